This is an optimization exercise on Yosys and OpenROAD, whose aim is small area, a short achievable clock period and few clock cycles, not a production implementation. At most, simulation tests tie the RTL to the original design; equivalence was not proved. Runs are listed by start time; runs that overlapped did not see each other's results, and the first one shown may already differ from the original design. The series may have gaps, and a smaller design here may also do less where the tests do not look. The RTL of runs 4 and 5 was laid out without a check of its function. Power figures rest on the tool's default switching activity, not on a simulated workload.

--- design.v ---
module HAMMING_IP #(parameter IP_BIT = 8) (
    IN_code,
    OUT_code
);
input [IP_BIT+4-1:0]  IN_code;
output reg [IP_BIT-1:0] OUT_code;
parameter EC_BIT = IP_BIT+4;         
wire [3:0] pos[EC_BIT-1:0];          
wire [3:0] tmp[EC_BIT-2:0];          
reg  [EC_BIT-1:0] decode_data;       
wire [3:0] err_idx, real_idx;        
genvar i;
generate
    for(i=0;i<EC_BIT;i=i+1) begin: position
        assign pos[i] = (IN_code[EC_BIT-1-i]) ? i+1 : 0;
    end
endgenerate
genvar j;
generate
    for(j=0;j<EC_BIT-1;j=j+1) begin: operate
        if(j==0)
            assign tmp[j] = pos[0] ^ pos[1];
        else
            assign tmp[j] = pos[j+1] ^ tmp[j-1];
    end
endgenerate
assign err_idx  = tmp[EC_BIT-2];
assign real_idx = EC_BIT - err_idx;
genvar k;
generate
    for(k=0;k<EC_BIT;k=k+1) begin: error_bit
        always @(*) begin
            if(k == real_idx)
                decode_data[k] = ~IN_code[k];
            else
                decode_data[k] = IN_code[k];
        end
    end
endgenerate
always @(*) begin
    OUT_code = {decode_data[EC_BIT-3], decode_data[EC_BIT-5], decode_data[EC_BIT-6], decode_data[EC_BIT-7],
                decode_data[EC_BIT-9 : 0]};
end
endmodule  
module MDC(
    clk,
	rst_n,
	in_valid,
    in_data, 
	in_mode,
    out_valid, 
	out_data
);
input clk, rst_n, in_valid;
input [8:0] in_mode;
input [14:0] in_data;
output reg out_valid;
output reg [206:0] out_data;
parameter s_IDLE          = 3'd0; 
parameter s_START         = 3'd1; 
parameter s_OUT           = 3'd2; 
parameter s_FOUR_STEP1    = 3'd3; 
parameter s_FOUR_STEP2    = 3'd4; 
parameter s_FOUR_STEP3    = 3'd5; 
parameter s_FOUR_STEP4    = 3'd6; 
reg  [2:0] c_s,n_s;
wire signed[10:0]data_decode;
reg  signed[10:0]data_reg;
wire [4:0] mode_decode;
reg  [4:0] mode;
reg  [4:0] in_cnt;                               
reg  [4:0] in_cnt_delay;                         
reg  [3:0] cnt_2_2;                              
reg  [1:0] cnt_3_3;                              
reg  [1:0] spec_cnt;                             
reg  signed [10:0] in_map      [15:0];           
reg  signed [22:0] result2_2   [8:0];            
reg  signed [22:0] special     [3:0];            
reg  signed [34:0] result3_3   [3:0];            
wire signed [47:0] result_4_4_reg;               
reg  signed [47:0] result_4_4;                   
wire signed [10:0] in_1, in_2, in_3, in_4;
wire signed [22:0] det1, det2;
reg  signed [10:0] mult1_1, mult2_1, mult3_1;
reg  signed [22:0] mult1_2, mult2_2, mult3_2;
wire signed [33:0] mult1, mult2, mult3;          
wire signed [34:0] subt;                         
wire signed [34:0] add_result;                   
wire signed [45:0] mult_4_4;                     
reg [1:0] idx_4_1, idx_4_2; 
wire result2_2_valid;
wire result3_3_valid;
wire special_valid;
reg [3:0] idx_2_2;
reg [1:0] idx_spec;
wire mode_2_2, mode_3_3, mode_4_4;
HAMMING_IP #(11) decode1 (.IN_code(in_data), .OUT_code(data_decode));
HAMMING_IP #(5)  decode2 (.IN_code(in_mode), .OUT_code(mode_decode));
always @(*)
begin
    case(c_s)
        s_IDLE:                                                       
            n_s = in_valid ? s_START : s_IDLE;
        s_START:                                                      
            n_s = (in_cnt_delay[4]) ? (mode_4_4 ? s_FOUR_STEP1 : s_OUT) : s_START; 
        s_OUT:                                                        
            n_s = s_IDLE;
        s_FOUR_STEP1:                                                 
            n_s = s_FOUR_STEP2;
        s_FOUR_STEP2:
            n_s = s_FOUR_STEP3;
        s_FOUR_STEP3:
            n_s = s_FOUR_STEP4;
        s_FOUR_STEP4:
            n_s = s_OUT;
        default:
            n_s = s_IDLE;
    endcase
end
always @(posedge clk or negedge rst_n)
begin
    if(!rst_n)
        c_s <= s_IDLE;
    else
        c_s <= n_s;
end
always @(posedge clk or negedge rst_n) begin
    if(!rst_n)
        in_cnt <= 0;
    else if(in_valid)
        in_cnt <= in_cnt + 1;
    else 
        in_cnt <= 0;
end
always @(posedge clk or negedge rst_n) begin
    if(!rst_n)
        in_cnt_delay <= 0; 
    else
        in_cnt_delay <= in_cnt; 
end
assign result2_2_valid = (in_cnt_delay == 5 || in_cnt_delay == 6 || in_cnt_delay == 7 || in_cnt_delay == 9 || in_cnt_delay == 10 || in_cnt_delay == 11 ||
                          in_cnt_delay == 13 || in_cnt_delay == 14 || in_cnt_delay == 15) ? 1 : 0;
always @(posedge clk or negedge rst_n) begin
    if(!rst_n)
        cnt_2_2 <= 0;
    else if(result2_2_valid)
        cnt_2_2 <= cnt_2_2 + 1;
    else if(n_s == s_IDLE)
        cnt_2_2 <= 0;
end
assign special_valid   = (in_cnt_delay == 10 || in_cnt_delay == 11 || in_cnt_delay == 14 || in_cnt_delay == 15) ? 1 : 0;
always @(posedge clk or negedge rst_n) begin
    if(!rst_n)  
        spec_cnt <= 0;
    else if(special_valid)
        spec_cnt <= spec_cnt + 1;
end
assign result3_3_valid = (in_cnt_delay == 11 || in_cnt_delay == 12 || in_cnt_delay == 15 || in_cnt_delay == 16) ? 1 : 0;  
always @(posedge clk or negedge rst_n) begin
    if(!rst_n)
        cnt_3_3 <= 0;
    else if(result3_3_valid)
        cnt_3_3 <= cnt_3_3 + 1;
end
always @(posedge clk) begin
    data_reg <= data_decode; 
end
always @(posedge clk) begin
    if(in_valid && in_cnt == 0)
        mode <= mode_decode;
end
always @(posedge clk) begin
    if(n_s == s_START) 
        in_map[in_cnt_delay] <= data_reg;
end
always @(posedge clk) begin 
    result2_2[cnt_2_2] <= det1;
end
always @(posedge clk) begin
    if(n_s == s_START || n_s == s_FOUR_STEP1)
        special[spec_cnt] <= det2; 
end
always @(posedge clk) begin
    if(result3_3_valid)
        result3_3[cnt_3_3] <= add_result;
    else if(n_s == s_FOUR_STEP2)
        result3_3[0] <= add_result;
    else if(n_s == s_FOUR_STEP3)
        result3_3[1] <= add_result;
end
always @(posedge clk or negedge rst_n) begin
    if(!rst_n)
        result_4_4 <= 0;
    else if(idx_4_2 == 3 || idx_4_2 == 2 || idx_4_1 == 1) 
        result_4_4 <= result_4_4_reg;
    else if(n_s == s_IDLE)
        result_4_4 <= 0;
end
assign mode_2_2 = (mode == 5'b00100) ? 1 : 0;
assign mode_3_3 = (mode == 5'b00110) ? 1 : 0;
assign mode_4_4 = (mode == 5'b10110) ? 1 : 0;
assign in_1 = (n_s == s_FOUR_STEP1) ? in_map[8]  : data_reg;
assign in_2 = (n_s == s_FOUR_STEP1) ? in_map[15] : in_map[in_cnt_delay-6];
assign in_3 = (n_s == s_FOUR_STEP1) ? in_map[11] : in_map[in_cnt_delay-4];
assign in_4 = (n_s == s_FOUR_STEP1) ? in_map[12] : in_map[in_cnt_delay-2];
DET deter1 (.in1(data_reg), .in2(in_map[in_cnt_delay-5]), .in3(in_map[in_cnt_delay-4]), .in4(in_map[in_cnt_delay-1]), 
            .out(det1));
DET deter2 (.in1(in_1), .in2(in_2), .in3(in_3), .in4(in_4), 
            .out(det2));
always @(*) begin
    case(in_cnt_delay)
    11: idx_2_2 = 4;
    12: idx_2_2 = 5;
    15: idx_2_2 = 7;
    16: idx_2_2 = 8;
    default: idx_2_2 = 0;
    endcase
end
always @(*) begin
    case(in_cnt_delay)
    11: idx_spec = 0;
    12: idx_spec = 1;
    15: idx_spec = 2;
    16: idx_spec = 3;
    default: idx_spec = 0;
    endcase
end
always @(*) begin
    if(n_s == s_FOUR_STEP2 || n_s == s_FOUR_STEP3) 
        mult1_1 = in_map[4];
    else
        mult1_1 = in_map[in_cnt_delay-11];
end
always @(*) begin
    if(n_s == s_FOUR_STEP2)
        mult3_1 = in_map[6];
    else if(n_s == s_FOUR_STEP3)
        mult3_1 = in_map[5];
    else
        mult3_1 = in_map[in_cnt_delay-10];
end
always @(*) begin
    if(n_s == s_FOUR_STEP2 || n_s == s_FOUR_STEP3)
        mult2_1 = in_map[7];
    else
        mult2_1 = in_map[in_cnt_delay-9];
end
always @(*) begin
    if(n_s == s_FOUR_STEP2)
        mult1_2 = result2_2[8];
    else if(n_s == s_FOUR_STEP3)
        mult1_2 = special[3];
    else
        mult1_2 = result2_2[idx_2_2];
end
always @(*) begin
    if(n_s == s_FOUR_STEP2 || n_s == s_FOUR_STEP3)
        mult3_2 = special[0];
    else
        mult3_2 = special[idx_spec];
end
always @(*) begin
    if(n_s == s_FOUR_STEP2)
        mult2_2 = special[2];
    else if(n_s == s_FOUR_STEP3)
        mult2_2 = result2_2[6];
    else
        mult2_2 = result2_2[idx_2_2-1];
end
assign mult1 = mult1_1 * mult1_2;            
assign mult2 = mult2_1 * mult2_2;            
assign mult3 = mult3_1 * mult3_2;            
assign subt  = mult1 - mult3;
assign add_result = subt + mult2;
always @(*) begin
    if(n_s == s_FOUR_STEP2)
        idx_4_1 = 0;
    else if(n_s == s_FOUR_STEP3)
        idx_4_1 = 3;
    else if(c_s == s_FOUR_STEP4)
        idx_4_1 = 2;
    else if(n_s == s_FOUR_STEP4)
        idx_4_1 = 1;
    else
        idx_4_1 = 0;
end
always @(*) begin
    if(n_s == s_FOUR_STEP2)
        idx_4_2 = 3;
    else if(n_s == s_FOUR_STEP3)
        idx_4_2 = 2;
    else if(c_s == s_FOUR_STEP4)
        idx_4_2 = 1;
    else if(n_s == s_FOUR_STEP4)
        idx_4_2 = 0;
    else
        idx_4_2 = 0;
end 
assign mult_4_4 = in_map[idx_4_1] * result3_3[idx_4_2];
assign result_4_4_reg = (idx_4_1 == 0 || idx_4_1 == 2) ? result_4_4 + mult_4_4 : result_4_4 - mult_4_4; 
always @(posedge clk or negedge rst_n) begin
    if(!rst_n)
        out_valid <= 0;
    else if(n_s == s_OUT && mode_2_2)
        out_valid <= 1;
    else if(c_s == s_OUT && mode_3_3)
        out_valid <= 1;
    else if(n_s == s_OUT && mode_4_4) 
        out_valid <= 1;
    else    
        out_valid <= 0;
end
always @(posedge clk or negedge rst_n) begin
    if(!rst_n)
        out_data <= 0;
    else if(n_s == s_OUT && mode_2_2)
        out_data <= {result2_2[0], result2_2[1], result2_2[2], result2_2[3], result2_2[4], result2_2[5], result2_2[6], result2_2[7], result2_2[8]};
    else if(c_s == s_OUT && mode_3_3)
        out_data <= {3'b0, {{16{result3_3[0][34]}},result3_3[0]},  {{16{result3_3[1][34]}},result3_3[1]}, {{16{result3_3[2][34]}},result3_3[2]}, {{16{result3_3[3][34]}},result3_3[3]}};
    else if(n_s == s_OUT && mode_4_4)
        out_data <= {{159{result_4_4_reg[47]}},result_4_4_reg};
    else
        out_data <= 0;
end
endmodule
module DET (in1, in2, in3, in4, out);
input  signed   [10:0] in1, in2, in3, in4;
output signed   [22:0] out;
wire signed     [21:0] mul1, mul2;
assign mul1 = in1 * in2;
assign mul2 = in3 * in4; 
assign out  = mul1 - mul2;
endmodule 
--- run.sh ---
#!/bin/bash
# synth_recipe.tcl (not shown) runs the flow's synth.tcl, then flattens the netlist and writes it again
# the make line also repeats each setting of config.mk as NAME=value (left out here)
make -C /OpenROAD-flow-scripts/flow DESIGN_CONFIG=/design/flow/config.mk WORK_HOME=/design/flow/orfs CLKGATE_MAP_FILE= SYNTH_SCRIPT=/design/flow/synth_recipe.tcl finish
--- config.mk ---
export PLATFORM = sky130hd
export DESIGN_NAME = MDC
export DESIGN_NICKNAME = MDC
export VERILOG_FILES = /design/flow/design.v
export SDC_FILE = /design/flow/constraint.sdc
export NUM_CORES = 4
export LEC_CHECK = 0
export CAP_MARGIN = 20
export CORE_MARGIN = 2
export CORE_UTILIZATION = 40
export SLEW_MARGIN = 20
--- constraint.sdc ---
create_clock -name core_clock -period 13.5 [get_ports {clk}]
set_input_delay 2.7000 -clock core_clock [delete_from_list [all_inputs] [get_ports {clk}]]
set_output_delay 2.7000 -clock core_clock [all_outputs]
set_load 0.01 [all_outputs]
==> out/results.ini, run 1 <==
[grt]
grt_pass1_vias = 82800
grt_max_degree = 141
antenna_found_initial = 24
grt_first_pass_wirelength_mm = 571
grt_usage = 0.290
grt_overflow = 0

[cells_and_area]
nNetsFinal = 12800
largest-register = result2_2
syn2layout_area_growth_pct = 11.8
fin_cells = 14200
largestRegisters = result2_2 x241, out_data x207, in_map x176
drive_gt1_frac = 0.104
fill_cells = 24700
largest_register_ffs = 241

[run]
max_cap_violations = 0

[floorplanning]
std_cell_rows = 188
core_area_sq_um = 263000
pin_count = 235
dieArea_sq_um = 268000
die_w_um = 518
start_util = 0.402
die_h_um = 518

[critical_path]
crit_arrival_ps = 13790
cp_slowest_stage_delay_ps = 750
cp_slowest_cell = nor4bb_1
start_kind = flip-flop
rr_worst_depth = 44
worstSetupPathType = flip-flop to flip-flop
critPathRequiredTime_ps = 14170
endpoint_kind = flip-flop
cpMostUsedCell = buf_4
critical_path.max_fanout = 26

[hold_path]
worstHoldPathCells = 0
min_path_type = flip-flop to flip-flop

[sta]
fin_crit_ps = 13120
setup_viol = 0
hold_viol_final = 0
worst_pin_slew_ps = 1190
slew_headroom = 0.209
rsz0062_at_grt = false
fin_skew_ps = 88.8
tns_ps = 0
fin_crit_sh = 0.972
slew_viol_final = 0
fmax_ghz = 0.0762

[yosys]
yosys.cell_types.count = 91
yosysWarnings = 3
ys_seq_area_frac = 0.254
syn_avg_cell_area_sq_um = 10.3
synthFlopType = edfxtp_1
synth_edf_count = 654
postSynthCellCount = 10300
ys_ff_latch = 942
syn_nets = 12500
synthArstFlopShare = 0.294
synth_area_sq_um = 106000

[clock_network]
clkLatencyLatePin_ps = 790
cts_buffers = 100
clkSinkCount = 942
cts_tree = yes
cts_resized = 0
cts_htree_levels = 3
path_clk_slew_ps = 60
clk_path_buf_depth = 3
cts_root_buf = clkbuf_16

[route]
vias = 80100
wl_per_cell_um = 27.5
antenna_left = 0
drc = 0
firstDrtPassIters = 11
wl_mm = 390
routed_via_density = 5.64
drt-initial-drc-count = 8497

[placement]
dp_hpwl_mm = 321
io_buffers = 234
gp_congestion = 1.03
dp_cells = 14000

[run_status]
status = finished clean

## kinds of logic (layout without fill, tap and decap cells)
| family | Yosys count | count (layout) | synth area share |
|---|---|---|---|
| and+or+nand+nor | 2987 | 2987 | 0.122 |
| adders and majority gates | 2184 | 2184 | 0.379 |
| other | 0 | 18 | 0 |
| xor gates and xnor gates | 294 | 294 | 0.0245 |
| buffers and inverters | 2269 | 2638 | 0.0810 |
| DFF | 942 | 942 | 0.254 |
| muxes | 401 | 401 | 0.0601 |
| AOI/OAI and AO/OA | 1217 | 1217 | 0.0798 |
## final cells by class
cell class,count,area (sq um),share of cell area
multi-input cells,7083,70800,0.600
flip-flops and latches,942,26800,0.227
inverters,1723,6470,0.0548
repair buffers,726,6210,0.0526
well taps,3515,4400,0.0372
clock buffers,127,2720,0.0230
clock inverters,62,662,0.00560
diodes,18,45.0,0.000381
## layout by cell type, fill, tap and decap left out, types with 44 or more instances in the layout
master,n
nor2_1,954
a21oi_1,265
mux2i_1,174
edfxtp_1,654
o211ai_1,60
clkbuf_16,102
or2_2,92
mux4_2,182
o21a_1,44
ha_1,491
fa_1,1691
nand2_1,1284
a221oi_1,109
nor2b_1,106
and2_1,132
nand2b_1,93
inv_1,1720
nor3_1,66
xor2_1,73
clkdlybuf4s50_1,233
nand3_1,106
a211oi_1,65
o21ai_0,202
a21o_1,79
xnor2_1,211
mux2_2,44
buf_4,478
dfrtp_1,274
## worst paths after layout
check | from | to | slack (ps)
worst min-delay path | in_cnt[4] | in_cnt_delay[4] | 440
max in group asynchronous | rst_n | out_data[132] | 9510
worst max register to register | c_s[2] | out_data[132] | 380
min in group asynchronous | rst_n | out_data[146] | 2000
worst max-delay path | c_s[2] | out_data[132] | 380
worst min register to register | in_cnt[4] | in_cnt_delay[4] | 440
## synth_stat cells (all sizes together), types with 79 or more instances
cell,count,share of area
inv,1721,0.061
fa,1691,0.32
nand2,1285,0.046
nor2,962,0.034
edfxtp,654,0.19
ha,493,0.058
clkbuf,482,0.017
dfrtp,277,0.066
a21oi,273,0.013
o21ai,244,0.012
xnor2,218,0.018
mux4,182,0.039
mux2i,175,0.017
and2,146,0.0087
a221oi,109,0.0090
nand3,107,0.0051
nor2b,107,0.0063
o211ai,101,0.0091
nand2b,94,0.0056
or2,94,0.0056
a21o,79,0.0056
## routing by layer
| metal | track usage | vias to the layer above | wire length, um |
|---|---|---|---|
| li1 | - | 33700 | - |
| met1 | 0.379 | 41500 | 152000 |
| met2 | 0.454 | 4031 | 178000 |
| met3 | 0.0563 | 854 | 34700 |
| met4 | 0.162 | 8 | 26300 |
| met5 | 0 | - | 37 |
## timing repair
| item | in CTS | in global routing |
|---|---|---|
| setup endpoints to repair | 0 | 16 |
| setup buffers | 0 | 11 |
| hold buffers | 0 | 0 |
## per-stage QoR
step / instance area, sq um / hold WS, ps / worst slack [ps] / utilization
2_1_floorplan: 106000 / 387 / 1150 / -
3_3_place_gp: 115000 / 423 / 785 / 0.436
3_5_place_dp: 115000 / 432 / 510 / 0.436
4_1_cts: 118000 / 439 / 499 / 0.449
5_1_grt: 118000 / 446 / 103 / 0.450
6_report: 118000 / 440 / 380 / 0.450
## worst max-delay path, delay by kind of cell (launching register included)
kind            cells  cell delay, ps
simple gates       16            3570
fa+ha+maj           7            3370
compound gates      8            2980
buf+inv            11            1950
flops               1             610
xor+xnor            2             450
Testbench counts, summed over its fixed seeds: cycles 49,680.
Power of run 1 is not shown: default switching activity piles up to over one toggle a cycle in this logic, so the estimate is an artifact.
==> inputs of run 2 (changes only) <==
==> design.v (replaced) <==
module HAMMING_IP #(parameter IP_BIT = 8) (
    input  [IP_BIT+4-1:0] IN_code,
    output [IP_BIT-1:0]   OUT_code
);
localparam EC_BIT = IP_BIT + 4;
reg [3:0] syn;
integer p;
always @(*) begin
    syn = 4'd0;
    for (p = 1; p <= EC_BIT; p = p + 1)
        if (IN_code[EC_BIT-p]) syn = syn ^ p[3:0];
end
reg [IP_BIT-1:0] d;
integer q, k;
always @(*) begin
    d = {IP_BIT{1'b0}};
    k = IP_BIT - 1;
    for (q = 3; q <= EC_BIT; q = q + 1)
        if (q != 4 && q != 8) begin
            d[k] = IN_code[EC_BIT-q] ^ (syn == q[3:0]);
            k = k - 1;
        end
end
assign OUT_code = d;
endmodule
module MDC(
    clk,
    rst_n,
    in_valid,
    in_data,
    in_mode,
    out_valid,
    out_data
);
input clk, rst_n, in_valid;
input [8:0] in_mode;
input [14:0] in_data;
output reg out_valid;
output [206:0] out_data;
reg  [3:0]  cnt;        
reg         v1;         
reg  [3:0]  k1;         
reg  [14:0] raw;
reg  [8:0]  rawm;
always @(posedge clk or negedge rst_n) begin
    if (!rst_n) begin
        cnt <= 4'd0;
        v1  <= 1'b0;
    end else begin
        v1  <= in_valid;
        cnt <= in_valid ? cnt + 4'd1 : 4'd0;
    end
end
always @(posedge clk) begin
    raw <= in_data;
    k1  <= cnt;
    if (in_valid && cnt == 4'd0)
        rawm <= in_mode;
end
wire [10:0] e;
wire [4:0]  md;
HAMMING_IP #(11) dec_data (.IN_code(raw),  .OUT_code(e));
HAMMING_IP #(5)  dec_mode (.IN_code(rawm), .OUT_code(md));
reg m4, m3;
always @(posedge clk) begin
    if (v1 && k1 == 4'd0) begin
        m4 <= md[4];             
        m3 <= md[1] & ~md[4];    
    end
end
wire m2 = ~m4 & ~m3;             
reg signed [10:0] sr [1:8];
reg signed [10:0] row0 [0:3];
integer i;
always @(posedge clk) begin
    sr[1] <= e;
    for (i = 2; i <= 8; i = i + 1)
        sr[i] <= sr[i-1];
    if (v1 && k1[3:2] == 2'd0)
        row0[k1[1:0]] <= e;
end
function [17:0] booth;
    input [10:0] v;
    input        ng;
    reg   [12:0] t;
    integer j;
    begin
        t = {v[10], v, 1'b0};
        for (j = 0; j < 6; j = j + 1)
            booth[3*j +: 3] = {t[2*j+2] ^ ng,
                               t[2*j+1] ^ t[2*j],
                               (t[2*j+2 -: 3] == 3'b011) || (t[2*j+2 -: 3] == 3'b100)};
    end
endfunction
wire [1:0] r = k1[3:2];
wire [1:0] c = k1[1:0];
wire pph  = v1 & ((m4 & r == 2'd1) | (m3 & r == 2'd2));    
wire ring = v1 & ((m4 & r == 2'd2) | (m3 & r == 2'd3));    
wire drow = v1 & m4 & (r == 2'd3);                         
wire d2   = v1 & m2 & (r != 2'd0);                         
wire rg3  = ring & m3;
wire c0 = c == 2'd0, c1 = c == 2'd1, c2 = c == 2'd2, c3 = c == 2'd3;
reg [10:0] x0v, x1v, x2v;
reg        x0n, x1n, x2n, x0e, x1e, x2e;
reg [8:0]  ys0n;   
reg [4:0]  as0n;   
reg [4:0]  ds0n;   
reg [5:0]  ys1n;   
reg [2:0]  as1n;   
reg [3:0]  ds1n;   
reg [7:0]  ys2n;   
reg [2:0]  as2n;   
reg [3:0]  ds2n;   
reg [8:0]  dfn;    
always @(*) begin
    x0v  = rg3 & c0 ? row0[0] : rg3 & c1 ? row0[3] : e;
    x0e  = pph | ring | drow;
    x0n  = pph ? c0 : (ring & m4) ? c1 : drow ? (c0 | c2) : 1'b0;
    ys0n = pph  ? {c0, c1, c2, c3, 5'b0} :
           (ring & m4) ? {4'b0, c0, c1, c2, c3, 1'b0} :
           rg3  ? {6'b0, c2, ~c2, 1'b0} :
           drow ? 9'b1 : 9'b0;
    as0n = pph  ? {c1, c2, c3, 2'b0} :
           ring ? {3'b0, ~c0, 1'b0} :
           drow ? {4'b0, ~c0} : 5'b0;
    ds0n = pph  ? {c0 | c1, c2, c3, 2'b0} :
           ring ? 5'b00010 :
           drow ? 5'b00001 : 5'b0;
    x1v  = rg3 & c0 ? row0[2] : rg3 & c3 ? row0[1] : e;
    x1e  = pph | ring | (d2 & ~c3);
    x1n  = pph ? (c0 | c1) : (ring & m4) ? (c1 | c2) : 1'b1;
    ys1n = pph  ? {c0, c1, c2, c3, 2'b0} :
           ring ? {4'b0, c0 | c2, c1 | c3} :
           d2   ? 6'b010000 : 6'b0;
    as1n = pph  ? {c2, c3, 1'b0} :
           ring ? {2'b0, ~c0} :
           drow ? 3'b001 : 3'b0;
    ds1n = pph  ? {c0, c1 | c2, c3, 1'b0} :
           (ring | drow) ? 4'b0001 :
           (d2 & ~c3) ? 4'b0100 : 4'b0;
    x2v  = rg3 & c2 ? row0[2] : rg3 & c3 ? row0[1] : e;
    x2e  = pph | ring | (d2 & ~c0);
    x2n  = pph ? ~c3 : (ring & m4) ? c2 : 1'b0;
    ys2n = pph  ? {c0, c1, c2, c3, 4'b0} :
           (ring & m4) ? {4'b0, c0, c1, c2, c3} :
           rg3  ? {4'b0, c0, c1 | c3, 1'b0, c2} :
           d2   ? 8'b00010000 : 8'b0;
    as2n = pph  ? {c3, 2'b0} :
           (ring | drow) ? {1'b0, drow | ~(c0 | c1), 1'b0} :
           d2   ? 3'b001 : 3'b0;
    ds2n = pph  ? {c0, c1, c2 | c3, 1'b0} :
           (ring | drow) ? 4'b0001 : 4'b0;
    dfn  = (d2 & ~c0) ? (9'd1 << (3 * (r - 2'd1) + (c - 2'd1))) : 9'b0;
end
reg [17:0] X0, X1, X2;
reg [8:0]  ys0; reg [4:0] as0, ds0;
reg [5:0]  ys1; reg [2:0] as1; reg [3:0] ds1;
reg [7:0]  ys2; reg [2:0] as2; reg [3:0] ds2;
reg [8:0]  dfe;
reg        rot3, rot0;
reg        done;
always @(posedge clk) begin
    X0  <= x0e ? booth(x0v, x0n) : 18'd0;
    X1  <= x1e ? booth(x1v, x1n) : 18'd0;
    X2  <= x2e ? booth(x2v, x2n) : 18'd0;
    ys0 <= ys0n; as0 <= as0n; ds0 <= ds0n;
    ys1 <= ys1n; as1 <= as1n; ds1 <= ds1n;
    ys2 <= ys2n; as2 <= as2n; ds2 <= ds2n;
    dfe <= dfn;
    rot3 <= ring | drow;
    rot0 <= drow;
end
always @(posedge clk or negedge rst_n) begin
    if (!rst_n)
        done <= 1'b0;
    else
        done <= v1 & (k1 == 4'd15);
end
reg  [206:0] R;
reg  [44:0]  DET;
reg  [21:0]  P01, P02, P03, P12, P13, P23;
wire [33:0]  POS0 = R[33:0];
wire [33:0]  POS1 = R[186:153];
wire [33:0]  POS2 = R[135:102];
wire [33:0]  POS3 = R[84:51];
function [33:0] sx11;  input [10:0] a; sx11 = {{23{a[10]}}, a}; endfunction
function [33:0] sx22;  input [21:0] a; sx22 = {{12{a[21]}}, a}; endfunction
wire [33:0] y0 = ({34{ys0[8]}} & sx11(sr[4])) | ({34{ys0[7]}} & sx11(sr[6])) |
                 ({34{ys0[6]}} & sx11(sr[7])) | ({34{ys0[5]}} & sx11(sr[8])) |
                 ({34{ys0[4]}} & sx22(P23))   | ({34{ys0[3]}} & sx22(P03))   |
                 ({34{ys0[2]}} & sx22(P01))   | ({34{ys0[1]}} & sx22(P12))   |
                 ({34{ys0[0]}} & POS0);
wire [44:0] a0 = ({45{as0[4]}} & {{23{P01[21]}}, P01}) |
                 ({45{as0[3]}} & {{23{P02[21]}}, P02}) |
                 ({45{as0[2]}} & {{23{P03[21]}}, P03}) |
                 ({45{as0[1]}} & {{11{POS1[33]}}, POS1}) |
                 ({45{as0[0]}} & DET);
wire [21:0] y1 = ({22{ys1[5]}} & sx11(sr[3])) | ({22{ys1[4]}} & sx11(sr[4])) |
                 ({22{ys1[3]}} & sx11(sr[6])) | ({22{ys1[2]}} & sx11(sr[7])) |
                 ({22{ys1[1]}} & P13)         | ({22{ys1[0]}} & P02);
wire [33:0] a1 = ({34{as1[2]}} & sx22(P12)) | ({34{as1[1]}} & sx22(P13)) |
                 ({34{as1[0]}} & POS2);
wire [21:0] y2 = ({22{ys2[7]}} & sx11(sr[2])) | ({22{ys2[6]}} & sx11(sr[3])) |
                 ({22{ys2[5]}} & sx11(sr[4])) | ({22{ys2[4]}} & sx11(sr[6])) |
                 ({22{ys2[3]}} & P12)         | ({22{ys2[2]}} & P23)         |
                 ({22{ys2[1]}} & P03)         | ({22{ys2[0]}} & P01);
wire [33:0] a2 = ({34{as2[2]}} & sx22(P23)) | ({34{as2[1]}} & POS3) |
                 ({34{as2[0]}} & sx22(P12));
wire [44:0] o0;
wire [33:0] o1, o2;
MAC #(.YW(34), .AW(45)) lane0 (.X(X0), .y(y0), .acc(a0), .o(o0));
MAC #(.YW(22), .AW(34)) lane1 (.X(X1), .y(y1), .acc(a1), .o(o1));
MAC #(.YW(22), .AW(34)) lane2 (.X(X2), .y(y2), .acc(a2), .o(o2));
always @(posedge clk) begin
    if (ds0[4])      P01 <= o0[21:0];
    if (ds0[3])      P02 <= o0[21:0];
    else if (ds1[3]) P02 <= o1[21:0];
    if (ds0[2])      P03 <= o0[21:0];
    else if (ds2[3]) P03 <= o2[21:0];
    if (ds1[2])      P12 <= o1[21:0];
    if (ds1[1])      P13 <= o1[21:0];
    else if (ds2[2]) P13 <= o2[21:0];
    if (ds2[1])      P23 <= o2[21:0];
    if (ds0[0])      DET <= o0;
end
reg [206:0] Rn;
integer m;
always @(*) begin
    Rn = R;
    for (m = 0; m < 9; m = m + 1)
        if (dfe[m]) Rn[206-23*m -: 23] = {o2[21], o2[21:0]};
    if (ds0[1])      Rn[33:0] = o0[33:0];
    else if (rot0)   Rn[33:0] = POS1;
    if (ds1[0])      Rn[186:153] = o1;
    if (ds2[0])      Rn[135:102] = o2;
    if (rot3)        Rn[84:51] = POS0;
end
always @(posedge clk) R <= Rn;
always @(posedge clk or negedge rst_n) begin
    if (!rst_n)
        out_valid <= 1'b0;
    else
        out_valid <= done;
end
wire [206:0] r3 = {3'b000,
                   {17{R[186]}}, R[186:153],
                   {17{R[135]}}, R[135:102],
                   {17{R[84]}},  R[84:51],
                   {17{R[33]}},  R[33:0]};
wire [206:0] r4 = {{162{DET[44]}}, DET};
assign out_data = ({207{out_valid & m2}} & R) |
                  ({207{out_valid & m3}} & r3) |
                  ({207{out_valid & m4}} & r4);
endmodule
module MAC #(parameter YW = 22, parameter AW = 34) (
    input  [17:0]   X,
    input  [YW-1:0] y,
    input  [AW-1:0] acc,
    output [AW-1:0] o
);
wire [AW-1:0] row [0:5];
wire [5:0]    ng;
genvar j;
generate
    for (j = 0; j < 6; j = j + 1) begin : pp
        wire n1 = X[3*j+2], one = X[3*j+1], two = X[3*j];
        wire [YW:0] mg = ({(YW+1){one}} & {y[YW-1], y}) |
                         ({(YW+1){two}} & {y, 1'b0});
        wire [YW:0] mm = mg ^ {(YW+1){n1}};
        assign row[j] = {{(AW-YW-1){1'b0}}, ~mm[YW], mm[YW-1:0]} << (2*j);
        assign ng[j]  = n1;
    end
endgenerate
wire [AW-1:0] negs = {ng[5], 1'b0, ng[4], 1'b0, ng[3], 1'b0,
                      ng[2], 1'b0, ng[1], 1'b0, ng[0]};
wire [AW-1:0] K = -(({{(AW-1){1'b0}}, 1'b1} << YW) * 1365);    
assign o = acc + row[0] + row[1] + row[2] + row[3] + row[4] + row[5] + negs + K;
endmodule
==> out/results.ini, run 2 <==
[run_status]
status = finished clean

[critical_path]
critical_path.max_fanout = 55
endpoint_kind = flip-flop
critPathRequiredTime_ps = 13910
rrSetupSlack_ps = 5150
rr_worst_depth = 20
r2r-start = ys2[5]
start_kind = flip-flop
crit_arrival_ps = 8760
worstReg2RegEnd = P03[18]
worstSetupPathType = flip-flop to flip-flop

[hold_path]
hold_end = sr[2][4]
min_path_type = flip-flop to flip-flop
worstHoldPathCells = 0
hp-start = sr[1][4]

[cells_and_area]
fin_area_sq_um = 59400
layout_common_cells = inv_1 (551), a22oi_1 (518), edfxtp_1 (435)
drive_gt1_frac = 0.0676
seqCellArea_sq_um = 17200
syn2layout_area_growth_pct = 11.8
fill_cells = 12400
nNetsFinal = 5941
largestRegisters = R x203, sr x88, DET x45
layout_commonest_cell = inv_1
largest-register = R
largest_register_ffs = 203
multiInputGateArea_sq_um = 32300

[sta]
hold_viol_final = 0
fin_crit_sh = 0.618
setup_viol = 0
fin_skew_ps = 37.2
fmax_ghz = 0.120
fin_crit_ps = 8350
rsz0062_at_grt = false
worst_pin_slew_ps = 1210
slew_headroom = 0.189
tns_ps = 0
slew_viol_final = 0

[yosys]
synth_area_leader_cell = edfxtp_1
synth_commonest_cells = inv_1 (551), a22oi_1 (518), edfxtp_1 (435)
synth_top_area_frac = 0.246
ys_ff_latch = 639
synth_area_sq_um = 53100
postSynthCellCount = 5232
synthMostInstantiatedCell = inv_1
syn_avg_cell_area_sq_um = 10.2
synth_edf_count = 435
synthFlopType = edfxtp_1
yosys.cell_types.count = 95
ys_seq_area_frac = 0.323
ys_top_cells_by_area = edfxtp_1 (25%), fa_1 (14%), dfxtp_1 (7.4%)
syn_nets = 5948
synthArstFlopShare = 0.0110
yosysWarnings = 6

[route]
antenna_left = 0
drc = 0
firstDrtPassIters = 22
wl_per_cell_um = 31.2
vias = 43900
wl_mm = 220
routed_via_density = 6.23
drt-initial-drc-count = 7045

[grt]
busiest_layer = met2
grt_max_degree = 67
grt_usage = 0.318
grt_pass1_vias = 42300
global_route.usage.met2 = 0.461
antenna_found_initial = 19
grt_overflow = 0
use_met1 = 0.418
grt_first_pass_wirelength_mm = 313
use_met3 = 0.110

[placement]
placed_cell_area_sq_um = 57000
gp_congestion = 1.01
dp_hpwl_mm = 163
io_buffers = 234

[clock_network]
clkSinkCount = 639
cts_tree = yes
cts_resized = 0
ctsHoldBuffers = 0
clk_path_buf_depth = 3
path_clk_slew_ps = 60
cts_htree_levels = 3
clkLatencyLatePin_ps = 660
cts_root_buf = clkbuf_16
post_cts_buffers = 0
cts_buffers = 73

[floorplanning]
dieArea_sq_um = 136000
std_cell_rows = 133
die_h_um = 368
die_w_um = 368
pin_count = 235
core_area_sq_um = 132000
start_util = 0.404

[power]
power_density_nw_per_um2 = 93.9
leakagePower_nw = 25.7
vdd_ir_drop_max_mv = 0.0835

[run]
max_cap_violations = 0

## run 2: cell types whose count changed in the layout (fill, tap and decap cells not counted), moves of 219 or more
cell	change
dfrtp_1	-267
edfxtp_1	-219
nand2_1	-954
nor2_1	-786
a22oi_1	+486
inv_1	-1169
fa_1	-1311
buf_4	-365
## run 2: layer usage
metal / vias up / wire length (um)
li1: 18400 / -
met1: 21900 / 84900
met2: 2991 / 92100
met3: 554 / 28700
met4: 28 / 13700
met5: - / 176
## run 2: where the power goes
part | internal [mW] | switching [mW] | leakage [nW] | total (mW)
clock network | 1.11 | 0.889 | 1.13 | 2.00
registers | 2.22 | 0.103 | 5.74 | 2.33
logic | 0.440 | 0.812 | 18.9 | 1.25
total | 3.77 | 1.80 | 25.7 | 5.58
## run 2: final cells by class
type	instances	area share
Antenna cell	9	0.000379
Clock buffer	96	0.0336
Clock inverter	37	0.00548
Inverter	552	0.0349
Multi-Input combinational cell	3609	0.545
Sequential cell	639	0.290
Tap cell	1755	0.0370
Timing Repair Buffer	350	0.0544
## run 2: stage by stage
stage           util  hold slack (ps)  cells  worst slack [ps]  power (mW)
6_report       0.451              320   7047              5150        5.58
5_1_grt        0.451              327   7039              4950        5.74
4_1_cts        0.451              324   7035              5120        5.53
3_5_place_dp   0.433              313   6902              5190        3.58
3_3_place_gp   0.433              310   6901              4870        3.56
2_1_floorplan      -              310   5232              6770        3.11
## run 2: cell families (layout without fill, tap and decap cells)
logic type	count (synthesis)	count (layout)	share of synthesized area
muxes	91	91	0.0199
other	0	9	0
AOI/OAI and AO/OA	1403	1403	0.195
xor gates and xnor gates	632	632	0.106
adders and majority gates	689	689	0.216
and+or+nand+nor	794	794	0.0696
buffers and inverters	984	1035	0.0699
DFF	639	639	0.323
## run 2: how the worst max path moves through the flow
stage                      start  endpoint  depth (start not counted)
final                     ys2[5]   P03[18]                         20
after global routing      ds2[3]    R[134]                         21
after CTS                 ds2[3]    R[134]                         21
after detailed placement  ds2[3]    R[134]                         21
after global placement    ds2[3]    R[134]                         21
after floorplan           ys2[5]     R[32]                         24
## run 2: critical path: stages (launching register included)
cell	delay, ps
dfxtp_4	790
buf_4	740
a22oi_1	190
nand4_1	560
a22oi_1	190
xor2_1	250
fa_1	480
fa_1	520
fa_1	500
inv_1	50
fa_1	430
ha_1	230
or2_2	310
nor3_1	130
o21ai_0	170
a221oi_1	350
o21ai_0	350
a31oi_1	320
xor2_1	540
inv_1	500
mux2_2	400
Testbench counts for the RTL of run 2, summed over its fixed seeds: cycles 45,600.
==> inputs of run 3 (changes only) <==
==> design.v (replaced) <==
module HAMMING_IP #(parameter IP_BIT = 8) (
    input  [IP_BIT+4-1:0] IN_code,
    output [IP_BIT-1:0]   OUT_code
);
localparam EC_BIT = IP_BIT + 4;
reg [3:0] syn;
integer p;
always @(*) begin
    syn = 4'd0;
    for (p = 1; p <= EC_BIT; p = p + 1)
        if (IN_code[EC_BIT-p]) syn = syn ^ p[3:0];
end
reg [IP_BIT-1:0] d;
integer q, k;
always @(*) begin
    d = {IP_BIT{1'b0}};
    k = IP_BIT - 1;
    for (q = 3; q <= EC_BIT; q = q + 1)
        if (q != 4 && q != 8) begin
            d[k] = IN_code[EC_BIT-q] ^ (syn == q[3:0]);
            k = k - 1;
        end
end
assign OUT_code = d;
endmodule
module MDC(
    clk,
    rst_n,
    in_valid,
    in_data,
    in_mode,
    out_valid,
    out_data
);
input clk, rst_n, in_valid;
input [8:0] in_mode;
input [14:0] in_data;
output reg out_valid;
output [206:0] out_data;
reg  [3:0]  cnt;        
reg         v1;         
reg  [3:0]  k1;         
reg  [14:0] raw;
reg  [8:0]  rawm;
always @(posedge clk or negedge rst_n) begin
    if (!rst_n) begin
        cnt <= 4'd0;
        v1  <= 1'b0;
    end else begin
        v1  <= in_valid;
        cnt <= in_valid ? cnt + 4'd1 : 4'd0;
    end
end
always @(posedge clk) begin
    raw <= in_data;
    k1  <= cnt;
    if (in_valid && cnt == 4'd0)
        rawm <= in_mode;
end
wire [10:0] e;
wire [4:0]  md;
HAMMING_IP #(11) dec_data (.IN_code(raw),  .OUT_code(e));
HAMMING_IP #(5)  dec_mode (.IN_code(rawm), .OUT_code(md));
reg m4, m3;
always @(posedge clk) begin
    if (v1 && k1 == 4'd0) begin
        m4 <= md[4];             
        m3 <= md[1] & ~md[4];    
    end
end
wire m2 = ~m4 & ~m3;             
reg signed [10:0] sr [1:8];
reg signed [10:0] row0 [0:3];
integer i;
always @(posedge clk) begin
    sr[1] <= e;
    for (i = 2; i <= 8; i = i + 1)
        sr[i] <= sr[i-1];
    if (v1 && k1[3:2] == 2'd0)
        row0[k1[1:0]] <= e;
end
function [17:0] booth;
    input [10:0] v;
    input        ng;
    reg   [12:0] t;
    integer j;
    begin
        t = {v[10], v, 1'b0};
        for (j = 0; j < 6; j = j + 1)
            booth[3*j +: 3] = {t[2*j+2] ^ ng,
                               t[2*j+1] ^ t[2*j],
                               (t[2*j+2 -: 3] == 3'b011) || (t[2*j+2 -: 3] == 3'b100)};
    end
endfunction
reg p16;
always @(posedge clk or negedge rst_n) begin
    if (!rst_n)
        p16 <= 1'b0;
    else
        p16 <= v1 & (k1 == 4'd15) & m4;
end
wire [1:0] r = k1[3:2];
wire [1:0] c = k1[1:0];
wire pph   = v1 & ((m4 & r == 2'd1) | (m3 & r == 2'd2));   
wire ring4 = v1 & m4 & (r == 2'd2);                         
wire ring4x= v1 & m4 & (k1 == 4'd12);                       
wire ring3 = v1 & m3 & (r == 2'd3);                         
wire det4  = (v1 & m4 & (r == 2'd3) & ~c[1] & c[0]) |       
             (v1 & m4 & (r == 2'd3) & c[1]) | p16;          
wire d2    = v1 & m2 & (r != 2'd0);                         
wire c0 = c == 2'd0, c1 = c == 2'd1, c2 = c == 2'd2, c3 = c == 2'd3;
wire ringa = ring4 | ring4x | ring3;
reg [10:0] x0v, x1v, x2v;
reg        x0n, x1n, x2n, x0e, x1e, x2e;
reg [9:0]  ys0n;   
reg [4:0]  as0n;   
reg [4:0]  ds0n;   
reg [6:0]  ys1n;   
reg [2:0]  as1n;   
reg [3:0]  ds1n;   
reg [7:0]  ys2n;   
reg [2:0]  as2n;   
reg [3:0]  ds2n;   
reg [8:0]  dfn;    
always @(*) begin
    x0v  = (ring3 & c0) ? row0[0] : (ring3 & c1) ? row0[2] :
           ring4x ? sr[4] : det4 ? sr[1] : e;
    x0e  = pph | (ring4 & ~c0) | ring4x | ring3 | det4;
    x0n  = pph ? c0 : ring4 ? c1 : ring3 ? c1 : det4 ? (~p16 & c[0]) : 1'b0;
    ys0n = pph   ? {c0, c1, c2, c3, 6'b0} :
           ring4 ? {4'b0, c0, c1, c2, c3, 2'b0} :
           ring4x? {4'b0, 1'b1, 5'b0} :
           ring3 ? {6'b0, c2, c0 | c3, c1, 1'b0} :
           det4  ? 10'b1 : 10'b0;
    as0n = pph   ? {c1, c2, c3, 2'b0} :
           ringa ? {3'b0, ~(c0 & ~ring4x), 1'b0} :
           det4  ? {4'b0, ~(c1 & ~p16)} : 5'b0;
    ds0n = pph   ? {c0 | c1, c2, c3, 2'b0} :
           ringa ? 5'b00010 :
           det4  ? 5'b00001 : 5'b0;
    x1v  = (ring3 & c0) ? row0[3] : (ring3 & c3) ? row0[1] :
           ring4x ? sr[4] : e;
    x1e  = pph | (ring4 & ~c0) | ring4x | ring3 | (d2 & ~c3);
    x1n  = pph ? (c0 | c1) : ring4 ? (c1 | c2) : ring3 ? ~c0 :
           ring4x ? 1'b0 : 1'b1;
    ys1n = pph   ? {c0, c1, c2, c3, 3'b0} :
           (ring4 | ring4x) ? {4'b0, c0 | c2, c1 | c3, 1'b0} :
           ring3 ? {4'b0, c2, c1 | c3, c0} :
           d2    ? 7'b0100000 : 7'b0;
    as1n = pph   ? {c2, c3, 1'b0} :
           ringa ? {2'b0, ~(c0 & ~ring4x)} :
           det4  ? 3'b001 : 3'b0;
    ds1n = pph   ? {c0, c1 | c2, c3, 1'b0} :
           (ringa | det4) ? 4'b0001 :
           (d2 & ~c3) ? 4'b0100 : 4'b0;
    x2v  = (ring3 & c2) ? row0[2] : (ring3 & c3) ? row0[1] : e;
    x2e  = pph | ring4 | ring3 | (d2 & ~c0);
    x2n  = pph ? ~c3 : ring4 ? c2 : 1'b0;
    ys2n = pph   ? {c0, c1, c2, c3, 4'b0} :
           ring4 ? {4'b0, c0, c1, c2, c3} :
           ring3 ? {4'b0, c0, c1 | c3, 1'b0, c2} :
           d2    ? 8'b00010000 : 8'b0;
    as2n = pph   ? {c3, 2'b0} :
           (ring4 | ring3) ? {1'b0, ~(c0 | c1), 1'b0} :
           (ring4x | det4) ? 3'b010 :
           d2    ? 3'b001 : 3'b0;
    ds2n = pph   ? {c0, c1, c2 | c3, 1'b0} :
           (ringa | det4) ? 4'b0001 : 4'b0;
    dfn  = (d2 & ~c0) ? (9'd1 << (3 * (r - 2'd1) + (c - 2'd1))) : 9'b0;
end
reg [17:0] X0, X1, X2;
reg [9:0]  ys0;
reg [6:0]  ys1;
reg [7:0]  ys2;
reg [4:0]  as0q, ds0q, as0, ds0;
reg [2:0]  as1q, as1, as2q, as2;
reg [3:0]  ds1q, ds1, ds2q, ds2;
reg [8:0]  dfq, dfe;
reg        rot3q, rot0q, rot3, rot0;
always @(posedge clk) begin
    X0  <= x0e ? booth(x0v, x0n) : 18'd0;
    X1  <= x1e ? booth(x1v, x1n) : 18'd0;
    X2  <= x2e ? booth(x2v, x2n) : 18'd0;
    ys0 <= ys0n; ys1 <= ys1n; ys2 <= ys2n;
    as0q <= as0n; ds0q <= ds0n; as0 <= as0q; ds0 <= ds0q;
    as1q <= as1n; ds1q <= ds1n; as1 <= as1q; ds1 <= ds1q;
    as2q <= as2n; ds2q <= ds2n; as2 <= as2q; ds2 <= ds2q;
    dfq <= dfn; dfe <= dfq;
    rot3q <= ringa | det4; rot3 <= rot3q;
    rot0q <= det4;         rot0 <= rot0q;
end
reg done1, done2;
reg ov2, ov3, ov4;
always @(posedge clk or negedge rst_n) begin
    if (!rst_n) begin
        done1 <= 1'b0;
        done2 <= 1'b0;
        out_valid <= 1'b0;
        ov2 <= 1'b0;
        ov3 <= 1'b0;
        ov4 <= 1'b0;
    end else begin
        done1 <= (v1 & (k1 == 4'd15) & ~m4) | p16;
        done2 <= done1;
        out_valid <= done2;
        ov2 <= done2 & m2;
        ov3 <= done2 & m3;
        ov4 <= done2 & m4;
    end
end
reg  [206:0] R;
reg  [44:0]  DET;
reg  [21:0]  P01, P02, P03, P12, P13, P23;
wire [33:0]  POS0 = R[33:0];
wire [33:0]  POS1 = R[186:153];
wire [33:0]  POS2 = R[135:102];
wire [33:0]  POS3 = R[84:51];
function [33:0] sx11;  input [10:0] a; sx11 = {{23{a[10]}}, a}; endfunction
function [33:0] sx22;  input [21:0] a; sx22 = {{12{a[21]}}, a}; endfunction
wire [33:0] y0 = ({34{ys0[9]}} & sx11(sr[4])) | ({34{ys0[8]}} & sx11(sr[6])) |
                 ({34{ys0[7]}} & sx11(sr[7])) | ({34{ys0[6]}} & sx11(sr[8])) |
                 ({34{ys0[5]}} & sx22(P23))   | ({34{ys0[4]}} & sx22(P03))   |
                 ({34{ys0[3]}} & sx22(P01))   | ({34{ys0[2]}} & sx22(P12))   |
                 ({34{ys0[1]}} & sx22(P13))   | ({34{ys0[0]}} & POS0);
wire [21:0] y1 = ({22{ys1[6]}} & sx11(sr[3])) | ({22{ys1[5]}} & sx11(sr[4])) |
                 ({22{ys1[4]}} & sx11(sr[6])) | ({22{ys1[3]}} & sx11(sr[7])) |
                 ({22{ys1[2]}} & P13)         | ({22{ys1[1]}} & P02)         |
                 ({22{ys1[0]}} & P12);
wire [21:0] y2 = ({22{ys2[7]}} & sx11(sr[2])) | ({22{ys2[6]}} & sx11(sr[3])) |
                 ({22{ys2[5]}} & sx11(sr[4])) | ({22{ys2[4]}} & sx11(sr[6])) |
                 ({22{ys2[3]}} & P12)         | ({22{ys2[2]}} & P23)         |
                 ({22{ys2[1]}} & P03)         | ({22{ys2[0]}} & P01);
wire [44:0] s0w, c0w;
wire [33:0] s1w, c1w, s2w, c2w;
MUL1 #(.YW(34), .AW(45)) mul0 (.X(X0), .y(y0), .s(s0w), .c(c0w));
MUL1 #(.YW(22), .AW(34)) mul1 (.X(X1), .y(y1), .s(s1w), .c(c1w));
MUL1 #(.YW(22), .AW(34)) mul2 (.X(X2), .y(y2), .s(s2w), .c(c2w));
reg [44:0] S0, C0;
reg [33:0] S1, C1, S2, C2;
always @(posedge clk) begin
    S0 <= s0w; C0 <= c0w;
    S1 <= s1w; C1 <= c1w;
    S2 <= s2w; C2 <= c2w;
end
wire [44:0] a0 = ({45{as0[4]}} & {{23{P01[21]}}, P01}) |
                 ({45{as0[3]}} & {{23{P02[21]}}, P02}) |
                 ({45{as0[2]}} & {{23{P03[21]}}, P03}) |
                 ({45{as0[1]}} & {{11{POS1[33]}}, POS1}) |
                 ({45{as0[0]}} & DET);
wire [33:0] a1 = ({34{as1[2]}} & sx22(P12)) | ({34{as1[1]}} & sx22(P13)) |
                 ({34{as1[0]}} & POS2);
wire [33:0] a2 = ({34{as2[2]}} & sx22(P23)) | ({34{as2[1]}} & POS3) |
                 ({34{as2[0]}} & sx22(P12));
wire [44:0] o0 = a0 + S0 + C0;
wire [33:0] o1 = a1 + S1 + C1;
wire [33:0] o2 = a2 + S2 + C2;
always @(posedge clk) begin
    if (ds0[4])      P01 <= o0[21:0];
    if (ds0[3])      P02 <= o0[21:0];
    else if (ds1[3]) P02 <= o1[21:0];
    if (ds0[2])      P03 <= o0[21:0];
    else if (ds2[3]) P03 <= o2[21:0];
    if (ds1[2])      P12 <= o1[21:0];
    if (ds1[1])      P13 <= o1[21:0];
    else if (ds2[2]) P13 <= o2[21:0];
    if (ds2[1])      P23 <= o2[21:0];
    if (ds0[0])      DET <= o0;
end
reg [206:0] Rn;
integer m;
always @(*) begin
    Rn = R;
    for (m = 0; m < 9; m = m + 1)
        if (dfe[m]) Rn[206-23*m -: 23] = {o2[21], o2[21:0]};
    if (ds0[1])      Rn[33:0] = o0[33:0];
    else if (rot0)   Rn[33:0] = POS1;
    if (ds1[0])      Rn[186:153] = o1;
    if (ds2[0])      Rn[135:102] = o2;
    if (rot3)        Rn[84:51] = POS0;
end
always @(posedge clk) R <= Rn;
wire [206:0] r3 = {3'b000,
                   {17{R[186]}}, R[186:153],
                   {17{R[135]}}, R[135:102],
                   {17{R[84]}},  R[84:51],
                   {17{R[33]}},  R[33:0]};
wire [206:0] r4 = {{162{DET[44]}}, DET};
assign out_data = ({207{ov2}} & R) | ({207{ov3}} & r3) | ({207{ov4}} & r4);
endmodule
module MUL1 #(parameter YW = 22, parameter AW = 34) (
    input  [17:0]   X,
    input  [YW-1:0] y,
    output [AW-1:0] s,
    output [AW-1:0] c
);
wire [AW-1:0] row [0:6];
wire [5:0]    ng;
genvar j;
generate
    for (j = 0; j < 6; j = j + 1) begin : pp
        wire n1 = X[3*j+2], one = X[3*j+1], two = X[3*j];
        wire [YW:0] mg = ({(YW+1){one}} & {y[YW-1], y}) |
                         ({(YW+1){two}} & {y, 1'b0});
        wire [YW:0] mm = mg ^ {(YW+1){n1}};
        assign row[j] = {{(AW-YW-1){1'b0}}, ~mm[YW], mm[YW-1:0]} << (2*j);
        assign ng[j]  = n1;
    end
endgenerate
wire [AW-1:0] K = -(({{(AW-1){1'b0}}, 1'b1} << YW) * 1365);
assign row[6] = K | {ng[5], 1'b0, ng[4], 1'b0, ng[3], 1'b0,
                     ng[2], 1'b0, ng[1], 1'b0, ng[0]};
function [2*AW-1:0] csa;
    input [AW-1:0] a, b, d;
    begin
        csa[AW-1:0]    = a ^ b ^ d;
        csa[2*AW-1:AW] = ((a & b) | (a & d) | (b & d)) << 1;
    end
endfunction
wire [AW-1:0] s1a, c1a, s1b, c1b, s2, c2, s3, c3;
assign {c1a, s1a} = csa(row[0], row[1], row[2]);
assign {c1b, s1b} = csa(row[3], row[4], row[5]);
assign {c2, s2}   = csa(s1a, c1a, s1b);
assign {c3, s3}   = csa(s2, c2, c1b);
assign {c, s}     = csa(s3, c3, row[6]);
endmodule
==> out/results.ini, run 3 <==
[yosys]
ys_seq_area_frac = 0.374
synth_area_sq_um = 59300
ys_ff_latch = 887
synth_edf_count = 435
synth_top_area_frac = 0.220
yosys.cell_types.count = 81
synth_area_leader_cell = edfxtp_1
yosysWarnings = 6
ys_top_cells_by_area = edfxtp_1 (22%), dfxtp_1 (15%), fa_1 (13%)
syn_nets = 6717
postSynthCellCount = 5978
synthMostInstantiatedCell = nand2_1
synth_commonest_cells = nand2_1 (752), inv_1 (668), a22oi_1 (560)
synthArstFlopShare = 0.0135
synthFlopType = dfxtp_1
syn_avg_cell_area_sq_um = 9.92

[grt]
grt_first_pass_wirelength_mm = 329
grt_pass1_vias = 46500
grt_overflow = 0
grt_max_degree = 92
antenna_found_initial = 7
grt_usage = 0.298

[floorplanning]
die_w_um = 389
die_h_um = 389
core_area_sq_um = 147000
start_util = 0.402
pin_count = 235
std_cell_rows = 141
dieArea_sq_um = 151000

[cells_and_area]
largestRegisters = R x203, sr x88
drive_gt1_frac = 0.0574
largest-register = R
largest_register_ffs = 203
layout_common_cells = nand2_1 (751), inv_1 (667), a22oi_1 (560)
nNetsFinal = 6721
syn2layout_area_growth_pct = 12.4
layout_commonest_cell = nand2_1
fin_cells = 7997

[clock_network]
post_cts_buffers = 0
clk_path_buf_depth = 3
cts_tree = yes
clkLatencyLatePin_ps = 730
cts_root_buf = clkbuf_16
clkSinkCount = 887
cts_resized = 0
path_clk_slew_ps = 70
cts_buffers = 95
ctsHoldBuffers = 0
cts_htree_levels = 3

[power]
total_power_mw = 7.49
leakagePower_nw = 28.0
vdd_ir_drop_max_mv = 0.103
power_density_nw_per_um2 = 112

[run_status]
status = finished clean

[sta]
fmax_ghz = 0.150
slew_headroom = 0.208
fin_skew_ps = 40.1
rsz0062_at_grt = false
fin_crit_ps = 6670
tns_ps = 0
hold_viol_final = 0
fin_crit_sh = 0.494
slew_viol_final = 0
worst_pin_slew_ps = 1180
setup_viol = 0

[hold_path]
min_path_type = flip-flop to flip-flop

[critical_path]
start_kind = flip-flop
worstSetupPathType = flip-flop to primary output
critPathRequiredTime_ps = 10800
critical_path.max_fanout = 91
endpoint_kind = primary output
crit_arrival_ps = 3970

[run]
max_cap_violations = 0

[route]
routed_via_density = 5.98
vias = 47800
wl_per_cell_um = 28.9
antenna_left = 0
drc = 0
wl_mm = 231
firstDrtPassIters = 10
drt-initial-drc-count = 7123

[placement]
gp_congestion = 1.02
dp_hpwl_mm = 174
io_buffers = 234
dp_cells = 7814

[run 3: per-layer routing]
layer  GRT usage  up-vias  share of wire
li1            -    20500              -
met1       0.378    23600           0.38
met2       0.453     3124           0.44
met3      0.0905      643           0.12
met4       0.168        2          0.067
met5           0        -       0.000056
[run 3: metrics by stage]
step | setup slack [ps] | hold WS, ps | utilization | cell area (sq um)
finish | 6830 | 327 | 0.452 | 66700
global route | 6540 | 327 | 0.452 | 66700
CTS | 6820 | 327 | 0.452 | 66700
detailed placement | 7580 | 312 | 0.429 | 63300
global placement | 7670 | 310 | 0.429 | 63300
floorplan | 8920 | 310 | - | 59300
[run 3: final timing paths]
kind	slack [ps]	depth (start not counted)	end	start
worst max register to register	7190	18	R[113]	ds1[1]
worst max-delay path	6830	5	out_data[3]	ov2
worst min register to register	330	0	ds0[1]	ds0q[1]
max in group asynchronous	10230	1	ov2	rst_n
worst min-delay path	330	0	ds0[1]	ds0q[1]
min in group asynchronous	2550	1	out_valid	rst_n
[run 3: logic make-up (layout without fill, tap and decap cells)]
| logic type | Yosys count | count (layout) | synth area share |
|---|---|---|---|
| compound gates | 1354 | 1354 | 0.164 |
| simple gates | 1224 | 1224 | 0.0878 |
| buf+inv | 1105 | 1188 | 0.0702 |
| flops | 887 | 887 | 0.374 |
| fa+ha+maj | 712 | 712 | 0.200 |
| xor+xnor | 649 | 649 | 0.0962 |
| mux | 47 | 47 | 0.00841 |
| other cells | 0 | 6 | 0 |
[run 3: power by group]
| group | internal [mW] | switching (mW) | total (mW) |
|---|---|---|---|
| logic | 0.510 | 0.956 | 1.47 |
| clock network | 1.70 | 1.18 | 2.87 |
| registers | 3.02 | 0.133 | 3.15 |
| total | 5.23 | 2.26 | 7.49 |
[run 3: area by class of cell]
class / count / area [sq um]
fill: 14000 / 80800
clock buffer: 127 / 2660
inverter: 680 / 2550
clock inverter: 49 / 702
sequential: 887 / 22200
tap: 1930 / 2410
multi-input combinational: 3986 / 33100
timing repair buffer: 332 / 3080
antenna: 6 / 15.0
[run 3: worst max-delay path: stages (launching register included)]
cell and delay [ps]:
dfrtp_2 330, buf_4 520, or2_4 560, buf_4 850, a22o_1 280, clkdlybuf4s50_1 550
Testbench counts for the RTL of run 3, summed over its fixed seeds: cycles 48,826.
==> inputs of run 4 (changes only) <==
--- a/design.v
+++ b/design.v
@@ -70,15 +70,19 @@
 end
 wire m2 = ~m4 & ~m3;             
 reg signed [10:0] sr [1:8];
-reg signed [10:0] row0 [0:3];
 integer i;
 always @(posedge clk) begin
     sr[1] <= e;
     for (i = 2; i <= 8; i = i + 1)
         sr[i] <= sr[i-1];
-    if (v1 && k1[3:2] == 2'd0)
-        row0[k1[1:0]] <= e;
 end
+wire [3:0] r0ld = (v1 && k1[3:2] == 2'd0) ? (4'd1 << k1[1:0]) : 4'd0;
+wire [44:0] DET;
+wire [10:0] row0 [0:3];
+assign row0[0] = DET[10:0];
+assign row0[1] = DET[21:11];
+assign row0[2] = DET[32:22];
+assign row0[3] = DET[43:33];
 function [17:0] booth;
     input [10:0] v;
     input        ng;
@@ -99,95 +103,60 @@
     else
         p16 <= v1 & (k1 == 4'd15) & m4;
 end
-wire [1:0] r = k1[3:2];
-wire [1:0] c = k1[1:0];
-wire pph   = v1 & ((m4 & r == 2'd1) | (m3 & r == 2'd2));   
-wire ring4 = v1 & m4 & (r == 2'd2);                         
-wire ring4x= v1 & m4 & (k1 == 4'd12);                       
-wire ring3 = v1 & m3 & (r == 2'd3);                         
-wire det4  = (v1 & m4 & (r == 2'd3) & ~c[1] & c[0]) |       
-             (v1 & m4 & (r == 2'd3) & c[1]) | p16;          
-wire d2    = v1 & m2 & (r != 2'd0);                         
-wire c0 = c == 2'd0, c1 = c == 2'd1, c2 = c == 2'd2, c3 = c == 2'd3;
-wire ringa = ring4 | ring4x | ring3;
-reg [10:0] x0v, x1v, x2v;
-reg        x0n, x1n, x2n, x0e, x1e, x2e;
-reg [9:0]  ys0n;   
-reg [4:0]  as0n;   
-reg [4:0]  ds0n;   
-reg [6:0]  ys1n;   
-reg [2:0]  as1n;   
-reg [3:0]  ds1n;   
-reg [7:0]  ys2n;   
-reg [2:0]  as2n;   
-reg [3:0]  ds2n;   
-reg [8:0]  dfn;    
-always @(*) begin
-    x0v  = (ring3 & c0) ? row0[0] : (ring3 & c1) ? row0[2] :
-           ring4x ? sr[4] : det4 ? sr[1] : e;
-    x0e  = pph | (ring4 & ~c0) | ring4x | ring3 | det4;
-    x0n  = pph ? c0 : ring4 ? c1 : ring3 ? c1 : det4 ? (~p16 & c[0]) : 1'b0;
-    ys0n = pph   ? {c0, c1, c2, c3, 6'b0} :
-           ring4 ? {4'b0, c0, c1, c2, c3, 2'b0} :
-           ring4x? {4'b0, 1'b1, 5'b0} :
-           ring3 ? {6'b0, c2, c0 | c3, c1, 1'b0} :
-           det4  ? 10'b1 : 10'b0;
-    as0n = pph   ? {c1, c2, c3, 2'b0} :
-           ringa ? {3'b0, ~(c0 & ~ring4x), 1'b0} :
-           det4  ? {4'b0, ~(c1 & ~p16)} : 5'b0;
-    ds0n = pph   ? {c0 | c1, c2, c3, 2'b0} :
-           ringa ? 5'b00010 :
-           det4  ? 5'b00001 : 5'b0;
-    x1v  = (ring3 & c0) ? row0[3] : (ring3 & c3) ? row0[1] :
-           ring4x ? sr[4] : e;
-    x1e  = pph | (ring4 & ~c0) | ring4x | ring3 | (d2 & ~c3);
-    x1n  = pph ? (c0 | c1) : ring4 ? (c1 | c2) : ring3 ? ~c0 :
-           ring4x ? 1'b0 : 1'b1;
-    ys1n = pph   ? {c0, c1, c2, c3, 3'b0} :
-           (ring4 | ring4x) ? {4'b0, c0 | c2, c1 | c3, 1'b0} :
-           ring3 ? {4'b0, c2, c1 | c3, c0} :
-           d2    ? 7'b0100000 : 7'b0;
-    as1n = pph   ? {c2, c3, 1'b0} :
-           ringa ? {2'b0, ~(c0 & ~ring4x)} :
-           det4  ? 3'b001 : 3'b0;
-    ds1n = pph   ? {c0, c1 | c2, c3, 1'b0} :
-           (ringa | det4) ? 4'b0001 :
-           (d2 & ~c3) ? 4'b0100 : 4'b0;
-    x2v  = (ring3 & c2) ? row0[2] : (ring3 & c3) ? row0[1] : e;
-    x2e  = pph | ring4 | ring3 | (d2 & ~c0);
-    x2n  = pph ? ~c3 : ring4 ? c2 : 1'b0;
-    ys2n = pph   ? {c0, c1, c2, c3, 4'b0} :
-           ring4 ? {4'b0, c0, c1, c2, c3} :
-           ring3 ? {4'b0, c0, c1 | c3, 1'b0, c2} :
-           d2    ? 8'b00010000 : 8'b0;
-    as2n = pph   ? {c3, 2'b0} :
-           (ring4 | ring3) ? {1'b0, ~(c0 | c1), 1'b0} :
-           (ring4x | det4) ? 3'b010 :
-           d2    ? 3'b001 : 3'b0;
-    ds2n = pph   ? {c0, c1, c2 | c3, 1'b0} :
-           (ringa | det4) ? 4'b0001 : 4'b0;
-    dfn  = (d2 & ~c0) ? (9'd1 << (3 * (r - 2'd1) + (c - 2'd1))) : 9'b0;
+reg        v2, p16b;
+reg  [3:0] k2;
+always @(posedge clk or negedge rst_n) begin
+    if (!rst_n) begin
+        v2   <= 1'b0;
+        p16b <= 1'b0;
+    end else begin
+        v2   <= v1;
+        p16b <= p16;
+    end
 end
+always @(posedge clk) k2 <= k1;
+wire [3:0] xs0, xs1, xs2;
+wire       x0e, x1e, x2e, x0n, x1n, x2n;
+wire [9:0] ys0n;
+wire [6:0] ys1n;
+wire [7:0] ys2n;
+wire [4:0] as0n, ds0n;
+wire [2:0] as1n, as2n;
+wire [3:0] ds1n, ds2n;
+wire [8:0] dfn;
+wire       rot3n, rot0n;
+CTL ctl_d (.v(v1), .k(k1), .p16(p16), .m4(m4), .m3(m3),
+           .xs0(xs0), .xs1(xs1), .xs2(xs2), .x0e(x0e), .x1e(x1e), .x2e(x2e),
+           .x0n(x0n), .x1n(x1n), .x2n(x2n), .ys0(ys0n), .ys1(ys1n), .ys2(ys2n),
+           .as0(), .ds0(), .as1(), .ds1(), .as2(), .ds2(), .df(), .rot3(), .rot0());
+CTL ctl_s (.v(v2), .k(k2), .p16(p16b), .m4(m4), .m3(m3),
+           .xs0(), .xs1(), .xs2(), .x0e(), .x1e(), .x2e(),
+           .x0n(), .x1n(), .x2n(), .ys0(), .ys1(), .ys2(),
+           .as0(as0n), .ds0(ds0n), .as1(as1n), .ds1(ds1n), .as2(as2n), .ds2(ds2n),
+           .df(dfn), .rot3(rot3n), .rot0(rot0n));
+wire [10:0] x0v = xs0[3] ? row0[0] : xs0[2] ? row0[2] : xs0[1] ? sr[4] : xs0[0] ? sr[1] : e;
+wire [10:0] x1v = xs1[3] ? row0[3] : xs1[2] ? row0[1] : xs1[1] ? sr[4] : e;
+wire [10:0] x2v = xs2[3] ? row0[2] : xs2[2] ? row0[1] : e;
 reg [17:0] X0, X1, X2;
 reg [9:0]  ys0;
 reg [6:0]  ys1;
 reg [7:0]  ys2;
-reg [4:0]  as0q, ds0q, as0, ds0;
-reg [2:0]  as1q, as1, as2q, as2;
-reg [3:0]  ds1q, ds1, ds2q, ds2;
-reg [8:0]  dfq, dfe;
-reg        rot3q, rot0q, rot3, rot0;
+reg [4:0]  as0, ds0;
+reg [2:0]  as1, as2;
+reg [3:0]  ds1, ds2;
+reg [8:0]  dfe;
+reg        rot3, rot0;
 always @(posedge clk) begin
     X0  <= x0e ? booth(x0v, x0n) : 18'd0;
     X1  <= x1e ? booth(x1v, x1n) : 18'd0;
     X2  <= x2e ? booth(x2v, x2n) : 18'd0;
     ys0 <= ys0n; ys1 <= ys1n; ys2 <= ys2n;
-    as0q <= as0n; ds0q <= ds0n; as0 <= as0q; ds0 <= ds0q;
-    as1q <= as1n; ds1q <= ds1n; as1 <= as1q; ds1 <= ds1q;
-    as2q <= as2n; ds2q <= ds2n; as2 <= as2q; ds2 <= ds2q;
-    dfq <= dfn; dfe <= dfq;
-    rot3q <= ringa | det4; rot3 <= rot3q;
-    rot0q <= det4;         rot0 <= rot0q;
+    as0 <= as0n; ds0 <= ds0n;
+    as1 <= as1n; ds1 <= ds1n;
+    as2 <= as2n; ds2 <= ds2n;
+    dfe <= dfn;
+    rot3 <= rot3n;
+    rot0 <= rot0n;
 end
 reg done1, done2;
 reg ov2, ov3, ov4;
@@ -209,7 +178,7 @@
     end
 end
 reg  [206:0] R;
-reg  [44:0]  DET;
+assign DET = {R[101:94], R[152:136], R[206:187]};
 reg  [21:0]  P01, P02, P03, P12, P13, P23;
 wire [33:0]  POS0 = R[33:0];
 wire [33:0]  POS1 = R[186:153];
@@ -264,12 +233,19 @@
     if (ds1[1])      P13 <= o1[21:0];
     else if (ds2[2]) P13 <= o2[21:0];
     if (ds2[1])      P23 <= o2[21:0];
-    if (ds0[0])      DET <= o0;
 end
 reg [206:0] Rn;
+reg [44:0]  Dn;
 integer m;
 always @(*) begin
     Rn = R;
+    Dn = DET;
+    if (ds0[0])  Dn = o0;
+    if (r0ld[0]) Dn[10:0]  = e;
+    if (r0ld[1]) Dn[21:11] = e;
+    if (r0ld[2]) Dn[32:22] = e;
+    if (r0ld[3]) Dn[43:33] = e;
+    {Rn[101:94], Rn[152:136], Rn[206:187]} = Dn;
     for (m = 0; m < 9; m = m + 1)
         if (dfe[m]) Rn[206-23*m -: 23] = {o2[21], o2[21:0]};
     if (ds0[1])      Rn[33:0] = o0[33:0];
@@ -323,3 +299,77 @@
 assign {c3, s3}   = csa(s2, c2, c1b);
 assign {c, s}     = csa(s3, c3, row[6]);
 endmodule
+module CTL (
+    input        v, p16, m4, m3,
+    input  [3:0] k,
+    output [3:0] xs0, xs1, xs2,      
+    output       x0e, x1e, x2e,      
+    output       x0n, x1n, x2n,      
+    output [9:0] ys0,    
+    output [6:0] ys1,    
+    output [7:0] ys2,    
+    output [4:0] as0,    
+    output [4:0] ds0,    
+    output [2:0] as1,    
+    output [3:0] ds1,    
+    output [2:0] as2,    
+    output [3:0] ds2,    
+    output [8:0] df,     
+    output       rot3, rot0
+);
+wire m2 = ~m4 & ~m3;
+wire [1:0] r = k[3:2];
+wire [1:0] c = k[1:0];
+wire pph   = v & ((m4 & r == 2'd1) | (m3 & r == 2'd2));   
+wire ring4 = v & m4 & (r == 2'd2);                         
+wire ring4x= v & m4 & (k == 4'd12);                        
+wire ring3 = v & m3 & (r == 2'd3);                         
+wire det4  = (v & m4 & (r == 2'd3) & (c != 2'd0)) | p16;   
+wire d2    = v & m2 & (r != 2'd0);                         
+wire c0 = c == 2'd0, c1 = c == 2'd1, c2 = c == 2'd2, c3 = c == 2'd3;
+wire ringa = ring4 | ring4x | ring3;
+assign xs0 = {ring3 & c0, ring3 & c1, ring4x, det4};
+assign x0e = pph | (ring4 & ~c0) | ring4x | ring3 | det4;
+assign x0n = pph ? c0 : ring4 ? c1 : ring3 ? c1 : det4 ? (~p16 & c[0]) : 1'b0;
+assign ys0 = pph   ? {c0, c1, c2, c3, 6'b0} :
+             ring4 ? {4'b0, c0, c1, c2, c3, 2'b0} :
+             ring4x? {4'b0, 1'b1, 5'b0} :
+             ring3 ? {6'b0, c2, c0 | c3, c1, 1'b0} :
+             det4  ? 10'b1 : 10'b0;
+assign as0 = pph   ? {c1, c2, c3, 2'b0} :
+             ringa ? {3'b0, ~(c0 & ~ring4x), 1'b0} :
+             det4  ? {4'b0, ~(c1 & ~p16)} : 5'b0;
+assign ds0 = pph   ? {c0 | c1, c2, c3, 2'b0} :
+             ringa ? 5'b00010 :
+             det4  ? 5'b00001 : 5'b0;
+assign xs1 = {ring3 & c0, ring3 & c3, ring4x, 1'b0};
+assign x1e = pph | (ring4 & ~c0) | ring4x | ring3 | (d2 & ~c3);
+assign x1n = pph ? (c0 | c1) : ring4 ? (c1 | c2) : ring3 ? ~c0 :
+             ring4x ? 1'b0 : 1'b1;
+assign ys1 = pph   ? {c0, c1, c2, c3, 3'b0} :
+             (ring4 | ring4x) ? {4'b0, c0 | c2, c1 | c3, 1'b0} :
+             ring3 ? {4'b0, c2, c1 | c3, c0} :
+             d2    ? 7'b0100000 : 7'b0;
+assign as1 = pph   ? {c2, c3, 1'b0} :
+             ringa ? {2'b0, ~(c0 & ~ring4x)} :
+             det4  ? 3'b001 : 3'b0;
+assign ds1 = pph   ? {c0, c1 | c2, c3, 1'b0} :
+             (ringa | det4) ? 4'b0001 :
+             (d2 & ~c3) ? 4'b0100 : 4'b0;
+assign xs2 = {ring3 & c2, ring3 & c3, 2'b0};
+assign x2e = pph | ring4 | ring3 | (d2 & ~c0);
+assign x2n = pph ? ~c3 : ring4 ? c2 : 1'b0;
+assign ys2 = pph   ? {c0, c1, c2, c3, 4'b0} :
+             ring4 ? {4'b0, c0, c1, c2, c3} :
+             ring3 ? {4'b0, c0, c1 | c3, 1'b0, c2} :
+             d2    ? 8'b00010000 : 8'b0;
+assign as2 = pph   ? {c3, 2'b0} :
+             (ring4 | ring3) ? {1'b0, ~(c0 | c1), 1'b0} :
+             (ring4x | det4) ? 3'b010 :
+             d2    ? 3'b001 : 3'b0;
+assign ds2 = pph   ? {c0, c1, c2 | c3, 1'b0} :
+             (ringa | det4) ? 4'b0001 : 4'b0;
+assign df  = (d2 & ~c0) ? (9'd1 << (3 * (r - 2'd1) + (c - 2'd1))) : 9'b0;
+assign rot3 = ringa | det4;
+assign rot0 = det4;
+endmodule
--- a/config.mk
+++ b/config.mk
@@ -5,7 +5,7 @@
 export SDC_FILE = /design/flow/constraint.sdc
 export NUM_CORES = 4
 export LEC_CHECK = 0
-export CAP_MARGIN = 20
+export CAP_MARGIN = 50
 export CORE_MARGIN = 2
 export CORE_UTILIZATION = 40
-export SLEW_MARGIN = 20
+export SLEW_MARGIN = 70
==> out/results.ini, run 4 <==
[route]
routed_via_density = 6.09
vias = 51200
wl_per_cell_um = 30.7
drt-initial-drc-count = 7356
firstDrtPassIters = 14
antenna_left = 0
wl_mm = 258
drc = 0

[placement]
dp_cells = 8184
io_buffers = 234
gp_congestion = 1.05
dp_hpwl_mm = 198

[yosys]
synth_edf_count = 348
yosys.cell_types.count = 91
synth_area_leader_cell = edfxtp_1
yosysWarnings = 6
synth_commonest_cells = nand2_1 (790), inv_1 (705), a22oi_1 (562)
postSynthCellCount = 6136
synthArstFlopShare = 0.0179
syn_avg_cell_area_sq_um = 9.49
synth_area_sq_um = 58200
ys_top_cells_by_area = edfxtp_1 (18%), dfxtp_1 (15%), fa_1 (14%)
synthMostInstantiatedCell = nand2_1
synth_top_area_frac = 0.180
syn_nets = 6882
ys_seq_area_frac = 0.331
synthFlopType = dfxtp_1
ys_ff_latch = 784

[sta]
setup_viol = 0
fin_crit_sh = 0.441
fmax_ghz = 0.168
hold_viol_final = 0
fin_skew_ps = 71.9
worst_pin_slew_ps = 510
tns_ps = 0
fin_crit_ps = 5950
slew_viol_final = 0
slew_headroom = 0.660
rsz0062_at_grt = false

[critical_path]
rr_worst_depth = 17
critPathRequiredTime_ps = 10800
crit_chain = buf_16 > buf_16 > or2_4 > buf_8 > buf_12 > nand2_1 > nand2_1 > clkdlybuf4s50_1
start_kind = flip-flop
crit_arrival_ps = 3250
worstSetupPathType = flip-flop to primary output
critical_path.max_fanout = 44
cp_slowest_cell = clkdlybuf4s50_1
cp_slowest_stage_delay_ps = 530
endpoint_kind = primary output

[clock_network]
path_clk_slew_ps = 70
clkLatencyLatePin_ps = 740
ctsHoldBuffers = 0
cts_htree_levels = 3
cts_root_buf = clkbuf_16
cts_resized = 0
clkSinkCount = 784
post_cts_buffers = 0
cts_tree = yes
clk_path_buf_depth = 3
cts_buffers = 92

[floorplanning]
std_cell_rows = 139
start_util = 0.404
die_w_um = 385
die_h_um = 385
core_area_sq_um = 144000
dieArea_sq_um = 149000
pin_count = 235

[grt]
antenna_found_initial = 14
grt_overflow = 0
grt_first_pass_wirelength_mm = 364
grt_usage = 0.341
grt_max_degree = 69
grt_pass1_vias = 49200

[cells_and_area]
drive_gt1_frac = 0.128
nNetsFinal = 7146
syn2layout_area_growth_pct = 19.2
fin_cells = 8396
layout_common_cells = nand2_1 (753), inv_1 (697), a22oi_1 (562)
largest_register_ffs = 205
fin_util = 0.482
largestRegisters = R x205, sr x88, S0 x45
largest-register = R
layout_commonest_cell = nand2_1

[hold_path]
min_path_type = flip-flop to flip-flop
worstHoldPathCells = 0

[run]
max_cap_violations = 0

[power]
leakagePower_nw = 29.4
power_density_nw_per_um2 = 99.6
vdd_ir_drop_max_mv = 0.0868

[run_status]
status = finished clean

-- run 4: changes by cell type after synthesis, moves of 13 or more --
cell / delta
mux2i_1: +22
edfxtp_1: -87
nand3_1: +16
nand2_1: +38
a211oi_1: +13
clkbuf_1: +35
a21oi_1: +15
inv_1: +37
dfxtp_1: -18
o21ai_0: +30
o211ai_1: +21
a21o_1: -30
-- run 4: layer usage --
layer | vias up | GRT usage | wire (um)
met5 | - | 0 | 98
met4 | 12 | 0.196 | 17600
met3 | 735 | 0.0979 | 30600
met2 | 3477 | 0.509 | 111000
met1 | 25300 | 0.441 | 98000
li1 | 21600 | - | -
-- run 4: worst max-delay path, delay by kind of cell (launching register included) --
| family | cells | cell delay [ps] |
|---|---|---|
| flip-flops | 1 | 520 |
| buffers and inverters | 5 | 1430 |
| AND/OR/NAND/NOR | 3 | 480 |
-- run 4: cell type report --
class / instances / area, sq um
inverters: 715 / 2700
clock buffers: 142 / 2980
clock inverters: 32 / 404
repair buffers: 626 / 5470
fillers: 13500 / 74600
flip-flops and latches: 784 / 19400
well taps: 1903 / 2380
multi-input cells: 4181 / 36000
diodes: 13 / 32.5
-- run 4: path summary, 6_finish.rpt --
check                               start  slack (ps)      endpoint
worst max-delay path                  ov2        7550  out_data[54]
max in group asynchronous           rst_n       11380           ov2
worst max register to register     R[160]        8260         R[95]
min in group asynchronous           rst_n        1850        cnt[0]
worst min-delay path            sr[5][10]         320     sr[6][10]
worst min register to register  sr[5][10]         320     sr[6][10]
-- run 4: power by group --
| part | switching, mW | leakage [nW] | internal [mW] |
|---|---|---|---|
| registers | 0.142 | 6.87 | 2.62 |
| clock network | 1.16 | 1.66 | 1.60 |
| logic | 0.878 | 20.9 | 0.506 |
-- run 4: logic make-up after synthesis --
kind of cell / after synthesis / synth area share
compound gates: 1443 / 0.178
simple gates: 1292 / 0.0956
buf+inv: 1171 / 0.0756
flops: 784 / 0.331
fa+ha+maj: 719 / 0.206
xor+xnor: 647 / 0.0997
mux: 80 / 0.0147
-- run 4: through the flow --
step	cell area (sq um)	power, mW	hold slack (ps)	setup slack (ps)
floorplan	58200	3.54	310	9090
global placement	62200	4.04	310	7330
detailed placement	65500	4.13	312	8320
CTS	68800	6.85	323	7530
global route	69300	7.10	332	7390
finish	69400	6.91	323	7550
==> inputs of run 5 (changes only) <==
==> flow/run.sh (new file) <==
#!/bin/bash
# Standard layout with a tighter internal setup target for timing repair
# (the clock period and constraints are unchanged).
set -euo pipefail
bash standard.sh SETUP_SLACK_MARGIN=9.5 SLEW_MARGIN=70 CAP_MARGIN=50 finish > standard_flow.log 2>&1
==> standard.sh (new file) <==
#!/bin/bash
# synth_recipe.tcl (not shown) runs the flow's synth.tcl, then flattens the netlist and writes it again
# the make line also repeats each setting of config.mk as NAME=value (left out here)
make -C /OpenROAD-flow-scripts/flow DESIGN_CONFIG=/design/flow/config.mk WORK_HOME=/design/flow/orfs CLKGATE_MAP_FILE= SYNTH_SCRIPT=/design/flow/synth_recipe.tcl "${@:-finish}"
removed: run.sh
==> out/results.ini, run 5 <==
[run_status]
status = finished clean

[route]
vias = 56800
top_layer_used = met5
drt-initial-drc-count = 8729
routed_via_density = 6.28
antenna_left = 0
drc = 0
met3_length_mm = 41.0
wl_met1_mm = 100
wl_mm = 290
firstDrtPassIters = 15
dr_wl_met2_mm = 121
wl_per_cell_um = 32.0

[floorplanning]
core_area_sq_um = 144000
pin_count = 235
std_cell_rows = 139
start_util = 0.404
die_w_um = 385
dieArea_sq_um = 149000
die_h_um = 385

[grt]
grt_max_degree = 70
antenna_found_initial = 17
grt_usage = 0.372
grt_pass1_vias = 53400
grt_first_pass_wirelength_mm = 395
grt_overflow = 0

[yosys]
synthArstFlopShare = 0.0179
syn_avg_cell_area_sq_um = 9.49
ys_top_cells_by_area = edfxtp_1 (18%), dfxtp_1 (15%), fa_1 (14%)
ys_ff_latch = 784
yosys.cell_types.count = 91
synth_edf_count = 348
synth_area_sq_um = 58200
yosysWarnings = 6
synth_area_leader_cell = edfxtp_1
synth_top_area_frac = 0.180
postSynthCellCount = 6136
ys_seq_area_frac = 0.331
syn_nets = 6882
synthMostInstantiatedCell = nand2_1
synth_commonest_cells = nand2_1 (790), inv_1 (705), a22oi_1 (562)
synthFlopType = dfxtp_1

[clock_network]
ctsHoldBuffers = 0
cts_tree = yes
cts_htree_levels = 3
clkLatencyLatePin_ps = 740
clkSinkCount = 784
path_clk_slew_ps = 60
clk_path_buf_depth = 3
cts_buffers = 89
cts_root_buf = clkbuf_16

[placement]
dp_hpwl_mm = 193
gp_congestion = 1.05
dp_slack_ps = 8280
io_buffers = 234

[cells_and_area]
seqCellArea_sq_um = 19400
fin_util = 0.573
syn2layout_area_growth_pct = 41.9
drive_gt1_frac = 0.383
largest-register = R
fill_cells = 11900
layout_common_cells = nand2_1 (629), inv_1 (581), buf_6 (393)
multiInputGateArea_sq_um = 42200
largestRegisters = R x205, sr x88, S0 x45
largest_register_ffs = 205
layout_commonest_cell = nand2_1
nNetsFinal = 7784

[critical_path]
crit_arrival_ps = 2400
critPathRequiredTime_ps = 10800
endpoint_kind = primary output
worstSetupPathType = flip-flop to primary output
start_kind = flip-flop
critical_path.max_fanout = 7

[power]
vdd_ir_drop_max_mv = 0.101
power_density_nw_per_um2 = 86.6
leakagePower_nw = 34.9

[sta]
slew_headroom = 0.498
worst_pin_slew_ps = 747
fin_crit_sh = 0.378
hold_viol_final = 0
setup_viol = 0
rsz0062_at_grt = true
fin_crit_ps = 5100
worst_slack_ps = 8400
fin_skew_ps = 44.9
slew_viol_final = 0
tns_ps = 0
fmax_ghz = 0.196

[run]
max_cap_violations = 0

[hold_path]
min_path_type = flip-flop to flip-flop

[run 5: layout make-up]
cell class | count | area share
well taps | 1903 | 0.0288
clock buffers | 135 | 0.0319
clock inverters | 33 | 0.00479
repair buffers | 1248 | 0.154
inverters | 715 | 0.0329
multi-input cells | 4200 | 0.512
diodes | 22 | 0.000667
flip-flops and latches | 784 | 0.235
[run 5: critical path, cell delays in order (launching register included)]
cell	delay [ps]
dfrtp_2	420
or2_4	300
buf_16	180
buf_16	180
buf_16	170
a22o_4	270
buf_6	130
[run 5: path summary, 6_finish.rpt]
check	end	start	slack (ps)	cells past startpoint
hold / removal	sr[6][1]	sr[5][1]	330	0
hold reg to reg	sr[6][1]	sr[5][1]	330	0
setup reg to reg	S0[26]	ys0[9]	8890	17
max in group asynchronous	ov4	rst_n	11350	1
setup / recovery	out_data[2]	ov2	8400	6
min in group asynchronous	cnt[2]	rst_n	1860	1
[run 5: what timing repair did]
| action | in CTS | in global routing |
|---|---|---|
| setup endpoints to repair | 579 | 595 |
| cloned | 49 | 8 |
| resized for setup | 1591 | 1188 |
| pin swaps | 491 | 469 |
| setup buffers | 362 | 198 |
[run 5: cells by family after synthesis]
logic type               after synthesis  share of synthesized area
AO/OA/AOI/OAI                       1443                      0.178
buffers and inverters               1171                     0.0756
multiplexers                          80                     0.0147
adder cells (fa/ha/maj)              719                      0.206
flip-flops                           784                      0.331
XOR/XNOR                             647                     0.0997
AND/OR/NAND/NOR                     1292                     0.0956
[run 5: through the flow]
| step | hold slack [ps] | cells | area, sq um | power, mW |
|---|---|---|---|---|
| 3_5_place_dp | 312 | 8168 | 65400 | 4.12 |
| 4_1_cts | 325 | 8747 | 77300 | 6.83 |
| 6_report | 325 | 9040 | 82600 | 7.15 |
| 3_3_place_gp | 310 | 7924 | 62300 | 4.03 |
| 5_1_grt | 331 | 9023 | 82500 | 7.30 |
| 2_1_floorplan | 310 | 6136 | 58400 | 3.55 |
[run 5: per-layer routing]
layer	track usage	up-vias
li1	-	23000
met1	0.441	27700
met2	0.547	4705
met3	0.151	1386
met4	0.261	4
met5	0	-
[run 5: power breakdown]
group | switching [mW] | internal [mW]
sequential | 0.147 | 2.62
combinational | 1.06 | 0.759
clock | 1.11 | 1.46
total | 2.32 | 4.84
==> inputs of run 6 (changes only) <==
--- a/design.v
+++ b/design.v
@@ -38,32 +38,20 @@
 output reg out_valid;
 output [206:0] out_data;
 reg  [3:0]  cnt;        
-reg         v1;         
-reg  [3:0]  k1;         
-reg  [14:0] raw;
-reg  [8:0]  rawm;
 always @(posedge clk or negedge rst_n) begin
-    if (!rst_n) begin
+    if (!rst_n)
         cnt <= 4'd0;
-        v1  <= 1'b0;
-    end else begin
-        v1  <= in_valid;
+    else
         cnt <= in_valid ? cnt + 4'd1 : 4'd0;
-    end
-end
-always @(posedge clk) begin
-    raw <= in_data;
-    k1  <= cnt;
-    if (in_valid && cnt == 4'd0)
-        rawm <= in_mode;
 end
+wire [3:0] k1 = cnt;
 wire [10:0] e;
 wire [4:0]  md;
-HAMMING_IP #(11) dec_data (.IN_code(raw),  .OUT_code(e));
-HAMMING_IP #(5)  dec_mode (.IN_code(rawm), .OUT_code(md));
+HAMMING_IP #(11) dec_data (.IN_code(in_data), .OUT_code(e));
+HAMMING_IP #(5)  dec_mode (.IN_code(in_mode), .OUT_code(md));
 reg m4, m3;
 always @(posedge clk) begin
-    if (v1 && k1 == 4'd0) begin
+    if (in_valid && cnt == 4'd0) begin
         m4 <= md[4];             
         m3 <= md[1] & ~md[4];    
     end
@@ -76,7 +64,7 @@
     for (i = 2; i <= 8; i = i + 1)
         sr[i] <= sr[i-1];
 end
-wire [3:0] r0ld = (v1 && k1[3:2] == 2'd0) ? (4'd1 << k1[1:0]) : 4'd0;
+wire [3:0] r0ld = (in_valid && k1[3:2] == 2'd0) ? (4'd1 << k1[1:0]) : 4'd0;
 wire [44:0] DET;
 wire [10:0] row0 [0:3];
 assign row0[0] = DET[10:0];
@@ -101,20 +89,19 @@
     if (!rst_n)
         p16 <= 1'b0;
     else
-        p16 <= v1 & (k1 == 4'd15) & m4;
+        p16 <= (k1 == 4'd15) & m4;
 end
-reg        v2, p16b;
+reg        p16b;
 reg  [3:0] k2;
 always @(posedge clk or negedge rst_n) begin
     if (!rst_n) begin
-        v2   <= 1'b0;
         p16b <= 1'b0;
+        k2   <= 4'd0;
     end else begin
-        v2   <= v1;
         p16b <= p16;
+        k2   <= k1;
     end
 end
-always @(posedge clk) k2 <= k1;
 wire [3:0] xs0, xs1, xs2;
 wire       x0e, x1e, x2e, x0n, x1n, x2n;
 wire [9:0] ys0n;
@@ -125,11 +112,11 @@
 wire [3:0] ds1n, ds2n;
 wire [8:0] dfn;
 wire       rot3n, rot0n;
-CTL ctl_d (.v(v1), .k(k1), .p16(p16), .m4(m4), .m3(m3),
+CTL ctl_d (.v(1'b1), .k(k1), .p16(p16), .m4(m4), .m3(m3),
            .xs0(xs0), .xs1(xs1), .xs2(xs2), .x0e(x0e), .x1e(x1e), .x2e(x2e),
            .x0n(x0n), .x1n(x1n), .x2n(x2n), .ys0(ys0n), .ys1(ys1n), .ys2(ys2n),
            .as0(), .ds0(), .as1(), .ds1(), .as2(), .ds2(), .df(), .rot3(), .rot0());
-CTL ctl_s (.v(v2), .k(k2), .p16(p16b), .m4(m4), .m3(m3),
+CTL ctl_s (.v(1'b1), .k(k2), .p16(p16b), .m4(m4), .m3(m3),
            .xs0(), .xs1(), .xs2(), .x0e(), .x1e(), .x2e(),
            .x0n(), .x1n(), .x2n(), .ys0(), .ys1(), .ys2(),
            .as0(as0n), .ds0(ds0n), .as1(as1n), .ds1(ds1n), .as2(as2n), .ds2(ds2n),
@@ -159,7 +146,7 @@
     rot0 <= rot0n;
 end
 reg done1, done2;
-reg ov2, ov3, ov4;
+reg ov2, ov3, ov4, ov23;
 always @(posedge clk or negedge rst_n) begin
     if (!rst_n) begin
         done1 <= 1'b0;
@@ -168,13 +155,15 @@
         ov2 <= 1'b0;
         ov3 <= 1'b0;
         ov4 <= 1'b0;
+        ov23 <= 1'b0;
     end else begin
-        done1 <= (v1 & (k1 == 4'd15) & ~m4) | p16;
+        done1 <= ((k1 == 4'd15) & ~m4) | p16;
         done2 <= done1;
         out_valid <= done2;
         ov2 <= done2 & m2;
         ov3 <= done2 & m3;
         ov4 <= done2 & m4;
+        ov23 <= done2 & ~m4;
     end
 end
 reg  [206:0] R;
@@ -255,13 +244,18 @@
     if (rot3)        Rn[84:51] = POS0;
 end
 always @(posedge clk) R <= Rn;
-wire [206:0] r3 = {3'b000,
-                   {17{R[186]}}, R[186:153],
-                   {17{R[135]}}, R[135:102],
-                   {17{R[84]}},  R[84:51],
-                   {17{R[33]}},  R[33:0]};
-wire [206:0] r4 = {{162{DET[44]}}, DET};
-assign out_data = ({207{ov2}} & R) | ({207{ov3}} & r3) | ({207{ov4}} & r4);
+wire t3f0 = ov3 & R[186];
+wire t3f1 = ov3 & R[135];
+wire t3f2 = ov3 & R[84];
+wire t3f3 = ov3 & R[33];
+wire t4s  = ov4 & DET[44];
+wire [206:0] t3 = {3'b000, {17{t3f0}}, 34'b0, {17{t3f1}}, 34'b0,
+                   {17{t3f2}}, 34'b0, {17{t3f3}}, 34'b0};
+wire [206:0] t4 = {{162{t4s}}, {45{ov4}} & DET};
+wire [206:0] ring_bits = {20'b0, {34{1'b1}}, 17'b0, {34{1'b1}}, 17'b0,
+                          {34{1'b1}}, 17'b0, {34{1'b1}}};
+assign out_data = (ring_bits & {207{ov23}} & R) |
+                  (~ring_bits & {207{ov2}} & R) | t3 | t4;
 endmodule
 module MUL1 #(parameter YW = 22, parameter AW = 34) (
     input  [17:0]   X,
==> run.sh (new file) <==
#!/bin/bash
# synth_recipe.tcl (not shown) runs the flow's synth.tcl, then flattens the netlist and writes it again
# the make line also repeats each setting of config.mk as NAME=value (left out here)
make -C /OpenROAD-flow-scripts/flow DESIGN_CONFIG=/design/flow/config.mk WORK_HOME=/design/flow/orfs CLKGATE_MAP_FILE= SYNTH_SCRIPT=/design/flow/synth_recipe.tcl finish
removed: flow/run.sh
removed: standard.sh
==> out/results.ini, run 6 <==
[placement]
placed_cell_area_sq_um = 64100
dp_cells = 8110
io_buffers = 234
dp_hpwl_mm = 195
gp_congestion = 1.04

[floorplanning]
die_h_um = 383
dieArea_sq_um = 146000
core_area_sq_um = 142000
start_util = 0.404
die_w_um = 383
std_cell_rows = 138
pin_count = 235

[clock_network]
post_cts_buffers = 0
cts_tree = yes
cts_resized = 0
ctsHoldBuffers = 0
clkSinkCount = 755
path_clk_slew_ps = 70
clkLatencyLatePin_ps = 710
cts_root_buf = clkbuf_16
cts_buffers = 89
clk_path_buf_depth = 3
cts_htree_levels = 3

[cells_and_area]
seqCellArea_sq_um = 18700
fill_cells = 13400
fin_cells = 8321
multiInputGateArea_sq_um = 35600
fin_area_sq_um = 67600
largest_register_ffs = 205
nNetsFinal = 7081
largest-register = R
largestRegisters = R x205, sr x88, S0 x45
drive_gt1_frac = 0.123
layout_common_cells = nand2_1 (760), inv_1 (686), a22oi_1 (561)
layout_commonest_cell = nand2_1
syn2layout_area_growth_pct = 18.0

[power]
vdd_ir_drop_max_mv = 0.105
total_power_mw = 7.63
power_density_nw_per_um2 = 113
leakagePower_nw = 29.0

[route]
wl_per_cell_um = 30.6
drt-initial-drc-count = 7654
wl_met1_mm = 94.7
wl_mm = 254
routed_via_density = 6.08
drc = 0
vias = 50600
dr_wl_met2_mm = 110
antenna_left = 0
firstDrtPassIters = 13
met3_length_mm = 32.9
top_layer_used = met5

[critical_path]
rr_worst_depth = 18
cp_slowest_cell = clkdlybuf4s50_1
r2r-start = ds0[3]
cp_slowest_stage_delay_ps = 580
endpoint_kind = flip-flop
rrSetupSlack_ps = 8030
worstReg2RegEnd = R[149]
start_kind = input pin
critical_path.max_fanout = 6
path_buf_inv = 4
worstSetupPathType = input pin to flip-flop
crit_family = XOR/XNOR gates
crit_arrival_ps = 6090
critPathRequiredTime_ps = 14070
crit_chain = clkdlybuf4s50_1 > xor2_2 > xnor2_2 > xnor2_2 > buf_2 > buf_2 > nor4b_4 > xnor2_4 > inv_2 > mux2i_1 > a21oi_1 > o21ai_2 > ha_1 > nor2b_1

[sta]
fin_crit_ps = 5520
fmax_ghz = 0.181
fin_crit_sh = 0.409
hold_slack_ps = 320
slew_headroom = 0.637
slew_viol_final = 0
tns_ps = 0
worst_pin_slew_ps = 541
hold_viol_final = 0
rsz0062_at_grt = false
fin_skew_ps = 33.7
setup_viol = 0

[yosys]
ys_seq_area_frac = 0.324
yosysWarnings = 6
syn_avg_cell_area_sq_um = 9.39
synthArstFlopShare = 0.0225
synth_edf_count = 339
synthMostInstantiatedCell = nand2_1
ys_ff_latch = 755
synth_area_sq_um = 57300
yosys.cell_types.count = 84
synthFlopType = dfxtp_1
synth_area_leader_cell = edfxtp_1
ys_top_cells_by_area = edfxtp_1 (18%), dfxtp_1 (14%), fa_1 (14%)
synth_top_area_frac = 0.178
syn_nets = 6849
synth_commonest_cells = nand2_1 (791), inv_1 (693), a22oi_1 (562)
postSynthCellCount = 6104

[hold_path]
min_path_type = flip-flop to flip-flop
worstHoldPathCells = 0
hold_end = sr[6][0]
hp-start = sr[5][0]

[run]
max_cap_violations = 0

[grt]
grt_pass1_vias = 48800
antenna_found_initial = 19
grt_usage = 0.340
grt_overflow = 0
grt_first_pass_wirelength_mm = 358
grt_max_degree = 71

[run_status]
status = finished clean

run 6: changes by cell type in the layout (fill, tap and decap cells not counted), moves of 79 or more:
cell / previous run / this run
buf_6: 393 / 26
inv_1: 581 / 686
a22oi_1: 297 / 561
buf_4: 376 / 145
ha_1: 188 / 316
clkbuf_2: 98 / 0
clkdlybuf4s50_1: 26 / 241
xnor2_2: 118 / 32
a22oi_2: 265 / 1
inv_2: 121 / 10
nand2_1: 629 / 760
xnor2_1: 378 / 457
o21ai_0: 98 / 233
run 6: power breakdown:
group | switching [mW] | total [mW] | internal, mW
logic | 1.51 | 2.32 | 0.813
clock network | 1.09 | 2.51 | 1.41
registers | 0.178 | 2.80 | 2.62
run 6: how the worst max path moves through the flow:
stage                            from             to  slack, ps  depth (start not counted)
final                      in_data[0]          X0[7]       7980                         14
after global routing       in_data[0]          X0[7]       7790                         14
after CTS                         ov4  out_data[162]       7800                          5
after detailed placement   in_data[0]          X0[7]       7290                         14
after global placement     in_data[0]          X2[3]       6910                         13
after floorplan           in_data[10]         X1[12]       8280                         13
run 6: layer usage:
metal | vias to the layer above | track usage
li1 | 21400 | -
met2 | 3550 | 0.513
met1 | 24900 | 0.432
met3 | 701 | 0.105
met5 | - | 0
met4 | 10 | 0.186
run 6: per-stage QoR:
step           utilization  worst slack [ps]
2_1_floorplan            -              8280
3_3_place_gp         0.433              6910
3_5_place_dp         0.452              7290
4_1_cts              0.473              7800
5_1_grt              0.476              7790
6_report             0.477              7980
run 6: layout make-up:
cell class              count  area share
multi-input cells        4184       0.527
flip-flops and latches    755       0.276
repair buffers            602      0.0785
inverters                 704      0.0392
clock buffers             115      0.0363
well taps                1890      0.0350
clock inverters            52     0.00744
diodes                     19    0.000703
run 6: logic make-up (layout without fill, tap and decap cells):
group,Yosys count,count (layout),synth area share
XOR/XNOR,644,644,0.100
other,0,19,0
buffers and inverters,1165,1473,0.0767
flip-flops,755,755,0.324
adder cells (fa/ha/maj),718,718,0.209
AO/OA/AOI/OAI,1456,1456,0.179
multiplexers,71,71,0.0133
AND/OR/NAND/NOR,1295,1295,0.0976
Testbench counts for the RTL of run 6, summed over its fixed seeds: cycles 46,426.
==> inputs of run 7 (changes only) <==
==> flow/run.sh (new file) <==
#!/bin/bash
# The standard layout (standard.sh, standard synthesis), with timing
# repair aiming at a setup slack of 8.7 ns on the 13.5 ns clock. The clock
# period and all constraints are unchanged.
set -euo pipefail
bash standard.sh SETUP_SLACK_MARGIN=8.7 finish > standard_flow.log 2>&1
==> standard.sh (new file) <==
#!/bin/bash
# synth_recipe.tcl (not shown) runs the flow's synth.tcl, then flattens the netlist and writes it again
# the make line also repeats each setting of config.mk as NAME=value (left out here)
make -C /OpenROAD-flow-scripts/flow DESIGN_CONFIG=/design/flow/config.mk WORK_HOME=/design/flow/orfs CLKGATE_MAP_FILE= SYNTH_SCRIPT=/design/flow/synth_recipe.tcl "${@:-finish}"
removed: run.sh
==> out/results.ini, run 7 <==
[yosys]
ys_ff_latch = 755
yosys.cell_types.count = 84
postSynthCellCount = 6104
synth_edf_count = 339
ys_top_cells_by_area = edfxtp_1 (18%), dfxtp_1 (14%), fa_1 (14%)
synthArstFlopShare = 0.0225
synth_commonest_cells = nand2_1 (791), inv_1 (693), a22oi_1 (562)
ys_seq_area_frac = 0.324
synthFlopType = dfxtp_1
synth_top_area_frac = 0.178
synth_area_sq_um = 57300
synth_area_leader_cell = edfxtp_1
synthMostInstantiatedCell = nand2_1
syn_avg_cell_area_sq_um = 9.39
yosysWarnings = 6
syn_nets = 6849

[floorplanning]
die_h_um = 383
pin_count = 235
die_w_um = 383
dieArea_sq_um = 146000
core_area_sq_um = 142000
std_cell_rows = 138
start_util = 0.404

[hold_path]
hp-start = sr[5][7]
worstHoldPathCells = 0
min_path_type = flip-flop to flip-flop
hold_end = sr[6][7]

[power]
leakagePower_nw = 31.4
total_power_mw = 7.98
vdd_ir_drop_max_mv = 0.101
power_density_nw_per_um2 = 111

[route]
drt-initial-drc-count = 8234
wl_mm = 261
vias = 52500
firstDrtPassIters = 13
wl_per_cell_um = 30.6
drc = 0
antenna_left = 0
routed_via_density = 6.16

[critical_path]
crit_chain = clkbuf_2 > xor3_1 > xnor3_2 > xnor2_4 > buf_12 > nor4_4 > xnor2_4 > buf_6 > nand2_2 > o21ai_2 > a211o_1 > ha_2 > nor2b_2
crit_arrival_ps = 5560
rrSetupSlack_ps = 8710
cp_slowest_stage_delay_ps = 500
start_kind = input pin
critical_path.max_fanout = 5
r2r-start = ds0[3]
worstReg2RegEnd = R[185]
crit_start = in_data[14]
rr_worst_depth = 16
critPathRequiredTime_ps = 14090
endpoint_kind = flip-flop
cp_slowest_cell = xnor3_2
worstSetupPathType = input pin to flip-flop
cpMostUsedCell = xnor2_4

[cells_and_area]
nNetsFinal = 7279
fin_area_sq_um = 72000
largestRegisters = R x205, sr x88, S0 x45
layout_common_cells = inv_1 (681), nand2_1 (624), a22oi_1 (554)
drive_gt1_frac = 0.221
largest_register_ffs = 205
largest-register = R
syn2layout_area_growth_pct = 25.5
layout_commonest_cell = inv_1

[grt]
grt_overflow = 0
grt_pass1_vias = 49900
grt_max_degree = 77
grt_first_pass_wirelength_mm = 361
antenna_found_initial = 17
grt_usage = 0.342

[clock_network]
cts_buffers = 87
clkSinkCount = 755
cts_tree = yes
clkLatencyLatePin_ps = 720
path_clk_slew_ps = 60
cts_htree_levels = 3
cts_root_buf = clkbuf_16
ctsHoldBuffers = 0
clk_path_buf_depth = 3

[sta]
hold_viol_final = 0
fmax_ghz = 0.201
setup_viol = 0
slew_headroom = 0.626
fin_skew_ps = 39.6
fin_crit_ps = 4970
worst_slack_ps = 8530
worst_pin_slew_ps = 561
fin_crit_sh = 0.368
rsz0062_at_grt = true
hold_slack_ps = 323
slew_viol_final = 0
tns_ps = 0

[placement]
dp_slack_ps = 7380
placed_cell_area_sq_um = 64400
dp_hpwl_mm = 192
gp_congestion = 1.04
io_buffers = 234

[run_status]
status = finished clean

[run]
max_cap_violations = 0

[run 7: cells by family after synthesis]
group	after synthesis	synth area share
compound gates	1456	0.179
xor+xnor	644	0.100
fa+ha+maj	718	0.209
buf+inv	1165	0.0767
flops	755	0.324
mux	71	0.0133
simple gates	1295	0.0976
[run 7: timing repair]
action | in CTS | in global routing
resized for setup | 854 | 543
pin swaps | 64 | 144
setup buffers | 90 | 66
setup endpoints to repair | 314 | 319
cloned | 22 | 13
[run 7: layout make-up]
cell class              instances  area (sq um)
fillers                     12900         70000
diodes                         25          62.6
flip-flops and latches        755         18700
multi-input cells            4185         37500
clock buffers                 118          2480
clock inverters                45           633
well taps                    1890          2360
inverters                     704          2660
repair buffers                801          7600
[run 7: how the worst max path moves through the flow]
stage	endpoint	slack, ps
floorplan	X0[7]	8410
global placement	X2[9]	7120
detailed placement	X0[7]	7380
CTS	out_data[153]	8500
global route	X2[9]	8450
finish	X0[10]	8530
[run 7: worst max-delay path, delay by kind of cell]
family | cells | cell delay (ps)
and+or+nand+nor | 3 | 600
xor gates and xnor gates | 4 | 1220
buffers and inverters | 3 | 400
AOI/OAI and AO/OA | 2 | 390
adders and majority gates | 1 | 270
[run 7: routing by layer]
| metal | track usage | up-vias | part of all wire |
|---|---|---|---|
| li1 | - | 21800 | - |
| met1 | 0.437 | 26000 | 0.37 |
| met2 | 0.506 | 3962 | 0.43 |
| met3 | 0.105 | 814 | 0.13 |
| met4 | 0.204 | 10 | 0.072 |
| met5 | 0 | - | 0.00031 |
[run 7: power by group]
group | switching [mW] | internal (mW)
registers | 0.176 | 2.62
logic | 1.60 | 0.964
clock network | 1.10 | 1.52
[run 7: per-stage QoR]
step | std cells | util
6_report | 8523 | 0.507
5_1_grt | 8499 | 0.507
4_1_cts | 8394 | 0.487
3_5_place_dp | 8119 | 0.454
3_3_place_gp | 7897 | 0.434
2_1_floorplan | 6104 | -
==> inputs of run 8 (changes only) <==
--- a/design.v
+++ b/design.v
@@ -64,7 +64,13 @@
     for (i = 2; i <= 8; i = i + 1)
         sr[i] <= sr[i-1];
 end
-wire [3:0] r0ld = (in_valid && k1[3:2] == 2'd0) ? (4'd1 << k1[1:0]) : 4'd0;
+reg  [3:0] r0ld;
+always @(posedge clk or negedge rst_n) begin
+    if (!rst_n)
+        r0ld <= 4'd0;
+    else
+        r0ld <= (in_valid && k1[3:2] == 2'd0) ? (4'd1 << k1[1:0]) : 4'd0;
+end
 wire [44:0] DET;
 wire [10:0] row0 [0:3];
 assign row0[0] = DET[10:0];
@@ -124,7 +130,7 @@
 wire [10:0] x0v = xs0[3] ? row0[0] : xs0[2] ? row0[2] : xs0[1] ? sr[4] : xs0[0] ? sr[1] : e;
 wire [10:0] x1v = xs1[3] ? row0[3] : xs1[2] ? row0[1] : xs1[1] ? sr[4] : e;
 wire [10:0] x2v = xs2[3] ? row0[2] : xs2[2] ? row0[1] : e;
-reg [17:0] X0, X1, X2;
+reg [11:0] X0, X1, X2;    
 reg [9:0]  ys0;
 reg [6:0]  ys1;
 reg [7:0]  ys2;
@@ -134,9 +140,9 @@
 reg [8:0]  dfe;
 reg        rot3, rot0;
 always @(posedge clk) begin
-    X0  <= x0e ? booth(x0v, x0n) : 18'd0;
-    X1  <= x1e ? booth(x1v, x1n) : 18'd0;
-    X2  <= x2e ? booth(x2v, x2n) : 18'd0;
+    X0  <= x0e ? {x0n, x0v} : 12'd0;
+    X1  <= x1e ? {x1n, x1v} : 12'd0;
+    X2  <= x2e ? {x2n, x2v} : 12'd0;
     ys0 <= ys0n; ys1 <= ys1n; ys2 <= ys2n;
     as0 <= as0n; ds0 <= ds0n;
     as1 <= as1n; ds1 <= ds1n;
@@ -190,9 +196,9 @@
                  ({22{ys2[1]}} & P03)         | ({22{ys2[0]}} & P01);
 wire [44:0] s0w, c0w;
 wire [33:0] s1w, c1w, s2w, c2w;
-MUL1 #(.YW(34), .AW(45)) mul0 (.X(X0), .y(y0), .s(s0w), .c(c0w));
-MUL1 #(.YW(22), .AW(34)) mul1 (.X(X1), .y(y1), .s(s1w), .c(c1w));
-MUL1 #(.YW(22), .AW(34)) mul2 (.X(X2), .y(y2), .s(s2w), .c(c2w));
+MUL1 #(.YW(34), .AW(45)) mul0 (.X(booth(X0[10:0], X0[11])), .y(y0), .s(s0w), .c(c0w));
+MUL1 #(.YW(22), .AW(34)) mul1 (.X(booth(X1[10:0], X1[11])), .y(y1), .s(s1w), .c(c1w));
+MUL1 #(.YW(22), .AW(34)) mul2 (.X(booth(X2[10:0], X2[11])), .y(y2), .s(s2w), .c(c2w));
 reg [44:0] S0, C0;
 reg [33:0] S1, C1, S2, C2;
 always @(posedge clk) begin
@@ -230,10 +236,10 @@
     Rn = R;
     Dn = DET;
     if (ds0[0])  Dn = o0;
-    if (r0ld[0]) Dn[10:0]  = e;
-    if (r0ld[1]) Dn[21:11] = e;
-    if (r0ld[2]) Dn[32:22] = e;
-    if (r0ld[3]) Dn[43:33] = e;
+    if (r0ld[0]) Dn[10:0]  = sr[1];
+    if (r0ld[1]) Dn[21:11] = sr[1];
+    if (r0ld[2]) Dn[32:22] = sr[1];
+    if (r0ld[3]) Dn[43:33] = sr[1];
     {Rn[101:94], Rn[152:136], Rn[206:187]} = Dn;
     for (m = 0; m < 9; m = m + 1)
         if (dfe[m]) Rn[206-23*m -: 23] = {o2[21], o2[21:0]};
@@ -244,11 +250,22 @@
     if (rot3)        Rn[84:51] = POS0;
 end
 always @(posedge clk) R <= Rn;
-wire t3f0 = ov3 & R[186];
-wire t3f1 = ov3 & R[135];
-wire t3f2 = ov3 & R[84];
-wire t3f3 = ov3 & R[33];
-wire t4s  = ov4 & DET[44];
+reg t3f0, t3f1, t3f2, t3f3, t4s;
+always @(posedge clk or negedge rst_n) begin
+    if (!rst_n) begin
+        t3f0 <= 1'b0;
+        t3f1 <= 1'b0;
+        t3f2 <= 1'b0;
+        t3f3 <= 1'b0;
+        t4s  <= 1'b0;
+    end else begin
+        t3f0 <= done2 & m3 & o1[33];
+        t3f1 <= done2 & m3 & o2[33];
+        t3f2 <= done2 & m3 & R[33];
+        t3f3 <= done2 & m3 & o0[33];
+        t4s  <= done2 & m4 & Dn[44];
+    end
+end
 wire [206:0] t3 = {3'b000, {17{t3f0}}, 34'b0, {17{t3f1}}, 34'b0,
                    {17{t3f2}}, 34'b0, {17{t3f3}}, 34'b0};
 wire [206:0] t4 = {{162{t4s}}, {45{ov4}} & DET};
==> out/results.ini, run 8 <==
[sta]
worst_pin_slew_ps = 551
setup_viol = 0
hold_viol_final = 0
slew_headroom = 0.633
tns_ps = 0
fin_crit_sh = 0.371
rsz0062_at_grt = true
fmax_ghz = 0.200
slew_viol_final = 0
fin_crit_ps = 5010
fin_skew_ps = 53.5
hold_slack_ps = 324

[critical_path]
start_kind = flip-flop
cpMostUsedCell = buf_16
crit_arrival_ps = 2310
rr_worst_depth = 19
worstSetupPathType = flip-flop to primary output
cp_slowest_cell = dfrtp_4
critPathRequiredTime_ps = 10800
crit_chain = buf_16 > buf_16 > buf_16 > buf_16 > a21o_1 > clkdlybuf4s15_2
endpoint_kind = primary output
rrSetupSlack_ps = 8620
critical_path.max_fanout = 7
cp_slowest_stage_delay_ps = 500
worstReg2RegEnd = R[141]
r2r-start = ds1[1]

[yosys]
synth_area_sq_um = 57300
synth_top_area_frac = 0.177
synth_area_leader_cell = edfxtp_1
ys_seq_area_frac = 0.323
ys_top_cells_by_area = edfxtp_1 (18%), fa_1 (14%), dfxtp_1 (13%)
synthArstFlopShare = 0.0334
syn_nets = 6700
synthMostInstantiatedCell = inv_1
yosys.cell_types.count = 85
yosysWarnings = 6
synthFlopType = dfxtp_1
syn_avg_cell_area_sq_um = 9.62
postSynthCellCount = 5958
synth_edf_count = 338
ys_ff_latch = 748
synth_commonest_cells = inv_1 (668), nand2_1 (529), a22oi_1 (517)

[run]
max_cap_violations = 0

[grt]
grt_overflow = 0
grt_first_pass_wirelength_mm = 369
grt_pass1_vias = 49500
antenna_found_initial = 16
grt_usage = 0.350
grt_max_degree = 57

[floorplanning]
start_util = 0.404
dieArea_sq_um = 146000
die_w_um = 382
pin_count = 235
die_h_um = 382
core_area_sq_um = 142000
std_cell_rows = 138

[route]
drt-initial-drc-count = 8173
vias = 52200
wl_per_cell_um = 31.9
wl_mm = 266
firstDrtPassIters = 15
routed_via_density = 6.26
antenna_left = 0
drc = 0

[power]
leakagePower_nw = 31.8
power_density_nw_per_um2 = 118
vdd_ir_drop_max_mv = 0.104

[clock_network]
cts_buffers = 85
clkLatencyLatePin_ps = 730
path_clk_slew_ps = 60
clkSinkCount = 748
clk_path_buf_depth = 3
ctsHoldBuffers = 0
cts_root_buf = clkbuf_16
cts_htree_levels = 3
cts_tree = yes

[hold_path]
worstHoldPathCells = 0
min_path_type = flip-flop to flip-flop
hold_end = sr[6][5]
hp-start = sr[5][5]

[cells_and_area]
syn2layout_area_growth_pct = 24.2
largestRegisters = R x205, sr x88, S0 x45
nNetsFinal = 7112
layout_commonest_cell = inv_1
fin_area_sq_um = 71100
layout_common_cells = inv_1 (654), a22oi_1 (514), nand2_1 (510)
fill_cells = 13000
fin_util = 0.501
largest_register_ffs = 205
drive_gt1_frac = 0.199
largest-register = R

[placement]
dp_hpwl_mm = 193
gp_congestion = 1.04
placed_cell_area_sq_um = 64500
io_buffers = 234

[run_status]
status = finished clean

[run 8: timing repair]
item | CTS | global route
endpoints found under the hold margin | 0 | 0
setup buffers | 58 | 87
setup endpoints to repair | 332 | 302
gates resized for setup | 643 | 376
cloned | 18 | 19
pin swaps | 59 | 94
[run 8: report_power, final]
part           internal (mW)  total, mW  switching [mW]
logic                   1.08       3.04            1.96
registers               2.66       2.89           0.226
clock network           1.38       2.45            1.07
total                   5.13       8.38            3.25
[run 8: how the worst max path moves through the flow]
stage	slack, ps	to	startpoint	depth (start not counted)
floorplan	8740	X1[1]	in_data[4]	10
global placement	7600	X0[2]	in_data[1]	12
detailed placement	7870	X1[7]	in_data[1]	10
CTS	8470	out_data[52]	ov23	5
global route	8480	out_data[62]	t4s	6
finish	8490	out_data[58]	t4s	6
[run 8: worst max-delay path, delay by kind of cell (launching register included)]
kind / cells / cell delay [ps]
compound gates: 1 / 170
buf+inv: 5 / 910
flops: 1 / 500
[run 8: final cells by class]
class | count | area [sq um] | share of cell area
diodes | 13 | 32.5 | 0.000457
clock buffers | 126 | 2470 | 0.0348
clock inverters | 33 | 415 | 0.00584
inverters | 674 | 2540 | 0.0357
multi-input cells | 4078 | 37200 | 0.523
flip-flops and latches | 748 | 18600 | 0.261
well taps | 1890 | 2360 | 0.0332
repair buffers | 783 | 7530 | 0.106
[run 8: through the flow]
stage	total power [mW]	worst slack, ps	std cells
global placement	5.47	7600	7739
finish	8.38	8490	8345
global route	8.69	8480	8333
CTS	8.14	8470	8208
floorplan	4.44	8740	5958
detailed placement	5.63	7870	7973
[run 8: logic make-up after synthesis]
group                      after synthesis  share of synthesized area
AOI/OAI and AO/OA                     1576                      0.195
muxes                                  101                     0.0186
and+or+nand+nor                       1014                     0.0779
adders and majority gates              715                      0.208
DFF                                    748                      0.323
xor gates and xnor gates               672                      0.103
buffers and inverters                 1132                     0.0743
[run 8: metal layers]
metal  up-vias  share of wire  global-route usage
met3       821           0.14               0.119
met1     26000           0.38               0.453
met4        12          0.070               0.201
met5         -        0.00047                   0
li1      21500              -                   -
met2      3929           0.42               0.507
Testbench counts for the RTL of run 8, summed over its fixed seeds: cycles 46,426.
==> inputs of run 9 (changes only) <==
==> run.sh (new file) <==
#!/bin/bash
# synth_recipe.tcl (not shown) runs the flow's synth.tcl, then flattens the netlist and writes it again
# the make line also repeats each setting of config.mk as NAME=value (left out here)
make -C /OpenROAD-flow-scripts/flow DESIGN_CONFIG=/design/flow/config.mk WORK_HOME=/design/flow/orfs CLKGATE_MAP_FILE= SYNTH_SCRIPT=/design/flow/synth_recipe.tcl finish
removed: flow/run.sh
removed: standard.sh
==> out/results.ini, run 9 <==
[run_status]
status = finished clean

[hold_path]
min_path_type = flip-flop to flip-flop
worstHoldPathCells = 0

[route]
wl_mm = 254
routed_via_density = 6.16
drt-initial-drc-count = 7861
vias = 50300
firstDrtPassIters = 10
antenna_left = 0
wl_per_cell_um = 31.2
drc = 0

[critical_path]
crit_family = buffers and inverters
path_buf_inv = 5
crit_chain = buf_16 > buf_8 > buf_12 > buf_12 > a21o_1 > clkdlybuf4s50_1
critical_path.max_fanout = 44
endpoint_kind = primary output
cpMostUsedCell = buf_12
start_kind = flip-flop
cp_slowest_stage_delay_ps = 600
cp_slowest_cell = dfrtp_4
crit_arrival_ps = 3000
crit_cells = 6
worstSetupPathType = flip-flop to primary output
critPathRequiredTime_ps = 10800
rr_worst_depth = 19

[sta]
rsz0062_at_grt = false
slew_viol_final = 0
slew_headroom = 0.643
fin_skew_ps = 43.8
setup_viol = 0
hold_viol_final = 0
worst_pin_slew_ps = 535
worst_slack_ps = 7800
fin_crit_sh = 0.422
fmax_ghz = 0.176
fin_crit_ps = 5700
tns_ps = 0

[grt]
antenna_found_initial = 17
grt_usage = 0.341
grt_first_pass_wirelength_mm = 361
grt_pass1_vias = 48800
grt_overflow = 0
grt_max_degree = 70

[cells_and_area]
layout_common_cells = inv_1 (663), a22oi_1 (516), nand2_1 (513)
drive_gt1_frac = 0.126
fill_cells = 13300
layout_commonest_cell = inv_1
syn2layout_area_growth_pct = 18.5
largest-register = R
largest_register_ffs = 205
largestRegisters = R x205, sr x88, S0 x45
nNetsFinal = 6937

[yosys]
syn_avg_cell_area_sq_um = 9.62
synthArstFlopShare = 0.0334
ys_top_cells_by_area = edfxtp_1 (18%), fa_1 (14%), dfxtp_1 (13%)
yosys.cell_types.count = 85
ys_seq_area_frac = 0.323
synthMostInstantiatedCell = inv_1
ys_ff_latch = 748
synth_commonest_cells = inv_1 (668), nand2_1 (529), a22oi_1 (517)
yosysWarnings = 6
synth_edf_count = 338
postSynthCellCount = 5958
syn_nets = 6700
synth_area_sq_um = 57300
synth_area_leader_cell = edfxtp_1
synth_top_area_frac = 0.177
synthFlopType = dfxtp_1

[power]
power_density_nw_per_um2 = 121
total_power_mw = 8.18
clock_power_share = 0.300
combPwrFrac = 0.348
p_sw_mw = 3.16
sw_frac_of_total = 0.386
vdd_ir_drop_max_mv = 0.104
p_seq_frac = 0.353
leakagePower_nw = 29.0
internal-power_mw = 5.02

[floorplanning]
std_cell_rows = 138
pin_count = 235
core_area_sq_um = 142000
die_w_um = 382
start_util = 0.404
dieArea_sq_um = 146000
die_h_um = 382

[clock_network]
clk_path_buf_depth = 3
cts_buffers = 85
cts_root_buf = clkbuf_16
cts_htree_levels = 3
clkLatencyLatePin_ps = 730
path_clk_slew_ps = 60
cts_resized = 0
ctsHoldBuffers = 0
cts_tree = yes
post_cts_buffers = 0
clkSinkCount = 748

[run]
max_cap_violations = 0

[placement]
gp_congestion = 1.04
io_buffers = 234
dp_slack_ps = 7870
dp_hpwl_mm = 193

## run 9: worst register-to-register path, stage by stage, from the launching register on
cell and delay, ps:
dfxtp_2 310, clkbuf_8 280, a222oi_1 370, nand2_1 150, fa_1 500, ha_1 210, inv_1 80, fa_1 470
nand2b_1 220, a2111oi_2 410, buf_1 190, o2111ai_1 190, a21boi_2 300, a41oi_2 280, o21ai_1 370, o21ba_2 260
a21oi_1 160, mux2i_1 160, a211oi_1 250, o221ai_1 150
## run 9: metal layers
layer,global-route usage,vias to the layer above,part of all wire
met5,0,-,0.00057
met4,0.188,12,0.066
met3,0.114,689,0.14
met2,0.493,3566,0.42
met1,0.447,24900,0.38
li1,-,21100,-
## run 9: power groups by stage
stage / combinational [mW] / sequential, mW / clock (mW)
2_1_floorplan: 1.64 / 2.80 / 0
3_3_place_gp: 2.54 / 2.93 / 0
3_5_place_dp: 2.71 / 2.92 / 0
4_1_cts: 2.75 / 2.87 / 2.45
5_1_grt: 3.07 / 2.89 / 2.54
6_report: 2.84 / 2.89 / 2.45
## run 9: cell families (layout without fill, tap and decap cells)
kind of cell	count (synthesis)	count (layout)	share of synthesized area
AOI/OAI and AO/OA	1576	1576	0.195
xor gates and xnor gates	672	672	0.103
adders and majority gates	715	715	0.208
buffers and inverters	1132	1441	0.0743
DFF	748	748	0.323
muxes	101	101	0.0186
other	0	5	0
and+or+nand+nor	1014	1014	0.0779
## run 9: worst paths after layout
check                              start            end  slack, ps
worst max-delay path                 t4s  out_data[115]       7800
worst min-delay path            sr[5][5]       sr[6][5]        330
worst max register to register    as0[0]          R[94]       7930
worst min register to register  sr[5][5]       sr[6][5]        330
max in group asynchronous          rst_n            t4s      10860
min in group asynchronous          rst_n      out_valid       2340
## run 9: area by class of cell
class,instances,area [sq um],area share
Sequential cell,748,18600,0.274
Inverter,674,2530,0.0373
Tap cell,1890,2360,0.0348
Clock buffer,126,2470,0.0364
Timing Repair Buffer,608,5470,0.0806
Clock inverter,33,415,0.00612
Antenna cell,5,12.5,0.000184
Multi-Input combinational cell,4078,36000,0.531
## run 9: through the flow
| stage | util | area [sq um] | instances | hold WS [ps] |
|---|---|---|---|---|
| after CTS | 0.475 | 67400 | 8132 | 322 |
| final | 0.478 | 67900 | 8162 | 326 |
| after global placement | 0.433 | 61400 | 7739 | 311 |
| after detailed placement | 0.454 | 64500 | 7973 | 312 |
| after floorplan | - | 57300 | 5958 | 310 |
| after global routing | 0.478 | 67900 | 8159 | 333 |
==> inputs of run 10 (changes only) <==
--- a/design.v
+++ b/design.v
@@ -127,32 +127,56 @@
            .x0n(), .x1n(), .x2n(), .ys0(), .ys1(), .ys2(),
            .as0(as0n), .ds0(ds0n), .as1(as1n), .ds1(ds1n), .as2(as2n), .ds2(ds2n),
            .df(dfn), .rot3(rot3n), .rot0(rot0n));
-wire [10:0] x0v = xs0[3] ? row0[0] : xs0[2] ? row0[2] : xs0[1] ? sr[4] : xs0[0] ? sr[1] : e;
-wire [10:0] x1v = xs1[3] ? row0[3] : xs1[2] ? row0[1] : xs1[1] ? sr[4] : e;
-wire [10:0] x2v = xs2[3] ? row0[2] : xs2[2] ? row0[1] : e;
-reg [11:0] X0, X1, X2;    
+wire [10:0] x0v = xs0[3] ? row0[0] : xs0[2] ? row0[2] : xs0[1] ? sr[4] : sr[1];
+wire [10:0] x1v = xs1[3] ? row0[3] : xs1[2] ? row0[1] : sr[4];
+wire [10:0] x2v = xs2[3] ? row0[2] : row0[1];
+reg [10:0] XA0, XA1, XA2;    
+reg [2:0]  XC0, XC1, XC2;    
 reg [9:0]  ys0;
 reg [6:0]  ys1;
 reg [7:0]  ys2;
-reg [4:0]  as0, ds0;
-reg [2:0]  as1, as2;
+reg [4:0]  ds0;
 reg [3:0]  ds1, ds2;
 reg [8:0]  dfe;
 reg        rot3, rot0;
 always @(posedge clk) begin
-    X0  <= x0e ? {x0n, x0v} : 12'd0;
-    X1  <= x1e ? {x1n, x1v} : 12'd0;
-    X2  <= x2e ? {x2n, x2v} : 12'd0;
+    XA0 <= x0v; XA1 <= x1v; XA2 <= x2v;
+    XC0 <= {x0e, x0n, |xs0};
+    XC1 <= {x1e, x1n, |xs1};
+    XC2 <= {x2e, x2n, |xs2};
     ys0 <= ys0n; ys1 <= ys1n; ys2 <= ys2n;
-    as0 <= as0n; ds0 <= ds0n;
-    as1 <= as1n; ds1 <= ds1n;
-    as2 <= as2n; ds2 <= ds2n;
+    ds0 <= ds0n;
+    ds1 <= ds1n;
+    ds2 <= ds2n;
     dfe <= dfn;
     rot3 <= rot3n;
     rot0 <= rot0n;
 end
 reg done1, done2;
 reg ov2, ov3, ov4, ov23;
+reg  [8:0] rawm;
+reg  [3:0] k3;
+reg        p16c, m4b, m3b;
+wire [4:0] mdb;
+HAMMING_IP #(5) dec_mode_b (.IN_code(rawm), .OUT_code(mdb));
+always @(posedge clk) begin
+    rawm <= in_mode;
+    if (in_valid && cnt == 4'd1) begin
+        m4b <= mdb[4];
+        m3b <= mdb[1] & ~mdb[4];
+    end
+end
+always @(posedge clk or negedge rst_n) begin
+    if (!rst_n) begin
+        k3   <= 4'd0;
+        p16c <= 1'b0;
+    end else begin
+        k3   <= k2;
+        p16c <= p16b;
+    end
+end
+wire done2b = ((k3 == 4'd15) & ~m4b) | p16c;
+reg ov2b, ov23b, t4sb;
 always @(posedge clk or negedge rst_n) begin
     if (!rst_n) begin
         done1 <= 1'b0;
@@ -162,6 +186,8 @@
         ov3 <= 1'b0;
         ov4 <= 1'b0;
         ov23 <= 1'b0;
+        ov2b <= 1'b0;
+        ov23b <= 1'b0;
     end else begin
         done1 <= ((k1 == 4'd15) & ~m4) | p16;
         done2 <= done1;
@@ -170,6 +196,8 @@
         ov3 <= done2 & m3;
         ov4 <= done2 & m4;
         ov23 <= done2 & ~m4;
+        ov2b <= done2b & ~m4b & ~m3b;
+        ov23b <= done2b & ~m4b;
     end
 end
 reg  [206:0] R;
@@ -196,28 +224,49 @@
                  ({22{ys2[1]}} & P03)         | ({22{ys2[0]}} & P01);
 wire [44:0] s0w, c0w;
 wire [33:0] s1w, c1w, s2w, c2w;
-MUL1 #(.YW(34), .AW(45)) mul0 (.X(booth(X0[10:0], X0[11])), .y(y0), .s(s0w), .c(c0w));
-MUL1 #(.YW(22), .AW(34)) mul1 (.X(booth(X1[10:0], X1[11])), .y(y1), .s(s1w), .c(c1w));
-MUL1 #(.YW(22), .AW(34)) mul2 (.X(booth(X2[10:0], X2[11])), .y(y2), .s(s2w), .c(c2w));
+wire [10:0] xv0 = {11{XC0[2]}} & (XC0[0] ? XA0 : sr[1]);
+wire [10:0] xv1 = {11{XC1[2]}} & (XC1[0] ? XA1 : sr[1]);
+wire [10:0] xv2 = {11{XC2[2]}} & (XC2[0] ? XA2 : sr[1]);
+MUL1 #(.YW(34), .AW(45)) mul0 (.X(booth(xv0, XC0[1])), .y(y0), .s(s0w), .c(c0w), .ng(n0w));
+MUL1 #(.YW(22), .AW(34)) mul1 (.X(booth(xv1, XC1[1])), .y(y1), .s(s1w), .c(c1w), .ng(n1w));
+MUL1 #(.YW(22), .AW(34)) mul2 (.X(booth(xv2, XC2[1])), .y(y2), .s(s2w), .c(c2w), .ng(n2w));
+wire [5:0] n0w, n1w, n2w;
+reg  [5:0] N0, N1, N2;
 reg [44:0] S0, C0;
 reg [33:0] S1, C1, S2, C2;
 always @(posedge clk) begin
     S0 <= s0w; C0 <= c0w;
+    N0 <= n0w; N1 <= n1w; N2 <= n2w;
     S1 <= s1w; C1 <= c1w;
     S2 <= s2w; C2 <= c2w;
 end
-wire [44:0] a0 = ({45{as0[4]}} & {{23{P01[21]}}, P01}) |
-                 ({45{as0[3]}} & {{23{P02[21]}}, P02}) |
-                 ({45{as0[2]}} & {{23{P03[21]}}, P03}) |
-                 ({45{as0[1]}} & {{11{POS1[33]}}, POS1}) |
-                 ({45{as0[0]}} & DET);
-wire [33:0] a1 = ({34{as1[2]}} & sx22(P12)) | ({34{as1[1]}} & sx22(P13)) |
-                 ({34{as1[0]}} & POS2);
-wire [33:0] a2 = ({34{as2[2]}} & sx22(P23)) | ({34{as2[1]}} & POS3) |
-                 ({34{as2[0]}} & sx22(P12));
-wire [44:0] o0 = a0 + S0 + C0;
-wire [33:0] o1 = a1 + S1 + C1;
-wire [33:0] o2 = a2 + S2 + C2;
+wire [44:0] o0;
+wire [33:0] o1, o2;
+reg  [44:0] A0;
+reg  [33:0] A1, A2;
+always @(posedge clk) begin
+    A0 <= ({45{as0n[4] | as0n[0]}} & o0) |
+          ({45{as0n[1]}} & {11'b0, o1}) |
+          ({45{as0n[3]}} & {23'b0, P02}) |
+          ({45{as0n[2]}} & {23'b0, P03});
+    A1 <= ({34{as1n[2]}} & o1) |
+          ({34{as1n[0]}} & o2) |
+          ({34{as1n[1]}} & {12'b0, P13});
+    A2 <= ({34{as2n[2]}} & o2) |
+          ({34{as2n[1]}} & POS0) |
+          ({34{as2n[0]}} & o1);
+end
+localparam [44:0] K34 = -((45'd1 << 34) * 1365);
+localparam [44:0] K22 = -((45'd1 << 22) * 1365);
+function [44:0] negs; input [5:0] n;
+    negs = {34'b0, n[5], 1'b0, n[4], 1'b0, n[3], 1'b0, n[2], 1'b0, n[1], 1'b0, n[0]};
+endfunction
+wire [44:0] nk0 = K34 | negs(N0);
+wire [44:0] nk1 = K22 | negs(N1);
+wire [44:0] nk2 = K22 | negs(N2);
+assign o0 = A0 + S0 + C0 + nk0;
+assign o1 = A1 + S1 + C1 + nk1[33:0];
+assign o2 = A2 + S2 + C2 + nk2[33:0];
 always @(posedge clk) begin
     if (ds0[4])      P01 <= o0[21:0];
     if (ds0[3])      P02 <= o0[21:0];
@@ -258,30 +307,33 @@
         t3f2 <= 1'b0;
         t3f3 <= 1'b0;
         t4s  <= 1'b0;
+        t4sb <= 1'b0;
     end else begin
         t3f0 <= done2 & m3 & o1[33];
         t3f1 <= done2 & m3 & o2[33];
         t3f2 <= done2 & m3 & R[33];
         t3f3 <= done2 & m3 & o0[33];
         t4s  <= done2 & m4 & Dn[44];
+        t4sb <= done2b & m4b & Dn[44];
     end
 end
 wire [206:0] t3 = {3'b000, {17{t3f0}}, 34'b0, {17{t3f1}}, 34'b0,
                    {17{t3f2}}, 34'b0, {17{t3f3}}, 34'b0};
-wire [206:0] t4 = {{162{t4s}}, {45{ov4}} & DET};
+wire [206:0] t4 = {{103{t4sb}}, {59{t4s}}, {45{ov4}} & DET};
 wire [206:0] ring_bits = {20'b0, {34{1'b1}}, 17'b0, {34{1'b1}}, 17'b0,
                           {34{1'b1}}, 17'b0, {34{1'b1}}};
-assign out_data = (ring_bits & {207{ov23}} & R) |
-                  (~ring_bits & {207{ov2}} & R) | t3 | t4;
+wire [206:0] f23 = {{103{ov23b}}, {104{ov23}}};
+wire [206:0] f2  = {{103{ov2b}},  {104{ov2}}};
+assign out_data = (ring_bits & f23 & R) | (~ring_bits & f2 & R) | t3 | t4;
 endmodule
 module MUL1 #(parameter YW = 22, parameter AW = 34) (
     input  [17:0]   X,
     input  [YW-1:0] y,
     output [AW-1:0] s,
-    output [AW-1:0] c
+    output [AW-1:0] c,
+    output [5:0]    ng       
 );
-wire [AW-1:0] row [0:6];
-wire [5:0]    ng;
+wire [AW-1:0] row [0:5];
 genvar j;
 generate
     for (j = 0; j < 6; j = j + 1) begin : pp
@@ -293,9 +345,6 @@
         assign ng[j]  = n1;
     end
 endgenerate
-wire [AW-1:0] K = -(({{(AW-1){1'b0}}, 1'b1} << YW) * 1365);
-assign row[6] = K | {ng[5], 1'b0, ng[4], 1'b0, ng[3], 1'b0,
-                     ng[2], 1'b0, ng[1], 1'b0, ng[0]};
 function [2*AW-1:0] csa;
     input [AW-1:0] a, b, d;
     begin
@@ -303,12 +352,11 @@
         csa[2*AW-1:AW] = ((a & b) | (a & d) | (b & d)) << 1;
     end
 endfunction
-wire [AW-1:0] s1a, c1a, s1b, c1b, s2, c2, s3, c3;
+wire [AW-1:0] s1a, c1a, s1b, c1b, s2, c2;
 assign {c1a, s1a} = csa(row[0], row[1], row[2]);
 assign {c1b, s1b} = csa(row[3], row[4], row[5]);
 assign {c2, s2}   = csa(s1a, c1a, s1b);
-assign {c3, s3}   = csa(s2, c2, c1b);
-assign {c, s}     = csa(s3, c3, row[6]);
+assign {c, s}     = csa(s2, c2, c1b);
 endmodule
 module CTL (
     input        v, p16, m4, m3,
@@ -380,7 +428,12 @@
              d2    ? 3'b001 : 3'b0;
 assign ds2 = pph   ? {c0, c1, c2 | c3, 1'b0} :
              (ringa | det4) ? 4'b0001 : 4'b0;
-assign df  = (d2 & ~c0) ? (9'd1 << (3 * (r - 2'd1) + (c - 2'd1))) : 9'b0;
+genvar g;
+generate
+    for (g = 0; g < 9; g = g + 1) begin : dfd
+        assign df[g] = d2 & (k == 4 * (g / 3) + (g % 3) + 5);
+    end
+endgenerate
 assign rot3 = ringa | det4;
 assign rot0 = det4;
 endmodule
==> flow/run.sh (new file) <==
#!/bin/bash
# The standard layout (standard.sh, standard synthesis), with timing
# repair aiming at a setup slack of 8.7 ns on the 13.5 ns clock. The clock
# period and all constraints are unchanged.
set -euo pipefail
bash standard.sh SETUP_SLACK_MARGIN=8.7 finish > standard_flow.log 2>&1
==> standard.sh (new file) <==
#!/bin/bash
# synth_recipe.tcl (not shown) runs the flow's synth.tcl, then flattens the netlist and writes it again
# the make line also repeats each setting of config.mk as NAME=value (left out here)
make -C /OpenROAD-flow-scripts/flow DESIGN_CONFIG=/design/flow/config.mk WORK_HOME=/design/flow/orfs CLKGATE_MAP_FILE= SYNTH_SCRIPT=/design/flow/synth_recipe.tcl "${@:-finish}"
removed: run.sh
==> out/results.ini, run 10 <==
[run_status]
status = finished clean

[cells_and_area]
fin_area_sq_um = 73200
largest_register_ffs = 205
largestRegisters = R x205, sr x88
nNetsFinal = 7254
layout_common_cells = inv_1 (694), nand2_1 (603), a22oi_1 (547)
largest-register = R
layout_commonest_cell = inv_1
syn2layout_area_growth_pct = 21.2
drive_gt1_frac = 0.167

[grt]
grt_usage = 0.341
antenna_found_initial = 24
grt_max_degree = 70
grt_overflow = 0
grt_pass1_vias = 50900
grt_first_pass_wirelength_mm = 374

[yosys]
ys_ff_latch = 891
synth_commonest_cells = inv_1 (706), nand2_1 (646), xnor2_1 (585)
synth_area_leader_cell = dfxtp_1
synthFlopType = dfxtp_1
syn_avg_cell_area_sq_um = 9.73
synthMostInstantiatedCell = inv_1
synth_top_area_frac = 0.172
postSynthCellCount = 6205
ys_top_cells_by_area = dfxtp_1 (17%), edfxtp_1 (17%), fa_1 (13%)
synth_area_sq_um = 60400
synthArstFlopShare = 0.0370
ys_seq_area_frac = 0.354
yosysWarnings = 6
yosys.cell_types.count = 77
synth_edf_count = 340
syn_nets = 6930

[route]
wl_mm = 268
firstDrtPassIters = 14
wl_per_cell_um = 31.0
drc = 0
vias = 53100
drt-initial-drc-count = 7949
routed_via_density = 6.13
antenna_left = 0

[critical_path]
cp_slowest_stage_delay_ps = 450
crit_arrival_ps = 2250
critical_path.max_fanout = 8
critPathRequiredTime_ps = 10800
crit_family = buffers and inverters
start_kind = flip-flop
endpoint_kind = primary output
cp_slowest_cell = dfrtp_2
crit_chain = buf_12 > bufbuf_16 > a22o_4 > dlygate4sd2_1
path_buf_inv = 3
worstSetupPathType = flip-flop to primary output

[placement]
placed_cell_area_sq_um = 68700
dp_hpwl_mm = 197
io_buffers = 234
gp_congestion = 1.06

[hold_path]
min_path_type = flip-flop to flip-flop

[sta]
fmax_ghz = 0.202
slew_headroom = 0.634
fin_crit_sh = 0.367
rsz0062_at_grt = true
worst_pin_slew_ps = 549
tns_ps = 0
setup_viol = 0
fin_crit_ps = 4950
hold_viol_final = 0
fin_skew_ps = 52.1
slew_viol_final = 0

[floorplanning]
pin_count = 235
core_area_sq_um = 150000
start_util = 0.403
dieArea_sq_um = 154000
die_w_um = 393
die_h_um = 393
std_cell_rows = 142

[clock_network]
cts_root_buf = clkbuf_16
ctsHoldBuffers = 0
path_clk_slew_ps = 60
cts_buffers = 100
clk_path_buf_depth = 3
clkSinkCount = 891
clkLatencyLatePin_ps = 760
cts_htree_levels = 3
cts_tree = yes

[power]
vdd_ir_drop_max_mv = 0.263
leakagePower_nw = 32.3
power_density_nw_per_um2 = 187

[run]
max_cap_violations = 0

[run 10: cell count changes in the layout (fill, tap and decap cells not counted), sizes merged, moves of 71 or more]
cell,before,now
clkbuf,133,220
buf,348,431
dfxtp,385,518
xnor2,395,585
nand2,529,646
xor2,275,84
o21ai,227,298
clkdlybuf4s50,241,32
dlygate4sd2,0,86
[run 10: logic make-up (layout without fill, tap and decap cells)]
logic type	after synthesis	count (layout)	synth area share
DFF	891	891	0.354
adders and majority gates	698	698	0.194
other	0	23	0
and+or+nand+nor	1076	1076	0.0768
AOI/OAI and AO/OA	1551	1551	0.180
muxes	138	138	0.0242
buffers and inverters	1182	1592	0.0735
xor gates and xnor gates	669	669	0.0971
[run 10: routing by layer]
layer	GRT usage	vias to the layer above	part of all wire
li1	-	22000	-
met1	0.413	26000	0.36
met2	0.490	3911	0.41
met3	0.147	1090	0.14
met4	0.221	20	0.085
met5	0.00989	-	0.0012
[run 10: final timing paths]
kind | startpoint | to | slack (ps) | cells past startpoint
min in group asynchronous | rst_n | t3f0 | 1840 | 1
setup reg to reg | A2[2] | R[104] | 8830 | 16
max in group asynchronous | rst_n | cnt[2] | 11350 | 1
hold / removal | sr[5][3] | sr[6][3] | 310 | 0
hold reg to reg | sr[5][3] | sr[6][3] | 310 | 0
setup / recovery | ov23 | out_data[26] | 8550 | 4
[run 10: where the power goes]
group	total, mW	switching (mW)	internal, mW	leakage, nW
registers	3.43	0.185	3.24	7.91
logic	7.38	5.17	2.21	22.8
clock network	2.92	1.23	1.68	1.66
[run 10: what timing repair did]
action / in CTS / in global routing
setup buffers: 25 / 15
pin swaps: 6 / 8
endpoints found under the setup margin: 208 / 143
resized for setup: 279 / 192
gates cloned: 8 / 4
[run 10: cell type report]
| cell class | count | area, sq um |
|---|---|---|
| Antenna cell | 23 | 57.6 |
| Clock buffer | 134 | 2770 |
| Clock inverter | 54 | 692 |
| Fill cell | 13900 | 76700 |
| Inverter | 722 | 2750 |
| Multi-Input combinational cell | 4132 | 37000 |
| Sequential cell | 891 | 21500 |
| Tap cell | 2016 | 2520 |
| Timing Repair Buffer | 682 | 5920 |
[run 10: per-stage QoR]
stage          hold slack [ps]  instances   util  setup WS [ps]  total power, mW
2_1_floorplan              310       6205      -           9520             6.32
3_3_place_gp               310       8122  0.432           8430             9.37
3_5_place_dp               312       8379  0.458           8660             10.1
4_1_cts                    301       8600  0.485           8530             13.0
5_1_grt                    328       8636  0.488           8530             13.9
6_report                   310       8654  0.488           8550             13.7
Testbench counts for the RTL of run 10, summed over its fixed seeds: cycles 46,426.
==> inputs of run 11 (changes only) <==
==> flow/run.sh (replaced) <==
#!/bin/bash
# The standard layout (standard.sh, standard synthesis), with timing
# repair aiming at a setup slack of 9.0 ns on the 13.5 ns clock. The clock
# period and all constraints are unchanged.
set -euo pipefail
bash standard.sh SETUP_SLACK_MARGIN=9.0 finish > standard_flow.log 2>&1
==> out/results.ini, run 11 <==
[run_status]
status = finished clean

[route]
vias = 54000
drc = 0
drt-initial-drc-count = 8315
antenna_left = 0
wl_per_cell_um = 31.2
wl_mm = 274
routed_via_density = 6.16
firstDrtPassIters = 13

[floorplanning]
die_h_um = 393
core_area_sq_um = 150000
die_w_um = 393
dieArea_sq_um = 154000
std_cell_rows = 142
pin_count = 235
start_util = 0.403

[yosys]
yosys.cell_types.count = 77
synth_commonest_cells = inv_1 (706), nand2_1 (646), xnor2_1 (585)
yosysWarnings = 6
ys_ff_latch = 891
postSynthCellCount = 6205
synthArstFlopShare = 0.0370
synth_edf_count = 340
synth_area_sq_um = 60400
ys_top_cells_by_area = dfxtp_1 (17%), edfxtp_1 (17%), fa_1 (13%)
synthMostInstantiatedCell = inv_1
syn_nets = 6930
ys_seq_area_frac = 0.354
synth_top_area_frac = 0.172
syn_avg_cell_area_sq_um = 9.73
synthFlopType = dfxtp_1
synth_area_leader_cell = dfxtp_1

[power]
p_sw_mw = 6.67
total_power_mw = 13.9
leakagePower_nw = 32.9
power_density_nw_per_um2 = 185
vdd_ir_drop_max_mv = 0.260
p_seq_frac = 0.246
combPwrFrac = 0.544
clock_power_share = 0.210
internal-power_mw = 7.23
sw_frac_of_total = 0.480

[clock_network]
clk_path_buf_depth = 3
cts_root_buf = clkbuf_16
clkLatencyLatePin_ps = 760
cts_htree_levels = 3
path_clk_slew_ps = 60
cts_tree = yes
clkSinkCount = 891
cts_buffers = 100

[grt]
use_met1 = 0.417
global_route.usage.met2 = 0.493
antenna_found_initial = 21
grt_usage = 0.346
busiest_layer = met2
grt_first_pass_wirelength_mm = 380
use_met3 = 0.155
grt_max_degree = 70
grt_pass1_vias = 51600
grt_overflow = 0

[sta]
slew_headroom = 0.566
worst_pin_slew_ps = 651
fmax_ghz = 0.208
fin_skew_ps = 53.4
fin_crit_ps = 4800
tns_ps = 0
rsz0062_at_grt = true
fin_crit_sh = 0.356
hold_viol_final = 0
setup_viol = 0
slew_viol_final = 0

[hold_path]
min_path_type = flip-flop to flip-flop

[cells_and_area]
fill_cells = 13600
layout_common_cells = inv_1 (695), nand2_1 (577), a22oi_1 (547)
fin_area_sq_um = 75300
layout_commonest_cell = inv_1
largestRegisters = R x205, sr x88
largest_register_ffs = 205
fin_cells = 8758
nNetsFinal = 7355
largest-register = R
syn2layout_area_growth_pct = 24.6
drive_gt1_frac = 0.203

[critical_path]
worstSetupPathType = flip-flop to primary output
endpoint_kind = primary output
crit_arrival_ps = 2100
start_kind = flip-flop
critical_path.max_fanout = 6
critPathRequiredTime_ps = 10800

[placement]
placed_cell_area_sq_um = 68700
dp_hpwl_mm = 197
dp_cells = 8379
io_buffers = 234
gp_congestion = 1.06

[run]
max_cap_violations = 0

==> run 11: metal layers <==
metal  wire length, um  part of all wire
met2            113000              0.41
met3             39500              0.14
met5               703            0.0026
met4             23700             0.087
met1             97000              0.35
==> run 11: repair_timing <==
action,CTS,global route
setup buffers,76,42
endpoints found under the setup margin,237,297
gates resized for setup,942,157
pin swaps,68,42
cloned,26,4
endpoints found under the hold margin,0,0
hold buffers,0,0
==> run 11: cell families (layout without fill, tap and decap cells) <==
group                      Yosys count  in the layout  share of synthesized area
muxes                              138            138                     0.0242
and+or+nand+nor                   1076           1076                     0.0768
adders and majority gates          698            698                      0.194
other                                0             26                          0
xor gates and xnor gates           669            669                     0.0971
AOI/OAI and AO/OA                 1551           1551                      0.180
buffers and inverters             1182           1693                     0.0735
DFF                                891            891                      0.354
==> run 11: stage by stage <==
| step | hold slack [ps] | setup WS (ps) | util |
|---|---|---|---|
| after floorplan | 310 | 9520 | - |
| after global placement | 310 | 8430 | 0.432 |
| after detailed placement | 312 | 8660 | 0.458 |
| after CTS | 301 | 8730 | 0.491 |
| after global routing | 325 | 8680 | 0.502 |
| final | 309 | 8700 | 0.502 |
==> run 11: critical path: stages, from the launching register on <==
cell and delay, ps:
dfrtp_2 470, buf_12 190, buf_16 170, a221o_1 370, buf_2 160
==> run 11: final timing paths <==
kind / start / to / slack, ps / cells after the start
setup / recovery: ov4 / out_data[42] / 8700 / 4
hold / removal: sr[5][3] / sr[6][3] / 310 / 0
setup reg to reg: A0[6] / R[148] / 9110 / 18
hold reg to reg: sr[5][3] / sr[6][3] / 310 / 0
max in group asynchronous: rst_n / cnt[2] / 11350 / 1
min in group asynchronous: rst_n / t3f0 / 1820 / 1
==> run 11: cell type report <==
cell class / count / area (sq um) / share of cell area
inverters: 722 / 2750 / 0.0365
clock buffers: 134 / 2770 / 0.0368
clock inverters: 54 / 692 / 0.00919
repair buffers: 783 / 7510 / 0.0998
well taps: 2016 / 2520 / 0.0335
flip-flops and latches: 891 / 21500 / 0.286
multi-input cells: 4132 / 37400 / 0.497
diodes: 26 / 65.1 / 0.000864
==> run 11: power by group through the flow <==
stage          registers (mW)  logic (mW)  clock network, mW
6_report                 3.42        7.56               2.92
5_1_grt                  3.44        7.57               3.02
4_1_cts                  3.42        6.74               2.92
3_5_place_dp             3.47        6.64                  0
3_3_place_gp             3.49        5.87                  0
2_1_floorplan            3.41        2.91                  0
==> inputs of run 12 (changes only) <==
--- a/design.v
+++ b/design.v
@@ -176,7 +176,7 @@
     end
 end
 wire done2b = ((k3 == 4'd15) & ~m4b) | p16c;
-reg ov2b, ov23b, t4sb;
+reg ov2b, ov23b, ov4b, t4sb;
 always @(posedge clk or negedge rst_n) begin
     if (!rst_n) begin
         done1 <= 1'b0;
@@ -188,6 +188,7 @@
         ov23 <= 1'b0;
         ov2b <= 1'b0;
         ov23b <= 1'b0;
+        ov4b <= 1'b0;
     end else begin
         done1 <= ((k1 == 4'd15) & ~m4) | p16;
         done2 <= done1;
@@ -198,6 +199,7 @@
         ov23 <= done2 & ~m4;
         ov2b <= done2b & ~m4b & ~m3b;
         ov23b <= done2b & ~m4b;
+        ov4b <= done2b & m4b;
     end
 end
 reg  [206:0] R;
@@ -319,7 +321,7 @@
 end
 wire [206:0] t3 = {3'b000, {17{t3f0}}, 34'b0, {17{t3f1}}, 34'b0,
                    {17{t3f2}}, 34'b0, {17{t3f3}}, 34'b0};
-wire [206:0] t4 = {{103{t4sb}}, {59{t4s}}, {45{ov4}} & DET};
+wire [206:0] t4 = {{103{t4sb}}, {59{t4s}}, {22{ov4b}} & DET[44:23], {23{ov4}} & DET[22:0]};
 wire [206:0] ring_bits = {20'b0, {34{1'b1}}, 17'b0, {34{1'b1}}, 17'b0,
                           {34{1'b1}}, 17'b0, {34{1'b1}}};
 wire [206:0] f23 = {{103{ov23b}}, {104{ov23}}};
==> out/results.ini, run 12 <==
[critical_path]
crit_chain = clkbuf_16 > buf_6 > a22o_1 > buf_2
cp_slowest_stage_delay_ps = 520
critical_path.max_fanout = 5
rrSetupSlack_ps = 9000
worstSetupPathType = flip-flop to primary output
start_kind = flip-flop
critPathRequiredTime_ps = 10800
cp_slowest_cell = dfrtp_2
crit_arrival_ps = 2010
endpoint_kind = primary output

[yosys]
synth_commonest_cells = inv_1 (701), nand2_1 (650), xnor2_1 (587)
synth-simple-area-share = 0.0765
ys_ff_latch = 892
synth_fa_ha_area_frac = 0.194
synth_top_area_frac = 0.172
syn_avg_cell_area_sq_um = 9.76
synth_compound_gate_area_share = 0.179
synth_edf_count = 340
synthXorXnorAreaFrac = 0.0970
yosys.cell_types.count = 74
synthArstFlopShare = 0.0381
synthMostInstantiatedCell = inv_1
syn_nets = 6899
postSynthCellCount = 6174
ys_top_cells_by_area = dfxtp_1 (17%), edfxtp_1 (17%), fa_1 (13%)
synth_top_family_by_area = adder cells
synth_area_sq_um = 60200
synth_area_leader_cell = dfxtp_1
yosysWarnings = 6
ys_seq_area_frac = 0.356
synthFlopType = dfxtp_1
synth_mux_area_frac = 0.0246

[floorplanning]
core_area_sq_um = 150000
die_w_um = 392
die_h_um = 392
dieArea_sq_um = 154000
std_cell_rows = 142
pin_count = 235
start_util = 0.403

[power]
sw_frac_of_total = 0.454
power_density_nw_per_um2 = 174
p_sw_mw = 5.80
leakagePower_nw = 32.2
clock_power_share = 0.212
vdd_ir_drop_max_mv = 0.236
p_seq_frac = 0.270
combPwrFrac = 0.518
internal-power_mw = 6.97

[cells_and_area]
syn2layout_area_growth_pct = 22.0
largestRegisters = R x205, sr x88
largest_register_ffs = 205
fin_cells = 8634
layout_commonest_cell = inv_1
nNetsFinal = 7251
largest-register = R
layout_common_cells = inv_1 (689), nand2_1 (573), a22oi_1 (547)
fin_util = 0.491
drive_gt1_frac = 0.196

[grt]
grt_overflow = 0
grt_usage = 0.326
grt_max_degree = 70
grt_first_pass_wirelength_mm = 362
antenna_found_initial = 22
grt_pass1_vias = 50700

[placement]
dp_cells = 8289
io_buffers = 234
gp_congestion = 1.00
dp_hpwl_mm = 186

[route]
wl_mm = 256
wl_per_cell_um = 29.6
drt-initial-drc-count = 7359
routed_via_density = 6.03
firstDrtPassIters = 9
drc = 0
antenna_left = 0
vias = 52100

[sta]
fin_skew_ps = 40.6
rsz0062_at_grt = true
slew_headroom = 0.612
slew_viol_final = 0
hold_viol_final = 0
fin_crit_sh = 0.349
setup_viol = 0
fmax_ghz = 0.212
worst_pin_slew_ps = 577
fin_crit_ps = 4710
tns_ps = 0

[clock_network]
cts_root_buf = clkbuf_16
clkSinkCount = 892
cts_htree_levels = 3
cts_buffers = 96
cts_tree = yes
path_clk_slew_ps = 60
clk_path_buf_depth = 3
clkLatencyLatePin_ps = 730
ctsHoldBuffers = 0

[run_status]
status = finished clean

[run]
max_cap_violations = 0

[hold_path]
min_path_type = flip-flop to flip-flop

## run 12: cell types whose count changed after synthesis, moves of 6 or more
cell      previous run  this run
nand2b_1            11        17
o211ai_1            12         5
a211oi_1            22        13
or3_1               15         9
and4_1               8         2
nor2_1             157       142
a31oi_1             20        11
a21o_1             163       182
## run 12: final cells by class
type | count | area, sq um
antenna | 11 | 27.5
clock buffer | 140 | 2770
clock inverter | 39 | 348
fill | 13800 | 76100
inverter | 718 | 2730
multi-input combinational | 4110 | 36900
sequential | 892 | 21500
tap | 2016 | 2520
timing repair buffer | 708 | 6640
## run 12: routing by layer
layer,global-route usage,vias up,share of wire
li1,-,21900,-
met1,0.412,25700,0.37
met2,0.487,3544,0.43
met3,0.102,894,0.13
met4,0.192,8,0.076
met5,0,-,0.00023
## run 12: cell families after synthesis
logic type | Yosys count
and+or+nand+nor | 1067
AOI/OAI and AO/OA | 1538
muxes | 140
DFF | 892
buffers and inverters | 1172
xor gates and xnor gates | 667
adders and majority gates | 698
## run 12: path summary, 6_finish.rpt
check,startpoint,endpoint,depth (start not counted)
worst max register to register,A1[2],R[183],15
max in group asynchronous,rst_n,ov2,1
worst min-delay path,sr[5][10],sr[6][10],0
worst max-delay path,ov23,out_data[26],4
min in group asynchronous,rst_n,r0ld[3],1
worst min register to register,sr[5][10],sr[6][10],0
## run 12: metrics by stage
stage / setup slack (ps) / cell area [sq um] / total power, mW / hold WS (ps)
finish: 8790 / 73500 / 12.8 / 327
global route: 8790 / 73500 / 13.1 / 332
CTS: 8840 / 72300 / 12.3 / 326
detailed placement: 8540 / 67500 / 9.40 / 312
global placement: 8260 / 64700 / 8.90 / 310
floorplan: 9210 / 60200 / 6.36 / 310
## run 12: repair_timing
item	4_1_cts	5_1_grt
endpoints found under the setup margin	261	310
pin swaps	74	72
gates cloned	25	8
gates resized for setup	1040	126
setup buffers	82	29
## run 12: power by group through the flow
stage | logic, mW | registers (mW) | clock network [mW]
5_1_grt | 6.83 | 3.47 | 2.81
4_1_cts | 6.12 | 3.44 | 2.71
6_report | 6.62 | 3.45 | 2.70
3_3_place_gp | 5.40 | 3.50 | 0
2_1_floorplan | 2.95 | 3.41 | 0
3_5_place_dp | 5.90 | 3.50 | 0
## run 12: critical path, delay by kind of cell, from the launching register on
kind            cells  cell delay [ps]
flops               1              520
buf+inv             3              530
compound gates      1              240
Testbench counts for the RTL of run 12, summed over its fixed seeds: cycles 46,426.
==> inputs of run 13 (changes only) <==
==> design.v: back to that of run 8 <==
==> out/results.ini, run 13 <==
[yosys]
postSynthCellCount = 5958
synth_top_area_frac = 0.177
synthMostInstantiatedCell = inv_1
syn_avg_cell_area_sq_um = 9.62
synth_area_sq_um = 57300
synth_area_leader_cell = edfxtp_1
yosysWarnings = 6
synth_commonest_cells = inv_1 (668), nand2_1 (529), a22oi_1 (517)
ys_top_cells_by_area = edfxtp_1 (18%), fa_1 (14%), dfxtp_1 (13%)
syn_nets = 6700
yosys.cell_types.count = 85
ys_ff_latch = 748
synthFlopType = dfxtp_1
ys_seq_area_frac = 0.323
synthArstFlopShare = 0.0334
synth_edf_count = 338

[clock_network]
cts_buffers = 85
clkLatencyLatePin_ps = 700
cts_root_buf = clkbuf_16
cts_htree_levels = 3
path_clk_slew_ps = 60
cts_tree = yes
clk_path_buf_depth = 3
clkSinkCount = 748

[grt]
antenna_found_initial = 19
grt_first_pass_wirelength_mm = 374
grt_usage = 0.356
grt_overflow = 0
grt_pass1_vias = 49800
grt_max_degree = 71

[run_status]
status = finished clean

[cells_and_area]
layout_common_cells = inv_1 (647), a22oi_1 (507), nand2_1 (446)
fin_util = 0.524
layout_commonest_cell = inv_1
largest_register_ffs = 205
fin_area_sq_um = 74400
largest-register = R
nNetsFinal = 7269
largestRegisters = R x205, sr x88, S0 x45
drive_gt1_frac = 0.263
syn2layout_area_growth_pct = 29.9

[critical_path]
worstSetupPathType = flip-flop to primary output
rr_worst_depth = 18
endpoint_kind = primary output
worstReg2RegEnd = R[98]
critical_path.max_fanout = 9
rrSetupSlack_ps = 8700
r2r-start = R[154]
critPathRequiredTime_ps = 10800
start_kind = flip-flop
crit_arrival_ps = 2210

[route]
drc = 0
routed_via_density = 6.23
antenna_left = 0
firstDrtPassIters = 12
drt-initial-drc-count = 8492
vias = 52900
wl_mm = 272
wl_per_cell_um = 32.1

[floorplanning]
start_util = 0.404
pin_count = 235
core_area_sq_um = 142000
die_h_um = 382
std_cell_rows = 138
dieArea_sq_um = 146000
die_w_um = 382

[placement]
dp_hpwl_mm = 193
placed_cell_area_sq_um = 64400
io_buffers = 234
gp_congestion = 1.03

[run]
max_cap_violations = 0

[hold_path]
worstHoldPathCells = 0
hold_end = sr[6][8]
hp-start = sr[5][8]
min_path_type = flip-flop to flip-flop

[power]
leakagePower_nw = 32.3
vdd_ir_drop_max_mv = 0.117
power_density_nw_per_um2 = 116

[sta]
fin_crit_ps = 4910
rsz0062_at_grt = true
slew_headroom = 0.659
setup_viol = 0
fmax_ghz = 0.203
fin_skew_ps = 28.8
hold_viol_final = 0
fin_crit_sh = 0.364
worst_pin_slew_ps = 509
slew_viol_final = 0
tns_ps = 0

[run 13: changes by cell type in the layout (fill, tap and decap cells not counted), sizes merged, moves of 72 or more]
| cell | change |
|---|---|
| dfxtp | -133 |
| nand2 | -120 |
| buf | +190 |
| xnor2 | -192 |
| o21ai | -72 |
| xor2 | +195 |
[run 13: layout make-up]
type | count | area [sq um]
Fill cell | 12800 | 67500
Multi-Input combinational cell | 4081 | 38800
Sequential cell | 748 | 18600
Timing Repair Buffer | 937 | 9300
Inverter | 674 | 2550
Clock buffer | 119 | 2440
Tap cell | 1890 | 2360
Clock inverter | 38 | 364
Antenna cell | 7 | 17.5
[run 13: power by group]
part | internal (mW) | switching [mW]
Clock | 1.36 | 1.05
Sequential | 2.66 | 0.233
Combinational | 1.28 | 2.05
[run 13: timing repair]
action,in CTS,in global routing
hold buffers,0,0
gates cloned,20,25
pin swaps,220,232
buffers inserted,169,121
setup endpoints to repair,462,467
resized for setup,1174,632
[run 13: routing by layer]
layer | track usage | part of all wire
met2 | 0.507 | 0.41
met4 | 0.210 | 0.077
met5 | 0 | 0.00058
met3 | 0.125 | 0.14
met1 | 0.462 | 0.37
[run 13: worst max-delay path by stage]
stage,start,cells after the start,end
6_report,ov23,6,out_data[21]
5_1_grt,ov23,6,out_data[21]
4_1_cts,ov23,5,out_data[12]
3_5_place_dp,in_data[1],12,X0[2]
3_3_place_gp,ds1[1],19,R[183]
2_1_floorplan,in_data[2],9,X1[1]
[run 13: cells by family after synthesis]
logic type               Yosys count  synth area share
AO/OA/AOI/OAI                   1576             0.195
XOR/XNOR                         672             0.103
adder cells (fa/ha/maj)          715             0.208
buffers and inverters           1132            0.0743
flip-flops                       748             0.323
multiplexers                     101            0.0186
AND/OR/NAND/NOR                 1014            0.0779
[run 13: worst max-delay path, cell delays in order (launching register included)]
cell and delay, ps:
dfrtp_4 510, buf_16 170, buf_16 160, buf_12 130, buf_4 140, a22o_4 270, buf_2 140
[run 13: metrics by stage]
step | setup WS, ps | hold WS (ps) | power (mW) | cells
after detailed placement | 7780 | 312 | 5.57 | 7964
after CTS | 8510 | 319 | 8.18 | 8310
after global placement | 7230 | 311 | 5.46 | 7747
final | 8590 | 321 | 8.64 | 8494
after floorplan | 8880 | 310 | 4.45 | 5958
after global routing | 8590 | 322 | 8.92 | 8487
Testbench counts for the RTL of run 13, summed over its fixed seeds: cycles 46,426.
==> inputs of run 14 (changes only) <==
--- a/design.v
+++ b/design.v
@@ -127,32 +127,58 @@
            .x0n(), .x1n(), .x2n(), .ys0(), .ys1(), .ys2(),
            .as0(as0n), .ds0(ds0n), .as1(as1n), .ds1(ds1n), .as2(as2n), .ds2(ds2n),
            .df(dfn), .rot3(rot3n), .rot0(rot0n));
-wire [10:0] x0v = xs0[3] ? row0[0] : xs0[2] ? row0[2] : xs0[1] ? sr[4] : xs0[0] ? sr[1] : e;
-wire [10:0] x1v = xs1[3] ? row0[3] : xs1[2] ? row0[1] : xs1[1] ? sr[4] : e;
-wire [10:0] x2v = xs2[3] ? row0[2] : xs2[2] ? row0[1] : e;
-reg [11:0] X0, X1, X2;    
+wire [10:0] x0v = xs0[3] ? row0[0] : xs0[2] ? row0[2] : xs0[1] ? sr[4] : sr[1];
+wire [10:0] x1v = xs1[3] ? row0[3] : xs1[2] ? row0[1] : sr[4];
+wire [10:0] x2v = xs2[3] ? row0[2] : row0[1];
+reg [10:0] XA0, XA1, XA2;    
+reg [2:0]  XC0, XC1, XC2;    
 reg [9:0]  ys0;
 reg [6:0]  ys1;
 reg [7:0]  ys2;
-reg [4:0]  as0, ds0;
-reg [2:0]  as1, as2;
+reg [4:0]  ds0;
 reg [3:0]  ds1, ds2;
 reg [8:0]  dfe;
 reg        rot3, rot0;
 always @(posedge clk) begin
-    X0  <= x0e ? {x0n, x0v} : 12'd0;
-    X1  <= x1e ? {x1n, x1v} : 12'd0;
-    X2  <= x2e ? {x2n, x2v} : 12'd0;
+    XA0 <= x0v; XA1 <= x1v; XA2 <= x2v;
+    XC0 <= {x0e, x0n, |xs0};
+    XC1 <= {x1e, x1n, |xs1};
+    XC2 <= {x2e, x2n, |xs2};
     ys0 <= ys0n; ys1 <= ys1n; ys2 <= ys2n;
-    as0 <= as0n; ds0 <= ds0n;
-    as1 <= as1n; ds1 <= ds1n;
-    as2 <= as2n; ds2 <= ds2n;
+    ds0 <= ds0n;
+    ds1 <= ds1n;
+    ds2 <= ds2n;
     dfe <= dfn;
     rot3 <= rot3n;
     rot0 <= rot0n;
 end
 reg done1, done2;
 reg ov2, ov3, ov4, ov23;
+reg  [8:0] rawm;
+reg  [3:0] k3;
+reg        p16c, m4b, m3b;
+wire [4:0] mdb;
+HAMMING_IP #(5) dec_mode_b (.IN_code(rawm), .OUT_code(mdb));
+always @(posedge clk) begin
+    rawm <= in_mode;
+    if (in_valid && cnt == 4'd1) begin
+        m4b <= mdb[4];
+        m3b <= mdb[1] & ~mdb[4];
+    end
+end
+always @(posedge clk or negedge rst_n) begin
+    if (!rst_n) begin
+        k3   <= 4'd0;
+        p16c <= 1'b0;
+    end else begin
+        k3   <= k2;
+        p16c <= p16b;
+    end
+end
+wire done2b = ((k3 == 4'd15) & ~m4b) | p16c;
+reg ov2b, ov23b, ov4b, t4sb;
+reg q15, done2c, done2d;
+reg ov2c, ov23c, ov4c, t4sc, ov2d, ov23d, t4sd;
 always @(posedge clk or negedge rst_n) begin
     if (!rst_n) begin
         done1 <= 1'b0;
@@ -162,6 +188,17 @@
         ov3 <= 1'b0;
         ov4 <= 1'b0;
         ov23 <= 1'b0;
+        ov2b <= 1'b0;
+        ov23b <= 1'b0;
+        ov4b <= 1'b0;
+        q15 <= 1'b0;
+        done2c <= 1'b0;
+        done2d <= 1'b0;
+        ov2c <= 1'b0;
+        ov23c <= 1'b0;
+        ov4c <= 1'b0;
+        ov2d <= 1'b0;
+        ov23d <= 1'b0;
     end else begin
         done1 <= ((k1 == 4'd15) & ~m4) | p16;
         done2 <= done1;
@@ -170,6 +207,17 @@
         ov3 <= done2 & m3;
         ov4 <= done2 & m4;
         ov23 <= done2 & ~m4;
+        ov2b <= done2b & ~m4b & ~m3b;
+        ov23b <= done2b & ~m4b;
+        ov4b <= done2b & m4b;
+        q15 <= (cnt == 4'd15);
+        done2c <= (q15 & ~m4) | p16b;
+        done2d <= ((k2 == 4'd15) & ~m4b) | p16b;
+        ov2c <= done2c & m2;
+        ov23c <= done2c & ~m4;
+        ov4c <= done2c & m4;
+        ov2d <= done2d & ~m4b & ~m3b;
+        ov23d <= done2d & ~m4b;
     end
 end
 reg  [206:0] R;
@@ -196,28 +244,49 @@
                  ({22{ys2[1]}} & P03)         | ({22{ys2[0]}} & P01);
 wire [44:0] s0w, c0w;
 wire [33:0] s1w, c1w, s2w, c2w;
-MUL1 #(.YW(34), .AW(45)) mul0 (.X(booth(X0[10:0], X0[11])), .y(y0), .s(s0w), .c(c0w));
-MUL1 #(.YW(22), .AW(34)) mul1 (.X(booth(X1[10:0], X1[11])), .y(y1), .s(s1w), .c(c1w));
-MUL1 #(.YW(22), .AW(34)) mul2 (.X(booth(X2[10:0], X2[11])), .y(y2), .s(s2w), .c(c2w));
+wire [10:0] xv0 = {11{XC0[2]}} & (XC0[0] ? XA0 : sr[1]);
+wire [10:0] xv1 = {11{XC1[2]}} & (XC1[0] ? XA1 : sr[1]);
+wire [10:0] xv2 = {11{XC2[2]}} & (XC2[0] ? XA2 : sr[1]);
+MUL1 #(.YW(34), .AW(45)) mul0 (.X(booth(xv0, XC0[1])), .y(y0), .s(s0w), .c(c0w), .ng(n0w));
+MUL1 #(.YW(22), .AW(34)) mul1 (.X(booth(xv1, XC1[1])), .y(y1), .s(s1w), .c(c1w), .ng(n1w));
+MUL1 #(.YW(22), .AW(34)) mul2 (.X(booth(xv2, XC2[1])), .y(y2), .s(s2w), .c(c2w), .ng(n2w));
+wire [5:0] n0w, n1w, n2w;
+reg  [5:0] N0, N1, N2;
 reg [44:0] S0, C0;
 reg [33:0] S1, C1, S2, C2;
 always @(posedge clk) begin
     S0 <= s0w; C0 <= c0w;
+    N0 <= n0w; N1 <= n1w; N2 <= n2w;
     S1 <= s1w; C1 <= c1w;
     S2 <= s2w; C2 <= c2w;
 end
-wire [44:0] a0 = ({45{as0[4]}} & {{23{P01[21]}}, P01}) |
-                 ({45{as0[3]}} & {{23{P02[21]}}, P02}) |
-                 ({45{as0[2]}} & {{23{P03[21]}}, P03}) |
-                 ({45{as0[1]}} & {{11{POS1[33]}}, POS1}) |
-                 ({45{as0[0]}} & DET);
-wire [33:0] a1 = ({34{as1[2]}} & sx22(P12)) | ({34{as1[1]}} & sx22(P13)) |
-                 ({34{as1[0]}} & POS2);
-wire [33:0] a2 = ({34{as2[2]}} & sx22(P23)) | ({34{as2[1]}} & POS3) |
-                 ({34{as2[0]}} & sx22(P12));
-wire [44:0] o0 = a0 + S0 + C0;
-wire [33:0] o1 = a1 + S1 + C1;
-wire [33:0] o2 = a2 + S2 + C2;
+wire [44:0] o0;
+wire [33:0] o1, o2;
+reg  [44:0] A0;
+reg  [33:0] A1, A2;
+always @(posedge clk) begin
+    A0 <= ({45{as0n[4] | as0n[0]}} & o0) |
+          ({45{as0n[1]}} & {11'b0, o1}) |
+          ({45{as0n[3]}} & {23'b0, P02}) |
+          ({45{as0n[2]}} & {23'b0, P03});
+    A1 <= ({34{as1n[2]}} & o1) |
+          ({34{as1n[0]}} & o2) |
+          ({34{as1n[1]}} & {12'b0, P13});
+    A2 <= ({34{as2n[2]}} & o2) |
+          ({34{as2n[1]}} & POS0) |
+          ({34{as2n[0]}} & o1);
+end
+localparam [44:0] K34 = -((45'd1 << 34) * 1365);
+localparam [44:0] K22 = -((45'd1 << 22) * 1365);
+function [44:0] negs; input [5:0] n;
+    negs = {34'b0, n[5], 1'b0, n[4], 1'b0, n[3], 1'b0, n[2], 1'b0, n[1], 1'b0, n[0]};
+endfunction
+wire [44:0] nk0 = K34 | negs(N0);
+wire [44:0] nk1 = K22 | negs(N1);
+wire [44:0] nk2 = K22 | negs(N2);
+assign o0 = A0 + S0 + C0 + nk0;
+assign o1 = A1 + S1 + C1 + nk1[33:0];
+assign o2 = A2 + S2 + C2 + nk2[33:0];
 always @(posedge clk) begin
     if (ds0[4])      P01 <= o0[21:0];
     if (ds0[3])      P02 <= o0[21:0];
@@ -258,30 +327,37 @@
         t3f2 <= 1'b0;
         t3f3 <= 1'b0;
         t4s  <= 1'b0;
+        t4sb <= 1'b0;
+        t4sc <= 1'b0;
+        t4sd <= 1'b0;
     end else begin
         t3f0 <= done2 & m3 & o1[33];
         t3f1 <= done2 & m3 & o2[33];
         t3f2 <= done2 & m3 & R[33];
         t3f3 <= done2 & m3 & o0[33];
         t4s  <= done2 & m4 & Dn[44];
+        t4sb <= done2b & m4b & Dn[44];
+        t4sc <= done2c & m4 & Dn[44];
+        t4sd <= done2d & m4b & Dn[44];
     end
 end
 wire [206:0] t3 = {3'b000, {17{t3f0}}, 34'b0, {17{t3f1}}, 34'b0,
                    {17{t3f2}}, 34'b0, {17{t3f3}}, 34'b0};
-wire [206:0] t4 = {{162{t4s}}, {45{ov4}} & DET};
+wire [206:0] t4 = {{51{t4sd}}, {52{t4sb}}, {52{t4sc}}, {7{t4s}}, {22{ov4c}} & DET[44:23], {23{ov4}} & DET[22:0]};
 wire [206:0] ring_bits = {20'b0, {34{1'b1}}, 17'b0, {34{1'b1}}, 17'b0,
                           {34{1'b1}}, 17'b0, {34{1'b1}}};
-assign out_data = (ring_bits & {207{ov23}} & R) |
-                  (~ring_bits & {207{ov2}} & R) | t3 | t4;
+wire [206:0] f23 = {{51{ov23d}}, {52{ov23b}}, {52{ov23c}}, {52{ov23}}};
+wire [206:0] f2  = {{51{ov2d}},  {52{ov2b}},  {52{ov2c}},  {52{ov2}}};
+assign out_data = (ring_bits & f23 & R) | (~ring_bits & f2 & R) | t3 | t4;
 endmodule
 module MUL1 #(parameter YW = 22, parameter AW = 34) (
     input  [17:0]   X,
     input  [YW-1:0] y,
     output [AW-1:0] s,
-    output [AW-1:0] c
+    output [AW-1:0] c,
+    output [5:0]    ng       
 );
-wire [AW-1:0] row [0:6];
-wire [5:0]    ng;
+wire [AW-1:0] row [0:5];
 genvar j;
 generate
     for (j = 0; j < 6; j = j + 1) begin : pp
@@ -293,9 +369,6 @@
         assign ng[j]  = n1;
     end
 endgenerate
-wire [AW-1:0] K = -(({{(AW-1){1'b0}}, 1'b1} << YW) * 1365);
-assign row[6] = K | {ng[5], 1'b0, ng[4], 1'b0, ng[3], 1'b0,
-                     ng[2], 1'b0, ng[1], 1'b0, ng[0]};
 function [2*AW-1:0] csa;
     input [AW-1:0] a, b, d;
     begin
@@ -303,12 +376,11 @@
         csa[2*AW-1:AW] = ((a & b) | (a & d) | (b & d)) << 1;
     end
 endfunction
-wire [AW-1:0] s1a, c1a, s1b, c1b, s2, c2, s3, c3;
+wire [AW-1:0] s1a, c1a, s1b, c1b, s2, c2;
 assign {c1a, s1a} = csa(row[0], row[1], row[2]);
 assign {c1b, s1b} = csa(row[3], row[4], row[5]);
 assign {c2, s2}   = csa(s1a, c1a, s1b);
-assign {c3, s3}   = csa(s2, c2, c1b);
-assign {c, s}     = csa(s3, c3, row[6]);
+assign {c, s}     = csa(s2, c2, c1b);
 endmodule
 module CTL (
     input        v, p16, m4, m3,
@@ -380,7 +452,12 @@
              d2    ? 3'b001 : 3'b0;
 assign ds2 = pph   ? {c0, c1, c2 | c3, 1'b0} :
              (ringa | det4) ? 4'b0001 : 4'b0;
-assign df  = (d2 & ~c0) ? (9'd1 << (3 * (r - 2'd1) + (c - 2'd1))) : 9'b0;
+genvar g;
+generate
+    for (g = 0; g < 9; g = g + 1) begin : dfd
+        assign df[g] = d2 & (k == 4 * (g / 3) + (g % 3) + 5);
+    end
+endgenerate
 assign rot3 = ringa | det4;
 assign rot0 = det4;
 endmodule
==> out/results.ini, run 14 <==
[run_status]
status = finished clean

[route]
antenna_left = 0
drc = 0
met3_length_mm = 41.8
wl_per_cell_um = 32.6
wl_mm = 287
wl_met1_mm = 109
drt-initial-drc-count = 8819
dr_wl_met2_mm = 115
vias = 54500
routed_via_density = 6.19
firstDrtPassIters = 10
top_layer_used = met5

[yosys]
syn_avg_cell_area_sq_um = 9.80
ys_ff_latch = 901
synth_area_leader_cell = dfxtp_1
synthMostInstantiatedCell = inv_1
synth_edf_count = 340
yosysWarnings = 6
synthFlopType = dfxtp_1
synthArstFlopShare = 0.0477
postSynthCellCount = 6242
synth_area_sq_um = 61200
synth_top_area_frac = 0.169
ys_top_cells_by_area = dfxtp_1 (17%), edfxtp_1 (17%), fa_1 (13%)
syn_nets = 6967
yosys.cell_types.count = 92
ys_seq_area_frac = 0.354
synth_commonest_cells = inv_1 (696), nand2_1 (638), xnor2_1 (562)

[critical_path]
critPathRequiredTime_ps = 10800
crit_arrival_ps = 2080
start_kind = flip-flop
critical_path.max_fanout = 8
worstSetupPathType = flip-flop to primary output
endpoint_kind = primary output

[cells_and_area]
nNetsFinal = 7384
layout_common_cells = inv_1 (683), a22oi_1 (555), nand2_1 (541)
drive_gt1_frac = 0.206
syn2layout_area_growth_pct = 23.2
fin_cells = 8800
largest-register = R
largest_register_ffs = 205
largestRegisters = R x205, sr x88
layout_commonest_cell = inv_1

[sta]
slew_viol_final = 0
setup_viol = 0
worst_pin_slew_ps = 564
hold_slack_ps = 298
fmax_ghz = 0.209
slew_headroom = 0.624
hold_viol_final = 0
fin_skew_ps = 73.2
tns_ps = 0
fin_crit_sh = 0.354
fin_crit_ps = 4780
rsz0062_at_grt = true

[grt]
grt_first_pass_wirelength_mm = 397
grt_overflow = 0
grt_max_degree = 61
grt_usage = 0.357
grt_pass1_vias = 51700
antenna_found_initial = 26

[power]
leakagePower_nw = 33.2
combPwrFrac = 0.523
sw_frac_of_total = 0.470
p_seq_frac = 0.255
power_density_nw_per_um2 = 182
total_power_mw = 13.7
internal-power_mw = 7.27
p_sw_mw = 6.44
clock_power_share = 0.222
vdd_ir_drop_max_mv = 0.246

[floorplanning]
std_cell_rows = 143
die_h_um = 395
die_w_um = 395
start_util = 0.403
pin_count = 235
dieArea_sq_um = 156000
core_area_sq_um = 152000

[clock_network]
cts_tree = yes
clkLatencyLatePin_ps = 780
path_clk_slew_ps = 60
clk_path_buf_depth = 3
ctsHoldBuffers = 0
clkSinkCount = 901
cts_htree_levels = 3
cts_buffers = 105
cts_root_buf = clkbuf_16

[placement]
dp_hpwl_mm = 208
io_buffers = 234
dp_cells = 8423
gp_congestion = 1.06

[hold_path]
min_path_type = flip-flop to flip-flop

[run]
max_cap_violations = 0

==> run 14: cell count changes in the layout (fill, tap and decap cells not counted), sizes merged, moves of 31 or more <==
cell    change
dfxtp     +133
xnor2     +167
inv        +38
mux2       +32
nand2     +108
o21ai      +39
a22oi      +41
nor2       -65
a21oi      -54
xor2      -178
a222oi     -31
nand3      +35
clkbuf     -31
buf       -104
==> run 14: logic make-up after synthesis <==
logic type                 synth area share
buffers and inverters                0.0732
muxes                                0.0262
xor gates and xnor gates             0.0947
and+or+nand+nor                      0.0783
adders and majority gates             0.191
AOI/OAI and AO/OA                     0.182
DFF                                   0.354
==> run 14: stage by stage <==
stage	instance area (sq um)	setup slack, ps	util
final	75400	8720	0.496
after global routing	75300	8700	0.496
after CTS	74100	8720	0.488
after detailed placement	68900	8670	0.454
after global placement	65800	8420	0.433
after floorplan	61200	9400	-
==> run 14: worst max-delay path: stages (launching register included) <==
cell	delay, ps
dfrtp_4	550
buf_6	150
a221o_1	420
buf_2	180
==> run 14: final cells by class <==
type | instances | area, sq um
Timing Repair Buffer | 772 | 7290
Antenna cell | 18 | 45.0
Tap cell | 2030 | 2540
Sequential cell | 901 | 21700
Clock inverter | 60 | 661
Fill cell | 13900 | 76500
Multi-Input combinational cell | 4166 | 37400
Inverter | 713 | 2710
Clock buffer | 140 | 3000
==> run 14: path summary, 6_finish.rpt <==
| check | from | to | slack (ps) | cells past startpoint |
|---|---|---|---|---|
| worst max-delay path | ov4c | out_data[36] | 8720 | 3 |
| max in group asynchronous | rst_n | ov4 | 11140 | 3 |
| min in group asynchronous | rst_n | k2[2] | 1900 | 2 |
| worst max register to register | A0[19] | R[99] | 9040 | 14 |
| worst min-delay path | sr[5][6] | sr[6][6] | 300 | 0 |
| worst min register to register | sr[5][6] | sr[6][6] | 300 | 0 |
==> run 14: power by group through the flow <==
stage          combinational [mW]  clock, mW  sequential [mW]
4_1_cts                      6.66       3.05             3.48
2_1_floorplan                3.06          0             3.43
6_report                     7.17       3.05             3.49
3_5_place_dp                 6.60          0             3.54
3_3_place_gp                 5.91          0             3.55
5_1_grt                      7.30       3.16             3.51
==> run 14: timing repair <==
action                     in CTS  in global routing
setup endpoints to repair     215                248
buffers inserted              100                 15
cloned                         26                  1
pin swaps                      70                 27
resized for setup            1036                146
==> run 14: routing by layer <==
| metal | vias up | GRT usage |
|---|---|---|
| li1 | 22400 | - |
| met1 | 27000 | 0.465 |
| met2 | 4092 | 0.495 |
| met3 | 958 | 0.143 |
| met4 | 38 | 0.208 |
| met5 | - | 0.00708 |
Testbench counts for the RTL of run 14, summed over its fixed seeds: cycles 46,426.
==> inputs of run 15 (changes only) <==
==> flow/run.sh (replaced) <==
#!/bin/bash
# The standard layout (standard.sh, standard synthesis), with timing
# repair aiming at a setup slack of 9.2 ns on the 13.5 ns clock. The clock
# period and all constraints are unchanged.
set -euo pipefail
bash standard.sh SETUP_SLACK_MARGIN=9.2 finish > standard_flow.log 2>&1
==> out/results.ini, run 15 <==
[yosys]
postSynthCellCount = 6242
synth_area_sq_um = 61200
synth_top_area_frac = 0.169
synth_edf_count = 340
synthArstFlopShare = 0.0477
ys_ff_latch = 901
ys_seq_area_frac = 0.354
yosys.cell_types.count = 92
synth_area_leader_cell = dfxtp_1
ys_top_cells_by_area = dfxtp_1 (17%), edfxtp_1 (17%), fa_1 (13%)
synth_commonest_cells = inv_1 (696), nand2_1 (638), xnor2_1 (562)
syn_nets = 6967
synthFlopType = dfxtp_1
yosysWarnings = 6
syn_avg_cell_area_sq_um = 9.80
synthMostInstantiatedCell = inv_1

[critical_path]
critical_path.max_fanout = 8
cp_slowest_cell = dfrtp_4
crit_start = ov4c
crit_chain = buf_6 > a221o_1 > buf_2
start_kind = flip-flop
r2r-start = ys2[6]
cp_slowest_stage_delay_ps = 560
endpoint_kind = primary output
worstReg2RegEnd = S0[23]
worstSetupPathType = flip-flop to primary output
crit_path_end = out_data[38]
crit_arrival_ps = 2120
critPathRequiredTime_ps = 10800
rrSetupSlack_ps = 9220
rr_worst_depth = 18

[hold_path]
min_path_type = flip-flop to flip-flop
worstHoldPathCells = 0

[grt]
grt_overflow = 0
grt_usage = 0.357
grt_max_degree = 61
grt_pass1_vias = 51800
antenna_found_initial = 34
grt_first_pass_wirelength_mm = 398

[cells_and_area]
layout_common_cells = inv_1 (683), a22oi_1 (553), nand2_1 (533)
syn2layout_area_growth_pct = 24.2
drive_gt1_frac = 0.215
layout_commonest_cell = inv_1
largest_register_ffs = 205
fin_cells = 8821
largest-register = R
nNetsFinal = 7401
largestRegisters = R x205, sr x88

[route]
drt-initial-drc-count = 8680
wl_per_cell_um = 32.6
vias = 54900
antenna_left = 0
drc = 0
firstDrtPassIters = 10
routed_via_density = 6.22
wl_mm = 288

[floorplanning]
die_h_um = 395
dieArea_sq_um = 156000
start_util = 0.403
die_w_um = 395
std_cell_rows = 143
core_area_sq_um = 152000
pin_count = 235

[clock_network]
path_clk_slew_ps = 60
clkSinkCount = 901
cts_htree_levels = 3
cts_tree = yes
clk_path_buf_depth = 3
clkLatencyLatePin_ps = 780
ctsHoldBuffers = 0
cts_buffers = 105
cts_root_buf = clkbuf_16

[sta]
setup_viol = 0
slew_headroom = 0.639
rsz0062_at_grt = true
tns_ps = 0
hold_viol_final = 0
fin_crit_ps = 4820
fin_skew_ps = 74.1
slew_viol_final = 0
fin_crit_sh = 0.357
fmax_ghz = 0.207
worst_pin_slew_ps = 540

[power]
p_sw_mw = 6.52
vdd_ir_drop_max_mv = 0.237
combPwrFrac = 0.529
leakagePower_nw = 33.3
sw_frac_of_total = 0.469
internal-power_mw = 7.38
clock_power_share = 0.219
p_seq_frac = 0.251
power_density_nw_per_um2 = 183

[placement]
dp_hpwl_mm = 208
dp_cells = 8423
gp_congestion = 1.06
io_buffers = 234

[run]
max_cap_violations = 0

[run_status]
status = finished clean

==> run 15: cell counts after synthesis <==
No cell type changed its count.
==> run 15: worst min path at each step <==
| stage | end | slack, ps | from |
|---|---|---|---|
| 6_report | sr[6][6] | 290 | sr[5][6] |
| 5_1_grt | sr[6][6] | 310 | sr[5][6] |
| 4_1_cts | sr[6][6] | 300 | sr[5][6] |
| 3_5_place_dp | sr[6][4] | 310 | sr[5][4] |
| 3_3_place_gp | sr[6][8] | 310 | sr[5][8] |
| 2_1_floorplan | sr[6][0] | 310 | sr[5][0] |
==> run 15: per-stage QoR <==
stage / hold slack (ps) / total power, mW / utilization / cell area (sq um) / worst slack [ps]
after floorplan: 310 / 6.49 / - / 61200 / 9400
after global placement: 310 / 9.46 / 0.433 / 65800 / 8420
after detailed placement: 312 / 10.1 / 0.454 / 68900 / 8670
after CTS: 305 / 13.2 / 0.489 / 74300 / 8720
after global routing: 313 / 14.2 / 0.500 / 75900 / 8700
final: 293 / 13.9 / 0.500 / 76000 / 8680
==> run 15: power groups by stage <==
stage / sequential [mW] / combinational [mW] / clock [mW]
after global placement: 3.55 / 5.91 / 0
after floorplan: 3.43 / 3.06 / 0
after CTS: 3.48 / 6.69 / 3.05
final: 3.49 / 7.36 / 3.05
after global routing: 3.51 / 7.50 / 3.16
after detailed placement: 3.54 / 6.60 / 0
==> run 15: critical path, delay by kind of cell, from the launching register on <==
family | cells | cell delay, ps
compound gates | 1 | 430
buf+inv | 2 | 350
flops | 1 | 560
==> run 15: kinds of logic (layout without fill, tap and decap cells) <==
| logic type | count (synthesis) | after routing | synth area share |
|---|---|---|---|
| AOI/OAI and AO/OA | 1564 | 1564 | 0.182 |
| xor gates and xnor gates | 659 | 659 | 0.0947 |
| adders and majority gates | 698 | 698 | 0.191 |
| buffers and inverters | 1175 | 1702 | 0.0732 |
| DFF | 901 | 901 | 0.354 |
| muxes | 151 | 151 | 0.0262 |
| other | 0 | 22 | 0 |
| and+or+nand+nor | 1094 | 1094 | 0.0783 |
==> run 15: what timing repair did <==
action | in CTS | in global routing
setup endpoints to repair | 249 | 317
cloned | 26 | 1
pin swaps | 78 | 43
buffers inserted | 103 | 29
gates resized for setup | 1063 | 220
==> run 15: final cells by class <==
type	count	area (sq um)
fill	13800	75900
multi-input combinational	4166	37800
sequential	901	21700
timing repair buffer	789	7510
clock buffer	140	3000
inverter	713	2710
tap	2030	2540
clock inverter	60	661
antenna	22	55.1
==> run 15: metal layers <==
metal  GRT usage  routed length (um)  part of all wire
met1       0.465              108000              0.38
met2       0.493              115000              0.40
met3       0.140               42000              0.15
met4       0.215               22200             0.077
met5     0.00708                 252           0.00088

[port drivers added, routing unchanged]
The flow's constraints put no driver on any port. The routed layouts listed below were extracted and timed again, unchanged, in two steps.
Step 1, drivers: a clkbuf_16 drives clk and a buf_2 each remaining input, both assumed.
Step 2 adds t to the input delays and takes it off the output delays; t is the mean of the earliest and latest rising clock arrival at the registers after step 1. Input paths then give back, and output paths get back, about the clock's delay inside the block.
a / b / c = ideal ports / drivers / drivers and shift; a / b = the first two.
run | t (ns) | slack for setup (ns) | hold WS [ns] | slew at the worst register clock pin (ns) | pins driven straight from the clock port
run 1 | 0.826 | 0.380 / 0.380 / 0.380 | 0.440 / 0.440 / 0.440 | 0.08 / 0.08 | 1
run 2 | 0.718 | 5.152 / 5.152 / 5.152 | 0.320 / 0.320 / 0.320 | 0.08 / 0.08 | 1
run 3 | 0.795 | 6.829 / 6.747 / 7.192 | 0.327 / 0.327 / 0.327 | 0.07 / 0.07 | 1
run 4 | 0.784 | 7.548 / 7.466 / 8.250 | 0.323 / 0.323 / 0.323 | 0.07 / 0.07 | 1
run 5 | 0.798 | 8.403 / 8.318 / 8.886 | 0.325 / 0.325 / 0.325 | 0.07 / 0.07 | 1
run 6 | 0.772 | 7.978 / 7.916 / 7.260 | 0.320 / 0.320 / 0.320 | 0.07 / 0.07 | 1
run 7 | 0.773 | 8.529 / 8.462 / 7.791 | 0.323 / 0.323 / 0.323 | 0.07 / 0.07 | 1
run 8 | 0.794 | 8.488 / 8.402 / 8.015 | 0.324 / 0.324 / 0.324 | 0.07 / 0.07 | 1
run 9 | 0.791 | 7.802 / 7.718 / 7.832 | 0.326 / 0.326 / 0.326 | 0.07 / 0.07 | 1
run 10 | 0.814 | 8.546 / 8.461 / 8.671 | 0.310 / 0.310 / 0.310 | 0.07 / 0.07 | 1
run 11 | 0.822 | 8.699 / 8.611 / 8.666 | 0.309 / 0.309 / 0.309 | 0.07 / 0.07 | 1
run 12 | 0.794 | 8.789 / 8.705 / 8.799 | 0.327 / 0.327 / 0.327 | 0.07 / 0.07 | 1
run 13 | 0.764 | 8.586 / 8.504 / 8.347 | 0.321 / 0.321 / 0.321 | 0.07 / 0.07 | 1
run 14 | 0.835 | 8.719 / 8.628 / 8.678 | 0.298 / 0.298 / 0.298 | 0.07 / 0.07 | 1
run 15 | 0.835 | 8.680 / 8.590 / 8.666 | 0.293 / 0.293 / 0.293 | 0.07 / 0.07 | 1
After both steps setup and hold are still met in every run listed. For run 7, which loses most, drivers alone change the setup slack by -0.067 ns; drivers and shift together by -0.738 ns.
